What follows belongs to an exercise in optimizing a design on an open flow for small area; a production flow would make more cautious choices.
RTL that was checked went through simulation tests only; none was proved equivalent to the original.
Order is by start time. A run may have started before the one above it ended, and the first run may already hold edits.
The series may have gaps, and a smaller design here may also do less where the tests do not look.
Only the layout flow was run in runs 2 to 8, 12 and 13; the RTL was not checked for function there.
In runs 13 to 17 the design's own scripts or RTL, not TritonCTS, make the clock network.
The clock input has no modelled driver; a real chip could not lean on it and would need a root buffer or a full tree.

==> flow/config.mk <==
export PLATFORM = sky130hd
export DESIGN_NAME = cq
export DESIGN_NICKNAME = cq
export VERILOG_FILES = /design/flow/design.v
export SDC_FILE = /design/flow/constraint.sdc
export NUM_CORES = 4
export LEC_CHECK = 0
export CAP_MARGIN = 20
export CORE_MARGIN = 2
export CORE_UTILIZATION = 40
export SLEW_MARGIN = 20
==> flow/constraint.sdc <==
create_clock -name core_clock -period 5.0 [get_ports {clk}]
set_input_delay 1.0000 -clock core_clock [delete_from_list [all_inputs] [get_ports {clk}]]
set_output_delay 1.0000 -clock core_clock [all_outputs]
set_load 0.01 [all_outputs]
==> flow/design.v <==
module invert (input wire i, output wire o);
   assign o = !i;
endmodule
module and2 (input wire i0, i1, output wire o);
  assign o = i0 & i1;
endmodule
module or2 (input wire i0, i1, output wire o);
  assign o = i0 | i1;
endmodule
module xor2 (input wire i0, i1, output wire o);
  assign o = i0 ^ i1;
endmodule
module nand2 (input wire i0, i1, output wire o);
   wire t;
   and2 and2_0 (i0, i1, t);
   invert invert_0 (t, o);
endmodule
module nor2 (input wire i0, i1, output wire o);
   wire t;
   or2 or2_0 (i0, i1, t);
   invert invert_0 (t, o);
endmodule
module xnor2 (input wire i0, i1, output wire o);
   wire t;
   xor2 xor2_0 (i0, i1, t);
   invert invert_0 (t, o);
endmodule
module and3 (input wire i0, i1, i2, output wire o);
   wire t;
   and2 and2_0 (i0, i1, t);
   and2 and2_1 (i2, t, o);
endmodule
module or3 (input wire i0, i1, i2, output wire o);
   wire t;
   or2 or2_0 (i0, i1, t);
   or2 or2_1 (i2, t, o);
endmodule
module nor3 (input wire i0, i1, i2, output wire o);
   wire t;
   or2 or2_0 (i0, i1, t);
   nor2 nor2_0 (i2, t, o);
endmodule
module nand3 (input wire i0, i1, i2, output wire o);
   wire t;
   and2 and2_0 (i0, i1, t);
   nand2 nand2_1 (i2, t, o);
endmodule
module xor3 (input wire i0, i1, i2, output wire o);
   wire t;
   xor2 xor2_0 (i0, i1, t);
   xor2 xor2_1 (i2, t, o);
endmodule
module xnor3 (input wire i0, i1, i2, output wire o);
   wire t;
   xor2 xor2_0 (i0, i1, t);
   xnor2 xnor2_0 (i2, t, o);
endmodule
module mux2 (input wire i0, i1, j, output wire o);
  assign o = (j==0)?i0:i1;
endmodule
module mux4 (input wire [0:3] i, input wire j1, j0, output wire o);
  wire  t0, t1;
  mux2 mux2_0 (i[0], i[1], j1, t0);
  mux2 mux2_1 (i[2], i[3], j1, t1);
  mux2 mux2_2 (t0, t1, j0, o);
endmodule
module mux8 (input wire [0:7] i, input wire j2, j1, j0, output wire o);
  wire  t0, t1;
  mux4 mux4_0 (i[0:3], j2, j1, t0);
  mux4 mux4_1 (i[4:7], j2, j1, t1);
  mux2 mux2_0 (t0, t1, j0, o);
endmodule
module demux2 (input wire i, j, output wire o0, o1);
  assign o0 = (j==0)?i:1'b0;
  assign o1 = (j==1)?i:1'b0;
endmodule
module demux4 (input wire i, j1, j0, output wire [0:3] o);
  wire  t0, t1;
  demux2 demux2_0 (i, j1, t0, t1);
  demux2 demux2_1 (t0, j0, o[0], o[1]);
  demux2 demux2_2 (t1, j0, o[2], o[3]);
endmodule
module demux8 (input wire i, j2, j1, j0, output wire [0:7] o);
  wire  t0, t1;
  demux2 demux2_0 (i, j2, t0, t1);
  demux4 demux4_0 (t0, j1, j0, o[0:3]);
  demux4 demux4_1 (t1, j1, j0, o[4:7]);
endmodule
module df (input wire clk, in, output wire out);
  reg df_out;
  always@(posedge clk) df_out <= in;
  assign out = df_out;
endmodule
module dfr (input wire clk, reset, in, output wire out);
  wire reset_, df_in;
  invert invert_0 (reset, reset_);
  and2 and2_0 (in, reset_, df_in);
  df df_0 (clk, df_in, out);
endmodule
module dfrl (input wire clk, reset, load, in, output wire out);
  wire _in;
  mux2 mux2_0(out, in, load, _in);
  dfr dfr_1(clk, reset, _in, out);
endmodule
module dfs (input wire clk, set, in, output wire out);
  wire dfr_in,dfr_out;
  invert invert_0(in, dfr_in);
  invert invert_1(dfr_out, out);
  dfr dfr_2(clk, set, dfr_in, dfr_out);
endmodule
module dfsl (input wire clk, set, load, in, output wire out);
  wire _in;
  mux2 mux2_0(out, in, load, _in);
  dfs dfs_1(clk, set, _in, out);
endmodule
module fa (input wire i0, i1, cin, output wire sum, cout);
   wire t0, t1, t2;
   xor3 _i0 (i0, i1, cin, sum);
   and2 _i1 (i0, i1, t0);
   and2 _i2 (i1, cin, t1);
   and2 _i3 (cin, i0, t2);
   or3 _i4 (t0, t1, t2, cout);
endmodule
module addsub (input wire addsub, i0, i1, cin, output wire sumdiff, cout);
  wire t;
  fa _i0 (i0, t, cin, sumdiff, cout);
  xor2 _i1 (i1, addsub, t);
endmodule
module alu_slice (input wire [1:0] op, input wire i0, i1, cin, output wire o, cout);
   wire t_sumdiff, t_and, t_or, t_andor;
   addsub _i0 (op[0], i0, i1, cin, t_sumdiff, cout);
   and2 _i1 (i0, i1, t_and);
   or2 _i2 (i0, i1, t_or);
   mux2 _i3 (t_and, t_or, op[0], t_andor);
   mux2 _i4 (t_sumdiff, t_andor, op[1], o);
endmodule
module alu (input wire [1:0] op, input wire [15:0] i0, i1,
    output wire [15:0] o, output wire cout);
   wire	[14:0] c;
   alu_slice _i0 (op, i0[0], i1[0], op[0] , o[0], c[0]);
   alu_slice _i1 (op, i0[1], i1[1], c[0], o[1], c[1]);
   alu_slice _i2 (op, i0[2], i1[2], c[1], o[2], c[2]);
   alu_slice _i3 (op, i0[3], i1[3], c[2], o[3], c[3]);
   alu_slice _i4 (op, i0[4], i1[4], c[3], o[4], c[4]);
   alu_slice _i5 (op, i0[5], i1[5], c[4], o[5], c[5]);
   alu_slice _i6 (op, i0[6], i1[6], c[5], o[6], c[6]);
   alu_slice _i7 (op, i0[7], i1[7], c[6], o[7], c[7]);
   alu_slice _i8 (op, i0[8], i1[8], c[7], o[8], c[8]);
   alu_slice _i9 (op, i0[9], i1[9], c[8], o[9], c[9]);
   alu_slice _i10 (op, i0[10], i1[10], c[9] , o[10], c[10]);
   alu_slice _i11 (op, i0[11], i1[11], c[10], o[11], c[11]);
   alu_slice _i12 (op, i0[12], i1[12], c[11], o[12], c[12]);
   alu_slice _i13 (op, i0[13], i1[13], c[12], o[13], c[13]);
   alu_slice _i14 (op, i0[14], i1[14], c[13], o[14], c[14]);
   alu_slice _i15 (op, i0[15], i1[15], c[14], o[15], cout);
endmodule
module reg_file (input wire clk, reset, wr, input wire [2:0] rd_addr_a, rd_addr_b, wr_addr, input wire [15:0] d_in, output wire [15:0] d_out_a, d_out_b);
	wire [15:0] t0, t1, t2, t3, t4, t5, t6, t7, reg_op0, reg_op1,  reg_op2,  reg_op3,  reg_op4,  reg_op5,  reg_op6,  reg_op7;
	wire [0:7] wrload;
	STBitDemux8 writer(wr_addr, d_in, t0, t1, t2, t3, t4, t5, t6, t7);
	demux8 load_demux(wr, wr_addr[2], wr_addr[1], wr_addr[0], wrload);
	STBitReg reg_0(clk, reset, wrload[0], d_in, reg_op0);
	STBitReg reg_1(clk, reset, wrload[1], d_in, reg_op1);
	STBitReg reg_2(clk, reset, wrload[2], d_in, reg_op2);
	STBitReg reg_3(clk, reset, wrload[3], d_in, reg_op3);
	STBitReg reg_4(clk, reset, wrload[4], d_in, reg_op4);
	STBitReg reg_5(clk, reset, wrload[5], d_in, reg_op5);
	STBitReg reg_6(clk, reset, wrload[6], d_in, reg_op6);
	STBitReg reg_7(clk, reset, wrload[7], d_in, reg_op7);
	STBitMux8 read_a(rd_addr_a, reg_op0, reg_op1,  reg_op2,  reg_op3,  reg_op4,  reg_op5,  reg_op6,  reg_op7, d_out_a);
	STBitMux8 read_b(rd_addr_b, reg_op0, reg_op1,  reg_op2,  reg_op3,  reg_op4,  reg_op5,  reg_op6,  reg_op7, d_out_b);
endmodule
module reg_alu (input wire clk, reset, sel, wr, input wire [1:0] op, input wire [2:0] rd_addr_a,
		rd_addr_b, wr_addr, input wire [15:0] d_in, output wire [15:0] d_out_a, d_out_b, output wire cout);
	wire [15:0] alu_outp, reg_din;
	wire alu_cout;
	reg_file reg_m(clk, reset, wr, rd_addr_a, rd_addr_b, wr_addr, reg_din, d_out_a, d_out_b);
	STBitMux2 din_mux(d_in, alu_outp, sel, reg_din);
	alu alu_m(op, d_out_a, d_out_b, alu_outp, alu_cout);
	dfr cout_dfr(clk, reset, alu_cout, cout);
endmodule
module STBitReg(input wire clk, rst, load, input wire[15:0] inp, output wire [15:0] outp);
	dfrl dfrl_0( clk, rst, load, inp[0], outp[0] );
	dfrl dfrl_1( clk, rst, load, inp[1], outp[1] );
	dfrl dfrl_2( clk, rst, load, inp[2], outp[2] );
	dfrl dfrl_3( clk, rst, load, inp[3], outp[3] );
	dfrl dfrl_4( clk, rst, load, inp[4], outp[4] );
	dfrl dfrl_5( clk, rst, load, inp[5], outp[5] );
	dfrl dfrl_6( clk, rst, load, inp[6], outp[6] );
	dfrl dfrl_7( clk, rst, load, inp[7], outp[7] );
	dfrl dfrl_8( clk, rst, load, inp[8], outp[8] );
	dfrl dfrl_9( clk, rst, load, inp[9], outp[9] );
	dfrl dfrl_10( clk, rst, load, inp[10], outp[10] );
	dfrl dfrl_11( clk, rst, load, inp[11], outp[11] );
	dfrl dfrl_12( clk, rst, load, inp[12], outp[12] );
	dfrl dfrl_13( clk, rst, load, inp[13], outp[13] );
	dfrl dfrl_14( clk, rst, load, inp[14], outp[14] );
	dfrl dfrl_15( clk, rst, load, inp[15], outp[15] );
endmodule
module STBitDemux8(input wire [2:0] s, input wire [15:0] inp, output [15:0] o0, o1, o2, o3, o4, o5, o6, o7);
	demux8 b_0( inp[0], s[2], s[1], s[0], { o0[0], o1[0], o2[0], o3[0], o4[0], o5[0], o6[0], o7[0] } );
	demux8 b_1( inp[1], s[2], s[1], s[0], { o0[1], o1[1], o2[1], o3[1], o4[1], o5[1], o6[1], o7[1] } );
	demux8 b_2( inp[2], s[2], s[1], s[0], { o0[2], o1[2], o2[2], o3[2], o4[2], o5[2], o6[2], o7[2] } );
	demux8 b_3( inp[3], s[2], s[1], s[0], { o0[3], o1[3], o2[3], o3[3], o4[3], o5[3], o6[3], o7[3] } );
	demux8 b_4( inp[4], s[2], s[1], s[0], { o0[4], o1[4], o2[4], o3[4], o4[4], o5[4], o6[4], o7[4] } );
	demux8 b_5( inp[5], s[2], s[1], s[0], { o0[5], o1[5], o2[5], o3[5], o4[5], o5[5], o6[5], o7[5] } );
	demux8 b_6( inp[6], s[2], s[1], s[0], { o0[6], o1[6], o2[6], o3[6], o4[6], o5[6], o6[6], o7[6] } );
	demux8 b_7( inp[7], s[2], s[1], s[0], { o0[7], o1[7], o2[7], o3[7], o4[7], o5[7], o6[7], o7[7] } );
	demux8 b_8( inp[8], s[2], s[1], s[0], { o0[8], o1[8], o2[8], o3[8], o4[8], o5[8], o6[8], o7[8] } );
	demux8 b_9( inp[9], s[2], s[1], s[0], { o0[9], o1[9], o2[9], o3[9], o4[9], o5[9], o6[9], o7[9] } );
	demux8 b_10( inp[10], s[2], s[1], s[0], { o0[10], o1[10], o2[10], o3[10], o4[10], o5[10], o6[10], o7[10] } );
	demux8 b_11( inp[11], s[2], s[1], s[0], { o0[11], o1[11], o2[11], o3[11], o4[11], o5[11], o6[11], o7[11] } );
	demux8 b_12( inp[12], s[2], s[1], s[0], { o0[12], o1[12], o2[12], o3[12], o4[12], o5[12], o6[12], o7[12] } );
	demux8 b_13( inp[13], s[2], s[1], s[0], { o0[13], o1[13], o2[13], o3[13], o4[13], o5[13], o6[13], o7[13] } );
	demux8 b_14( inp[14], s[2], s[1], s[0], { o0[14], o1[14], o2[14], o3[14], o4[14], o5[14], o6[14], o7[14] } );
	demux8 b_15( inp[15], s[2], s[1], s[0], { o0[15], o1[15], o2[15], o3[15], o4[15], o5[15], o6[15], o7[15] } );
endmodule
module STBitMux8(input wire [2:0] s, input wire [15:0] i0, i1, i2, i3, i4, i5, i6, i7, output wire [15:0] out);
	mux8 b_0( { i0[0], i1[0], i2[0], i3[0], i4[0], i5[0], i6[0], i7[0] }, s[0], s[1], s[2], out[0] );
	mux8 b_1( { i0[1], i1[1], i2[1], i3[1], i4[1], i5[1], i6[1], i7[1] }, s[0], s[1], s[2], out[1] );
	mux8 b_2( { i0[2], i1[2], i2[2], i3[2], i4[2], i5[2], i6[2], i7[2] }, s[0], s[1], s[2], out[2] );
	mux8 b_3( { i0[3], i1[3], i2[3], i3[3], i4[3], i5[3], i6[3], i7[3] }, s[0], s[1], s[2], out[3] );
	mux8 b_4( { i0[4], i1[4], i2[4], i3[4], i4[4], i5[4], i6[4], i7[4] }, s[0], s[1], s[2], out[4] );
	mux8 b_5( { i0[5], i1[5], i2[5], i3[5], i4[5], i5[5], i6[5], i7[5] }, s[0], s[1], s[2], out[5] );
	mux8 b_6( { i0[6], i1[6], i2[6], i3[6], i4[6], i5[6], i6[6], i7[6] }, s[0], s[1], s[2], out[6] );
	mux8 b_7( { i0[7], i1[7], i2[7], i3[7], i4[7], i5[7], i6[7], i7[7] }, s[0], s[1], s[2], out[7] );
	mux8 b_8( { i0[8], i1[8], i2[8], i3[8], i4[8], i5[8], i6[8], i7[8] }, s[0], s[1], s[2], out[8] );
	mux8 b_9( { i0[9], i1[9], i2[9], i3[9], i4[9], i5[9], i6[9], i7[9] }, s[0], s[1], s[2], out[9] );
	mux8 b_10( { i0[10], i1[10], i2[10], i3[10], i4[10], i5[10], i6[10], i7[10] }, s[0], s[1], s[2], out[10] );
	mux8 b_11( { i0[11], i1[11], i2[11], i3[11], i4[11], i5[11], i6[11], i7[11] }, s[0], s[1], s[2], out[11] );
	mux8 b_12( { i0[12], i1[12], i2[12], i3[12], i4[12], i5[12], i6[12], i7[12] }, s[0], s[1], s[2], out[12] );
	mux8 b_13( { i0[13], i1[13], i2[13], i3[13], i4[13], i5[13], i6[13], i7[13] }, s[0], s[1], s[2], out[13] );
	mux8 b_14( { i0[14], i1[14], i2[14], i3[14], i4[14], i5[14], i6[14], i7[14] }, s[0], s[1], s[2], out[14] );
	mux8 b_15( { i0[15], i1[15], i2[15], i3[15], i4[15], i5[15], i6[15], i7[15] }, s[0], s[1], s[2], out[15] );
endmodule
module STBitMux2(input [15:0] i0, i1, input s, output [15:0] o);
    mux2 op_0( i0[0], i1[0], s, o[0] );
    mux2 op_1( i0[1], i1[1], s, o[1] );
    mux2 op_2( i0[2], i1[2], s, o[2] );
    mux2 op_3( i0[3], i1[3], s, o[3] );
    mux2 op_4( i0[4], i1[4], s, o[4] );
    mux2 op_5( i0[5], i1[5], s, o[5] );
    mux2 op_6( i0[6], i1[6], s, o[6] );
    mux2 op_7( i0[7], i1[7], s, o[7] );
    mux2 op_8( i0[8], i1[8], s, o[8] );
    mux2 op_9( i0[9], i1[9], s, o[9] );
    mux2 op_10( i0[10], i1[10], s, o[10] );
    mux2 op_11( i0[11], i1[11], s, o[11] );
    mux2 op_12( i0[12], i1[12], s, o[12] );
    mux2 op_13( i0[13], i1[13], s, o[13] );
    mux2 op_14( i0[14], i1[14], s, o[14] );
    mux2 op_15( i0[15], i1[15], s, o[15] );
endmodule
module isEqual(input wire[2:0] din_a,din_b , output wire o);
    wire [2:0] t;
    xnor2 x[2:0] (din_a, din_b, t);
    and3 an1(t[2], t[1], t[0], o);
endmodule
module inc(input wire[2:0] din, output wire[2:0] dout);
    wire t1, t2, t3;
    fa f1(din[0], 1'b1, 1'b0, dout[0], t1);
    fa f2(din[1], 1'b0, t1, dout[1], t2);
    fa f3(din[2], 1'b0, t2, dout[2], t3);
endmodule
module ThreeBitReg(input wire clk, reset, load, input wire[2:0] inp, output wire [2:0] outp);
	dfrl dfrl_0(clk, reset, load, inp[0], outp[0]);
	dfrl dfrl_1(clk, reset, load, inp[1], outp[1]);
	dfrl dfrl_2(clk, reset, load, inp[2], outp[2]);
endmodule
module cq(input wire clk, reset, wr, rd, input wire[15:0] din, output wire empty, full, output wire[15:0] dout);
    wire [2:0] rd_addr, wr_addr;
    wire [2:0] rd_inc, wr_inc;
    wire [15:0] fakeDout; 
    wire wr_load, rd_load;
    inc i2(wr_addr, wr_inc);
    inc i1(rd_addr, rd_inc);
    isEqual empty0(rd_addr, wr_addr, empty);
    isEqual full0(rd_addr, wr_inc, full);
    and2 rl(rd, !empty, rd_load);
    and2 wl(wr, !full, wr_load);
    ThreeBitReg read_addr (clk, reset, rd_load, rd_inc, rd_addr); 
    ThreeBitReg write_addr (clk, reset, wr_load, wr_inc, wr_addr);
    reg_file rf1 (clk, reset, wr_load, rd_addr[2:0], 3'b000, wr_addr[2:0], din[15:0], dout[15:0], fakeDout[15:0]); 
endmodule
`default_nettype wire
==> flow/run.sh <==
#!/bin/bash
# synth_recipe.tcl (not shown) runs the flow's synth.tcl, then flattens the netlist and writes it again
# the make line also repeats each setting of config.mk as NAME=value (left out here)
make -C /OpenROAD-flow-scripts/flow DESIGN_CONFIG=/design/flow/config.mk WORK_HOME=/design/flow/orfs CLKGATE_MAP_FILE= SYNTH_SCRIPT=/design/flow/synth_recipe.tcl finish
==> impl_metrics.ini, run 1 <==
[synth]
ys_types = 29
ys_seq_elements = 134
yosysTopAreaCellShare_pct = 43.08
synth_area_leaders = dfxtp_1 43%, mux2i_1 21%, mux4_2 12%
synth_cells = 551
syn-num-nets = 573
synth_warnings = 1
yosysSeqAreaShare_pct = 43.08
post_synth.cell_area_avg_um2 = 11.30
synth_area_mm2 = 0.006227
netlist.top_cell.by_area = dfxtp_1

[place]
port_buffers = 37
place_hpwl_um = 7850
routabilityCongestion = 0.7231

[setup_path]
worstRegToRegCells = 6
worstPathRequired_ns = 4.00
cp_slowest_cell = xnor2_2
worstPathCellList = ha_1 -> xnor2_2 -> nand3_1 -> inv_1 -> clkdlybuf4s50_1
timing.rr.end = rf1.reg_4.dfrl_6.dfr_1.df_0.df_out
start_kind = register
cp_max_fo = 11
rrSetupSlack_ns = 1.67
crit_family = XOR/XNOR gates
path_buf_inv = 2
r2r_start = read_addr.dfrl_1.dfr_1.df_0.df_out
path_class = register to primary output
crit_path_end_kind = primary output
critical-path-max-stage-delay_ns = 0.86
cp.arrival_ns = 3.04

[timing]
fin_worst_skew_ns = 0.008192
rsz0062_at_grt = no
finalCritPeriodShare_pct = 80.78
setup_tns_ns = 0
fmax_mhz = 247.6
relSlewSlack_pct = 25.72
min_period_ns = 4.039
finalHoldViolations = 0
final_max_slew_viol_count = 0
worst_pin_slew_ns = 1.109
setup_viol = 0

[cts]
cts_buffer_depth = 2
ctsHoldBuffers = 0
clock_sinks = 134
clkTransAtPathRegs_ns = 0.05
htreeDepth = 4
cts_tree = yes
cts_root_buffer = clkbuf_16
cts_buffers = 17
insertion_delay_ns = 0.41
cts_resized = 0
cts_setup_buffers = 0

[layout]
area_delta_synth_final_pct = 13.38
antenna_cells = 0
drive_gt1_share_pct = 17.56
num-nets-final = 570
utilization_pct = 46.44

[drt]
drt-initial-drc-count = 177
wire_per_inst_um = 17.59
drt-total-wl_um = 13120
highest_layer = met4
wl_met1_um = 6118
num_vias = 3909
drtPass1Iterations = 4
drc = 0
viasPerCell = 5.240
antenna_left = 0
route.met2.wl_um = 6451
wl_met3_um = 368

[status]
run_status = no timing/DRC/antenna violations

[job]
timing.max_cap.violations = 0

[floorplan]
die_h_um = 128.8
die_w_um = 128.8
core_mm2 = 0.01520
die-area_mm2 = 0.01658
start_util_pct = 40.96
rows = 45
io_pins = 38

[grt]
grt_pass1_wl_um = 21330
grt_overflow_total = 0
grt_usage_pct = 16.92
grt_pass1_vias = 4016
antenna_found_initial = 0
grt_max_degree = 95

[hold_path]
hold_path_depth = 2
min_from = rf1.reg_1.dfrl_6.dfr_1.df_0.df_out
hold_path_class = register to register
hold_end = rf1.reg_1.dfrl_6.dfr_1.df_0.df_out
-- cells by family (layout without fill, tap and decap cells) --
| family | after synthesis | in the layout | share of synthesized area, % |
|---|---|---|---|
| flops | 134 | 134 | 43.08 |
| fa+ha+maj | 2 | 2 | 0.4018 |
| simple gates | 141 | 141 | 8.901 |
| compound gates | 12 | 12 | 3.536 |
| mux | 178 | 178 | 35.36 |
| buf+inv | 75 | 82 | 7.113 |
| xor+xnor | 9 | 9 | 1.607 |
-- final cells by class --
cell class,instances,area (µm²)
sequential,134,2685
clock inverter,5,75.07
clock buffer,24,471.7
tap,188,235.2
timing repair buffer,49,457.9
inverter,4,15.01
fill,1378,8142
multi-input combinational,342,3120
-- worst max path at each step --
stage	to	depth (start not counted)	slack (ns)	start
after floorplan	dout[11]	6	1.89	read_addr.dfrl_0.dfr_1.df_0.df_out
final	full	5	0.96	write_addr.dfrl_1.dfr_1.df_0.df_out
after CTS	full	5	0.93	write_addr.dfrl_1.dfr_1.df_0.df_out
after global placement	full	5	1.45	read_addr.dfrl_1.dfr_1.df_0.df_out
after global routing	full	5	0.82	write_addr.dfrl_1.dfr_1.df_0.df_out
after detailed placement	full	5	1.38	write_addr.dfrl_1.dfr_1.df_0.df_out
-- cell usage in the layout, fill, tap and decap left out, types with 2 or more instances in the layout --
cell             synthesis  final
mux4_2                  32     32
nor2_1                 134    134
clkbuf_8                 0      2
bufinv_16                0      2
clkbuf_16                0     17
inv_1                    4      4
nand3_1                  2      2
xor2_1                   4      4
mux2i_1                130    130
buf_4                   18     13
ha_1                     2      2
clkinv_2                 0      3
clkdlybuf4s50_1          0     36
nand3b_1                 2      2
dfxtp_2                  0      2
dfxtp_1                134    132
clkbuf_1                19      5
a311oi_4                 5      6
mux2_2                  16     16
xnor2_1                  3      2
a31oi_4                  2      2
-- worst reg2reg max path: stages, from the launching register on --
cell	delay [ns]
dfxtp_2	0.85
buf_4	0.38
xnor2_2	0.36
a311oi_4	0.92
buf_4	0.39
mux2i_1	0.23
nor2_1	0.05
-- routing by layer --
layer  vias up  track usage (%)
li1       1892                -
met1      1953            21.45
met2        49            27.76
met3        15            4.407
met4         0            6.458
met5         -                0
-- through the flow --
| step | worst slack [ns] | cell area [µm²] | hold slack [ns] | cells |
|---|---|---|---|---|
| floorplan | 1.894 | 6227 | 0.4546 | 551 |
| global placement | 1.448 | 6514 | 0.4670 | 717 |
| detailed placement | 1.381 | 6514 | 0.4763 | 717 |
| CTS | 0.9343 | 7061 | 0.4910 | 746 |
| global route | 0.8207 | 7061 | 0.5123 | 746 |
| finish | 0.9608 | 7061 | 0.4876 | 746 |
-- cells in the mapped netlist (all sizes together) --
library cell	n
a31oi	3
or4bb	1
a311oi	7
mux4	32
or4b	1
o311ai	1
xor2	5
xnor2	3
mux2	16
mux2i	130
nor2	134
ha	2
xnor3	1
nor3	1
nand3b	2
dfxtp	134
clkbuf	20
inv	4
o31ai	1
nand3	2
buf	51
Power of run 1 is not shown: the default activity estimate is doubtful for this run.
==> inputs of run 2 (changes only) <==
--- a/flow/design.v
+++ b/flow/design.v
@@ -251,35 +251,40 @@
     mux2 op_14( i0[14], i1[14], s, o[14] );
     mux2 op_15( i0[15], i1[15], s, o[15] );
 endmodule
-module isEqual(input wire[2:0] din_a,din_b , output wire o);
-    wire [2:0] t;
-    xnor2 x[2:0] (din_a, din_b, t);
-    and3 an1(t[2], t[1], t[0], o);
-endmodule
-module inc(input wire[2:0] din, output wire[2:0] dout);
-    wire t1, t2, t3;
-    fa f1(din[0], 1'b1, 1'b0, dout[0], t1);
-    fa f2(din[1], 1'b0, t1, dout[1], t2);
-    fa f3(din[2], 1'b0, t2, dout[2], t3);
-endmodule
-module ThreeBitReg(input wire clk, reset, load, input wire[2:0] inp, output wire [2:0] outp);
-	dfrl dfrl_0(clk, reset, load, inp[0], outp[0]);
-	dfrl dfrl_1(clk, reset, load, inp[1], outp[1]);
-	dfrl dfrl_2(clk, reset, load, inp[2], outp[2]);
-endmodule
 module cq(input wire clk, reset, wr, rd, input wire[15:0] din, output wire empty, full, output wire[15:0] dout);
-    wire [2:0] rd_addr, wr_addr;
-    wire [2:0] rd_inc, wr_inc;
-    wire [15:0] fakeDout; 
-    wire wr_load, rd_load;
-    inc i2(wr_addr, wr_inc);
-    inc i1(rd_addr, rd_inc);
-    isEqual empty0(rd_addr, wr_addr, empty);
-    isEqual full0(rd_addr, wr_inc, full);
-    and2 rl(rd, !empty, rd_load);
-    and2 wl(wr, !full, wr_load);
-    ThreeBitReg read_addr (clk, reset, rd_load, rd_inc, rd_addr); 
-    ThreeBitReg write_addr (clk, reset, wr_load, wr_inc, wr_addr);
-    reg_file rf1 (clk, reset, wr_load, rd_addr[2:0], 3'b000, wr_addr[2:0], din[15:0], dout[15:0], fakeDout[15:0]); 
-endmodule
-`default_nettype wire
+    reg [2:0] cnt;
+    reg [15:0] e0, e1, e2, e3, e4, e5, e6;
+    assign empty = (cnt == 3'd0);
+    assign full  = (cnt == 3'd7);
+    wire push = wr & ~full;
+    wire pop  = rd & ~empty;
+    always @(posedge clk) begin
+        if (reset)
+            cnt <= 3'd0;
+        else if (push & ~pop)
+            cnt <= cnt + 3'd1;
+        else if (pop & ~push)
+            cnt <= cnt - 3'd1;
+    end
+    always @(posedge clk) begin
+        if (push) begin
+            e0 <= din;
+            e1 <= e0;
+            e2 <= e1;
+            e3 <= e2;
+            e4 <= e3;
+            e5 <= e4;
+            e6 <= e5;
+        end
+    end
+    wire s1 = (cnt == 3'd1);
+    wire s2 = (cnt == 3'd2);
+    wire s3 = (cnt == 3'd3);
+    wire s4 = (cnt == 3'd4);
+    wire s5 = (cnt == 3'd5);
+    wire s6 = (cnt == 3'd6);
+    wire s7 = (cnt == 3'd7);
+    assign dout = ({16{s1}} & e0) | ({16{s2}} & e1) | ({16{s3}} & e2) |
+                  ({16{s4}} & e3) | ({16{s5}} & e4) | ({16{s6}} & e5) |
+                  ({16{s7}} & e6);
+endmodule
--- a/flow/config.mk
+++ b/flow/config.mk
@@ -7,5 +7,7 @@
 export LEC_CHECK = 0
 export CAP_MARGIN = 20
 export CORE_MARGIN = 2
-export CORE_UTILIZATION = 40
+export CORE_UTILIZATION = 80
+export CTS_BUF_LIST = sky130_fd_sc_hd__clkbuf_8
+export CTS_CLUSTER_SIZE = 30
 export SLEW_MARGIN = 20
==> impl_metrics.ini, run 2 <==
[synth]
netlist.top_cell.by_area = edfxtp_1
ys_types = 34
synth_cells = 238
yosysTopAreaCellShare_pct = 77.04
ys_seq_elements = 115
synth_compound_area_share_pct = 11.61
synth_edf_count = 112
synth_area_mm2 = 0.004365
synthSimpleGateAreaFrac_pct = 2.637
yosysSeqAreaShare_pct = 78.42
async_reset_ff_share_pct = 0
yosysMostFrequentCell = edfxtp_1
synth_xor_area_share_pct = 0.4013
syn-num-nets = 266
synth_adder_area_share_pct = 2.293
post_synth.cell_area_avg_um2 = 18.34
synth_mux_area_share_pct = 2.207
synth_area_leaders = edfxtp_1 77%, a222oi_1 2.3%, ha_1 2.3%
synth_warnings = 1
synth_ff_type = edfxtp_1
synthTopCellsByCount = 112 x edfxtp_1, 10 x a222oi_1, 10 x nand2_1, 9 x a21oi_1, 8 x ha_1
synth_top_family_by_area = compound AO/OA/AOI/OAI gates

[place]
place_hpwl_um = 5791
port_buffers = 37
routabilityCongestion = 0.7743

[floorplan]
die_h_um = 77.87
die_w_um = 77.87
io_pins = 38
start_util_pct = 84.40
rows = 26

[status]
error = [ERROR DPL-0038] Utilization greater than 100%, impossible to legalize
stop_stage = clock tree synthesis
run_status = aborted with a tool error

[cts]
htreeDepth = 4
cts_buffer_depth = 2
cts_root_buffer = clkbuf_8
cts_buffers = 17
clock_sinks = 115
-- run 2: cell types whose count changed after synthesis, moves of 11 or more --
cell and delta:
mux2i_1 -129, clkbuf_1 -17, mux2_2 -11, buf_4 -15
buf_2 -16, nor2_1 -130, edfxtp_1 +112, dfxtp_1 -131
mux4_2 -32
-- run 2: kinds of logic after synthesis --
kind of cell,Yosys count
mux,8
buf+inv,16
compound gates,65
xor+xnor,2
flops,115
fa+ha+maj,8
simple gates,24
-- run 2: per-stage QoR --
step | cells | instance area [µm²] | setup slack [ns] | util [%] | hold slack (ns)
3_5_place_dp | 337 | 4773 | 1.376 | 92.28 | 0.4355
3_3_place_gp | 337 | 4773 | 1.662 | 92.28 | 0.4253
2_1_floorplan | 238 | 4373 | 1.152 | - | 0.4204
-- run 2: worst max-delay path by stage --
stage	end	slack, ns	cells after the start
2_1_floorplan	cnt[2]	1.15	9
3_3_place_gp	dout[11]	1.66	6
3_5_place_dp	dout[12]	1.38	7
==> inputs of run 3 (changes only) <==
--- a/flow/config.mk
+++ b/flow/config.mk
@@ -7,7 +7,7 @@
 export LEC_CHECK = 0
 export CAP_MARGIN = 20
 export CORE_MARGIN = 2
-export CORE_UTILIZATION = 80
-export CTS_BUF_LIST = sky130_fd_sc_hd__clkbuf_8
-export CTS_CLUSTER_SIZE = 30
+export CORE_UTILIZATION = 70
+export CTS_BUF_LIST = sky130_fd_sc_hd__clkbuf_4
+export CTS_CLUSTER_SIZE = 20
 export SLEW_MARGIN = 20
==> impl_metrics.ini, run 3 <==
[setup_path]
crit_path_end_kind = primary output
start_kind = register
worstRegToRegCells = 7
worstPathRequired_ns = 4.00
cp_max_fo = 20
path_class = register to primary output
rrSetupSlack_ns = 1.61
r2r_start = cnt[2]
cp.arrival_ns = 3.40
timing.rr.end = cnt[2]

[timing]
relSlewSlack_pct = 38.56
final_max_slew_viol_count = 0
setup_viol = 0
finalCritPeriodShare_pct = 88.09
min_period_ns = 4.404
worst_pin_slew_ns = 0.9217
fmax_mhz = 227.0
fin_worst_skew_ns = 0.01747
final.setup.worst_slack_ns = 0.5956
finalHoldViolations = 0
whs_ns = 0.4384
rsz0062_at_grt = no
setup_tns_ns = 0

[synth]
netlist.top_cell.by_area = edfxtp_1
synth_warnings = 1
synth_area_leaders = edfxtp_1 77%, a222oi_1 2.3%, ha_1 2.3%
synth_ff_type = edfxtp_1
syn-num-nets = 266
synth_area_mm2 = 0.004365
async_reset_ff_share_pct = 0
yosysMostFrequentCell = edfxtp_1
synth_cells = 238
post_synth.cell_area_avg_um2 = 18.34
synthTopCellsByCount = 112 x edfxtp_1, 10 x a222oi_1, 10 x nand2_1, 9 x a21oi_1, 8 x ha_1
synth_edf_count = 112
yosysSeqAreaShare_pct = 78.42
ys_types = 34
yosysTopAreaCellShare_pct = 77.04
ys_seq_elements = 115

[drt]
drt-total-wl_um = 8478
wire_per_inst_um = 22.73
drc = 0
antenna_left = 0
drt-initial-drc-count = 328
viasPerCell = 6.657
drtPass1Iterations = 7
num_vias = 2483

[place]
routabilityCongestion = 0.7845
place_hpwl_um = 4763
port_buffers = 37
place_area_mm2 = 0.004785
place_ws_ns = 1.237

[layout]
drive_gt1_share_pct = 13.76
final_cell_mix = 112 x edfxtp_1, 37 x clkdlybuf4s50_1, 18 x clkbuf_4
area_delta_synth_final_pct = 16.54
layout_commonest_cell = edfxtp_1
design_area_mm2 = 0.005087
multi_input_area_um2 = 843.3
num-nets-final = 313
ff_latch_area_mm2 = 0.003423
antenna_cells = 0
fillCellCount = 277

[floorplan]
die-area_mm2 = 0.006884
die_h_um = 82.97
core_mm2 = 0.005991
rows = 28
io_pins = 38
start_util_pct = 72.87
die_w_um = 82.97

[grt]
grt_max_degree = 114
grt_overflow_total = 0
grt_pass1_vias = 2471
grt_pass1_wl_um = 13430
grt_usage_pct = 26.64
antenna_found_initial = 0

[hold_path]
hold_path_class = register to register
hold_path_depth = 0
min_from = e2[0]
hold_end = e3[0]

[cts]
ctsHoldBuffers = 0
cts_buffer_depth = 2
cts_root_buffer = clkbuf_4
clock_sinks = 115
cts_tree = yes
clkTransAtPathRegs_ns = 0.11
cts_resized = 0
insertion_delay_ns = 0.51
cts_buffers = 17
htreeDepth = 4
cts_setup_buffers = 0

[status]
run_status = no timing/DRC/antenna violations

[job]
timing.max_cap.violations = 0
[run 3: cell counts after synthesis]
No cell type changed its count.
[run 3: layout make-up]
class | count | area share [%]
timing repair buffer | 41 | 8.116
clock buffer | 18 | 2.656
clock inverter | 14 | 3.296
tap | 75 | 1.845
inverter | 3 | 0.2213
sequential | 115 | 67.29
multi-input combinational | 107 | 16.58
[run 3: logic make-up after synthesis]
family	share of synthesized area (%)
DFF	78.42
buffers and inverters	2.436
muxes	2.207
adders and majority gates	2.293
AOI/OAI and AO/OA	11.61
xor gates and xnor gates	0.4013
and+or+nand+nor	2.637
[run 3: worst max-delay path by stage]
stage,slack [ns],startpoint,cells after the start,endpoint
after floorplan,1.15,cnt[0],9,cnt[2]
after CTS,0.58,cnt[2],6,dout[6]
final,0.60,cnt[2],6,dout[6]
after global routing,0.42,cnt[2],6,dout[6]
after global placement,1.30,cnt[2],6,dout[6]
after detailed placement,1.24,cnt[2],6,dout[6]
[run 3: routing by layer]
| layer | up-vias | routed length [µm] | global-route usage [%] | part of all wire [%] |
|---|---|---|---|---|
| met2 | 155 | 4170 | 39.37 | 49 |
| met1 | 1221 | 3362 | 36.42 | 40 |
| met4 | 0 | 163 | 11.03 | 1.9 |
| met3 | 17 | 782 | 9.940 | 9.2 |
| met5 | - | 0 | 0 | 0 |
| li1 | 1090 | - | - | - |
[run 3: critical path: stages (launching register included)]
cell and delay, ns:
dfxtp_1 0.90, inv_2 0.25, ha_1 0.55, a22oi_1 0.30, o211ai_1 0.12, a221o_1 0.29, clkdlybuf4s50_1 0.48
[run 3: through the flow]
stage,std cells,utilization [%]
global route,373,84.92
global placement,341,79.87
CTS,373,84.92
detailed placement,341,79.87
finish,373,84.92
floorplan,238,-
Power of run 3 is not shown: the default activity estimate is doubtful for this run.
==> inputs of run 4 (changes only) <==
--- a/flow/design.v
+++ b/flow/design.v
@@ -252,39 +252,21 @@
     mux2 op_15( i0[15], i1[15], s, o[15] );
 endmodule
 module cq(input wire clk, reset, wr, rd, input wire[15:0] din, output wire empty, full, output wire[15:0] dout);
-    reg [2:0] cnt;
+    reg [7:0] p;    
     reg [15:0] e0, e1, e2, e3, e4, e5, e6;
-    assign empty = (cnt == 3'd0);
-    assign full  = (cnt == 3'd7);
+    assign empty = p[0];
+    assign full  = p[7];
     wire push = wr & ~full;
     wire pop  = rd & ~empty;
     always @(posedge clk) begin
-        if (reset)
-            cnt <= 3'd0;
-        else if (push & ~pop)
-            cnt <= cnt + 3'd1;
-        else if (pop & ~push)
-            cnt <= cnt - 3'd1;
+        if (reset) p <= 8'd1;
+        else if (push & ~pop) p <= {p[6:0], 1'b0};
+        else if (pop & ~push) p <= {1'b0, p[7:1]};
     end
-    always @(posedge clk) begin
-        if (push) begin
-            e0 <= din;
-            e1 <= e0;
-            e2 <= e1;
-            e3 <= e2;
-            e4 <= e3;
-            e5 <= e4;
-            e6 <= e5;
-        end
+    always @(posedge clk) if (push) begin
+        e0 <= din; e1 <= e0; e2 <= e1; e3 <= e2; e4 <= e3; e5 <= e4; e6 <= e5;
     end
-    wire s1 = (cnt == 3'd1);
-    wire s2 = (cnt == 3'd2);
-    wire s3 = (cnt == 3'd3);
-    wire s4 = (cnt == 3'd4);
-    wire s5 = (cnt == 3'd5);
-    wire s6 = (cnt == 3'd6);
-    wire s7 = (cnt == 3'd7);
-    assign dout = ({16{s1}} & e0) | ({16{s2}} & e1) | ({16{s3}} & e2) |
-                  ({16{s4}} & e3) | ({16{s5}} & e4) | ({16{s6}} & e5) |
-                  ({16{s7}} & e6);
-endmodule
+    assign dout = ({16{p[1]}} & e0) | ({16{p[2]}} & e1) | ({16{p[3]}} & e2) |
+                  ({16{p[4]}} & e3) | ({16{p[5]}} & e4) | ({16{p[6]}} & e5) |
+                  ({16{p[7]}} & e6);
+endmodule
--- a/flow/config.mk
+++ b/flow/config.mk
@@ -7,7 +7,7 @@
 export LEC_CHECK = 0
 export CAP_MARGIN = 20
 export CORE_MARGIN = 2
-export CORE_UTILIZATION = 70
-export CTS_BUF_LIST = sky130_fd_sc_hd__clkbuf_4
-export CTS_CLUSTER_SIZE = 20
+export CORE_UTILIZATION = 60
+export CTS_BUF_LIST = sky130_fd_sc_hd__clkbuf_8
+export CTS_CLUSTER_SIZE = 30
 export SLEW_MARGIN = 20
==> impl_metrics.ini, run 4 <==
[grt]
met2_usage_pct = 32.29
grt_usage_pct = 21.30
grt-busiest-layer = met2
grt_overflow_total = 0
use_met1_pct = 29.99
antenna_found_initial = 0
grt_pass1_vias = 2283
use_met3_pct = 6.648
grt_pass1_wl_um = 12020
grt_max_degree = 114

[timing]
setup_tns_ns = 0
finalHoldViolations = 0
rsz0062_at_grt = no
fin_worst_skew_ns = 0.007314
worst_pin_slew_ns = 0.9547
relSlewSlack_pct = 36.27
setup_viol = 0
fmax_mhz = 305.5
finalCritPeriodShare_pct = 65.47
min_period_ns = 3.274
final_max_slew_viol_count = 0
final.setup.worst_slack_ns = 1.726

[drt]
drtPass1Iterations = 6
drt-total-wl_um = 7781
wire_per_inst_um = 20.58
num_vias = 2331
drc = 0
viasPerCell = 6.167
antenna_left = 0
drt-initial-drc-count = 309

[status]
run_status = no timing/DRC/antenna violations

[cts]
cts_setup_buffers = 0
cts_buffer_depth = 2
clkTransAtPathRegs_ns = 0.07
cts_buffers = 17
htreeDepth = 4
cts_resized = 0
ctsHoldBuffers = 0
cts_root_buffer = clkbuf_8
cts_tree = yes
insertion_delay_ns = 0.41
clock_sinks = 120

[synth]
ys_types = 22
post_synth.cell_area_avg_um2 = 18.89
yosysSeqAreaShare_pct = 81.43
yosysTopAreaCellShare_pct = 77.73
synthTopCellsByCount = 112 x edfxtp_1, 32 x a22oi_1, 16 x a222oi_1, 16 x nand3_1, 9 x buf_2
netlist.top_cell.by_area = edfxtp_1
async_reset_ff_share_pct = 0
synth_cells = 229
synth_warnings = 1
yosysMostFrequentCell = edfxtp_1
ys_seq_elements = 120
synth_edf_count = 112
syn-num-nets = 250
synth_area_leaders = edfxtp_1 78%, a22oi_1 5.6%, a222oi_1 3.7%
synth_ff_type = edfxtp_1
synth_area_mm2 = 0.004327

[hold_path]
min_from = e1[14]
hold_path_depth = 0
hold_path_class = register to register
hold_end = e2[14]

[setup_path]
worstPathRequired_ns = 4.00
worstPathCellList = a222oi_1 -> nand3_1 -> clkdlybuf4s50_1
cp.depth = 3
crit_family = flip-flops
cp_max_fo = 19
path_buf_inv = 1
start_kind = register
cp_slowest_cell = dfxtp_1
r2r_start = p[7]
rrSetupSlack_ns = 2.59
timing.rr.end = p[6]
path_class = register to primary output
cp.arrival_ns = 2.27
worstRegToRegCells = 5
crit_path_end_kind = primary output
critical-path-max-stage-delay_ns = 0.92

[floorplan]
die-area_mm2 = 0.007907
die_w_um = 88.92
io_pins = 38
start_util_pct = 62.99
die_h_um = 88.92
rows = 30
core_mm2 = 0.006869

[layout]
final_cell_mix = 112 x edfxtp_1, 37 x clkdlybuf4s50_1, 32 x a22oi_1
area_delta_synth_final_pct = 18.97
layout_commonest_cell = edfxtp_1
drive_gt1_share_pct = 10.64
fillCellCount = 418
ff_latch_area_mm2 = 0.003523
layoutNonFillerInstCount = 378
num-nets-final = 290
antenna_cells = 0
multi_input_area_um2 = 689.4
design_area_mm2 = 0.005147

[place]
numPlacedInstances = 346
place_hpwl_um = 3925
port_buffers = 37
place_area_mm2 = 0.004727
routabilityCongestion = 0.7512
place_ws_ns = 1.834

[job]
timing.max_cap.violations = 0
## run 4: final cells by class
| type | count | share of cell area [%] |
|---|---|---|
| clock inverter | 15 | 3.622 |
| multi-input combinational | 91 | 13.39 |
| sequential | 120 | 68.45 |
| tap | 96 | 2.333 |
| clock buffer | 17 | 4.545 |
| inverter | 1 | 0.07292 |
| timing repair buffer | 38 | 7.584 |
## run 4: worst max path at each step
stage	startpoint	end
finish	p[2]	dout[13]
global route	p[2]	dout[13]
CTS	p[2]	dout[13]
detailed placement	wr	p[6]
global placement	wr	p[3]
floorplan	wr	p[5]
## run 4: logic make-up (layout without fill, tap and decap cells)
| family | count (synthesis) | in the layout | share of synthesized area, % |
|---|---|---|---|
| DFF | 120 | 120 | 81.43 |
| adders and majority gates | 1 | 1 | 0.2891 |
| buffers and inverters | 18 | 71 | 2.804 |
| AOI/OAI and AO/OA | 57 | 57 | 10.64 |
| and+or+nand+nor | 27 | 27 | 3.441 |
| muxes | 6 | 6 | 1.388 |
## run 4: per-stage QoR
step           utilization (%)  hold slack (ns)
3_3_place_gp             68.82           0.4308
2_1_floorplan                -           0.4260
5_1_grt                  74.94           0.4576
3_5_place_dp             68.82           0.4352
4_1_cts                  74.94           0.4509
6_report                 74.94           0.4516
## run 4: worst register-to-register path: stages, from the launching register on
cell	delay [ns]
dfxtp_1	0.61
nor2b_4	0.26
buf_12	0.44
ha_1	0.57
mux2i_1	0.15
a211oi_1	0.29
## run 4: per-layer routing
| layer | share of wire [%] | vias to the layer above |
|---|---|---|
| li1 | - | 1047 |
| met1 | 43 | 1178 |
| met2 | 49 | 101 |
| met3 | 7.1 | 5 |
| met4 | 0.95 | 0 |
| met5 | 0 | - |
Power of run 4 is not shown: the default activity estimate is doubtful for this run.
==> inputs of run 5 (changes only) <==
==> flow/flow/run.sh (new file) <==
#!/bin/bash
# Standard ORFS layout, with the port buffers made as sky130_fd_sc_hd__buf_1.
set -euo pipefail
bash standard.sh synth > synth.log 2>&1
BUFFER_PORTS_ARGS="-buffer_cell sky130_fd_sc_hd__buf_1" bash standard.sh > layout.log 2>&1
==> flow/standard.sh (new file) <==
#!/bin/bash
# synth_recipe.tcl (not shown) runs the flow's synth.tcl, then flattens the netlist and writes it again
# the make line also repeats each setting of config.mk as NAME=value (left out here)
make -C /OpenROAD-flow-scripts/flow DESIGN_CONFIG=/design/flow/config.mk WORK_HOME=/design/flow/orfs CLKGATE_MAP_FILE= SYNTH_SCRIPT=/design/flow/synth_recipe.tcl "${@:-finish}"
--- a/flow/config.mk
+++ b/flow/config.mk
@@ -7,7 +7,7 @@
 export LEC_CHECK = 0
 export CAP_MARGIN = 20
 export CORE_MARGIN = 2
-export CORE_UTILIZATION = 60
-export CTS_BUF_LIST = sky130_fd_sc_hd__clkbuf_8
-export CTS_CLUSTER_SIZE = 30
+export CORE_UTILIZATION = 70
+export CTS_BUF_LIST = sky130_fd_sc_hd__clkbuf_4
+export CTS_CLUSTER_SIZE = 20
 export SLEW_MARGIN = 20
removed: flow/run.sh
==> impl_metrics.ini, run 5 <==
[place]
numPlacedInstances = 326
place_hpwl_um = 4755
routabilityCongestion = 0.7971
port_buffers = 37

[floorplan]
rows = 28
die-area_mm2 = 0.006826
core_mm2 = 0.005956
io_pins = 38
die_h_um = 82.62
start_util_pct = 72.65
die_w_um = 82.62

[synth]
ys_types = 22
synth_warnings = 1
yosysSeqAreaShare_pct = 81.43
async_reset_ff_share_pct = 0
ys_seq_elements = 120
synth_ff_type = edfxtp_1
yosysMostFrequentCell = edfxtp_1
yosysTopAreaCellShare_pct = 77.73
synthTopCellsByCount = 112 x edfxtp_1, 32 x a22oi_1, 16 x a222oi_1, 16 x nand3_1, 9 x buf_2
syn-num-nets = 250
synth_edf_count = 112
post_synth.cell_area_avg_um2 = 18.89
synth_cells = 229
netlist.top_cell.by_area = edfxtp_1
synth_area_leaders = edfxtp_1 78%, a22oi_1 5.6%, a222oi_1 3.7%
synth_area_mm2 = 0.004327

[cts]
cts_buffer_depth = 2
cts_resized = 0
htreeDepth = 4
clkTransAtPathRegs_ns = 0.10
ctsHoldBuffers = 0
cts_setup_buffers = 0
cts_buffers = 17
cts_tree = yes
cts_root_buffer = clkbuf_4
insertion_delay_ns = 0.49
clock_sinks = 120

[setup_path]
critical-path-max-stage-delay_ns = 0.94
cp_max_fo = 19
crit_path_end_kind = primary output
worstPathRequired_ns = 4.00
worstPathCellList = a22oi_1 -> nand3_1 -> buf_1
cp_slowest_cell = dfxtp_1
path_class = register to primary output
cp.arrival_ns = 2.00
start_kind = register

[timing]
final_max_slew_viol_count = 0
fmax_mhz = 332.9
min_period_ns = 3.004
worst_pin_slew_ns = 1.020
fin_worst_skew_ns = 0.01763
finalHoldViolations = 0
setup_viol = 0
setup_tns_ns = 0
rsz0062_at_grt = no
relSlewSlack_pct = 31.82
finalCritPeriodShare_pct = 60.08

[drt]
highest_layer = met4
wl_met1_um = 3245
wire_per_inst_um = 22.99
route.met2.wl_um = 4051
wl_met3_um = 765
drtPass1Iterations = 5
viasPerCell = 6.658
num_vias = 2377
drt-total-wl_um = 8206
antenna_left = 0
drc = 0
drt-initial-drc-count = 275

[layout]
utilization_pct = 79.60
drive_gt1_share_pct = 10.28
num-nets-final = 291
fillCellCount = 309
area_delta_synth_final_pct = 9.572
layout_commonest_cell = edfxtp_1
layoutNonFillerInstCount = 357
final_cell_mix = 112 x edfxtp_1, 37 x buf_1, 32 x a22oi_1
antenna_cells = 0

[job]
timing.max_cap.violations = 0

[grt]
grt_max_degree = 40
antenna_found_initial = 0
grt_overflow_total = 0
grt_usage_pct = 25.66
grt_pass1_wl_um = 11970
grt_pass1_vias = 2287

[hold_path]
hold_path_class = register to register

[status]
run_status = no timing/DRC/antenna violations
run 5: cell counts after synthesis:
Identical to the previous run, type by type.
run 5: layout make-up:
cell class                 count  area, µm²  area share (%)
tap                           75      93.84           1.979
timing repair buffer          39      153.9           3.246
multi-input combinational     91      689.4           14.54
clock buffer                  19      142.6           3.009
sequential                   120       3523           74.32
clock inverter                12      133.9           2.824
inverter                       1      3.754         0.07918
run 5: cell families after synthesis:
logic type	after synthesis	share of synthesized area, %
and+or+nand+nor	27	3.441
muxes	6	1.388
buffers and inverters	18	2.804
AOI/OAI and AO/OA	57	10.64
adders and majority gates	1	0.2891
DFF	120	81.43
run 5: routing by layer:
| layer | global-route usage, % | up-vias |
|---|---|---|
| met1 | 34.62 | 1155 |
| met5 | 0 | - |
| met4 | 11.64 | 0 |
| met3 | 8.261 | 15 |
| li1 | - | 1050 |
| met2 | 38.79 | 157 |
run 5: critical path: cells and delay by family (launching register included):
family / cells / cell delay, ns
DFF: 1 / 0.94
AOI/OAI and AO/OA: 1 / 0.23
and+or+nand+nor: 1 / 0.17
buffers and inverters: 1 / 0.16
run 5: worst paths after layout:
path,startpoint,end,slack [ns],cells after the start
hold / removal,e1[8],e2[8],0.45,0
hold reg to reg,e1[8],e2[8],0.45,0
setup / recovery,p[2],dout[7],2.00,3
setup reg to reg,p[7],p[6],2.21,4
run 5: metrics by stage:
stage / area, µm² / worst slack (ns) / hold slack, ns
2_1_floorplan: 4334 / 1.289 / 0.4260
3_3_place_gp: 4464 / 2.226 / 0.4297
3_5_place_dp: 4464 / 1.855 / 0.4387
4_1_cts: 4741 / 1.982 / 0.4507
5_1_grt: 4741 / 1.882 / 0.4501
6_report: 4741 / 1.996 / 0.4500
Power of run 5 is not shown: the default activity estimate is doubtful for this run.
==> inputs of run 6 (changes only) <==
==> flow/flow/run.sh (replaced) <==
#!/bin/bash
# Standard ORFS layout, with the port buffers made as sky130_fd_sc_hd__buf_1
# and a clock tree without dummy loads.
set -euo pipefail
bash standard.sh synth > synth.log 2>&1
export BUFFER_PORTS_ARGS="-buffer_cell sky130_fd_sc_hd__buf_1"
export CTS_ARGS="-sink_clustering_enable -repair_clock_nets -dont_use_dummy_load -buf_list sky130_fd_sc_hd__clkbuf_8 -sink_clustering_size 30"
bash standard.sh > layout.log 2>&1
==> impl_metrics.ini, run 6 <==
[synth]
synth_mux_area_share_pct = 1.388
ys_seq_elements = 120
synth_area_mm2 = 0.004327
async_reset_ff_share_pct = 0
synthTopCellsByCount = 112 x edfxtp_1, 32 x a22oi_1, 16 x a222oi_1, 16 x nand3_1, 9 x buf_2
synth_area_leaders = edfxtp_1 78%, a22oi_1 5.6%, a222oi_1 3.7%
yosysMostFrequentCell = edfxtp_1
synthSimpleGateAreaFrac_pct = 3.441
ys_types = 22
synth_edf_count = 112
synth_compound_area_share_pct = 10.64
post_synth.cell_area_avg_um2 = 18.89
synth_xor_area_share_pct = 0
synth_adder_area_share_pct = 0.2892
synth_cells = 229
yosysSeqAreaShare_pct = 81.43
yosysTopAreaCellShare_pct = 77.73
synth_warnings = 1
synth_top_family_by_area = compound AO/OA/AOI/OAI gates
netlist.top_cell.by_area = edfxtp_1
syn-num-nets = 250
synth_ff_type = edfxtp_1

[setup_path]
worstPathRequired_ns = 4.00
path_class = register to primary output
cp.arrival_ns = 1.94
rrSetupSlack_ns = 2.14
worstRegToRegCells = 4
crit_family = flip-flops
start_kind = register
cp_max_fo = 20
worstPathCellList = a222oi_1 -> nand3_1 -> buf_1
timing.rr.end = p[6]
path_buf_inv = 1
crit_path_end_kind = primary output
critical-path-max-stage-delay_ns = 1.00
r2r_start = p[7]
cp_slowest_cell = dfxtp_1

[grt]
grt_max_degree = 40
grt_pass1_wl_um = 12090
grt_usage_pct = 26.02
grt_pass1_vias = 2303
antenna_found_initial = 0
grt_overflow_total = 0

[cts]
clock_sinks = 120
cts_buffer_depth = 2
cts_tree = yes
cts_buffers = 17
ctsHoldBuffers = 0
clkTransAtPathRegs_ns = 0.06
cts_resized = 0
htreeDepth = 4
insertion_delay_ns = 0.42
cts_setup_buffers = 0
cts_root_buffer = clkbuf_8

[drt]
wire_per_inst_um = 24.08
drtPass1Iterations = 5
drt-total-wl_um = 8261
drt-initial-drc-count = 319
viasPerCell = 6.921
drc = 0
num_vias = 2374
antenna_left = 0

[layout]
layout_commonest_cell = edfxtp_1
num-nets-final = 291
antenna_cells = 0
area_delta_synth_final_pct = 8.589
final_cell_mix = 112 x edfxtp_1, 37 x buf_1, 32 x a22oi_1
fillCellCount = 307
design_area_mm2 = 0.004698
drive_gt1_share_pct = 7.463

[place]
port_buffers = 37
place_hpwl_um = 4755
place_area_mm2 = 0.004464
routabilityCongestion = 0.7971

[timing]
fmax_mhz = 340.2
setup_tns_ns = 0
fin_worst_skew_ns = 0.01764
setup_viol = 0
finalCritPeriodShare_pct = 58.78
worst_pin_slew_ns = 1.035
finalHoldViolations = 0
rsz0062_at_grt = no
relSlewSlack_pct = 30.86
min_period_ns = 2.939
final_max_slew_viol_count = 0

[floorplan]
die-area_mm2 = 0.006826
die_h_um = 82.62
core_mm2 = 0.005956
start_util_pct = 72.65
rows = 28
io_pins = 38
die_w_um = 82.62

[hold_path]
min_from = e3[8]
hold_end = e4[8]
hold_path_depth = 0
hold_path_class = register to register

[status]
run_status = no timing/DRC/antenna violations

[job]
timing.max_cap.violations = 0
[run 6: cell counts after synthesis]
No cell type changed its count.
[run 6: kinds of logic after synthesis]
kind of cell / after synthesis
AOI/OAI and AO/OA: 57
adders and majority gates: 1
buffers and inverters: 18
DFF: 120
muxes: 6
and+or+nand+nor: 27
[run 6: worst max path at each step]
stage,start,to,slack [ns],depth (start not counted)
floorplan,wr,p[5],1.29,5
global placement,wr,p[6],2.23,5
detailed placement,wr,p[6],1.85,5
CTS,p[7],dout[4],2.07,3
global route,p[2],dout[14],2.00,3
finish,p[7],dout[4],2.06,3
[run 6: layer usage]
metal	share of wire, %	up-vias	GRT usage (%)
li1	-	1030	-
met3	8.1	16	9.674
met2	50	150	39.27
met5	0	-	0
met1	41	1178	34.38
met4	1.8	0	11.48
[run 6: cell type report]
class	count	area [µm²]	share of cell area [%]
well taps	75	93.84	1.997
flip-flops and latches	120	3523	74.99
clock buffers	17	234.0	4.980
repair buffers	39	153.9	3.276
multi-input cells	91	689.4	14.67
inverters	1	3.754	0.07989
[run 6: worst register-to-register path: cells and delay by family, from the launching register on]
| family | cells | cell delay (ns) |
|---|---|---|
| and+or+nand+nor | 1 | 0.97 |
| DFF | 1 | 0.63 |
| adders and majority gates | 1 | 0.58 |
| AOI/OAI and AO/OA | 1 | 0.39 |
| muxes | 1 | 0.17 |
[run 6: through the flow]
step	instances	worst slack, ns	utilization, %	hold WS, ns
3_5_place_dp	326	1.855	74.96	0.4387
6_report	343	2.061	78.89	0.4446
5_1_grt	343	1.998	78.89	0.4385
4_1_cts	343	2.071	78.89	0.4362
3_3_place_gp	326	2.226	74.96	0.4297
2_1_floorplan	229	1.289	-	0.4260
Power of run 6 is not shown: the default activity estimate is doubtful for this run.
==> inputs of run 7 (changes only) <==
==> flow/flow/run.sh (replaced) <==
#!/bin/bash
# Standard ORFS layout, with the port buffers made as sky130_fd_sc_hd__buf_1
# and a clock tree without dummy loads.
set -euo pipefail
bash standard.sh synth > synth.log 2>&1
export BUFFER_PORTS_ARGS="-buffer_cell sky130_fd_sc_hd__buf_1"
export CTS_ARGS="-sink_clustering_enable -repair_clock_nets -dont_use_dummy_load -buf_list sky130_fd_sc_hd__clkbuf_16 -sink_clustering_size 60 -sink_clustering_max_diameter 300"
bash standard.sh > layout.log 2>&1
==> impl_metrics.ini, run 7 <==
[status]
run_status = no timing/DRC/antenna violations

[grt]
grt_max_degree = 40
grt_pass1_wl_um = 12430
grt_pass1_vias = 2402
grt_overflow_total = 0
grt_usage_pct = 26.94
antenna_found_initial = 0

[hold_path]
min_from = e1[8]
hold_path_depth = 0
hold_path_class = register to register
hold_end = e2[8]

[synth]
yosysMostFrequentCell = edfxtp_1
ys_seq_elements = 120
async_reset_ff_share_pct = 0
yosysTopAreaCellShare_pct = 77.73
ys_types = 22
synth_cells = 229
synthTopCellsByCount = 112 x edfxtp_1, 32 x a22oi_1, 16 x a222oi_1, 16 x nand3_1, 9 x buf_2
synth_area_mm2 = 0.004327
yosysSeqAreaShare_pct = 81.43
syn-num-nets = 250
post_synth.cell_area_avg_um2 = 18.89
synth_warnings = 1
netlist.top_cell.by_area = edfxtp_1
synth_edf_count = 112
synth_ff_type = edfxtp_1
synth_area_leaders = edfxtp_1 78%, a22oi_1 5.6%, a222oi_1 3.7%

[timing]
finalCritPeriodShare_pct = 58.88
relSlewSlack_pct = 30.38
fin_worst_skew_ns = 0.01624
min_period_ns = 2.944
finalHoldViolations = 0
final_max_slew_viol_count = 0
worst_pin_slew_ns = 1.043
fmax_mhz = 339.7
setup_tns_ns = 0
setup_viol = 0
rsz0062_at_grt = no

[setup_path]
cp_max_fo = 20
worstRegToRegCells = 4
timing.rr.end = p[6]
path_class = register to primary output
start_kind = register
rrSetupSlack_ns = 2.12
cp.arrival_ns = 1.94
r2r_start = p[7]
critPathLaunch = p[7]
cp_slowest_cell = dfxtp_1
worstPathCellList = a222oi_1 -> nand3_1 -> buf_1
crit_path_end_kind = primary output
critical-path-max-stage-delay_ns = 1.01
worstPathRequired_ns = 4.00

[floorplan]
io_pins = 38
start_util_pct = 72.65
rows = 28
die_h_um = 82.62
die-area_mm2 = 0.006826
die_w_um = 82.62
core_mm2 = 0.005956

[cts]
cts_setup_buffers = 0
cts_tree = yes
cts_buffer_depth = 2
htreeDepth = 4
clock_sinks = 120
cts_buffers = 17
cts_root_buffer = clkbuf_16
ctsHoldBuffers = 0
clkTransAtPathRegs_ns = 0.05
insertion_delay_ns = 0.40
cts_resized = 0

[layout]
layout_commonest_cell = edfxtp_1
antenna_cells = 0
utilization_pct = 82.10
area_delta_synth_final_pct = 13.01
num-nets-final = 291
fillCellCount = 279
drive_gt1_share_pct = 7.463
final_cell_mix = 112 x edfxtp_1, 37 x buf_1, 32 x a22oi_1

[drt]
drt-total-wl_um = 8528
viasPerCell = 7.093
drt-initial-drc-count = 275
drtPass1Iterations = 5
drc = 0
antenna_left = 0
wire_per_inst_um = 24.86
num_vias = 2433

[place]
place_hpwl_um = 4755
routabilityCongestion = 0.7971
port_buffers = 37

[job]
timing.max_cap.violations = 0
[run 7: cells by family after synthesis]
kind of cell             synth area share, %
flip-flops                             81.43
AO/OA/AOI/OAI                          10.64
AND/OR/NAND/NOR                        3.441
buffers and inverters                  2.804
multiplexers                           1.388
adder cells (fa/ha/maj)               0.2891
[run 7: routing by layer]
layer  vias up  wire length, µm  part of all wire, %  track usage (%)
li1       1031                -                    -                -
met1      1214             3396                   40            35.49
met2       176             4173                   49            39.76
met3        12              846                  9.9            10.33
met4         0              112                  1.3            13.44
met5         -                0                    0                0
[run 7: final cells by class]
class                      count  area [µm²]  share of cell area (%)
sequential                   120        3523                   72.06
clock buffer                  17       425.4                   8.700
timing repair buffer          39       153.9                   3.147
multi-input combinational     91       689.4                   14.10
tap                           75       93.84                   1.919
inverter                       1       3.754                 0.07677
[run 7: through the flow]
stage / instance area [µm²] / cells / worst slack (ns) / hold slack [ns]
finish: 4890 / 343 / 2.056 / 0.4358
global route: 4890 / 343 / 2.023 / 0.4422
CTS: 4890 / 343 / 2.095 / 0.4382
detailed placement: 4464 / 326 / 1.855 / 0.4387
global placement: 4464 / 326 / 2.226 / 0.4297
floorplan: 4334 / 229 / 1.289 / 0.4260
[run 7: worst max path at each step]
stage              end  slack, ns  cells past startpoint
6_report       dout[4]       2.06                      3
3_5_place_dp      p[6]       1.85                      5
4_1_cts        dout[4]       2.10                      3
5_1_grt           p[6]       2.02                      4
2_1_floorplan     p[5]       1.29                      5
3_3_place_gp      p[6]       2.23                      5
[run 7: worst max-delay path: cells and delay by family, from the launching register on]
family	cells	cell delay [ns]
AO/OA/AOI/OAI	1	0.19
buffers and inverters	1	0.17
flip-flops	1	1.01
AND/OR/NAND/NOR	1	0.17
Power of run 7 is not shown: the default activity estimate is doubtful for this run.
==> inputs of run 8 (changes only) <==
--- a/flow/design.v
+++ b/flow/design.v
@@ -251,22 +251,49 @@
     mux2 op_14( i0[14], i1[14], s, o[14] );
     mux2 op_15( i0[15], i1[15], s, o[15] );
 endmodule
+module cq_dec(input wire [2:0] c, output wire [7:1] s);
+    assign s[1] = ~c[2] & ~c[1] &  c[0];
+    assign s[2] = ~c[2] &  c[1] & ~c[0];
+    assign s[3] = ~c[2] &  c[1] &  c[0];
+    assign s[4] =  c[2] & ~c[1] & ~c[0];
+    assign s[5] =  c[2] & ~c[1] &  c[0];
+    assign s[6] =  c[2] &  c[1] & ~c[0];
+    assign s[7] =  c[2] &  c[1] &  c[0];
+endmodule
+module cq_rmux(input wire [7:1] s, input wire [15:0] e0, e1, e2, e3, e4, e5, e6,
+               output wire [15:0] o);
+    assign o = ({16{s[1]}} & e0) | ({16{s[2]}} & e1) | ({16{s[3]}} & e2) |
+               ({16{s[4]}} & e3) | ({16{s[5]}} & e4) | ({16{s[6]}} & e5) |
+               ({16{s[7]}} & e6);
+endmodule
 module cq(input wire clk, reset, wr, rd, input wire[15:0] din, output wire empty, full, output wire[15:0] dout);
-    reg [7:0] p;    
+    reg [2:0] c;
     reg [15:0] e0, e1, e2, e3, e4, e5, e6;
-    assign empty = p[0];
-    assign full  = p[7];
+    wire [7:1] s;
+    assign empty = ~c[2] & ~c[1] & ~c[0];
+    assign full  = s[7];
     wire push = wr & ~full;
     wire pop  = rd & ~empty;
+    wire inc = push & ~pop, dec = pop & ~push;
     always @(posedge clk) begin
-        if (reset) p <= 8'd1;
-        else if (push & ~pop) p <= {p[6:0], 1'b0};
-        else if (pop & ~push) p <= {1'b0, p[7:1]};
+        if (reset) c <= 3'b000;
+        else begin
+            c[0] <= c[0] ^ (inc | dec);
+            c[1] <= c[1] ^ ((inc & c[0]) | (dec & ~c[0]));
+            c[2] <= c[2] ^ ((inc & c[0] & c[1]) | (dec & ~c[0] & ~c[1]));
+        end
     end
-    always @(posedge clk) if (push) begin
-        e0 <= din; e1 <= e0; e2 <= e1; e3 <= e2; e4 <= e3; e5 <= e4; e6 <= e5;
+    always @(posedge clk) begin
+        if (push) begin
+            e0 <= din;
+            e1 <= e0;
+            e2 <= e1;
+            e3 <= e2;
+            e4 <= e3;
+            e5 <= e4;
+            e6 <= e5;
+        end
     end
-    assign dout = ({16{p[1]}} & e0) | ({16{p[2]}} & e1) | ({16{p[3]}} & e2) |
-                  ({16{p[4]}} & e3) | ({16{p[5]}} & e4) | ({16{p[6]}} & e5) |
-                  ({16{p[7]}} & e6);
-endmodule
+    cq_dec dec0 (c, s);
+    cq_rmux rmux0 (s, e0, e1, e2, e3, e4, e5, e6, dout);
+endmodule
==> flow/flow/run.sh (replaced) <==
#!/bin/bash
# Standard ORFS layout, with the port buffers made as sky130_fd_sc_hd__buf_1
# and a clock tree of sky130_fd_sc_hd__clkbuf_4 without dummy loads.
set -euo pipefail
bash standard.sh synth > synth.log 2>&1
export BUFFER_PORTS_ARGS="-buffer_cell sky130_fd_sc_hd__buf_1"
export CTS_ARGS="-sink_clustering_enable -repair_clock_nets -dont_use_dummy_load -buf_list sky130_fd_sc_hd__clkbuf_4"
bash standard.sh > layout.log 2>&1
--- a/flow/config.mk
+++ b/flow/config.mk
@@ -7,7 +7,6 @@
 export LEC_CHECK = 0
 export CAP_MARGIN = 20
 export CORE_MARGIN = 2
-export CORE_UTILIZATION = 70
-export CTS_BUF_LIST = sky130_fd_sc_hd__clkbuf_4
-export CTS_CLUSTER_SIZE = 20
+export CORE_UTILIZATION = 55
 export SLEW_MARGIN = 20
+export SYNTH_HIERARCHICAL = 1
==> impl_metrics.ini, run 8 <==
[cts]
insertion_delay_ns = 0.48
htreeDepth = 4
ctsHoldBuffers = 0
clock_sinks = 115
clkTransAtPathRegs_ns = 0.08
cts_root_buffer = clkbuf_4
cts_buffer_depth = 2
cts_buffers = 17
cts_tree = yes
cts_setup_buffers = 0
cts_resized = 0

[drt]
num_vias = 2215
drc = 0
drtPass1Iterations = 7
drt-initial-drc-count = 286
viasPerCell = 6.153
drt-total-wl_um = 7299
antenna_left = 0
wire_per_inst_um = 20.28

[timing]
relSlewSlack_pct = 42.56
fmax_mhz = 293.2
rsz0062_at_grt = no
fin_worst_skew_ns = 0.02828
setup_tns_ns = 0
setup_viol = 0
min_period_ns = 3.411
finalHoldViolations = 0
worst_pin_slew_ns = 0.8606
finalCritPeriodShare_pct = 68.22
final_max_slew_viol_count = 0

[grt]
grt_usage_pct = 18.92
grt_pass1_wl_um = 11590
antenna_found_initial = 0
grt_max_degree = 65
grt_overflow_total = 0
grt_pass1_vias = 2248

[floorplan]
die_h_um = 90.87
die-area_mm2 = 0.008256
io_pins = 38
core_mm2 = 0.007292
die_w_um = 90.87
rows = 31
start_util_pct = 56.91

[setup_path]
critical-path-max-stage-delay_ns = 0.80
crit_path_end_kind = primary output
cp.arrival_ns = 2.41
cp_max_fo = 16
path_buf_inv = 1
start_kind = register
cp_slowest_cell = nor3b_4
path_class = register to primary output
worstPathRequired_ns = 4.00
worstPathCellList = nor3b_4 -> a22oi_1 -> nand3_1 -> buf_1
crit_family = simple AND/OR/NAND/NOR gates

[layout]
ff_latch_area_mm2 = 0.003423
area_delta_synth_final_pct = 9.255
multi_input_area_um2 = 683.2
design_area_mm2 = 0.004534
antenna_cells = 0
layout_commonest_cell = edfxtp_1
drive_gt1_share_pct = 11.49
final_cell_mix = 112 x edfxtp_1, 37 x buf_1, 32 x a22oi_1
fillCellCount = 570
num-nets-final = 285

[synth]
synth_edf_count = 112
synth_cells = 214
async_reset_ff_share_pct = 0
synthTopCellsByCount = 112 x edfxtp_1, 32 x a22oi_1, 16 x a222oi_1, 16 x nand3_1, 5 x buf_2
synth_area_leaders = edfxtp_1 81%, a22oi_1 5.8%, a222oi_1 3.9%
ys_seq_elements = 115
yosysTopAreaCellShare_pct = 81.04
yosysMostFrequentCell = edfxtp_1
synth_ff_type = edfxtp_1
yosysSeqAreaShare_pct = 82.48
synth_area_mm2 = 0.004150
netlist.top_cell.by_area = edfxtp_1
ys_types = 23
syn-num-nets = 236
synth_warnings = 7
post_synth.cell_area_avg_um2 = 19.39

[status]
run_status = no timing/DRC/antenna violations

[job]
timing.max_cap.violations = 0

[place]
port_buffers = 37
place_hpwl_um = 4235
place_area_mm2 = 0.004400
routabilityCongestion = 0.7586

[hold_path]
hold_path_class = register to register
run 8: cell count changes after synthesis, sizes merged, moves of 3 or more:
cell | before | now
buf | 15 | 7
dfxtp | 8 | 3
nor3b | 0 | 5
nor2b | 6 | 1
and3b | 0 | 3
a211oi | 6 | 0
mux2i | 6 | 1
run 8: kinds of logic (layout without fill, tap and decap cells):
logic type / count (synthesis) / count (layout) / synth area share, %
flops: 115 / 115 / 82.48
simple gates: 32 / 32 / 4.734
mux: 1 / 1 / 0.2412
compound gates: 49 / 49 / 9.768
buf+inv: 13 / 60 / 1.749
xor+xnor: 2 / 2 / 0.4221
fa+ha+maj: 2 / 2 / 0.6029
run 8: final timing paths:
check	start	end	slack, ns	cells past startpoint
max	c[0]	dout[13]	1.59	4
min	e4[12]	e5[12]	0.43	0
max reg2reg	c[1]	c[2]	2.84	7
min reg2reg	e4[12]	e5[12]	0.43	0
run 8: per-layer routing:
| layer | routed length [µm] | track usage (%) | vias up |
|---|---|---|---|
| met3 | 525 | 7.346 | 5 |
| met4 | 62 | 6.692 | 0 |
| li1 | - | - | 1004 |
| met1 | 3205 | 25.34 | 1120 |
| met2 | 3506 | 28.67 | 86 |
| met5 | 0 | 0 | - |
run 8: layout make-up:
class                   instances  share of cell area (%)
well taps                      99                   2.732
flip-flops and latches        115                   75.50
repair buffers                 41                   3.725
inverters                       2                  0.1656
multi-input cells              86                   15.07
clock buffers                  17                   2.815
run 8: metrics by stage:
| step | hold slack, ns | cells | utilization (%) | setup slack, ns |
|---|---|---|---|---|
| 2_1_floorplan | 0.4252 | 214 | - | 0.08638 |
| 3_3_place_gp | 0.4294 | 343 | 60.35 | 1.970 |
| 3_5_place_dp | 0.4383 | 343 | 60.35 | 1.818 |
| 4_1_cts | 0.4349 | 360 | 62.10 | 1.276 |
| 5_1_grt | 0.4357 | 360 | 62.18 | 1.410 |
| 6_report | 0.4350 | 360 | 62.18 | 1.589 |
run 8: modules after synthesis (local to each module, per instance):
module   cells inside  copies in the design  cell area, µm²
cq_dec              7                     1           60.06
cq                132                     1            3545
cq_rmux            75                     1           545.5
Power of run 8 is not shown: the default activity estimate is doubtful for this run.
==> inputs of run 9 (changes only) <==
--- a/flow/design.v
+++ b/flow/design.v
@@ -251,49 +251,23 @@
     mux2 op_14( i0[14], i1[14], s, o[14] );
     mux2 op_15( i0[15], i1[15], s, o[15] );
 endmodule
-module cq_dec(input wire [2:0] c, output wire [7:1] s);
-    assign s[1] = ~c[2] & ~c[1] &  c[0];
-    assign s[2] = ~c[2] &  c[1] & ~c[0];
-    assign s[3] = ~c[2] &  c[1] &  c[0];
-    assign s[4] =  c[2] & ~c[1] & ~c[0];
-    assign s[5] =  c[2] & ~c[1] &  c[0];
-    assign s[6] =  c[2] &  c[1] & ~c[0];
-    assign s[7] =  c[2] &  c[1] &  c[0];
-endmodule
-module cq_rmux(input wire [7:1] s, input wire [15:0] e0, e1, e2, e3, e4, e5, e6,
-               output wire [15:0] o);
-    assign o = ({16{s[1]}} & e0) | ({16{s[2]}} & e1) | ({16{s[3]}} & e2) |
-               ({16{s[4]}} & e3) | ({16{s[5]}} & e4) | ({16{s[6]}} & e5) |
-               ({16{s[7]}} & e6);
-endmodule
 module cq(input wire clk, reset, wr, rd, input wire[15:0] din, output wire empty, full, output wire[15:0] dout);
-    reg [2:0] c;
+    reg [7:1] p;    
     reg [15:0] e0, e1, e2, e3, e4, e5, e6;
-    wire [7:1] s;
-    assign empty = ~c[2] & ~c[1] & ~c[0];
-    assign full  = s[7];
+    assign empty = ~|p;
+    assign full  = p[7];
     wire push = wr & ~full;
     wire pop  = rd & ~empty;
-    wire inc = push & ~pop, dec = pop & ~push;
-    always @(posedge clk) begin
-        if (reset) c <= 3'b000;
-        else begin
-            c[0] <= c[0] ^ (inc | dec);
-            c[1] <= c[1] ^ ((inc & c[0]) | (dec & ~c[0]));
-            c[2] <= c[2] ^ ((inc & c[0] & c[1]) | (dec & ~c[0] & ~c[1]));
-        end
+    wire inc = push & ~pop, dec = pop & ~push, hld = ~(inc | dec);
+    wire [8:0] q = {1'b0, p, empty};
+    integer i;
+    always @(posedge clk)
+        for (i = 1; i < 8; i = i + 1)
+            p[i] <= ~reset & ((inc & q[i-1]) | (dec & q[i+1]) | (hld & q[i]));
+    always @(posedge clk) if (push) begin
+        e0 <= din; e1 <= e0; e2 <= e1; e3 <= e2; e4 <= e3; e5 <= e4; e6 <= e5;
     end
-    always @(posedge clk) begin
-        if (push) begin
-            e0 <= din;
-            e1 <= e0;
-            e2 <= e1;
-            e3 <= e2;
-            e4 <= e3;
-            e5 <= e4;
-            e6 <= e5;
-        end
-    end
-    cq_dec dec0 (c, s);
-    cq_rmux rmux0 (s, e0, e1, e2, e3, e4, e5, e6, dout);
-endmodule
+    assign dout = ({16{p[1]}} & e0) | ({16{p[2]}} & e1) | ({16{p[3]}} & e2) |
+                  ({16{p[4]}} & e3) | ({16{p[5]}} & e4) | ({16{p[6]}} & e5) |
+                  ({16{p[7]}} & e6);
+endmodule
--- a/flow/config.mk
+++ b/flow/config.mk
@@ -9,4 +9,3 @@
 export CORE_MARGIN = 2
 export CORE_UTILIZATION = 55
 export SLEW_MARGIN = 20
-export SYNTH_HIERARCHICAL = 1
==> impl_metrics.ini, run 9 <==
[hold_path]
hold_path_depth = 0
hold_path_class = register to register

[floorplan]
core_mm2 = 0.007370
rows = 31
die_w_um = 91.74
die-area_mm2 = 0.008416
die_h_um = 91.74
start_util_pct = 57.45
io_pins = 38

[cts]
cts_root_buffer = clkbuf_4
cts_buffers = 17
ctsHoldBuffers = 0
insertion_delay_ns = 0.46
cts_setup_buffers = 0
htreeDepth = 4
clkTransAtPathRegs_ns = 0.09
cts_buffer_depth = 2
clock_sinks = 119
cts_tree = yes
cts_resized = 0

[grt]
use_met1_pct = 27.05
grt-busiest-layer = met2
grt_max_degree = 66
grt_overflow_total = 0
use_met3_pct = 6.738
met2_usage_pct = 30.58
grt_pass1_vias = 2359
grt_usage_pct = 20.03
antenna_found_initial = 0
grt_pass1_wl_um = 12540

[drt]
num_vias = 2291
wire_per_inst_um = 21.54
drt-total-wl_um = 7775
drc = 0
drtPass1Iterations = 5
drt-initial-drc-count = 314
antenna_left = 0
viasPerCell = 6.346

[setup_path]
cp_slowest_cell = or4_4
worstRegToRegCells = 3
cp.arrival_ns = 2.08
crit_path_end_kind = primary output
worstPathCellList = or4_4 -> nor2_1 -> buf_1
critical-path-max-stage-delay_ns = 0.69
cp_max_fo = 20
critPathLaunch = p[5]
endpoint = empty
rrSetupSlack_ns = 2.42
timing.rr.end = e5[4]
path_class = register to primary output
start_kind = register
worstPathRequired_ns = 4.00
r2r_start = p[7]

[layout]
area_delta_synth_final_pct = 7.772
fillCellCount = 526
final_cell_mix = 112 x edfxtp_1, 37 x buf_1, 34 x a22oi_1
num-nets-final = 286
antenna_cells = 0
layout_commonest_cell = edfxtp_1
drive_gt1_share_pct = 8.015

[synth]
yosysTopAreaCellShare_pct = 79.43
ys_types = 18
synth_cells = 222
syn-num-nets = 244
yosysMostFrequentCell = edfxtp_1
post_synth.cell_area_avg_um2 = 19.07
async_reset_ff_share_pct = 0
synth_area_mm2 = 0.004234
synth_area_leaders = edfxtp_1 79%, a22oi_1 6.0%, a222oi_1 5.0%
yosysSeqAreaShare_pct = 82.74
synth_edf_count = 112
ys_seq_elements = 119
synthTopCellsByCount = 112 x edfxtp_1, 34 x a22oi_1, 21 x a222oi_1, 16 x nand3_1
synth_ff_type = edfxtp_1
netlist.top_cell.by_area = edfxtp_1
synth_warnings = 1

[timing]
final_max_slew_viol_count = 0
setup_viol = 0
worst_pin_slew_ns = 0.9778
min_period_ns = 3.079
relSlewSlack_pct = 34.73
fin_worst_skew_ns = 0.02898
setup_tns_ns = 0
finalHoldViolations = 0
fmax_mhz = 324.7
rsz0062_at_grt = no
finalCritPeriodShare_pct = 61.59

[status]
run_status = no timing/DRC/antenna violations

[place]
place_hpwl_um = 4303
routabilityCongestion = 0.7810
port_buffers = 37

[job]
timing.max_cap.violations = 0
==> run 9: changes by cell type after synthesis, moves of 3 or more <==
cell / change
nor3b_1: -4
dfxtp_1: +4
a222oi_1: +5
clkbuf_1: +3
nor2_1: +5
and3b_2: -3
buf_1: +3
==> run 9: area by class of cell <==
class                   count  area, µm²  share of cell area, %
flip-flops and latches    119       3503                  76.78
multi-input cells          87      655.6                  14.37
repair buffers             38      146.4                  3.208
clock buffers              17      127.6                  2.797
well taps                  99      123.9                  2.715
inverters                   1      6.256                 0.1371
==> run 9: cell families (layout without fill, tap and decap cells) <==
family	Yosys count	in the layout	share of synthesized area, %
adder cells (fa/ha/maj)	2	2	0.5909
flip-flops	119	119	82.74
AND/OR/NAND/NOR	27	27	3.221
buffers and inverters	16	56	1.773
AO/OA/AOI/OAI	58	58	11.67
==> run 9: worst max-delay path: cells and delay by family (launching register included) <==
kind | cells | cell delay, ns
flip-flops | 1 | 0.62
AND/OR/NAND/NOR | 2 | 0.84
buffers and inverters | 1 | 0.17
==> run 9: per-layer routing <==
metal | vias up | wire length (µm)
met1 | 1154 | 3378
met4 | 0 | 35
met5 | - | 0
li1 | 1029 | -
met2 | 104 | 3851
met3 | 4 | 509
==> run 9: stage by stage <==
step                      hold slack, ns  cell area, µm²  worst slack, ns  util, %  std cells
after global placement            0.4306            4436            2.292    60.19        344
after detailed placement          0.4337            4436            2.165    60.19        344
final                             0.4168            4563            1.921    61.92        361
after floorplan                   0.4252            4234           0.8340        -        222
after global routing              0.4183            4563            1.802    61.92        361
after CTS                         0.4162            4563            1.900    61.92        361
==> run 9: worst min-delay path by stage <==
stage / start / to / slack (ns)
3_3_place_gp: e3[12] / e4[12] / 0.43
4_1_cts: e5[13] / e6[13] / 0.42
5_1_grt: e5[13] / e6[13] / 0.42
6_report: e5[13] / e6[13] / 0.42
2_1_floorplan: e3[14] / e4[14] / 0.43
3_5_place_dp: e0[11] / e1[11] / 0.43
Power of run 9 is not shown: the default activity estimate is doubtful for this run.
==> inputs of run 10 (changes only) <==
--- a/flow/design.v
+++ b/flow/design.v
@@ -251,23 +251,61 @@
     mux2 op_14( i0[14], i1[14], s, o[14] );
     mux2 op_15( i0[15], i1[15], s, o[15] );
 endmodule
+module cq_dec(input wire [2:0] c, output wire [7:1] s);
+    assign s[1] = ~c[2] & ~c[1] &  c[0];
+    assign s[2] = ~c[2] &  c[1] & ~c[0];
+    assign s[3] = ~c[2] &  c[1] &  c[0];
+    assign s[4] =  c[2] & ~c[1] & ~c[0];
+    assign s[5] =  c[2] & ~c[1] &  c[0];
+    assign s[6] =  c[2] &  c[1] & ~c[0];
+    assign s[7] =  c[2] &  c[1] &  c[0];
+endmodule
+module cq_aoi222(input wire a0, b0, a1, b1, a2, b2, output wire y);
+    assign y = ~((a0 & b0) | (a1 & b1) | (a2 & b2));
+endmodule
+module cq_rbit(input wire [7:1] s, input wire [6:0] e, output wire o);
+    wire n0, n1;
+    cq_aoi222 g0 (s[1], e[0], s[2], e[1], s[3], e[2], n0);
+    cq_aoi222 g1 (s[4], e[3], s[5], e[4], s[6], e[5], n1);
+    assign o = ~(n0 & n1 & ~(s[7] & e[6]));
+endmodule
+module cq_rmux(input wire [7:1] s, input wire [15:0] e0, e1, e2, e3, e4, e5, e6,
+               output wire [15:0] o);
+    genvar i;
+    generate
+        for (i = 0; i < 16; i = i + 1) begin : b
+            cq_rbit r (s, {e6[i], e5[i], e4[i], e3[i], e2[i], e1[i], e0[i]}, o[i]);
+        end
+    endgenerate
+endmodule
 module cq(input wire clk, reset, wr, rd, input wire[15:0] din, output wire empty, full, output wire[15:0] dout);
-    reg [7:1] p;    
+    reg [2:0] c;
     reg [15:0] e0, e1, e2, e3, e4, e5, e6;
-    assign empty = ~|p;
-    assign full  = p[7];
+    wire [7:1] s;
+    assign empty = ~c[2] & ~c[1] & ~c[0];
+    assign full  = s[7];
     wire push = wr & ~full;
     wire pop  = rd & ~empty;
-    wire inc = push & ~pop, dec = pop & ~push, hld = ~(inc | dec);
-    wire [8:0] q = {1'b0, p, empty};
-    integer i;
-    always @(posedge clk)
-        for (i = 1; i < 8; i = i + 1)
-            p[i] <= ~reset & ((inc & q[i-1]) | (dec & q[i+1]) | (hld & q[i]));
-    always @(posedge clk) if (push) begin
-        e0 <= din; e1 <= e0; e2 <= e1; e3 <= e2; e4 <= e3; e5 <= e4; e6 <= e5;
+    wire inc = push & ~pop, dec = pop & ~push;
+    always @(posedge clk) begin
+        if (reset) c <= 3'b000;
+        else begin
+            c[0] <= c[0] ^ (inc | dec);
+            c[1] <= c[1] ^ ((inc & c[0]) | (dec & ~c[0]));
+            c[2] <= c[2] ^ ((inc & c[0] & c[1]) | (dec & ~c[0] & ~c[1]));
+        end
     end
-    assign dout = ({16{p[1]}} & e0) | ({16{p[2]}} & e1) | ({16{p[3]}} & e2) |
-                  ({16{p[4]}} & e3) | ({16{p[5]}} & e4) | ({16{p[6]}} & e5) |
-                  ({16{p[7]}} & e6);
-endmodule
+    always @(posedge clk) begin
+        if (push) begin
+            e0 <= din;
+            e1 <= e0;
+            e2 <= e1;
+            e3 <= e2;
+            e4 <= e3;
+            e5 <= e4;
+            e6 <= e5;
+        end
+    end
+    cq_dec dec0 (c, s);
+    cq_rmux rmux0 (s, e0, e1, e2, e3, e4, e5, e6, dout);
+endmodule
--- a/flow/config.mk
+++ b/flow/config.mk
@@ -5,7 +5,8 @@
 export SDC_FILE = /design/flow/constraint.sdc
 export NUM_CORES = 4
 export LEC_CHECK = 0
-export CAP_MARGIN = 20
+export CAP_MARGIN = 0
 export CORE_MARGIN = 2
 export CORE_UTILIZATION = 55
-export SLEW_MARGIN = 20
+export SLEW_MARGIN = 0
+export SYNTH_HIERARCHICAL = 1
==> impl_metrics.ini, run 10 <==
[floorplan]
die_h_um = 89.97
die-area_mm2 = 0.008095
die_w_um = 89.97
io_pins = 38
rows = 31
core_mm2 = 0.007214
start_util_pct = 56.35

[synth]
synth_area_mm2 = 0.004065
synth_area_leaders = edfxtp_1 83%, a222oi_1 7.9%, nand3_1 2.0%
netlist.top_cell.by_area = edfxtp_1
synthTopCellsByCount = 112 x edfxtp_1, 32 x a222oi_1, 16 x nand2_1, 16 x nand3_1, 4 x nor3b_1
synth_ff_type = edfxtp_1
ys_types = 19
async_reset_ff_share_pct = 0
synth_cells = 203
synth_top_family_by_area = compound AO/OA/AOI/OAI gates
ys_seq_elements = 115
syn-num-nets = 225
synth_mux_area_share_pct = 0.2462
yosysTopAreaCellShare_pct = 82.73
post_synth.cell_area_avg_um2 = 20.03
synth_xor_area_share_pct = 0.4309
synth_adder_area_share_pct = 0.6156
synth_compound_area_share_pct = 8.002
yosysSeqAreaShare_pct = 84.21
yosysMostFrequentCell = edfxtp_1
synth_warnings = 7
synthSimpleGateAreaFrac_pct = 6.310
synth_edf_count = 112

[cts]
cts_tree = yes
cts_buffer_depth = 2
clock_sinks = 115
insertion_delay_ns = 0.47
cts_buffers = 17
cts_setup_buffers = 0
htreeDepth = 4
cts_resized = 0
ctsHoldBuffers = 0
cts_root_buffer = clkbuf_4
clkTransAtPathRegs_ns = 0.11

[timing]
rsz0062_at_grt = no
worst_pin_slew_ns = 1.014
setup_tns_ns = 0
setup_viol = 0
fin_worst_skew_ns = 0.03265
relSlewSlack_pct = 32.28
finalCritPeriodShare_pct = 64.73
final.setup.worst_slack_ns = 1.763
final_max_slew_viol_count = 0
fmax_mhz = 309.0
finalHoldViolations = 0
whs_ns = 0.4422
min_period_ns = 3.237

[drt]
drtPass1Iterations = 7
drc = 0
wire_per_inst_um = 21.10
wl_met1_um = 3206
wl_met3_um = 682
drt-initial-drc-count = 373
route.met2.wl_um = 3641
antenna_left = 0
drt-total-wl_um = 7616
viasPerCell = 6.294
highest_layer = met4
num_vias = 2272

[setup_path]
path_class = register to primary output
start_kind = register
cp_max_fo = 10
cp_slowest_cell = nor3b_2
cp.arrival_ns = 2.24
worstPathRequired_ns = 4.00
crit_path_end_kind = primary output
crit_family = simple AND/OR/NAND/NOR gates
worstPathCellList = nor3b_2 -> buf_4 -> a222oi_1 -> nand3_1 -> buf_1
critical-path-max-stage-delay_ns = 0.55
path_buf_inv = 2

[grt]
grt_pass1_vias = 2270
grt_max_degree = 44
grt_usage_pct = 19.91
grt_pass1_wl_um = 12030
antenna_found_initial = 0
grt_overflow_total = 0

[hold_path]
hold_path_class = register to register

[place]
routabilityCongestion = 0.7253
port_buffers = 37
place_ws_ns = 2.046
place_hpwl_um = 4317

[job]
timing.max_cap.violations = 0

[status]
run_status = no timing/DRC/antenna violations

[layout]
multi_input_area_um2 = 656.9
layout_commonest_cell = edfxtp_1
num-nets-final = 286
area_delta_synth_final_pct = 11.08
fillCellCount = 571
antenna_cells = 0
final_cell_mix = 112 x edfxtp_1, 37 x buf_1, 32 x a222oi_1
drive_gt1_share_pct = 11.83
ff_latch_area_mm2 = 0.003423
==> run 10: cell types whose count changed after synthesis, sizes merged, moves of 2 or more <==
cell and change:
a22oi -34, nand2 +16, a222oi +11, buf -10, clkbuf -5, nor2 -5, nor3b +5, dfxtp -4
and3b +3, and3 +2, nor3 +2, xor2 +2
==> run 10: Yosys stat by module, one instance, submodules excluded, excerpt <==
module,flip-flops and latches,cells
cq_aoi222,0,1
cq_rbit,0,2
cq,115,132
cq_dec,0,7
==> run 10: layout make-up <==
class                      count  share of cell area [%]
clock buffer                  17                   2.826
inverter                       2                  0.1663
multi-input combinational     86                   14.55
sequential                   115                   75.81
tap                           99                   2.743
timing repair buffer          42                   3.907
==> run 10: per-stage QoR <==
stage / cells / area [µm²] / utilization, %
final: 361 / 4516 / 62.59
after detailed placement: 344 / 4388 / 60.82
after CTS: 361 / 4516 / 62.59
after floorplan: 203 / 4068 / -
after global placement: 344 / 4388 / 60.82
after global routing: 361 / 4516 / 62.59
==> run 10: metal layers <==
metal  up-vias  global-route usage [%]
li1       1000                       -
met1      1136                   27.84
met2       130                   28.66
met3         6                   7.376
met4         0                   8.333
met5         -                       0
==> run 10: final timing paths <==
kind	from	to	slack, ns	cells past startpoint
min reg2reg	e2[5]	e3[5]	0.44	0
min	e2[5]	e3[5]	0.44	0
max	c[2]	dout[15]	1.76	5
max reg2reg	c[0]	e4[3]	2.24	3
==> run 10: cells by family (layout without fill, tap and decap cells) <==
logic type      after synthesis  after routing
flops                       115            115
simple gates                 48             48
compound gates               33             33
fa+ha+maj                     2              2
xor+xnor                      2              2
buf+inv                       2             61
mux                           1              1
Power of run 10 is not shown: the default activity estimate is doubtful for this run.
==> inputs of run 11 (changes only) <==
--- a/flow/config.mk
+++ b/flow/config.mk
@@ -5,8 +5,8 @@
 export SDC_FILE = /design/flow/constraint.sdc
 export NUM_CORES = 4
 export LEC_CHECK = 0
-export CAP_MARGIN = 0
+export CAP_MARGIN = 20
 export CORE_MARGIN = 2
 export CORE_UTILIZATION = 55
-export SLEW_MARGIN = 0
+export SLEW_MARGIN = 20
 export SYNTH_HIERARCHICAL = 1
==> impl_metrics.ini, run 11 <==
[grt]
grt_usage_pct = 19.91
grt_pass1_wl_um = 12030
grt_overflow_total = 0
grt_pass1_vias = 2270
grt_max_degree = 44
antenna_found_initial = 0

[timing]
final.setup.worst_slack_ns = 1.763
min_period_ns = 3.237
final_max_slew_viol_count = 0
rsz0062_at_grt = no
setup_tns_ns = 0
worst_pin_slew_ns = 1.014
relSlewSlack_pct = 32.28
finalHoldViolations = 0
setup_viol = 0
fmax_mhz = 309.0
finalCritPeriodShare_pct = 64.73
fin_worst_skew_ns = 0.03265

[place]
routabilityCongestion = 0.7253
numPlacedInstances = 344
place_hpwl_um = 4317
port_buffers = 37
place_ws_ns = 2.046
place_area_mm2 = 0.004388

[layout]
layoutNonFillerInstCount = 361
design_area_mm2 = 0.004516
num-nets-final = 286
layout_commonest_cell = edfxtp_1
antenna_cells = 0
area_delta_synth_final_pct = 11.08
final_cell_mix = 112 x edfxtp_1, 37 x buf_1, 32 x a222oi_1
fillCellCount = 571
drive_gt1_share_pct = 11.83

[synth]
synth_area_mm2 = 0.004065
yosysMostFrequentCell = edfxtp_1
post_synth.cell_area_avg_um2 = 20.03
synth_cells = 203
synth_edf_count = 112
syn-num-nets = 225
yosysTopAreaCellShare_pct = 82.73
synth_area_leaders = edfxtp_1 83%, a222oi_1 7.9%, nand3_1 2.0%
ys_types = 19
synth_warnings = 7
synthTopCellsByCount = 112 x edfxtp_1, 32 x a222oi_1, 16 x nand2_1, 16 x nand3_1, 4 x nor3b_1
synth_ff_type = edfxtp_1
yosysSeqAreaShare_pct = 84.21
netlist.top_cell.by_area = edfxtp_1
async_reset_ff_share_pct = 0
ys_seq_elements = 115

[cts]
clock_sinks = 115
cts_buffer_depth = 2
insertion_delay_ns = 0.47
cts_setup_buffers = 0
ctsHoldBuffers = 0
cts_root_buffer = clkbuf_4
clkTransAtPathRegs_ns = 0.11
cts_buffers = 17
cts_tree = yes
cts_resized = 0
htreeDepth = 4

[hold_path]
hold_path_class = register to register
hold_path_depth = 0

[drt]
wire_per_inst_um = 21.10
drtPass1Iterations = 7
antenna_left = 0
num_vias = 2272
drt-initial-drc-count = 373
drc = 0
drt-total-wl_um = 7616
viasPerCell = 6.294

[setup_path]
path_class = register to primary output
cp_max_fo = 10
cp.arrival_ns = 2.24
worstPathRequired_ns = 4.00
worstRegToRegCells = 3
start_kind = register
worstPathCellList = nor3b_2 -> buf_4 -> a222oi_1 -> nand3_1 -> buf_1
crit_path_end_kind = primary output
critical-path-max-stage-delay_ns = 0.55
cp_slowest_cell = nor3b_2

[status]
run_status = no timing/DRC/antenna violations

[floorplan]
die_h_um = 89.97
die-area_mm2 = 0.008095
die_w_um = 89.97
rows = 31
start_util_pct = 56.35
io_pins = 38
core_mm2 = 0.007214

[job]
timing.max_cap.violations = 0
run 11: cell type report:
type / instances / area (µm²) / share of cell area, %
clock buffer: 17 / 127.6 / 2.826
sequential: 115 / 3423 / 75.81
tap: 99 / 123.9 / 2.743
inverter: 2 / 7.507 / 0.1663
timing repair buffer: 42 / 176.4 / 3.907
multi-input combinational: 86 / 656.9 / 14.55
run 11: per-layer routing:
| layer | vias to the layer above | track usage [%] | wire length, µm |
|---|---|---|---|
| met5 | - | 0 | 0 |
| met2 | 130 | 28.66 | 3641 |
| met1 | 1136 | 27.84 | 3206 |
| met4 | 0 | 8.333 | 86 |
| met3 | 6 | 7.376 | 682 |
| li1 | 1000 | - | - |
run 11: Yosys stat by module (local to each module, per instance), a selection:
module | times used | area, µm²
cq | 1 | 3545
cq_aoi222 | 32 | 10.01
cq_dec | 1 | 60.06
cq_rbit | 16 | 8.758
run 11: final timing paths:
check | start | end | slack (ns)
max | c[2] | dout[15] | 1.76
min | e2[5] | e3[5] | 0.44
max reg2reg | c[0] | e4[3] | 2.24
min reg2reg | e2[5] | e3[5] | 0.44
run 11: cell families after synthesis:
family	share of synthesized area [%]
flip-flops	84.21
adder cells (fa/ha/maj)	0.6155
multiplexers	0.2462
buffers and inverters	0.1847
XOR/XNOR	0.4310
AO/OA/AOI/OAI	8.002
AND/OR/NAND/NOR	6.310
run 11: worst max-delay path: cells and delay by family, from the launching register on:
kind                   cells  cell delay, ns
buffers and inverters      2            0.48
AOI/OAI and AO/OA          1            0.12
and+or+nand+nor            2            0.67
DFF                        1            0.51
run 11: per-stage QoR:
stage	hold slack, ns	utilization, %
CTS	0.4401	62.59
finish	0.4422	62.59
global placement	0.4284	60.82
floorplan	0.4252	-
global route	0.4504	62.59
detailed placement	0.4353	60.82
Power of run 11 is not shown: the default activity estimate is doubtful for this run.
==> inputs of run 12 (changes only) <==
--- a/flow/design.v
+++ b/flow/design.v
@@ -251,14 +251,24 @@
     mux2 op_14( i0[14], i1[14], s, o[14] );
     mux2 op_15( i0[15], i1[15], s, o[15] );
 endmodule
+module cq_and3(input wire a, b, c, output wire y);
+    assign y = a & b & c;
+endmodule
+module cq_inv(input wire a, output wire y);
+    assign y = ~a;
+endmodule
 module cq_dec(input wire [2:0] c, output wire [7:1] s);
-    assign s[1] = ~c[2] & ~c[1] &  c[0];
-    assign s[2] = ~c[2] &  c[1] & ~c[0];
-    assign s[3] = ~c[2] &  c[1] &  c[0];
-    assign s[4] =  c[2] & ~c[1] & ~c[0];
-    assign s[5] =  c[2] & ~c[1] &  c[0];
-    assign s[6] =  c[2] &  c[1] & ~c[0];
-    assign s[7] =  c[2] &  c[1] &  c[0];
+    wire [2:0] n;
+    cq_inv i0 (c[0], n[0]);
+    cq_inv i1 (c[1], n[1]);
+    cq_inv i2 (c[2], n[2]);
+    cq_and3 d1 (n[2], n[1], c[0], s[1]);
+    cq_and3 d2 (n[2], c[1], n[0], s[2]);
+    cq_and3 d3 (n[2], c[1], c[0], s[3]);
+    cq_and3 d4 (c[2], n[1], n[0], s[4]);
+    cq_and3 d5 (c[2], n[1], c[0], s[5]);
+    cq_and3 d6 (c[2], c[1], n[0], s[6]);
+    cq_and3 d7 (c[2], c[1], c[0], s[7]);
 endmodule
 module cq_aoi222(input wire a0, b0, a1, b1, a2, b2, output wire y);
     assign y = ~((a0 & b0) | (a1 & b1) | (a2 & b2));
==> impl_metrics.ini, run 12 <==
[grt]
grt_usage_pct = 19.28
grt_pass1_wl_um = 11820
grt_max_degree = 85
grt_overflow_total = 0
grt_pass1_vias = 2278
antenna_found_initial = 0

[cts]
htreeDepth = 4
cts_setup_buffers = 0
cts_buffers = 17
clock_sinks = 115
cts_tree = yes
cts_root_buffer = clkbuf_4
cts_buffer_depth = 2
clkTransAtPathRegs_ns = 0.09
ctsHoldBuffers = 0
cts_resized = 0
insertion_delay_ns = 0.49

[timing]
relSlewSlack_pct = 41.76
setup_viol = 0
rsz0062_at_grt = no
fmax_mhz = 300.0
final_max_slew_viol_count = 0
setup_tns_ns = 0
finalCritPeriodShare_pct = 66.66
fin_worst_skew_ns = 0.02698
min_period_ns = 3.333
worst_pin_slew_ns = 0.8736
finalHoldViolations = 0

[synth]
ys_seq_elements = 115
ys_types = 17
netlist.top_cell.by_area = edfxtp_1
synthTopCellsByCount = 112 x edfxtp_1, 32 x a222oi_1, 16 x nand2_1, 16 x nand3_1, 8 x and3_1
synth_area_mm2 = 0.004060
synth_warnings = 7
synth_cells = 206
synth_area_leaders = edfxtp_1 83%, a222oi_1 7.9%, nand3_1 2.0%
synth_edf_count = 112
synth_ff_type = edfxtp_1
yosysTopAreaCellShare_pct = 82.84
post_synth.cell_area_avg_um2 = 19.71
syn-num-nets = 228
yosysSeqAreaShare_pct = 84.31
async_reset_ff_share_pct = 0
yosysMostFrequentCell = edfxtp_1

[drt]
antenna_left = 0
drtPass1Iterations = 5
drt-total-wl_um = 7323
viasPerCell = 6.175
num_vias = 2223
drt-initial-drc-count = 311
wire_per_inst_um = 20.34
drc = 0

[floorplan]
start_util_pct = 56.28
core_mm2 = 0.007214
die_w_um = 89.92
die-area_mm2 = 0.008086
die_h_um = 89.92
rows = 31
io_pins = 38

[setup_path]
worstPathRequired_ns = 4.00
path_class = register to primary output
rrSetupSlack_ns = 2.34
crit_path_end_kind = primary output
cp.arrival_ns = 2.33
start_kind = register
cp_max_fo = 16

[place]
place_hpwl_um = 4138
port_buffers = 37
routabilityCongestion = 0.7599

[layout]
layout_commonest_cell = edfxtp_1
final_cell_mix = 112 x edfxtp_1, 37 x buf_1, 32 x a222oi_1
area_delta_synth_final_pct = 10.29
antenna_cells = 0
drive_gt1_share_pct = 7.663
fillCellCount = 556
num-nets-final = 285

[job]
timing.max_cap.violations = 0

[status]
run_status = no timing/DRC/antenna violations

[hold_path]
hold_path_class = register to register
run 12: final cells by class:
cell class | instances | area [µm²] | area share [%]
Clock buffer | 17 | 127.6 | 2.850
Inverter | 5 | 18.77 | 0.4191
Multi-Input combinational cell | 86 | 625.6 | 13.97
Sequential cell | 115 | 3423 | 76.45
Tap cell | 99 | 123.9 | 2.766
Timing Repair Buffer | 38 | 158.9 | 3.548
run 12: kinds of logic after synthesis:
family                   synth area share [%]
AND/OR/NAND/NOR                         5.917
multiplexers                           0.2465
flip-flops                              84.31
buffers and inverters                  0.4623
XOR/XNOR                               0.4315
adder cells (fa/ha/maj)                0.6162
AO/OA/AOI/OAI                           8.012
run 12: worst paths after layout:
check        startpoint  endpoint  depth (start not counted)
max reg2reg        c[0]      c[1]                          7
min              e2[11]    e3[11]                          0
min reg2reg      e2[11]    e3[11]                          0
max                c[0]   dout[0]                          5
run 12: per-module statistics from Yosys, one instance, submodules excluded, excerpt:
module / area (µm²) / flip-flops and latches / times used
cq: 3545 / 115 / 1
cq_and3: 6.256 / 0 / 7
cq_rbit: 8.758 / 0 / 16
cq_inv: 3.754 / 0 / 3
cq_aoi222: 10.01 / 0 / 32
run 12: critical path: stages (launching register included):
cell and delay [ns]:
dfxtp_1 0.51, inv_1 0.11, and3_1 0.46, a222oi_1 0.49, nand3_1 0.14, buf_1 0.16
run 12: through the flow:
step / utilization, % / setup slack [ns] / hold slack, ns / area, µm² / instances
floorplan: - / 0.09096 / 0.4252 / 4063 / 206
global placement: 60.30 / 2.272 / 0.4286 / 4350 / 343
detailed placement: 60.30 / 2.192 / 0.4335 / 4350 / 343
CTS: 62.07 / 1.695 / 0.4357 / 4478 / 360
global route: 62.07 / 1.523 / 0.4480 / 4478 / 360
finish: 62.07 / 1.667 / 0.4353 / 4478 / 360
run 12: metal layers:
metal	up-vias	track usage, %	share of wire [%]	routed length [µm]
met3	14	5.784	7.3	533
met1	1104	25.58	41	3013
met2	101	29.80	50	3657
met5	-	0	0	0
li1	1004	-	-	-
met4	0	8.846	1.6	119
Power of run 12 is not shown: the default activity estimate is doubtful for this run.
==> inputs of run 13 (changes only) <==
==> flow/flow/run.sh (replaced) <==
#!/bin/bash
# Standard ORFS layout, with the port buffers made as sky130_fd_sc_hd__buf_1
# and a clock tree built by flow/cts_pre.tcl (see there).
set -euo pipefail
here=$(pwd)
bash standard.sh synth > synth.log 2>&1
export BUFFER_PORTS_ARGS="-buffer_cell sky130_fd_sc_hd__buf_1"
export PRE_CTS_TCL="$here/flow/cts_pre.tcl"
bash standard.sh > layout.log 2>&1
==> flow/flow/cts_pre.tcl (new file) <==
# Sourced by ORFS's cts.tcl before clock_tree_synthesis (PRE_CTS_TCL).
# Builds the clock tree here: the flip-flops are split by place into
# balanced groups, each driven by one clock buffer at its centre, and the
# group buffers are driven by one root buffer fed by the clock port.
# TritonCTS is then skipped.
source [file join [file dirname [info script]] mytree.tcl]
mytree 6 sky130_fd_sc_hd__clkbuf_8 sky130_fd_sc_hd__clkbuf_4
set_propagated_clock [all_clocks]
proc clock_tree_synthesis {args} {
  puts "clock tree built by cts_pre.tcl; clock_tree_synthesis skipped"
}
==> flow/flow/mytree.tcl (new file) <==
# Manual clock tree: cluster the flip-flops by place into K groups (k-means),
# give each group a clock buffer at its centre, and drive the group buffers
# from one root buffer next to the clock port.
proc mytree {K leafcell rootcell} {
  set block [ord::get_db_block]
  set db [ord::get_db]
  set clknet [$block findNet clk]
  set lm [$db findMaster $leafcell]
  set rm [$db findMaster $rootcell]
  set sinks {}
  foreach it [$clknet getITerms] {
    set inst [$it getInst]
    set bb [$inst getBBox]
    lappend sinks [list $it [expr {([$bb xMin]+[$bb xMax])/2.0}] [expr {([$bb yMin]+[$bb yMax])/2.0}]]
  }
  set n [llength $sinks]
  # k-means, seeded by sorting on y then x
  set sorted [lsort -real -index 2 $sinks]
  set cx {}; set cy {}
  for {set k 0} {$k < $K} {incr k} {
    set s [lindex $sorted [expr {int(($k + 0.5) * $n / $K)}]]
    lappend cx [lindex $s 1]; lappend cy [lindex $s 2]
  }
  for {set iter 0} {$iter < 50} {incr iter} {
    set asg {}
    foreach s $sinks {
      set best 0; set bd 1e30
      for {set k 0} {$k < $K} {incr k} {
        set d [expr {abs([lindex $s 1]-[lindex $cx $k]) + abs([lindex $s 2]-[lindex $cy $k])}]
        if {$d < $bd} {set bd $d; set best $k}
      }
      lappend asg $best
    }
    set sx [lrepeat $K 0.0]; set sy [lrepeat $K 0.0]; set cnt [lrepeat $K 0]
    foreach s $sinks a $asg {
      lset sx $a [expr {[lindex $sx $a] + [lindex $s 1]}]
      lset sy $a [expr {[lindex $sy $a] + [lindex $s 2]}]
      lset cnt $a [expr {[lindex $cnt $a] + 1}]
    }
    for {set k 0} {$k < $K} {incr k} {
      if {[lindex $cnt $k] > 0} {
        lset cx $k [expr {[lindex $sx $k] / [lindex $cnt $k]}]
        lset cy $k [expr {[lindex $sy $k] / [lindex $cnt $k]}]
      }
    }
  }
  # balance: move the sinks farthest from their centre out of clusters over
  # capacity into the nearest cluster with room
  set cap [expr {int(ceil(double($n) / $K))}]
  for {set pass 0} {$pass < 200} {incr pass} {
    set over -1
    for {set k 0} {$k < $K} {incr k} { if {[lindex $cnt $k] > $cap} { set over $k; break } }
    if {$over < 0} break
    set far -1; set fd -1
    set i 0
    foreach s $sinks a $asg {
      if {$a == $over} {
        set d [expr {abs([lindex $s 1]-[lindex $cx $a]) + abs([lindex $s 2]-[lindex $cy $a])}]
        set bd 1e30
        for {set k 0} {$k < $K} {incr k} {
          if {[lindex $cnt $k] < $cap} {
            set dd [expr {abs([lindex $s 1]-[lindex $cx $k]) + abs([lindex $s 2]-[lindex $cy $k])}]
            if {$dd < $bd} { set bd $dd; set bk $k }
          }
        }
        set cost [expr {$bd - $d}]
        if {$far < 0 || $cost < $fd} { set far $i; set fd $cost; set fk $bk }
      }
      incr i
    }
    lset asg $far $fk
    lset cnt $over [expr {[lindex $cnt $over] - 1}]
    lset cnt $fk [expr {[lindex $cnt $fk] + 1}]
  }
  # recentre
  set sx [lrepeat $K 0.0]; set sy [lrepeat $K 0.0]
  foreach s $sinks a $asg {
    lset sx $a [expr {[lindex $sx $a] + [lindex $s 1]}]
    lset sy $a [expr {[lindex $sy $a] + [lindex $s 2]}]
  }
  for {set k 0} {$k < $K} {incr k} {
    lset cx $k [expr {[lindex $sx $k] / [lindex $cnt $k]}]
    lset cy $k [expr {[lindex $sy $k] / [lindex $cnt $k]}]
  }
  puts "mytree: cluster sizes $cnt"
  # root buffer at the centre of the leaf buffers
  set rx 0.0; set ry 0.0
  for {set k 0} {$k < $K} {incr k} { set rx [expr {$rx + [lindex $cx $k]/$K}]; set ry [expr {$ry + [lindex $cy $k]/$K}] }
  set root [odb::dbInst_create $block $rm "clkbuf_root"]
  $root setLocation [expr {int($rx)}] [expr {int($ry)}]
  $root setPlacementStatus PLACED
  set rnet [odb::dbNet_create $block "clknet_root"]
  $rnet setSigType CLOCK
  [$root findITerm A] connect $clknet
  [$root findITerm X] connect $rnet
  for {set k 0} {$k < $K} {incr k} {
    set b [odb::dbInst_create $block $lm "clkbuf_leaf_$k"]
    $b setLocation [expr {int([lindex $cx $k])}] [expr {int([lindex $cy $k])}]
    $b setPlacementStatus PLACED
    set net [odb::dbNet_create $block "clknet_leaf_$k"]
    $net setSigType CLOCK
    [$b findITerm A] connect $rnet
    [$b findITerm X] connect $net
    foreach s $sinks a $asg {
      if {$a == $k} {
        set it [lindex $s 0]
        $it disconnect
        $it connect $net
      }
    }
  }
}
==> impl_metrics.ini, run 13 <==
[status]
run_status = no timing/DRC/antenna violations

[synth]
synth_mux_area_share_pct = 0.2465
ys_seq_elements = 115
synth_adder_area_share_pct = 0.6163
synth_top_family_by_area = compound AO/OA/AOI/OAI gates
synth_compound_area_share_pct = 8.012
synth_cells = 206
synth_area_leaders = edfxtp_1 83%, a222oi_1 7.9%, nand3_1 2.0%
yosysMostFrequentCell = edfxtp_1
syn-num-nets = 228
async_reset_ff_share_pct = 0
netlist.top_cell.by_area = edfxtp_1
yosysTopAreaCellShare_pct = 82.84
synthTopCellsByCount = 112 x edfxtp_1, 32 x a222oi_1, 16 x nand2_1, 16 x nand3_1, 8 x and3_1
synth_area_mm2 = 0.004060
post_synth.cell_area_avg_um2 = 19.71
yosysSeqAreaShare_pct = 84.31
synth_edf_count = 112
synth_ff_type = edfxtp_1
ys_types = 17
synthSimpleGateAreaFrac_pct = 5.917
synth_xor_area_share_pct = 0.4314
synth_warnings = 7

[layout]
area_delta_synth_final_pct = 9.368
layout_commonest_cell = edfxtp_1
layoutNonFillerInstCount = 350
fillCellCount = 554
final_cell_mix = 112 x edfxtp_1, 37 x buf_1, 32 x a222oi_1
multi_input_area_um2 = 625.6
drive_gt1_share_pct = 3.984
num-nets-final = 275
ff_latch_area_mm2 = 0.003423
antenna_cells = 0

[setup_path]
path_buf_inv = 2
path_class = register to primary output
worstPathCellList = inv_1 -> and3_1 -> a222oi_1 -> nand3_1 -> buf_1
cp_max_fo = 16
r2r_start = c[0]
cp_slowest_cell = dfxtp_1
worstRegToRegCells = 7
rrSetupSlack_ns = 2.32
crit_family = simple AND/OR/NAND/NOR gates
crit_path_end_kind = primary output
start_kind = register
timing.rr.end = c[1]
worstPathRequired_ns = 4.00
cp.arrival_ns = 2.28
critical-path-max-stage-delay_ns = 0.52

[floorplan]
io_pins = 38
core_mm2 = 0.007214
rows = 31
start_util_pct = 56.28
die-area_mm2 = 0.008086
die_w_um = 89.92
die_h_um = 89.92

[cts]
ctsHoldBuffers = 0
cts_setup_buffers = 0
clkTransAtPathRegs_ns = 0.11
insertion_delay_ns = 0.43
cts_resized = 0

[place]
place_ws_ns = 2.192
place_hpwl_um = 4138
port_buffers = 37
routabilityCongestion = 0.7599
numPlacedInstances = 343

[grt]
grt_max_degree = 85
antenna_found_initial = 0
grt_pass1_vias = 2189
grt_usage_pct = 17.42
grt_pass1_wl_um = 11620
grt_overflow_total = 0

[timing]
finalCritPeriodShare_pct = 65.65
relSlewSlack_pct = 41.39
final_max_slew_viol_count = 0
rsz0062_at_grt = no
min_period_ns = 3.282
final.setup.worst_slack_ns = 1.718
worst_pin_slew_ns = 0.8773
setup_tns_ns = 0
finalHoldViolations = 0
fin_worst_skew_ns = 0.007792
whs_ns = 0.4605
setup_viol = 0
fmax_mhz = 304.7

[hold_path]
hold_end = e2[12]
min_from = e1[12]
hold_path_depth = 0
hold_path_class = register to register

[drt]
drt-initial-drc-count = 258
wire_per_inst_um = 20.45
drt-total-wl_um = 7157
num_vias = 2178
antenna_left = 0
drc = 0
viasPerCell = 6.223
drtPass1Iterations = 5

[job]
timing.max_cap.violations = 0
run 13: cell types whose count changed in the layout (fill, tap and decap cells not counted), sizes merged:
| cell | before | now |
|---|---|---|
| clkbuf | 17 | 7 |
run 13: cells by family (layout without fill, tap and decap cells):
family	Yosys count	in the layout
adder cells (fa/ha/maj)	2	2
buffers and inverters	5	50
multiplexers	1	1
AND/OR/NAND/NOR	48	48
flip-flops	115	115
XOR/XNOR	2	2
AO/OA/AOI/OAI	33	33
run 13: Yosys stat by module (local to each module, per instance), a selection:
module / cells inside / cell area, µm² / copies in the design / flip-flops and latches
cq_aoi222: 1 / 10.01 / 32 / 0
cq: 132 / 3545 / 1 / 115
cq_inv: 1 / 3.754 / 3 / 0
cq_and3: 1 / 6.256 / 7 / 0
cq_rbit: 2 / 8.758 / 16 / 0
run 13: area by class of cell:
cell class / instances / share of cell area [%]
multi-input combinational: 86 / 14.09
timing repair buffer: 38 / 3.578
inverter: 5 / 0.4227
buffer: 7 / 2.029
sequential: 115 / 77.09
tap: 99 / 2.790
run 13: stage by stage:
step,area (µm²),util [%]
after floorplan,4063,-
after global placement,4350,60.30
after detailed placement,4350,60.30
after CTS,4441,61.55
after global routing,4441,61.55
final,4441,61.55
run 13: worst max-delay path by stage:
stage	cells past startpoint	start	slack, ns	to
global route	5	c[0]	1.55	dout[0]
floorplan	5	wr	0.09	c[2]
global placement	5	c[0]	2.27	dout[15]
CTS	5	c[0]	1.72	dout[0]
detailed placement	7	wr	2.19	c[1]
finish	5	c[0]	1.72	dout[0]
run 13: routing by layer:
metal / vias up / part of all wire [%] / GRT usage (%)
met1: 1108 / 41 / 25.04
met3: 7 / 6.5 / 1.928
met4: 0 / 1.2 / 2.308
met5: - / 0 / 0
met2: 84 / 51 / 30.18
li1: 979 / - / -
Power of run 13 is not shown: the default activity estimate is doubtful for this run.
==> inputs of run 14 (changes only) <==
--- a/flow/design.v
+++ b/flow/design.v
@@ -257,6 +257,30 @@
 module cq_inv(input wire a, output wire y);
     assign y = ~a;
 endmodule
+module cq_nor2(input wire a, b, output wire y);
+    assign y = ~(a | b);
+endmodule
+module cq_nor3(input wire a, b, c, output wire y);
+    assign y = ~(a | b | c);
+endmodule
+module cq_push(input wire full, wr, output wire push);
+    assign push = wr & ~full;
+endmodule
+module cq_pop(input wire [2:0] c, input wire rd, output wire pop);
+    assign pop = rd & (c[2] | c[1] | c[0]);
+endmodule
+module cq_nand2(input wire a, b, output wire y);
+    assign y = ~(a & b);
+endmodule
+module cq_nand3(input wire a, b, c, output wire y);
+    assign y = ~(a & b & c);
+endmodule
+module cq_xor2(input wire a, b, output wire y);
+    assign y = a ^ b;
+endmodule
+module cq_xnor2(input wire a, b, output wire y);
+    assign y = ~(a ^ b);
+endmodule
 module cq_dec(input wire [2:0] c, output wire [7:1] s);
     wire [2:0] n;
     cq_inv i0 (c[0], n[0]);
@@ -292,19 +316,25 @@
     reg [2:0] c;
     reg [15:0] e0, e1, e2, e3, e4, e5, e6;
     wire [7:1] s;
-    assign empty = ~c[2] & ~c[1] & ~c[0];
-    assign full  = s[7];
-    wire push = wr & ~full;
-    wire pop  = rd & ~empty;
-    wire inc = push & ~pop, dec = pop & ~push;
-    always @(posedge clk) begin
-        if (reset) c <= 3'b000;
-        else begin
-            c[0] <= c[0] ^ (inc | dec);
-            c[1] <= c[1] ^ ((inc & c[0]) | (dec & ~c[0]));
-            c[2] <= c[2] ^ ((inc & c[0] & c[1]) | (dec & ~c[0] & ~c[1]));
-        end
-    end
+    cq_nor3 g_empty (c[2], c[1], c[0], empty);
+    assign full = s[7];
+    wire push, pop;
+    cq_push g_push (full, wr, push);
+    cq_pop g_pop (c, rd, pop);
+    wire t, k0, k1, x0, n1, x1, n2, x2;
+    wire [2:0] cn;
+    cq_xor2 g_t (push, pop, t);
+    cq_xnor2 g_k0 (c[0], push, k0);
+    cq_xnor2 g_k1 (c[1], push, k1);
+    cq_xnor2 g_x0 (c[0], t, x0);
+    cq_nor2 g_c0 (reset, x0, cn[0]);
+    cq_nand2 g_n1 (t, k0, n1);
+    cq_xor2 g_x1 (c[1], n1, x1);
+    cq_nor2 g_c1 (reset, x1, cn[1]);
+    cq_nand3 g_n2 (t, k0, k1, n2);
+    cq_xor2 g_x2 (c[2], n2, x2);
+    cq_nor2 g_c2 (reset, x2, cn[2]);
+    always @(posedge clk) c <= cn;
     always @(posedge clk) begin
         if (push) begin
             e0 <= din;
==> impl_metrics.ini, run 14 <==
[layout]
drive_gt1_share_pct = 4.032
ff_latch_area_mm2 = 0.003423
multi_input_area_um2 = 609.3
layoutNonFillerInstCount = 347
num-nets-final = 270
fillCellCount = 536
final_cell_mix = 112 x edfxtp_1, 37 x buf_1, 32 x a222oi_1
area_delta_synth_final_pct = 9.220
layout_commonest_cell = edfxtp_1
antenna_cells = 0

[hold_path]
min_from = e1[0]
hold_path_class = register to register
hold_path_depth = 0
hold_end = e2[0]

[synth]
yosysMostFrequentCell = edfxtp_1
yosysSeqAreaShare_pct = 84.65
netlist.top_cell.by_area = edfxtp_1
synth_area_mm2 = 0.004044
synthTopCellsByCount = 112 x edfxtp_1, 32 x a222oi_1, 17 x nand2_1, 17 x nand3_1, 7 x and3_1
post_synth.cell_area_avg_um2 = 19.92
yosysTopAreaCellShare_pct = 83.17
synth_area_leaders = edfxtp_1 83%, a222oi_1 7.9%, nand3_1 2.1%
synth_edf_count = 112
synth_cells = 203
ys_types = 13
async_reset_ff_share_pct = 0
synth_warnings = 7
synth_ff_type = edfxtp_1
ys_seq_elements = 115
syn-num-nets = 223

[grt]
grt_usage_pct = 17.56
grt_overflow_total = 0
grt_pass1_vias = 2140
antenna_found_initial = 0
grt_max_degree = 98
grt_pass1_wl_um = 11480

[cts]
cts_setup_buffers = 0
cts_resized = 0
clkTransAtPathRegs_ns = 0.11
ctsHoldBuffers = 0
insertion_delay_ns = 0.43

[drt]
drc = 0
num_vias = 2200
drt-initial-drc-count = 339
drtPass1Iterations = 5
viasPerCell = 6.340
wire_per_inst_um = 20.83
antenna_left = 0
drt-total-wl_um = 7229

[timing]
min_period_ns = 3.337
fmax_mhz = 299.7
fin_worst_skew_ns = 0.01406
worst_pin_slew_ns = 0.8663
finalCritPeriodShare_pct = 66.74
setup_tns_ns = 0
final_max_slew_viol_count = 0
rsz0062_at_grt = no
relSlewSlack_pct = 42.25
whs_ns = 0.4538
finalHoldViolations = 0
setup_viol = 0

[place]
port_buffers = 37
place_hpwl_um = 4169
numPlacedInstances = 340
routabilityCongestion = 0.7609

[setup_path]
timing.rr.end = c[2]
crit_path_end_kind = primary output
path_buf_inv = 2
cp_max_fo = 16
crit_family = simple AND/OR/NAND/NOR gates
cp_slowest_cell = dfxtp_1
critical-path-max-stage-delay_ns = 0.52
worstRegToRegCells = 6
worstPathRequired_ns = 4.00
rrSetupSlack_ns = 2.59
start_kind = register
cp.arrival_ns = 2.34
worstPathCellList = inv_1 -> and3_1 -> a222oi_1 -> nand3_1 -> buf_1
path_class = register to primary output
r2r_start = c[1]

[status]
run_status = no timing/DRC/antenna violations

[floorplan]
die-area_mm2 = 0.008054
io_pins = 38
rows = 31
die_w_um = 89.75
core_mm2 = 0.007176
die_h_um = 89.75
start_util_pct = 56.36

[job]
timing.max_cap.violations = 0
## run 14: cell types whose count changed after synthesis, moves of 2 or more
cell / change
xnor2_1: +3
ha_1: -2
inv_1: -2
nor3_1: -2
## run 14: worst max-delay path by stage
| stage | slack [ns] | cells after the start | start | to |
|---|---|---|---|---|
| floorplan | 1.43 | 5 | wr | c[2] |
| global placement | 2.28 | 4 | c[0] | dout[0] |
| detailed placement | 2.16 | 5 | c[0] | dout[4] |
| CTS | 1.69 | 5 | c[0] | dout[4] |
| global route | 1.51 | 5 | c[0] | dout[4] |
| finish | 1.66 | 5 | c[1] | dout[0] |
## run 14: area by class of cell
cell class              instances  share of cell area (%)
well taps                      99                   2.805
multi-input cells              85                   13.80
plain buffers                   7                   2.040
repair buffers                 38                   3.598
inverters                       3                  0.2550
flip-flops and latches        115                   77.51
## run 14: stage by stage
| step | worst slack [ns] | utilization [%] | area, µm² |
|---|---|---|---|
| 2_1_floorplan | 1.434 | - | 4044 |
| 3_3_place_gp | 2.283 | 60.30 | 4327 |
| 3_5_place_dp | 2.163 | 60.30 | 4327 |
| 4_1_cts | 1.685 | 61.55 | 4417 |
| 5_1_grt | 1.514 | 61.55 | 4417 |
| 6_report | 1.663 | 61.55 | 4417 |
## run 14: kinds of logic (layout without fill, tap and decap cells)
group,count (synthesis),in the layout,share of synthesized area [%]
compound gates,33,33,8.137
xor+xnor,6,6,1.300
buf+inv,3,48,0.2784
flops,115,115,84.65
simple gates,46,46,5.631
## run 14: Yosys stat by module, one instance, submodules excluded, excerpt
module | area (µm²) | flops+latches | cells
cq | 3423 | 115 | 115
cq_and3 | 6.256 | 0 | 1
cq_aoi222 | 10.01 | 0 | 1
cq_inv | 3.754 | 0 | 1
cq_nand2 | 3.754 | 0 | 1
cq_nand3 | 5.005 | 0 | 1
cq_nor2 | 3.754 | 0 | 1
cq_nor3 | 10.01 | 0 | 1
cq_pop | 8.758 | 0 | 1
cq_push | 13.76 | 0 | 1
cq_rbit | 8.758 | 0 | 2
cq_xor2 | 8.758 | 0 | 1
## run 14: per-layer routing
layer  vias up  global-route usage, %  share of wire [%]  routed length (µm)
met4         0                  4.103                2.6                 188
li1        964                      -                  -                   -
met2       118                  27.78                 47                3392
met3        15                  1.509                8.7                 626
met1      1103                  27.24                 42                3021
met5         -                      0                  0                   0
Power of run 14 is not shown: the default activity estimate is doubtful for this run.
==> inputs of run 15 (changes only) <==
==> flow/flow/cts_pre.tcl (replaced) <==
# Sourced by ORFS's cts.tcl before clock_tree_synthesis (PRE_CTS_TCL).
# Builds the clock tree here: the flip-flops are split by place into
# balanced groups, each driven by one clock inverter at its centre, and the
# group inverters are driven by one root inverter fed by the clock port.
# TritonCTS and repair_clock_inverters are then skipped.
source [file join [file dirname [info script]] mytree.tcl]
mytree 6 sky130_fd_sc_hd__clkinv_4 sky130_fd_sc_hd__clkinv_8
set_propagated_clock [all_clocks]
# The tree is made of inverters: keep repair_clock_inverters from cloning them.
proc repair_clock_inverters {args} {
  puts "clock inverters placed by cts_pre.tcl; repair_clock_inverters skipped"
}
proc clock_tree_synthesis {args} {
  puts "clock tree built by cts_pre.tcl; clock_tree_synthesis skipped"
}
--- a/flow/flow/mytree.tcl
+++ b/flow/flow/mytree.tcl
@@ -1,3 +1,9 @@
+proc outterm {inst} {
+  foreach it [$inst getITerms] {
+    if {[$it isOutputSignal]} { return $it }
+  }
+}
+
 # Manual clock tree: cluster the flip-flops by place into K groups (k-means),
 # give each group a clock buffer at its centre, and drive the group buffers
 # from one root buffer next to the clock port.
@@ -92,7 +98,7 @@
   set rnet [odb::dbNet_create $block "clknet_root"]
   $rnet setSigType CLOCK
   [$root findITerm A] connect $clknet
-  [$root findITerm X] connect $rnet
+  [outterm $root] connect $rnet
   for {set k 0} {$k < $K} {incr k} {
     set b [odb::dbInst_create $block $lm "clkbuf_leaf_$k"]
     $b setLocation [expr {int([lindex $cx $k])}] [expr {int([lindex $cy $k])}]
@@ -100,7 +106,7 @@
     set net [odb::dbNet_create $block "clknet_leaf_$k"]
     $net setSigType CLOCK
     [$b findITerm A] connect $rnet
-    [$b findITerm X] connect $net
+    [outterm $b] connect $net
     foreach s $sinks a $asg {
       if {$a == $k} {
         set it [lindex $s 0]
==> impl_metrics.ini, run 15 <==
[cts]
cts_resized = 0
ctsHoldBuffers = 0
insertion_delay_ns = 0.21
cts_setup_buffers = 0
clkTransAtPathRegs_ns = 0.12

[floorplan]
io_pins = 38
die_h_um = 89.75
core_mm2 = 0.007176
start_util_pct = 56.36
die_w_um = 89.75
die-area_mm2 = 0.008054
rows = 31

[place]
port_buffers = 37
routabilityCongestion = 0.7609
place_hpwl_um = 4169

[timing]
fin_worst_skew_ns = 0.01383
relSlewSlack_pct = 42.79
setup_viol = 0
fmax_mhz = 319.6
finalHoldViolations = 0
final_max_slew_viol_count = 0
rsz0062_at_grt = no
finalCritPeriodShare_pct = 62.58
setup_tns_ns = 0
worst_pin_slew_ns = 0.8582
min_period_ns = 3.129

[setup_path]
path_class = register to primary output
worstPathRequired_ns = 4.00
cp.arrival_ns = 2.13
worstPathCellList = inv_1 -> and3_1 -> a222oi_1 -> nand3_1 -> buf_1
cp_max_fo = 16
cp_slowest_cell = dfxtp_1
critical-path-max-stage-delay_ns = 0.53
start_kind = register
crit_path_end_kind = primary output

[synth]
post_synth.cell_area_avg_um2 = 19.92
synthTopCellsByCount = 112 x edfxtp_1, 32 x a222oi_1, 17 x nand2_1, 17 x nand3_1, 7 x and3_1
synth_cells = 203
synth_ff_type = edfxtp_1
netlist.top_cell.by_area = edfxtp_1
synth_area_leaders = edfxtp_1 83%, a222oi_1 7.9%, nand3_1 2.1%
yosysMostFrequentCell = edfxtp_1
ys_types = 13
yosysTopAreaCellShare_pct = 83.17
ys_seq_elements = 115
async_reset_ff_share_pct = 0
yosysSeqAreaShare_pct = 84.65
synth_area_mm2 = 0.004044
synth_warnings = 7
synth_edf_count = 112
syn-num-nets = 223

[drt]
drc = 0
wire_per_inst_um = 20.88
antenna_left = 0
num_vias = 2192
drt-total-wl_um = 7244
viasPerCell = 6.317
drt-initial-drc-count = 284
drtPass1Iterations = 5

[layout]
num-nets-final = 270
layout_commonest_cell = edfxtp_1
antenna_cells = 0
final_cell_mix = 112 x edfxtp_1, 37 x buf_1, 32 x a222oi_1
area_delta_synth_final_pct = 8.694
drive_gt1_share_pct = 4.032

[grt]
antenna_found_initial = 0
grt_max_degree = 98
grt_usage_pct = 17.56
grt_pass1_wl_um = 11450
grt_pass1_vias = 2131
grt_overflow_total = 0

[status]
run_status = no timing/DRC/antenna violations

[hold_path]
hold_path_class = register to register

[job]
timing.max_cap.violations = 0
[run 15: cell counts after synthesis]
Identical to the previous run, type by type.
[run 15: logic make-up after synthesis]
kind of cell | synth area share, %
flip-flops | 84.65
AND/OR/NAND/NOR | 5.631
AO/OA/AOI/OAI | 8.137
XOR/XNOR | 1.300
buffers and inverters | 0.2784
[run 15: final timing paths]
kind	startpoint	to	slack, ns	cells after the start
worst max-delay path	c[1]	dout[0]	1.87	5
worst min register to register	e1[0]	e2[0]	0.45	0
worst min-delay path	e1[0]	e2[0]	0.45	0
worst max register to register	c[1]	c[2]	2.56	6
[run 15: cell type report]
cell class,instances,area (µm²)
fill,544,2780
inverter,10,80.08
multi-input combinational,85,609.3
sequential,115,3423
tap,99,123.9
timing repair buffer,38,158.9
[run 15: stage by stage]
step / instance area [µm²] / util [%] / hold slack [ns] / worst slack [ns] / cells
after floorplan: 4044 / - / 0.4252 / 1.434 / 203
after global placement: 4327 / 60.30 / 0.4272 / 2.283 / 340
after detailed placement: 4327 / 60.30 / 0.4328 / 2.163 / 340
after CTS: 4395 / 61.26 / 0.4538 / 1.905 / 347
after global routing: 4395 / 61.26 / 0.4663 / 1.728 / 347
final: 4395 / 61.26 / 0.4532 / 1.871 / 347
[run 15: critical path: cells and delay by family (launching register included)]
family / cells / cell delay, ns
AO/OA/AOI/OAI: 1 / 0.51
AND/OR/NAND/NOR: 2 / 0.59
buffers and inverters: 2 / 0.28
flip-flops: 1 / 0.53
[run 15: modules after synthesis (local to each module, per instance), a selection]
module | cells inside | copies in the design | flip-flops and latches | cell area (µm²)
cq_pop | 1 | 1 | 0 | 8.758
cq_rbit | 2 | 16 | 0 | 8.758
cq_nand2 | 1 | 1 | 0 | 3.754
cq_aoi222 | 1 | 32 | 0 | 10.01
cq_push | 1 | 1 | 0 | 13.76
cq_nand3 | 1 | 1 | 0 | 5.005
cq_nor2 | 1 | 3 | 0 | 3.754
cq_xor2 | 1 | 3 | 0 | 8.758
cq_and3 | 1 | 7 | 0 | 6.256
cq_xnor2 | 1 | 3 | 0 | 8.758
cq_nor3 | 1 | 1 | 0 | 10.01
cq | 115 | 1 | 115 | 3423
cq_inv | 1 | 3 | 0 | 3.754
[run 15: metal layers]
metal | routed length (µm) | GRT usage (%) | vias to the layer above | part of all wire, %
met1 | 3041 | 27.42 | 1094 | 42
met4 | 144 | 4.103 | 0 | 2.0
met2 | 3496 | 27.65 | 113 | 48
met3 | 561 | 1.425 | 12 | 7.7
li1 | - | - | 973 | -
met5 | 0 | 0 | - | 0
Power of run 15 is not shown: the default activity estimate is doubtful for this run.
==> inputs of run 16 (changes only) <==
--- a/flow/flow/cts_pre.tcl
+++ b/flow/flow/cts_pre.tcl
@@ -4,7 +4,7 @@
 # group inverters are driven by one root inverter fed by the clock port.
 # TritonCTS and repair_clock_inverters are then skipped.
 source [file join [file dirname [info script]] mytree.tcl]
-mytree 6 sky130_fd_sc_hd__clkinv_4 sky130_fd_sc_hd__clkinv_8
+mytree 7 sky130_fd_sc_hd__clkinv_4 sky130_fd_sc_hd__clkinv_8
 set_propagated_clock [all_clocks]
 # The tree is made of inverters: keep repair_clock_inverters from cloning them.
 proc repair_clock_inverters {args} {
==> impl_metrics.ini, run 16 <==
[status]
run_status = no timing/DRC/antenna violations

[grt]
grt_max_degree = 98
grt_usage_pct = 17.49
grt_pass1_wl_um = 11450
grt_overflow_total = 0
grt_pass1_vias = 2138
antenna_found_initial = 0

[synth]
yosysTopAreaCellShare_pct = 83.17
post_synth.cell_area_avg_um2 = 19.92
syn-num-nets = 223
yosysMostFrequentCell = edfxtp_1
synthTopCellsByCount = 112 x edfxtp_1, 32 x a222oi_1, 17 x nand2_1, 17 x nand3_1, 7 x and3_1
ys_types = 13
synth_edf_count = 112
synth_area_leaders = edfxtp_1 83%, a222oi_1 7.9%, nand3_1 2.1%
synth_ff_type = edfxtp_1
synth_cells = 203
synth_area_mm2 = 0.004044
yosysSeqAreaShare_pct = 84.65
netlist.top_cell.by_area = edfxtp_1
async_reset_ff_share_pct = 0
synth_warnings = 7
ys_seq_elements = 115

[floorplan]
core_mm2 = 0.007176
io_pins = 38
start_util_pct = 56.36
rows = 31
die-area_mm2 = 0.008054
die_h_um = 89.75
die_w_um = 89.75

[setup_path]
cp.arrival_ns = 2.12
worstPathRequired_ns = 4.00
start_kind = register
r2r_start = c[1]
crit_path_end_kind = primary output
cp_max_fo = 16
worstRegToRegCells = 6
critPathLaunch = c[1]
path_class = register to primary output

[layout]
final_cell_mix = 112 x edfxtp_1, 37 x buf_1, 32 x a222oi_1
ff_latch_area_mm2 = 0.003423
multi_input_area_um2 = 609.3
antenna_cells = 0
layout_commonest_cell = edfxtp_1
drive_gt1_share_pct = 4.418
num-nets-final = 271
fillCellCount = 537
area_delta_synth_final_pct = 8.911
layoutNonFillerInstCount = 348
utilization_pct = 61.38

[timing]
rsz0062_at_grt = no
final_max_slew_viol_count = 0
worst_pin_slew_ns = 0.8443
finalHoldViolations = 0
fmax_mhz = 320.2
setup_tns_ns = 0
fin_worst_skew_ns = 0.009174
setup_viol = 0
min_period_ns = 3.123
finalCritPeriodShare_pct = 62.47
relSlewSlack_pct = 43.71

[cts]
ctsHoldBuffers = 0
cts_setup_buffers = 0
clkTransAtPathRegs_ns = 0.10
cts_resized = 0
insertion_delay_ns = 0.22

[hold_path]
min_from = e3[8]
hold_path_depth = 0
hold_path_class = register to register

[drt]
drtPass1Iterations = 8
antenna_left = 0
drc = 0
drt-initial-drc-count = 338
viasPerCell = 6.330
wire_per_inst_um = 20.89
num_vias = 2203
drt-total-wl_um = 7268

[place]
port_buffers = 37
numPlacedInstances = 340
routabilityCongestion = 0.7609
place_hpwl_um = 4169

[job]
timing.max_cap.violations = 0
-- run 16: cell counts after synthesis --
Identical to the previous run, type by type.
-- run 16: per-module statistics from Yosys, one instance, submodules excluded, a selection --
module,flops+latches,copies in the design
cq_aoi222,0,32
cq_nor3,0,1
cq_xor2,0,3
cq_nand2,0,1
cq_pop,0,1
cq_nand3,0,1
cq_push,0,1
cq_inv,0,3
cq_rbit,0,16
-- run 16: path summary, 6_finish.rpt --
| path | endpoint | slack, ns |
|---|---|---|
| min reg2reg | e4[8] | 0.45 |
| max | dout[0] | 1.88 |
| min | e4[8] | 0.45 |
| max reg2reg | c[1] | 2.60 |
-- run 16: area by class of cell --
cell class / count / share of cell area [%]
Multi-Input combinational cell: 85 / 13.84
Timing Repair Buffer: 38 / 3.608
Inverter: 11 / 2.017
Sequential cell: 115 / 77.73
Tap cell: 99 / 2.813
-- run 16: kinds of logic (layout without fill, tap and decap cells) --
kind of cell	after synthesis	in the layout	share of synthesized area, %
AO/OA/AOI/OAI	33	33	8.137
buffers and inverters	3	49	0.2784
flip-flops	115	115	84.65
XOR/XNOR	6	6	1.300
AND/OR/NAND/NOR	46	46	5.631
-- run 16: routing by layer --
metal / wire [µm] / track usage (%) / up-vias
met4: 182 / 3.718 / 0
met1: 2919 / 26.76 / 1093
met3: 688 / 2.096 / 17
met5: 0 / 0 / -
li1: - / - / 973
met2: 3478 / 27.78 / 120
-- run 16: per-stage QoR --
| step | area, µm² | worst slack (ns) | hold WS, ns |
|---|---|---|---|
| floorplan | 4044 | 1.434 | 0.4252 |
| global placement | 4327 | 2.283 | 0.4272 |
| detailed placement | 4327 | 2.163 | 0.4328 |
| CTS | 4404 | 1.910 | 0.4522 |
| global route | 4404 | 1.738 | 0.4650 |
| finish | 4404 | 1.877 | 0.4522 |
-- run 16: worst max-delay path, cell delays in order, from the launching register on --
cell,delay [ns]
dfxtp_1,0.53
inv_1,0.12
and3_1,0.43
a222oi_1,0.50
nand3_1,0.17
buf_1,0.16
Power of run 16 is not shown: the default activity estimate is doubtful for this run.
==> inputs of run 17 (changes only) <==
--- a/flow/design.v
+++ b/flow/design.v
@@ -263,9 +263,6 @@
 module cq_nor3(input wire a, b, c, output wire y);
     assign y = ~(a | b | c);
 endmodule
-module cq_push(input wire full, wr, output wire push);
-    assign push = wr & ~full;
-endmodule
 module cq_pop(input wire [2:0] c, input wire rd, output wire pop);
     assign pop = rd & (c[2] | c[1] | c[0]);
 endmodule
@@ -319,7 +316,9 @@
     cq_nor3 g_empty (c[2], c[1], c[0], empty);
     assign full = s[7];
     wire push, pop;
-    cq_push g_push (full, wr, push);
+    wire wr_n;
+    cq_inv g_wrn (wr, wr_n);
+    cq_nor2 g_push (full, wr_n, push);
     cq_pop g_pop (c, rd, pop);
     wire t, k0, k1, x0, n1, x1, n2, x2;
     wire [2:0] cn;
--- a/flow/flow/cts_pre.tcl
+++ b/flow/flow/cts_pre.tcl
@@ -4,7 +4,7 @@
 # group inverters are driven by one root inverter fed by the clock port.
 # TritonCTS and repair_clock_inverters are then skipped.
 source [file join [file dirname [info script]] mytree.tcl]
-mytree 7 sky130_fd_sc_hd__clkinv_4 sky130_fd_sc_hd__clkinv_8
+mytree 6 sky130_fd_sc_hd__clkinv_4 sky130_fd_sc_hd__clkinv_8
 set_propagated_clock [all_clocks]
 # The tree is made of inverters: keep repair_clock_inverters from cloning them.
 proc repair_clock_inverters {args} {
==> impl_metrics.ini, run 17 <==
[drt]
drtPass1Iterations = 6
num_vias = 2197
drt-total-wl_um = 7366
antenna_left = 0
viasPerCell = 6.295
wire_per_inst_um = 21.11
drc = 0
drt-initial-drc-count = 329

[layout]
area_delta_synth_final_pct = 8.770
design_area_mm2 = 0.004392
final_cell_mix = 112 x edfxtp_1, 37 x buf_1, 32 x a222oi_1
antenna_cells = 0
num-nets-final = 272
layout_commonest_cell = edfxtp_1
drive_gt1_share_pct = 4.400
utilization_pct = 61.20

[floorplan]
start_util_pct = 56.27
die_w_um = 89.68
rows = 31
die_h_um = 89.68
io_pins = 38
die-area_mm2 = 0.008043
core_mm2 = 0.007176

[synth]
synth_area_mm2 = 0.004038
syn-num-nets = 224
synth_cells = 204
netlist.top_cell.by_area = edfxtp_1
yosysTopAreaCellShare_pct = 83.30
post_synth.cell_area_avg_um2 = 19.79
synthTopCellsByCount = 112 x edfxtp_1, 32 x a222oi_1, 17 x nand2_1, 17 x nand3_1, 7 x and3_1
synth_warnings = 7
synth_area_leaders = edfxtp_1 83%, a222oi_1 7.9%, nand3_1 2.1%
ys_seq_elements = 115
yosysMostFrequentCell = edfxtp_1
async_reset_ff_share_pct = 0
ys_types = 12
synth_ff_type = edfxtp_1
yosysSeqAreaShare_pct = 84.78
synth_edf_count = 112

[grt]
grt_usage_pct = 18.29
grt_overflow_total = 0
grt_max_degree = 44
grt_pass1_vias = 2070
grt_pass1_wl_um = 11200
antenna_found_initial = 0

[setup_path]
critPathLaunch = c[0]
timing.rr.end = e4[5]
rrSetupSlack_ns = 2.24
worstRegToRegCells = 3
crit_path_end_kind = primary output
r2r_start = c[0]
endpoint = dout[7]
worstPathRequired_ns = 4.00
cp_max_fo = 16
path_class = register to primary output
cp.arrival_ns = 2.12
start_kind = register

[timing]
setup_tns_ns = 0
setup_viol = 0
worst_pin_slew_ns = 0.9351
relSlewSlack_pct = 37.66
fin_worst_skew_ns = 0.01593
fmax_mhz = 320.2
rsz0062_at_grt = no
finalCritPeriodShare_pct = 62.47
min_period_ns = 3.124
final_max_slew_viol_count = 0
final.setup.worst_slack_ns = 1.877
finalHoldViolations = 0

[cts]
cts_resized = 0
cts_setup_buffers = 0
insertion_delay_ns = 0.22
clkTransAtPathRegs_ns = 0.12
ctsHoldBuffers = 0

[place]
port_buffers = 37
place_ws_ns = 2.167
routabilityCongestion = 0.7415
place_hpwl_um = 4233
place_area_mm2 = 0.004323

[hold_path]
hold_path_class = register to register
min_from = e0[6]

[job]
timing.max_cap.violations = 0

[status]
run_status = no timing/DRC/antenna violations
[run 17: area by class of cell]
type / instances / area (µm²)
Sequential cell: 115 / 3423
Inverter: 11 / 83.83
Fill cell: 537 / 2784
Timing Repair Buffer: 39 / 153.9
Multi-Input combinational cell: 85 / 606.8
Tap cell: 99 / 123.9
[run 17: layer usage]
layer	vias up	share of wire, %	global-route usage, %
met5	-	0	0
met4	0	1.8	3.799
met3	12	9.5	2.377
met2	120	46	28.88
met1	1091	42	27.90
li1	974	-	-
[run 17: worst min path at each step]
| stage | to | slack (ns) | cells after the start |
|---|---|---|---|
| CTS | e1[6] | 0.46 | 0 |
| detailed placement | e2[2] | 0.43 | 0 |
| global placement | e4[2] | 0.43 | 0 |
| finish | e1[6] | 0.45 | 0 |
| floorplan | e1[0] | 0.43 | 0 |
| global route | e1[6] | 0.47 | 0 |
[run 17: logic make-up after synthesis]
kind of cell | share of synthesized area (%)
AO/OA/AOI/OAI | 8.150
buffers and inverters | 0.3718
flip-flops | 84.78
XOR/XNOR | 1.302
AND/OR/NAND/NOR | 5.392
[run 17: per-module statistics from Yosys (local to each module, per instance), excerpt]
| module | times used | flip-flops and latches | cell area [µm²] |
|---|---|---|---|
| cq_nor3 | 1 | 0 | 10.01 |
| cq_aoi222 | 32 | 0 | 10.01 |
| cq_nor2 | 4 | 0 | 3.754 |
| cq_rbit | 16 | 0 | 8.758 |
| cq_and3 | 7 | 0 | 6.256 |
| cq_pop | 1 | 0 | 8.758 |
| cq_xnor2 | 3 | 0 | 8.758 |
| cq_inv | 4 | 0 | 3.754 |
| cq_nand2 | 1 | 0 | 3.754 |
| cq_nand3 | 1 | 0 | 5.005 |
| cq_xor2 | 3 | 0 | 8.758 |
| cq | 1 | 115 | 3423 |
[run 17: worst max-delay path, cell delays in order, from the launching register on]
cell      delay [ns]
dfxtp_1         0.52
inv_1           0.12
and3_1          0.47
a222oi_1        0.46
nand3_1         0.17
buf_1           0.16
[run 17: metrics by stage]
step	std cells	hold WS, ns
floorplan	204	0.4252
global placement	342	0.4308
detailed placement	342	0.4341
CTS	349	0.4557
global route	349	0.4663
finish	349	0.4511
Power of run 17 is not shown: the default activity estimate is doubtful for this run.

## afterwards: timing with drivers on the ports
No port has a modelled driver above. Below, the same layouts with a new extraction and two added sets of constraints.
Step 1 sets driving cells, clkbuf_16 on the clock port and buf_2 on the other inputs (assumed; they add their load-dependent delay and slew).
Step 2 times the ports against the registers' clock, not the clock port: input delays grow and output delays shrink by t, the midpoint of the rising clock arrivals with the driver on.
Slacks: ideal / step 1 / step 2; pairs: ideal / step 1.
run | t (ns) | setup WS [ns] | hold slack, ns | worst register clock-pin slew, ns | cell pins on the clock port's net
run 1 | 0.445 | 0.961 / 0.922 / 1.367 | 0.488 / 0.488 / 0.488 | 0.06 / 0.06 | 1
run 3 | 0.533 | 0.596 / 0.567 / 1.100 | 0.438 / 0.438 / 0.438 | 0.11 / 0.11 | 1
run 4 | 0.438 | 1.726 / 1.694 / 1.818 | 0.452 / 0.452 / 0.452 | 0.07 / 0.07 | 1
run 5 | 0.512 | 1.996 / 1.968 / 1.894 | 0.450 / 0.450 / 0.450 | 0.11 / 0.11 | 1
run 6 | 0.442 | 2.061 / 2.027 / 1.844 | 0.445 / 0.445 / 0.445 | 0.06 / 0.06 | 1
run 7 | 0.426 | 2.056 / 2.022 / 1.818 | 0.436 / 0.436 / 0.436 | 0.05 / 0.05 | 1
run 8 | 0.492 | 1.589 / 1.559 / 2.052 | 0.435 / 0.435 / 0.435 | 0.10 / 0.10 | 1
run 9 | 0.483 | 1.921 / 1.891 / 2.178 | 0.417 / 0.417 / 0.417 | 0.10 / 0.10 | 1
run 10 | 0.482 | 1.763 / 1.734 / 2.055 | 0.442 / 0.442 / 0.442 | 0.11 / 0.11 | 1
run 11 | 0.482 | 1.763 / 1.734 / 2.055 | 0.442 / 0.442 / 0.442 | 0.11 / 0.11 | 1
run 12 | 0.504 | 1.667 / 1.640 / 2.144 | 0.435 / 0.435 / 0.435 | 0.10 / 0.10 | 1
run 13 | 0.451 | 1.718 / 1.691 / 2.142 | 0.460 / 0.460 / 0.460 | 0.11 / 0.11 | 1
run 14 | 0.445 | 1.663 / 1.637 / 2.082 | 0.454 / 0.454 / 0.454 | 0.11 / 0.11 | 1
run 15 | 0.258 | 1.871 / 1.820 / 2.078 | 0.453 / 0.453 / 0.453 | 0.12 / 0.12 | 1
run 16 | 0.264 | 1.877 / 1.827 / 2.090 | 0.452 / 0.452 / 0.452 | 0.10 / 0.10 | 1
run 17 | 0.263 | 1.876 / 1.828 / 2.091 | 0.451 / 0.451 / 0.451 | 0.12 / 0.12 | 1
After both steps setup and hold are still met in every run listed. The setup slack of run 7, which loses most, moves by -0.034 ns with the drivers and by -0.238 ns with both steps.
